Source: an optimization exercise on an open RTL-to-GDS flow (aim: small area). Production flows keep margins and buffers that such runs may drop. Where RTL was checked, it was by simulation tests only, not by an equivalence proof against the original. The runs stand in the order in which they began. Some may have run side by side, so a run need not build on the results above it, and the first need not be the original design. Some runs may be left out. An edit can pass the tests and still lose a function that they never use. The RTL of runs 9 and 10 was laid out without a check of its function. No driver is modelled on the clock port, so clocking that relies on it looks cheaper here than on a real chip. Power and IR drop assume default switching activity.

===== flow/design.v =====
module wordle(switch_input, clk, enter, SS1, SS2, SS3, SS4, LED1, LED2, LED3, LED4, LED5, LED6, LED7, LED8, LED9, LED0, reset, rst);
	input [9:0] switch_input;  
	input clk, enter, reset; 
	input rst;  
	output reg[6:0] SS1, SS2, SS3, SS4;  
	output reg LED1, LED2, LED3, LED4;  
	output reg LED7, LED8, LED9, LED0;  
	output reg LED5, LED6;  
	reg[6:0] SW1, SW2, SW3, SW4;  
	reg[6:0] sevenSegment;  
	reg[9:0] UG1, UG2, UG3, UG4;  
	reg[31:0] flash_counter;  
	reg slow_clk;  
	reg [5:0] clk_counter;  
	reg enter_old, B, reset_old, led_state, led_state_next;  
	reg [1:0] S;  
	reg [4:0] state, next_state; 
	reg[3:0] count, next_count;
	parameter s0= 4'b0000, s1= 4'b0001, s2= 4'b0010, s3= 4'b0011,  
				 s4= 4'b0100, s5= 4'b0101, s6= 4'b0110, s7= 4'b0111,
				 s8= 4'b1000, s9= 4'b1001; 
	parameter c0= 3'b000, c1= 3'b001, c2= 3'b010, c3= 3'b011, c4= 3'b100, c5= 3'b101, c6= 3'b111;
	always @(posedge clk) begin
	  if (rst) begin
		UG1 <= 10'b0000000000; UG2 <= 10'b0000000000; UG3 <= 10'b0000000000; UG4 <= 10'b0000000000;
		B <= 0; S <= 0;
		state <= s0; next_state <= s0;
		count <= c0; next_count <= c0;
		SW1 <= 7'b1111111; SW2 <= 7'b1111111; SW3 <= 7'b1111111; SW4 <= 7'b1111111;
		flash_counter <= 0; slow_clk <= 0; clk_counter <= 0;
		enter_old <= 0; reset_old <= 0;
	  end else begin
		if (flash_counter == 7500000) begin  
			 flash_counter <= 0;
			 slow_clk <= ~slow_clk;  
		end else begin
			 flash_counter <= flash_counter + 1;  
		end
		if ((enter==0) && (enter_old==1)) begin
			B <= 1;  
		end
		if ((reset==0) && (reset_old==1)) begin
			UG1 <= 10'b0000000000; UG2 <= 10'b0000000000; UG3 <= 10'b0000000000; UG4 <= 10'b0000000000;
			next_state <= s0; 
			next_count <= c0;
			B <= 0;
			S <= 0;
		end
		if (state == s0) begin  
			if (clk_counter == 5'b10011) begin 
				clk_counter <= 5'b00000;  
			end else begin
				clk_counter <= clk_counter + 1;  
			end
		end
		if (B == 1) begin  
			B <= 0;  
			case (state)
				s0: begin  
					case(switch_input)  
						10'b1000000000 : S <= 1;  
						10'b0100000000 : S <= 2;  
						10'b0010000000 : S <= 3;  
					endcase
					if ( S == 1 ) begin
						next_state <= s1;  
						case (clk_counter)  
							5'b00000: begin  
									SW1<=7'b0110001;  
									SW2<=7'b0001000;  
									SW3<=7'b0000100;  
									SW4<=7'b0110000;  
								end
							5'b00001: begin  
									SW1<=7'b1100000;  
									SW2<=7'b0110000;  
									SW3<=7'b0001000;  
									SW4<=7'b1000010;  
								end
							5'b00010: begin  
									SW1<=7'b0110000;  
									SW2<=7'b1000010;  
									SW3<=7'b0000100;  
									SW4<=7'b0110000;  
								end
							5'b00011: begin  
									SW1<=7'b0111000;  
									SW2<=7'b0001000;  
									SW3<=7'b0110001;  
									SW4<=7'b0110000;  
								end
							5'b00100: begin  
									SW1<=7'b1000010;  
									SW2<=7'b0110000;  
									SW3<=7'b0001000;  
									SW4<=7'b1000010;  
								end
							5'b00101: begin  
									SW1<=7'b0111000;  
									SW2<=7'b0110000;  
									SW3<=7'b0110000;  
									SW4<=7'b1000010;  
								end
							5'b00110: begin  
									SW1<=7'b0001000;  
									SW2<=7'b0110001;  
									SW3<=7'b0110000;  
									SW4<=7'b1000010;  
								end
							5'b00111: begin  
									SW1<=7'b1000010;  
									SW2<=7'b0110000;  
									SW3<=7'b0001000;  
									SW4<=7'b0111000;  
								end
							5'b01000: begin  
									SW1<=7'b0001000;  
									SW2<=7'b0000100;  
									SW3<=7'b0110000;  
									SW4<=7'b1000010;  
								end
							5'b01001: begin  
									SW1<=7'b0111000;  
									SW2<=7'b0001000;  
									SW3<=7'b1000010;  
									SW4<=7'b0110000;  
								end
							5'b01010: begin  
									SW1<=7'b1000010;  
									SW2<=7'b0110000;  
									SW3<=7'b0110000;  
									SW4<=7'b1000010;  
								end
							5'b01011: begin  
									SW1<=7'b0110001;  
									SW2<=7'b0001000;  
									SW3<=7'b0000100;  
									SW4<=7'b0110000;  
								end
							5'b01100: begin  
									SW1<=7'b1100000;  
									SW2<=7'b0110000;  
									SW3<=7'b0001000;  
									SW4<=7'b1000010;  
								end
							5'b01101: begin  
									SW1<=7'b0110000;  
									SW2<=7'b1000010;  
									SW3<=7'b0000100;  
									SW4<=7'b0110000;  
								end
							5'b01110: begin  
									SW1<=7'b0111000;  
									SW2<=7'b0001000;  
									SW3<=7'b0110001;  
									SW4<=7'b0110000;  
								end
							5'b01111: begin  
									SW1<=7'b1000010;  
									SW2<=7'b0110000;  
									SW3<=7'b0001000;  
									SW4<=7'b1000010;  
								end
							5'b10000: begin  
									SW1<=7'b0111000;  
									SW2<=7'b0110000;  
									SW3<=7'b0110000;  
									SW4<=7'b1000010;  
								end
							5'b10001: begin  
									SW1<=7'b0001000;  
									SW2<=7'b0110001;  
									SW3<=7'b0110000;  
									SW4<=7'b1000010;  
								end
							5'b10010: begin  
									SW1<=7'b1000010;  
									SW2<=7'b0110000;  
									SW3<=7'b0001000;  
									SW4<=7'b0111000;  
								end
							5'b10011: begin  
									SW1<=7'b0111000;  
									SW2<=7'b0001000;  
									SW3<=7'b1000010;  
									SW4<=7'b0110000;  
								end
							endcase
					end else if ( S ==2 ) begin
						next_state <= s1;  
						case (clk_counter)  
							5'b00000: begin  
								SW1<=7'b0110001;  
								SW2<=7'b0001000;  
								SW3<=7'b1101010;  
								SW4<=7'b0110000;  
								end
							5'b00001: begin  
								SW1<=7'b1110001;  
								SW2<=7'b0001000;  
								SW3<=7'b1101010;  
								SW4<=7'b1000010;  
								end
							5'b00010: begin  
								SW1<=7'b1100000;  
								SW2<=7'b0110000;  
								SW3<=7'b0001000;  
								SW4<=7'b1101010;  
								end
							5'b00011: begin  
								SW1<=7'b1101010;  
								SW2<=7'b0001000;  
								SW3<=7'b1011010;  
								SW4<=7'b0110000;  
								end
							5'b00100: begin  
								SW1<=7'b1011010;  
								SW2<=7'b0001000;  
								SW3<=7'b1000010;  
								SW4<=7'b0110000;  
								end
							5'b00101: begin  
								SW1<=7'b1011010;  
								SW2<=7'b0001000;  
								SW3<=7'b1001111;  
								SW4<=7'b1000010;  
								end
							5'b00110: begin  
								SW1<=7'b1110001;  
								SW2<=7'b0001000;  
								SW3<=7'b1101010;  
								SW4<=7'b0110000;  
								end
							5'b00111: begin  
								SW1<=7'b1101000;  
								SW2<=7'b0001000;  
								SW3<=7'b1101010;  
								SW4<=7'b1000010;  
								end
							5'b01000: begin  
								SW1<=7'b1011010;  
								SW2<=7'b0001000;  
								SW3<=7'b1001111;  
								SW4<=7'b1101010;  
								end
							5'b01001: begin  
								SW1<=7'b1100000;  
								SW2<=7'b0001000;  
								SW3<=7'b1101010;  
								SW4<=7'b1000010;  
								end
							5'b01010: begin  
								SW1<=7'b0110001;  
								SW2<=7'b1110001;  
								SW3<=7'b0001000;  
								SW4<=7'b1101010;  
								end
							5'b01011: begin  
								SW1<=7'b1011010;  
								SW2<=7'b0001000;  
								SW3<=7'b1001111;  
								SW4<=7'b1110001;  
								end
							5'b01100: begin  
								SW1<=7'b1011010;  
								SW2<=7'b0110000;  
								SW3<=7'b1101010;  
								SW4<=7'b1000010;  
								end
							5'b01101: begin  
								SW1<=7'b0111000;  
								SW2<=7'b1001111;  
								SW3<=7'b1110001;  
								SW4<=7'b1011010;  
								end
							5'b01110: begin  
								SW1<=7'b1000010;  
								SW2<=7'b1001111;  
								SW3<=7'b0001000;  
								SW4<=7'b1110001;  
								end
							5'b01111: begin  
								SW1<=7'b1101010;  
								SW2<=7'b0110000;  
								SW3<=7'b0110000;  
								SW4<=7'b1000010;  
								end
							5'b10000: begin  
								SW1<=7'b1101010;  
								SW2<=7'b0001000;  
								SW3<=7'b1001111;  
								SW4<=7'b1110001;  
								end
							5'b10001: begin  
								SW1<=7'b1110001;  
								SW2<=7'b1001111;  
								SW3<=7'b1011010;  
								SW4<=7'b0001000;  
								end
							5'b10010: begin  
								SW1<=7'b1110001;  
								SW2<=7'b0001000;  
								SW3<=7'b1011010;  
								SW4<=7'b1100000;  
								end
							5'b10011: begin  
								SW1<=7'b0000100;  
								SW2<=7'b1110001;  
								SW3<=7'b0001000;  
								SW4<=7'b1011010;  
								end
							endcase
					end else if ( S==3 ) begin
						next_state <= s1;  
						case (clk_counter)  
							5'b00000: begin  
								SW1<=7'b0110001;  
								SW2<=7'b0000001;  
								SW3<=7'b1000010;  
								SW4<=7'b0110000;  
								end
							5'b00001: begin  
								SW1<=7'b1110001;  
								SW2<=7'b0000001;  
								SW3<=7'b1101011;  
								SW4<=7'b0110000;  
								end
							5'b00010: begin  
								SW1<=7'b0111000;  
								SW2<=7'b1110001;  
								SW3<=7'b1001111;  
								SW4<=7'b0011000;  
								end
							5'b00011: begin  
								SW1<=7'b0111000;  
								SW2<=7'b1110001;  
								SW3<=7'b0000001;  
								SW4<=7'b0011000;  
								end
							5'b00100: begin  
								SW1<=7'b0111000;  
								SW2<=7'b0011000;  
								SW3<=7'b0000100;  
								SW4<=7'b0001000;  
								end
							5'b00101: begin  
								SW1<=7'b1100000;  
								SW2<=7'b1110001;  
								SW3<=7'b1000001;  
								SW4<=7'b0110000;  
								end
							5'b00110: begin  
								SW1<=7'b0100100;  
								SW2<=7'b1001110;  
								SW3<=7'b0001000;  
								SW4<=7'b1111010;  
								end
							5'b00111: begin  
								SW1<=7'b0111000;  
								SW2<=7'b1001111;  
								SW3<=7'b1111010;  
								SW4<=7'b0110000;  
								end
							5'b01000: begin  
								SW1<=7'b0000100;  
								SW2<=7'b0000001;  
								SW3<=7'b1110001;  
								SW4<=7'b1000010;  
								end
							5'b01001: begin  
								SW1<=7'b1001001;  
								SW2<=7'b1001111;  
								SW3<=7'b1101010;  
								SW4<=7'b1000010;  
								end
							5'b01010: begin  
								SW1<=7'b0011000;  
								SW2<=7'b0001000;  
								SW3<=7'b1111010;  
								SW4<=7'b1111000;  
								end
							5'b01011: begin  
								SW1<=7'b1011010;  
								SW2<=7'b0000001;  
								SW3<=7'b0000001;  
								SW4<=7'b1101010;  
								end
							5'b01100: begin  
								SW1<=7'b1001001;  
								SW2<=7'b0001000;  
								SW3<=7'b1101011;  
								SW4<=7'b0110000;  
								end
							5'b01101: begin  
								SW1<=7'b1100000;  
								SW2<=7'b0000001;  
								SW3<=7'b0000001;  
								SW4<=7'b1111000;  
								end
							5'b01110: begin  
								SW1<=7'b1001110;  
								SW2<=7'b1111010;  
								SW3<=7'b0110000;  
								SW4<=7'b0110000;  
								end
							5'b01111: begin  
								SW1<=7'b0110001;  
								SW2<=7'b0001000;  
								SW3<=7'b1110001;  
								SW4<=7'b1011010;  
								end
							5'b10000: begin  
								SW1<=7'b1111010;  
								SW2<=7'b0001000;  
								SW3<=7'b1001111;  
								SW4<=7'b1101010;  
								end
							5'b10001: begin  
								SW1<=7'b1100000;  
								SW2<=7'b1111010;  
								SW3<=7'b1001111;  
								SW4<=7'b1011010;  
								end
							5'b10010: begin  
								SW1<=7'b0000100;  
								SW2<=7'b1110001;  
								SW3<=7'b0000001;  
								SW4<=7'b1001001;  
								end
							5'b10011: begin  
								SW1<=7'b1100000;  
								SW2<=7'b1001111;  
								SW3<=7'b1001110;  
								SW4<=7'b0100100;  
								end
							endcase
					end  
				end  
				s1: begin 
						UG1 <= sevenSegment;
						next_state <= s2;
					end  
				s2: begin 
						UG2 <= sevenSegment;
						next_state <= s3;
					end  
				s3: begin
						UG3 <= sevenSegment;
						next_state <= s4;
					end  
				s4: begin 
						UG4 <= sevenSegment;
						next_state <= s5;
					end  
				s5: begin 
						if ((count == c0) || (count == c1) || (count == c2) || (count == c3) || (count == c4))begin  
							if ((UG1==SW1)&&(UG2==SW2)&&(UG3==SW3)&&(UG4==SW4)) begin  
								next_state <= s7;  
							end 
							else begin
								next_state <= s6;  
							end
						end else if (count == c5)begin  
							next_state <= s8;  
						end
						case (count)
							c0: next_count <= c1;
							c1: next_count <= c2;
							c2: next_count <= c3;
							c3: next_count <= c4;
							c4: next_count <= c5;
							c5: next_count <= c0;
							default: next_count <= c0;
						endcase
					end  
				s6: next_state <= s1;
				s7: next_state <= s0;
				s8: next_state <= s9;
				s9: next_state <= s0; 
			endcase  
		end  
		state <= next_state;
		count <= next_count;
		enter_old <= enter;
		reset_old <= reset;
	  end  
	end  
	always @*  
		begin
			case(switch_input)  
			10'b1000000000 : sevenSegment = 7'b0001000;  
			10'b0100000000 : sevenSegment = 7'b1100000;  
			10'b0010000000 : sevenSegment = 7'b0110001;  
			10'b0001000000 : sevenSegment = 7'b1000010;  
			10'b0000100000 : sevenSegment = 7'b0110000;  
			10'b0000010000 : sevenSegment = 7'b0111000;  
			10'b0000001000 : sevenSegment = 7'b0000100;  
			10'b1000000001 : sevenSegment = 7'b1101000;  
			10'b0100000001 : sevenSegment = 7'b1001111;  
			10'b0010000001 : sevenSegment = 7'b1000111;  
			10'b0001000001 : sevenSegment = 7'b1111000;  
			10'b0000100001 : sevenSegment = 7'b1110001;  
			10'b0000010001 : sevenSegment = 7'b1011010;  
			10'b0000001001 : sevenSegment = 7'b1101010;  
			10'b1000000010 : sevenSegment = 7'b0000001;  
			10'b0100000010 : sevenSegment = 7'b0011000;  
			10'b0010000010 : sevenSegment = 7'b0001100;  
			10'b0001000010 : sevenSegment = 7'b1111010;  
			10'b0000100010 : sevenSegment = 7'b0100100;  
			10'b0000010010 : sevenSegment = 7'b1001110;  
			10'b0000001010 : sevenSegment = 7'b1000001;  
			10'b1000000100 : sevenSegment = 7'b1101011;  
			10'b0100000100 : sevenSegment = 7'b1001001;  
			10'b0010000100 : sevenSegment = 7'b1001000;  
			10'b0001000100 : sevenSegment = 7'b1000100;  
			10'b0000100100 : sevenSegment = 7'b0010010;  
			default : sevenSegment = 7'b0000000;  
		endcase	
	end  
	always @(posedge clk) begin
	  if (rst) begin
		SS1 <= 7'b1111111; SS2 <= 7'b1111111; SS3 <= 7'b1111111; SS4 <= 7'b1111111;
		LED1 <= 0; LED2 <= 0; LED3 <= 0; LED4 <= 0;
		LED5 <= 0; LED6 <= 0;
		LED7 <= 0; LED8 <= 0; LED9 <= 0; LED0 <= 0;
	  end else begin
		case (state)
        s0: begin
				LED5 <= 0; LED6 <= 0;
				case(switch_input)
					10'b1000000000 : begin  
						SS1 <= 7'b0110000;  
						SS2 <= 7'b0001000;  
						SS3 <= 7'b0100100;  
						SS4 <= 7'b1000100;  
						end
					10'b0100000000 : begin  
						SS1 <= 7'b1011010;  
						SS2 <= 7'b0110000;  
						SS3 <= 7'b1000010;  
						SS4 <= 7'b1111111;
						end
					10'b0010000000 : begin  
						SS1 <= 7'b1101000;  
						SS2 <= 7'b0001000;  
						SS3 <= 7'b1111010;  
						SS4 <= 7'b1000010;  
						end
					default: begin
						SS1 <= 7'b0100100;  
						SS2 <= 7'b0110000;  
						SS3 <= 7'b1110001;  
						SS4 <= 7'b0110000;  
						end
					endcase
				end  
        s1: begin 
				SS1 <= sevenSegment;  
				SS2 <= 7'b1111111;  
				SS3 <= 7'b1111111;  
				SS4 <= 7'b1111111;  
				end
		  s2: begin
				SS1 <= UG1;  
				SS2 <= sevenSegment;  
				SS3 <= 7'b1111111;  
				SS4 <= 7'b1111111;  
				end
        s3: begin
				SS1 <= UG1;  
				SS2 <= UG2;  
				SS3 <= sevenSegment;  
				SS4 <= 7'b1111111;  
				end
        s4: begin
				SS1 <= UG1;  
				SS2 <= UG2;  
				SS3 <= UG3;  
				SS4 <= sevenSegment;  
				end
		  s5: begin
				SS1 <= UG1;
				SS2 <= UG2;
				SS3 <= UG3; 
				SS4 <= UG4;
				end 
		  s6: begin
				SS1 <= 7'b1111111;  
            SS2 <= 7'b1111111; 
            SS3 <= 7'b1111111;
            SS4 <= 7'b1111111;
				if (UG1 == SW1) begin 
					LED1 <= 1;
				end else begin
					LED1 <= 0;
					end				
				if (UG2 == SW2) begin 
					LED2 <= 1;  
				end else begin
					LED2 <= 0;
					end
				if (UG3 == SW3) begin 
					LED3 <= 1;  
				end else begin
					LED3 <= 0;
					end
				if (UG4 == SW4) begin 
					LED4 <= 1;  
				end else begin
					LED4 <= 0;
					end
				case (count)
						c0: begin  
								LED7 <= 0;
								LED8 <= 0;
								LED9 <= 0; 
								LED0 <= 0; 
							end
						c1: begin  
								LED7 <= 0;
								LED8 <= 0;
								LED9 <= 0; 
								LED0 <= 1; 
							end
						c2: begin  
								LED7 <= 0;
								LED8 <= 0;
								LED9 <= 1; 
								LED0 <= 1;  
							end
						c3: begin  
								LED7 <= 0;
								LED8 <= 1;
								LED9 <= 1; 
								LED0 <= 1; 
							end
						c4: begin  
								LED7 <= 1;
								LED8 <= 1;
								LED9 <= 1; 
								LED0 <= 1; 
							end
						c5: begin  
								LED7 <= 1;
								LED8 <= 1;
								LED9 <= 1; 
								LED0 <= 1; 
							end
					endcase  
				end  
		  s7: begin
            SS1 <= 7'b1001001;  
            SS2 <= 7'b1001111;  
            SS3 <= 7'b1101010;  
            SS4 <= 7'b0100100;  
            LED1 <= slow_clk;
            LED2 <= slow_clk; 
				LED3 <= slow_clk;
            LED4 <= slow_clk;
				LED5 <= slow_clk;
            LED6 <= slow_clk;
				LED7 <= slow_clk;
            LED8 <= slow_clk;
				LED9 <= slow_clk;
            LED0 <= slow_clk;
				end
        s8: begin
            SS1 <= 7'b1110001;  
            SS2 <= 7'b0000001;  
            SS3 <= 7'b0100100;  
            SS4 <= 7'b0110000;  
				LED7 <= 0;
            LED8 <= 0; 
				LED9 <= 0;
            LED0 <= 0; 
				end
       s9: begin
            SS1 <= SW1;
            SS2 <= SW2;
            SS3 <= SW3;
            SS4 <= SW4;
				end
		endcase
	  end  
	end  
endmodule	

===== flow/run.sh =====
#!/bin/bash
# synth_recipe.tcl (not shown) runs the flow's synth.tcl, then flattens the netlist and writes it again
# the make line also repeats each setting of config.mk as NAME=value (left out here)
make -C /OpenROAD-flow-scripts/flow DESIGN_CONFIG=/design/flow/config.mk WORK_HOME=/design/flow/orfs CLKGATE_MAP_FILE= SYNTH_SCRIPT=/design/flow/synth_recipe.tcl finish

===== flow/config.mk =====
export PLATFORM = sky130hd
export DESIGN_NAME = wordle
export DESIGN_NICKNAME = wordle
export VERILOG_FILES = /design/flow/design.v
export SDC_FILE = /design/flow/constraint.sdc
export NUM_CORES = 4
export LEC_CHECK = 0
export ABC_AREA = 1
export CAP_MARGIN = 20
export CORE_MARGIN = 2
export CORE_UTILIZATION = 40
export PLACE_DENSITY = 0.6
export SLEW_MARGIN = 20

===== flow/constraint.sdc =====
create_clock -name core_clock -period 10.0 [get_ports {clk}]
set_input_delay 2.0000 -clock core_clock [delete_from_list [all_inputs] [get_ports {clk}]]
set_output_delay 2.0000 -clock core_clock [all_outputs]
set_load 0.01 [all_outputs]

==> results of run 1 <==
==> worst paths after layout <==
check,cells after the start,start,slack (ps),endpoint
max,11,switch_input[3],6090,SS4[1]
min,2,next_state[2],420,state[2]
max reg2reg,10,S[1],6820,next_state[0]
min reg2reg,2,next_state[2],420,state[2]
==> where the power goes <==
group / leakage (nW) / internal [mW] / switching (mW) / total [mW]
clock network: 0.273 / 0.331 / 0.316 / 0.647
logic: 3.57 / 0.0639 / 0.132 / 0.196
registers: 1.36 / 0.675 / 0.00810 / 0.683
total: 5.20 / 1.07 / 0.456 / 1.53
==> logic make-up after synthesis <==
logic type,Yosys count,synth area share
adders and majority gates,11,0.0134
buffers and inverters,253,0.0974
and+or+nand+nor,1009,0.432
xor gates and xnor gates,31,0.0264
DFF,167,0.325
AOI/OAI and AO/OA,192,0.106
==> per-layer routing <==
metal / vias to the layer above / wire [um] / GRT usage
li1: 5488 / - / -
met4: 0 / 1510 / 0.111
met3: 95 / 2220 / 0.0447
met1: 5039 / 15500 / 0.348
met2: 404 / 16000 / 0.429
met5: - / 0 / 0
==> worst min-delay path: stages, from the launching register on <==
cell	delay [ps]
dfxtp_1	300
inv_1	40
nor2_1	40
==> Yosys cell counts (2+ instances only) <==
cell type | instances | area (um2)
nand3b_1 | 2 | 15.0
or2_2 | 14 | 87.6
ha_1 | 11 | 138
inv_2 | 9 | 33.8
buf_4 | 4 | 30.0
xnor2_1 | 16 | 140
o211ai_1 | 15 | 113
a22oi_1 | 2 | 15.0
buf_1 | 6 | 22.5
o22ai_1 | 6 | 37.5
buf_6 | 4 | 45.0
nor2_1 | 216 | 811
a31oi_1 | 4 | 25.0
clkinv_1 | 3 | 11.3
nor3_1 | 57 | 285
o31ai_1 | 3 | 22.5
nand2_2 | 8 | 50.1
nor3b_1 | 4 | 30.0
clkbuf_1 | 22 | 82.6
a221oi_1 | 8 | 70.1
nor2_2 | 12 | 75.1
nand4_2 | 2 | 25.0
nand3_2 | 5 | 50.1
nand4_1 | 36 | 225
a211oi_1 | 5 | 37.5
o2111ai_1 | 2 | 17.5
nor2_4 | 5 | 56.3
o21ai_0 | 76 | 380
nand3_1 | 185 | 926
o21ai_1 | 2 | 10.0
xor2_1 | 15 | 131
nor4_1 | 12 | 75.1
nand2_1 | 445 | 1670
inv_1 | 199 | 747
a21oi_1 | 65 | 325
buf_2 | 6 | 30.0
dfxtp_1 | 167 | 3340
==> flip-flops by register name, summed over array words and instances, names as in the netlist, 10 cells and up <==
name / flops
UG1: 10
flash_counter: 32
UG3: 10
UG4: 10
UG2: 10
==> layout make-up <==
type,count,area [um2]
clock buffers,18,429
clock inverters,14,134
fillers,2718,13600
inverters,211,792
multi-input cells,1243,5950
flip-flops and latches,167,3340
well taps,330,413
repair buffers,56,548
==> out/qor.txt, run 1 <==
Crit path required time = 10320 ps
Placed Instance Area = 11000 um2
GRT Resource Usage Total = 0.265
Pre-CTS setup slack = 5370 ps
VDD IR-drop max = 80.5 uV
Antenna violations before repair = 0
Gr ovfl total = 0
H-tree depth = 4
Fmax = 0.256 GHz
Clock latency at the later pin of the worst-skew pair = 440 ps
Max-cap violations = 0
Sequential share of the synthesized area = 0.325
Routed WL = 35300 um
Final Util = 0.460
PwrDens = 131 nW/um2
RSZ-0062 raised after global routing = false
Drt pass-1 iters = 6
Vias in the first global route = 10300
Port-buffer cells = 51
Area grow syn2layout = 12.8%
Worst setup margin = 6090 ps
Largest stage delay, worst path = 530 ps
Starting Density = 0.407
Drt via density = 5.41
Post-DRT Antenna Nets = 0
Core area = 25300 um2
Fin. Hold Viols = 0
Critical path capture point type = register
Layout Cell Area excl Fill = 11600 um2
Slew headroom = 0.505
Total CTS buffers = 17
Largest delay share family, worst path = simple AND/OR/NAND/NOR gates
Final nets = 1721
Ratio of final minimum period to clock period = 0.391
CP Max Fanout = 6
Maximum root-to-sink buffer count = 2
Max Slew Vio Count = 0
Post-layout min period = 3910 ps
Cells resized by post-CTS repair = 0
Most common cell after layout, fill and taps aside = nand2_1
CP arrival = 4230 ps
Number of remaining DRC errors = 0
Worst Clk Skew = 13.2 ps
Syn_area_per_cell = 6.19 um2
Most frequent cells in the layout = nand2_1, nor2_1, inv_1
Die area = 27000 um2
Worst min-delay path category = reg -> reg
N_diodes = 0
Crit path launch type = input pin
Clock Sinks = 167
GP Congestion = 1.03
Design Power = 1.53 mW
Layout Cells excl Fill = 2039
Number of flops mapped to enable cells by yosys = 0
Post-Synthesis Cells = 1663
Share of layout cells above drive strength 1 = 0.0562
Critical path type = in -> reg
Netlist Area Pre-Place = 10300 um2
Cell total after placement = 2007
Least-Margin Pin Slew = 739 ps
Largest net degree at the start of global routing = 57
Die X = 164 um
Leakage = 5.20 nW
Vias = 11000
Post-Syn Nets = 1688
#FFs+latches synth = 167
Ys async rst share = 0
Hold buffer count at cts = 0
Postcts setup bufs = 0
Post-DR wirelength/cell = 17.3 um
First-pass GRT wire length = 55700 um
Top-Level Pins = 52
Final setup violation count = 0
Starting DRC count in detailed routing = 1143
Site Rows = 58
Root buf cell = clkbuf_16
Hold_ws = 421 ps
Clk slew on worst S/H paths = 80 ps
Post-synth top flop = dfxtp_1
CTS tree = yes
Yosys cell types = 47
CP max-delay cell = clkdlybuf4s50_1
Setup TNS = 0 ps
Yosys warnings = 1
Most frequent cell on the critical path = nand2_1
Die H = 164 um
CP bufs+invs = 3
CP Cell Sequence = clkdlybuf4s50_1, inv_1, nand2_1, inv_1, nand2_1, nor2_1, nand2_1, nand2_1, a21oi_1, a21boi_0, nand4_1
Status = timing/DRC/antenna clean
HPWL reported at the end of detailed placement = 27400 um
==> run 2, diff against run 1 <==
==> flow/design.v (replaced) <==
module wordle(switch_input, clk, enter, SS1, SS2, SS3, SS4, LED1, LED2, LED3, LED4, LED5, LED6, LED7, LED8, LED9, LED0, reset, rst);
	input [9:0] switch_input;
	input clk, enter, reset;
	input rst;  
	output reg [6:0] SS1, SS2, SS3, SS4;
	output reg LED1, LED2, LED3, LED4;
	output reg LED7, LED8, LED9, LED0;
	output LED5, LED6;
	localparam S0 = 4'd0, S1 = 4'd1, S2 = 4'd2, S3 = 4'd3, S4 = 4'd4,
	           S5 = 4'd5, S6 = 4'd6, S7 = 4'd7, S8 = 4'd8, S9 = 4'd9;
	reg [3:0] state, next_state;
	reg [2:0] count, next_count;
	reg [6:0] UG1, UG2, UG3, UG4;    
	reg [1:0] S;                     
	reg [1:0] wm;                    
	reg [4:0] cc;                    
	reg [22:0] fc;                   
	reg slow_clk;
	reg enter_old, reset_old, B;
	reg led56;
	assign LED5 = led56;
	assign LED6 = led56;
	reg [6:0] seg;
	always @* begin
		case (switch_input)
		10'b1000000000 : seg = 7'b0001000;  
		10'b0100000000 : seg = 7'b1100000;  
		10'b0010000000 : seg = 7'b0110001;  
		10'b0001000000 : seg = 7'b1000010;  
		10'b0000100000 : seg = 7'b0110000;  
		10'b0000010000 : seg = 7'b0111000;  
		10'b0000001000 : seg = 7'b0000100;  
		10'b1000000001 : seg = 7'b1101000;  
		10'b0100000001 : seg = 7'b1001111;  
		10'b0010000001 : seg = 7'b1000111;  
		10'b0001000001 : seg = 7'b1111000;  
		10'b0000100001 : seg = 7'b1110001;  
		10'b0000010001 : seg = 7'b1011010;  
		10'b0000001001 : seg = 7'b1101010;  
		10'b1000000010 : seg = 7'b0000001;  
		10'b0100000010 : seg = 7'b0011000;  
		10'b0010000010 : seg = 7'b0001100;  
		10'b0001000010 : seg = 7'b1111010;  
		10'b0000100010 : seg = 7'b0100100;  
		10'b0000010010 : seg = 7'b1001110;  
		10'b0000001010 : seg = 7'b1000001;  
		10'b1000000100 : seg = 7'b1101011;  
		10'b0100000100 : seg = 7'b1001001;  
		10'b0010000100 : seg = 7'b1001000;  
		10'b0001000100 : seg = 7'b1000100;  
		10'b0000100100 : seg = 7'b0010010;  
		default        : seg = 7'b0000000;
		endcase
	end
	reg [27:0] w;
	always @* begin
		case ({wm, cc})
      7'd32: w = 28'b1000010011000000010000111000;
      7'd33: w = 28'b0111000000100010000100110000;
      7'd34: w = 28'b0110001000100000001000110000;
      7'd35: w = 28'b1100000011000000010001000010;
      7'd36: w = 28'b0110000100001000001000110000;
      7'd37: w = 28'b0111000000100001100010110000;
      7'd38: w = 28'b1000010011000000010001000010;
      7'd39: w = 28'b0111000011000001100001000010;
      7'd40: w = 28'b0001000011000101100001000010;
      7'd41: w = 28'b1000010011000000010000111000;
      7'd42: w = 28'b0001000000010001100001000010;
      7'd43: w = 28'b0111000000100010000100110000;
      7'd44: w = 28'b1000010011000001100001000010;
      7'd45: w = 28'b0110001000100000001000110000;
      7'd46: w = 28'b1100000011000000010001000010;
      7'd47: w = 28'b0110000100001000001000110000;
      7'd48: w = 28'b0111000000100001100010110000;
      7'd49: w = 28'b1000010011000000010001000010;
      7'd50: w = 28'b0111000011000001100001000010;
      7'd51: w = 28'b0001000011000101100001000010;
      7'd64: w = 28'b1110001000100010110101100000;
      7'd65: w = 28'b0000100111000100010001011010;
      7'd66: w = 28'b0110001000100011010100110000;
      7'd67: w = 28'b1110001000100011010101000010;
      7'd68: w = 28'b1100000011000000010001101010;
      7'd69: w = 28'b1101010000100010110100110000;
      7'd70: w = 28'b1011010000100010000100110000;
      7'd71: w = 28'b1011010000100010011111000010;
      7'd72: w = 28'b1110001000100011010100110000;
      7'd73: w = 28'b1101000000100011010101000010;
      7'd74: w = 28'b1011010000100010011111101010;
      7'd75: w = 28'b1100000000100011010101000010;
      7'd76: w = 28'b0110001111000100010001101010;
      7'd77: w = 28'b1011010000100010011111110001;
      7'd78: w = 28'b1011010011000011010101000010;
      7'd79: w = 28'b0111000100111111100011011010;
      7'd80: w = 28'b1000010100111100010001110001;
      7'd81: w = 28'b1101010011000001100001000010;
      7'd82: w = 28'b1101010000100010011111110001;
      7'd83: w = 28'b1110001100111110110100001000;
      7'd96: w = 28'b0000100111000100000011001001;
      7'd97: w = 28'b1100000100111110011100100100;
      7'd98: w = 28'b0110001000000110000100110000;
      7'd99: w = 28'b1110001000000111010110110000;
      7'd100: w = 28'b0111000111000110011110011000;
      7'd101: w = 28'b0111000111000100000010011000;
      7'd102: w = 28'b0111000001100000001000001000;
      7'd103: w = 28'b1100000111000110000010110000;
      7'd104: w = 28'b0100100100111000010001111010;
      7'd105: w = 28'b0111000100111111110100110000;
      7'd106: w = 28'b0000100000000111100011000010;
      7'd107: w = 28'b1001001100111111010101000010;
      7'd108: w = 28'b0011000000100011110101111000;
      7'd109: w = 28'b1011010000000100000011101010;
      7'd110: w = 28'b1001001000100011010110110000;
      7'd111: w = 28'b1100000000000100000011111000;
      7'd112: w = 28'b1001110111101001100000110000;
      7'd113: w = 28'b0110001000100011100011011010;
      7'd114: w = 28'b1111010000100010011111101010;
      7'd115: w = 28'b1100000111101010011111011010;
		default: w = 28'b0;
		endcase
	end
	wire [6:0] SW1 = w[27:21], SW2 = w[20:14], SW3 = w[13:7], SW4 = w[6:0];
	wire m1 = (UG1 == SW1), m2 = (UG2 == SW2), m3 = (UG3 == SW3), m4 = (UG4 == SW4);
	reg [4:0] cc_next;
	always @* begin
		case (cc)
      5'd0: cc_next = 5'd1;
      5'd1: cc_next = 5'd2;
      5'd2: cc_next = 5'd3;
      5'd3: cc_next = 5'd4;
      5'd4: cc_next = 5'd5;
      5'd5: cc_next = 5'd6;
      5'd6: cc_next = 5'd7;
      5'd7: cc_next = 5'd8;
      5'd8: cc_next = 5'd9;
      5'd9: cc_next = 5'd10;
      5'd10: cc_next = 5'd11;
      5'd11: cc_next = 5'd12;
      5'd12: cc_next = 5'd13;
      5'd13: cc_next = 5'd14;
      5'd14: cc_next = 5'd15;
      5'd15: cc_next = 5'd16;
      5'd16: cc_next = 5'd17;
      5'd17: cc_next = 5'd18;
      5'd18: cc_next = 5'd19;
      5'd19: cc_next = 5'd0;
		default: cc_next = 5'd0;
		endcase
	end
	wire tc = (fc == 23'h4aeebd);
	wire ep = ~enter & enter_old;
	wire rp = ~reset & reset_old;
	reg [3:0] ns;
	reg [2:0] nc;
	always @* begin
		ns = rp ? S0 : next_state;
		nc = rp ? 3'd0 : next_count;
		if (B) begin
			case (state)
			S0: if (S != 2'd0) ns = S1;
			S1: ns = S2;
			S2: ns = S3;
			S3: ns = S4;
			S4: ns = S5;
			S5: begin
				ns = (count == 3'd5) ? S8 : ((m1 & m2 & m3 & m4) ? S7 : S6);
				nc = (count == 3'd5) ? 3'd0 : count + 3'd1;
			end
			S6: ns = S1;
			S7: ns = S0;
			S8: ns = S9;
			S9: ns = S0;
			default: ;
			endcase
		end
	end
	always @(posedge clk) begin
		if (rst) begin
			state <= S0; next_state <= S0;
			count <= 3'd0; next_count <= 3'd0;
			UG1 <= 7'd0; UG2 <= 7'd0; UG3 <= 7'd0; UG4 <= 7'd0;
			S <= 2'd0; wm <= 2'd0; cc <= 5'd0;
			fc <= 23'd0; slow_clk <= 1'b0;
			enter_old <= 1'b0; reset_old <= 1'b0; B <= 1'b0;
		end else begin
			if (tc) begin
				fc <= 23'd0;
				slow_clk <= ~slow_clk;
			end else
				fc <= {fc[21:0], ~(fc[22] ^ fc[17])};
			enter_old <= enter;
			reset_old <= reset;
			B <= ep & ~rp & ~B;
			if (state == S0) cc <= cc_next;
			if (rp) begin
				UG1 <= 7'd0; UG2 <= 7'd0; UG3 <= 7'd0; UG4 <= 7'd0;
				S <= 2'd0;
			end
			if (B) begin
				case (state)
				S0: begin
					case (switch_input)
					10'b1000000000: S <= 2'd1;
					10'b0100000000: S <= 2'd2;
					10'b0010000000: S <= 2'd3;
					default: ;
					endcase
					if (S != 2'd0) wm <= S;
				end
				S1: UG1 <= seg;
				S2: UG2 <= seg;
				S3: UG3 <= seg;
				S4: UG4 <= seg;
				default: ;
				endcase
			end
			next_state <= ns;
			state <= next_state;
			next_count <= nc;
			count <= next_count;
		end
	end
	always @(posedge clk) begin
		if (rst) begin
			SS1 <= 7'b1111111; SS2 <= 7'b1111111; SS3 <= 7'b1111111; SS4 <= 7'b1111111;
			LED1 <= 0; LED2 <= 0; LED3 <= 0; LED4 <= 0;
			led56 <= 0;
			LED7 <= 0; LED8 <= 0; LED9 <= 0; LED0 <= 0;
		end else begin
			case (state)
			S0: begin
				led56 <= 0;
				case (switch_input)
				10'b1000000000: begin SS1 <= 7'b0110000; SS2 <= 7'b0001000; SS3 <= 7'b0100100; SS4 <= 7'b1000100; end
				10'b0100000000: begin SS1 <= 7'b1011010; SS2 <= 7'b0110000; SS3 <= 7'b1000010; SS4 <= 7'b1111111; end
				10'b0010000000: begin SS1 <= 7'b1101000; SS2 <= 7'b0001000; SS3 <= 7'b1111010; SS4 <= 7'b1000010; end
				default:        begin SS1 <= 7'b0100100; SS2 <= 7'b0110000; SS3 <= 7'b1110001; SS4 <= 7'b0110000; end
				endcase
			end
			S1: begin SS1 <= seg; SS2 <= 7'b1111111; SS3 <= 7'b1111111; SS4 <= 7'b1111111; end
			S2: begin SS1 <= UG1; SS2 <= seg; SS3 <= 7'b1111111; SS4 <= 7'b1111111; end
			S3: begin SS1 <= UG1; SS2 <= UG2; SS3 <= seg; SS4 <= 7'b1111111; end
			S4: begin SS1 <= UG1; SS2 <= UG2; SS3 <= UG3; SS4 <= seg; end
			S5: begin SS1 <= UG1; SS2 <= UG2; SS3 <= UG3; SS4 <= UG4; end
			S6: begin
				SS1 <= 7'b1111111; SS2 <= 7'b1111111; SS3 <= 7'b1111111; SS4 <= 7'b1111111;
				LED1 <= m1; LED2 <= m2; LED3 <= m3; LED4 <= m4;
				LED0 <= (count != 3'd0);
				LED9 <= (count >= 3'd2);
				LED8 <= (count >= 3'd3);
				LED7 <= (count >= 3'd4);
			end
			S7: begin
				SS1 <= 7'b1001001; SS2 <= 7'b1001111; SS3 <= 7'b1101010; SS4 <= 7'b0100100;
				LED1 <= slow_clk; LED2 <= slow_clk; LED3 <= slow_clk; LED4 <= slow_clk;
				led56 <= slow_clk;
				LED7 <= slow_clk; LED8 <= slow_clk; LED9 <= slow_clk; LED0 <= slow_clk;
			end
			S8: begin
				SS1 <= 7'b1110001; SS2 <= 7'b0000001; SS3 <= 7'b0100100; SS4 <= 7'b0110000;
				LED7 <= 0; LED8 <= 0; LED9 <= 0; LED0 <= 0;
			end
			S9: begin SS1 <= SW1; SS2 <= SW2; SS3 <= SW3; SS4 <= SW4; end
			default: ;
			endcase
		end
	end
endmodule
==> out/qor.txt, run 2 <==
Status = timing/DRC/antenna clean
Post-DR wirelength/cell = 18.8 um
Design Power = 1.29 mW
Total CTS buffers = 17
Final setup violation count = 0
Placed Instance Area = 8690 um2
Die H = 146 um
Layout Cells excl Fill = 1672
Max reg flops = 23
Clock latency at the later pin of the worst-skew pair = 430 ps
Area leader, netlist = dfxtp_1
Post-layout min period = 4200 ps
Site Rows = 51
Least-Margin Pin Slew = 1040 ps
Yosys cell types = 45
Commonest cells post-synth = nand2_1, nor2_1, inv_1, nand3_1, dfxtp_1
Met2 usage = 0.443
VDD IR-drop max = 124 uV
N_diodes = 0
Most frequent cell on the critical path = nor2_1
Critical path capture point type = register
Fin. Hold Viols = 0
Maximum root-to-sink buffer count = 2
CP Max Fanout = 8
Starting DRC count in detailed routing = 1065
Hold buffer count at cts = 0
Worst Clk Skew = 9.92 ps
CP Cell Sequence = clkdlybuf4s50_1, nor2_1, nand2_1, inv_1, nand3_1, o21ai_0, nor2_1, nand2_1, nor2_1, nor2_1, a211oi_1, o21bai_1
Starting Density = 0.410
CP max-delay cell = nor2_1
Vias in the first global route = 8556
Crit path required time = 10310 ps
Die X = 146 um
H-tree depth = 4
Die area = 21200 um2
Post-Syn Nets = 1391
Most common cell after layout, fill and taps aside = nand2_1
Cell total after placement = 1640
Gr ovfl total = 0
Final nets = 1423
Area grow syn2layout = 15.9%
Syn_area_per_cell = 5.89 um2
Largest stage delay, worst path = 750 ps
Critical path type = in -> reg
Most frequent cells in the layout = nand2_1, nor2_1, inv_1
Largest delay share family, worst path = simple AND/OR/NAND/NOR gates
GP Congestion = 1.01
Slew headroom = 0.304
Setup TNS = 0 ps
Share of layout cells above drive strength 1 = 0.0625
Clock Sinks = 115
Drt via density = 5.59
Sequential share of the synthesized area = 0.287
Leakage = 4.35 nW
Layout Cell Area excl Fill = 9300 um2
Most common cell in the netlist = nand2_1
HPWL reported at the end of detailed placement = 23000 um
Ratio of final minimum period to clock period = 0.420
Clk slew on worst S/H paths = 60 ps
GR Util met1 = 0.385
Post-DRT Antenna Nets = 0
CP arrival = 4500 ps
Yosys warnings = 1
Max Slew Vio Count = 0
Root buf cell = clkbuf_16
CP bufs+invs = 2
Postcts setup bufs = 0
Drt pass-1 iters = 7
Post-Synthesis Cells = 1362
RSZ-0062 raised after global routing = false
Port-buffer cells = 51
CTS tree = yes
Worst min-delay path category = reg -> reg
Number of flops mapped to enable cells by yosys = 0
Post-synth top flop = dfxtp_1
#FFs+latches synth = 115
Hold_ws = 425 ps
Global routing's busiest layer = met2
Top-area cell type share of the netlist area = 0.287
Ys async rst share = 0
Routed WL = 31500 um
Synth area leaders = dfxtp_1, nand2_1, nand3_1
PwrDens = 139 nW/um2
Crit path launch type = input pin
Netlist Area Pre-Place = 8030 um2
First-pass GRT wire length = 48100 um
Number of remaining DRC errors = 0
Met3 GRT Util = 0.0843
Cells resized by post-CTS repair = 0
Vias = 9345
Largest net degree at the start of global routing = 51
Fillers = 2135
Top-Level Pins = 52
GRT Resource Usage Total = 0.290
Core area = 19600 um2
Max-cap violations = 0
Top reg by flops = fc
Antenna violations before repair = 0
Fmax = 0.238 GHz
run 2: cell count changes in the layout (fill, tap and decap cells not counted), moves of 11 or more:
cell / previous run / this run
a21oi_1: 65 / 83
dfxtp_1: 167 / 115
inv_1: 198 / 151
nand2_1: 444 / 399
nand3_1: 185 / 140
nand4_1: 36 / 16
nor2_1: 215 / 169
nor3_1: 57 / 17
o21ai_1: 2 / 15
or2_2: 14 / 3
xnor2_1: 16 / 0
xor2_1: 15 / 4
run 2: stage by stage:
step,utilization,worst slack [ps]
floorplan,-,6640
global placement,0.444,5510
detailed placement,0.444,5480
CTS,0.475,5900
global route,0.475,5590
finish,0.475,5800
run 2: cell families (layout without fill, tap and decap cells):
group	count (synthesis)	after routing	synth area share
AO/OA/AOI/OAI	228	228	0.163
XOR/XNOR	4	4	0.00437
adder cells (fa/ha/maj)	15	15	0.0234
buffers and inverters	217	262	0.110
flip-flops	115	115	0.287
AND/OR/NAND/NOR	783	783	0.412
run 2: per-layer routing:
layer | share of wire | up-vias
li1 | - | 4505
met1 | 0.42 | 4208
met2 | 0.44 | 545
met3 | 0.11 | 87
met4 | 0.039 | 0
met5 | 0 | -
run 2: tightest hold or removal path, cell delays in order (launching register included):
cell	delay, ps
dfxtp_1	290
inv_1	60
nor2_1	40
run 2: path summary, 6_finish.rpt:
path / endpoint / startpoint / cells past startpoint / slack (ps)
hold / removal: state[1] / next_state[1] / 2 / 420
setup / recovery: SS2[3] / switch_input[0] / 12 / 5800
setup reg to reg: next_state[0] / cc[1] / 15 / 6420
hold reg to reg: state[1] / next_state[1] / 2 / 420
run 2: area by class of cell:
type | instances | area (um2) | share of cell area
repair buffers | 61 | 581 | 0.0624
well taps | 265 | 332 | 0.0357
clock inverters | 15 | 183 | 0.0196
multi-input cells | 1030 | 4840 | 0.521
inverters | 169 | 637 | 0.0685
flip-flops and latches | 115 | 2300 | 0.248
clock buffers | 17 | 425 | 0.0457
run 2: where the power goes:
part / leakage (nW) / switching, mW / total, mW / internal (mW)
Sequential: 0.936 / 0.00657 / 0.474 / 0.467
Clock: 0.298 / 0.257 / 0.636 / 0.379
Combinational: 3.11 / 0.125 / 0.179 / 0.0540
==> run 3, diff against run 2 <==
==> flow/flow/run.sh (new file) <==
#!/bin/bash
# Layout flow: the standard flow (standard.sh) with three changes that only
# affect how the layout is made:
#  - synthesis maps the logic with an area-driven ABC script (area.abc) instead of
#    ORFS's delay-biased abc_area.script; everything else in synthesis is the standard flow's own
#    script (synth_recipe.tcl), so the registers and their names are unchanged;
#  - port buffers use sky130_fd_sc_hd__buf_1;
#  - CTS does not insert dummy loads.
# Each tool's output goes to its own log under orfs/logs (ORFS), plus flow.log here.
set -euo pipefail
W=$PWD
cp flow/area.abc $W/area.abc
{
  printf 'proc abc {args} {\n'
  printf '  set i [lsearch -exact $args -script]\n'
  printf '  if {$i >= 0} { lset args [expr {$i + 1}] %s }\n' "$W/area.abc"
  printf '  yosys abc {*}$args\n'
  printf '}\n'
  cat synth_recipe.tcl
} > $W/area_synth.tcl
CTS="-sink_clustering_enable -repair_clock_nets -dont_use_dummy_load"
if [[ -f flow/cts_args ]]; then CTS=$(cat flow/cts_args); fi
sed -e "s#SYNTH_SCRIPT=[^ ]*#SYNTH_SCRIPT=$W/area_synth.tcl#" \
    -e "s#\"\${@:-finish}\"#BUFFER_PORTS_ARGS='-buffer_cell sky130_fd_sc_hd__buf_1' CTS_ARGS='$CTS' \"\${@:-finish}\"#" \
    standard.sh > $W/area_standard.sh
bash $W/area_standard.sh > $W/flow.log 2>&1
==> flow/flow/area.abc (new file) <==
strash; &get -n; &deepsyn -T 60; &dch -f; &nf -R 1000; &put; topo
==> flow/standard.sh (new file) <==
#!/bin/bash
# synth_recipe.tcl (not shown) runs the flow's synth.tcl, then flattens the netlist and writes it again
# the make line also repeats each setting of config.mk as NAME=value (left out here)
make -C /OpenROAD-flow-scripts/flow DESIGN_CONFIG=/design/flow/config.mk WORK_HOME=/design/flow/orfs CLKGATE_MAP_FILE= SYNTH_SCRIPT=/design/flow/synth_recipe.tcl "${@:-finish}"
removed: flow/run.sh
==> out/qor.txt, run 3 <==
Status = timing/DRC/antenna clean
Post-synth top flop = dfxtp_1
GP Congestion = 1.03
Largest family of logic cells by synthesized area = simple AND/OR/NAND/NOR gates
Final nets = 971
Slew headroom = 0.327
Post-Syn Nets = 887
Compound-cell area share of the yosys netlist = 0.285
Post-layout min period = 4520 ps
Die area = 17400 um2
Area share of and/or/nand/nor cells after synthesis = 0.292
Port-buffer cells = 51
Max-cap violations = 0
Root buf cell = clkbuf_16
Final Util = 0.472
Critical path capture point type = register
Postcts setup bufs = 0
Largest net degree at the start of global routing = 46
Most frequent cells in the layout = nand2_1, dfxtp_1, nor2_1
Adder-cell share of the synthesized area = 0.0288
Fmax = 0.221 GHz
Critical path type = reg -> reg
Drt pass-1 iters = 9
PwrDens = 138 nW/um2
Cells resized by post-CTS repair = 0
Total CTS buffers = 17
Gr ovfl total = 0
Top reg by flops = fc
#FFs+latches synth = 115
Drt via density = 6.51
Commonest cells post-synth = nand2_1, dfxtp_1, nor2_1, o21ai_0, a21oi_1
Max Slew Vio Count = 0
Worst min-delay path category = reg -> reg
Setup TNS = 0 ps
CP arrival = 4840 ps
CP Max Fanout = 26
Share of layout cells above drive strength 1 = 0.0351
Sequential share of the synthesized area = 0.353
Post-DR wirelength/cell = 23.0 um
Worst Clk Skew = 25.4 ps
Site Rows = 46
Multiplexer share of the synthesized area = 0
Clk slew on worst S/H paths = 50 ps
Maximum root-to-sink buffer count = 2
Number of flops mapped to enable cells by yosys = 0
Netlist Area Pre-Place = 6530 um2
Hold buffer count at cts = 0
H-tree depth = 4
Synth area leaders = dfxtp_1, nand2_1, nor2_1
RSZ-0062 raised after global routing = false
Ratio of final minimum period to clock period = 0.452
Crit path required time = 10320 ps
Most common cell in the netlist = nand2_1
Post-synthesis xor/xnor area fraction = 0.0336
Number of remaining DRC errors = 0
Post-Synthesis Cells = 858
Area grow syn2layout = 15.3%
CTS tree = yes
Area leader, netlist = dfxtp_1
Fin. Hold Viols = 0
Starting DRC count in detailed routing = 1130
Most common cell after layout, fill and taps aside = nand2_1
Yosys warnings = 1
First-pass GRT wire length = 41200 um
Starting Density = 0.409
Top-Level Pins = 52
Ys async rst share = 0
Vias = 7530
Top-area cell type share of the netlist area = 0.353
GRT Resource Usage Total = 0.304
Max reg flops = 23
Die X = 132 um
Least-Margin Pin Slew = 1010 ps
Syn_area_per_cell = 7.61 um2
Core area = 15900 um2
Final setup violation count = 0
HPWL reported at the end of detailed placement = 19500 um
VDD IR-drop max = 106 uV
Antenna violations before repair = 1
Die H = 132 um
Crit path launch type = register
Routed WL = 26600 um
Yosys cell types = 56
Post-DRT Antenna Nets = 0
Clock Sinks = 115
Vias in the first global route = 7137
Leakage = 2.70 nW
Clock latency at the later pin of the worst-skew pair = 410 ps
run 3: critical path: stages (launching register included):
cell       delay, ps
dfxtp_1          310
buf_4            230
nor2_1           790
nand2_1          340
a221oi_1         380
a21oi_1          140
a41oi_1          440
xor2_1           150
a21oi_1          140
o2111ai_1        110
nor4_1           600
nand4_1          210
or3_1            350
a221oi_1         250
run 3: area by class of cell:
| cell class | count | area (um2) |
|---|---|---|
| clock buffers | 17 | 425 |
| well taps | 216 | 270 |
| repair buffers | 66 | 305 |
| fillers | 1645 | 8420 |
| diodes | 1 | 2.50 |
| inverters | 13 | 48.8 |
| multi-input cells | 729 | 4170 |
| flip-flops and latches | 115 | 2300 |
run 3: metal layers:
metal	GRT usage	wire length (um)	vias to the layer above
met2	0.427	10600	576
met5	0	0	-
li1	-	-	3385
met1	0.418	11200	3460
met4	0.145	1320	0
met3	0.0996	3480	109
run 3: cell families (layout without fill, tap and decap cells):
logic type	Yosys count	after routing
adders and majority gates	15	15
and+or+nand+nor	411	411
AOI/OAI and AO/OA	278	278
buffers and inverters	14	96
other	0	1
DFF	115	115
xor gates and xnor gates	25	25
run 3: worst paths after layout:
check / to / from / depth (start not counted) / slack (ps)
worst max register to register: next_state[0] / cc[3] / 13 / 5480
worst min register to register: next_count[0] / next_count[0] / 2 / 440
worst min-delay path: next_count[0] / next_count[0] / 2 / 440
worst max-delay path: next_state[0] / cc[3] / 13 / 5480
run 3: where the power goes:
group | switching, mW | total (mW) | internal, mW
Sequential | 0.00398 | 0.470 | 0.466
Clock | 0.181 | 0.473 | 0.292
Combinational | 0.0682 | 0.0943 | 0.0261
run 3: stage by stage:
stage	area [um2]	std cells	hold WS, ps	power, mW	worst slack (ps)
after floorplan	6530	858	417	0.531	5820
after global placement	7090	1139	427	0.571	5310
after detailed placement	7090	1139	438	0.567	5290
after CTS	7520	1156	444	1.04	5710
after global routing	7520	1156	461	1.07	5260
final	7520	1157	445	1.04	5480
==> run 4, diff against run 3 <==
--- a/flow/flow/run.sh
+++ b/flow/flow/run.sh
@@ -6,5 +6,6 @@
 #    script (synth_recipe.tcl), so the registers and their names are unchanged;
 #  - port buffers use sky130_fd_sc_hd__buf_1;
-#  - CTS does not insert dummy loads.
+#  - CTS uses smaller clock buffers and inserts no dummy loads;
+#  - no adder extraction before ABC.
 # Each tool's output goes to its own log under orfs/logs (ORFS), plus flow.log here.
 set -euo pipefail
@@ -17,7 +18,9 @@
   printf '  yosys abc {*}$args\n'
   printf '}\n'
+  # no half/full-adder extraction: abc maps that logic better than fixed adder cells
+  printf 'proc extract_fa {args} {}\n'
   cat synth_recipe.tcl
 } > $W/area_synth.tcl
-CTS="-sink_clustering_enable -repair_clock_nets -dont_use_dummy_load"
+CTS="-sink_clustering_enable -repair_clock_nets -dont_use_dummy_load -root_buf sky130_fd_sc_hd__clkbuf_4 -buf_list sky130_fd_sc_hd__clkbuf_8"
 if [[ -f flow/cts_args ]]; then CTS=$(cat flow/cts_args); fi
 sed -e "s#SYNTH_SCRIPT=[^ ]*#SYNTH_SCRIPT=$W/area_synth.tcl#" \
==> out/qor.txt, run 4 <==
GRT Resource Usage Total = 0.290
Yosys cell types = 53
Vias = 6954
Leakage = 2.44 nW
Final Util = 0.458
Share of layout cells above drive strength 1 = 0.0330
Pre-CTS setup slack = 4730 ps
Least-Margin Pin Slew = 1110 ps
Worst setup margin = 4540 ps
Post-Syn Nets = 842
CP Cell Sequence = clkinv_1, nor2_1, a21oi_1, a32o_1, a21oi_1, o21ai_0, nand2b_1, o21a_1, o31ai_1, a221oi_1, o311ai_0, nand3_1, o2111ai_1, xor2_1, nor4_1, nand4_1, a221oi_1
Most common cell in the netlist = nand2_1
Antenna violations before repair = 1
Die H = 128 um
Starting DRC count in detailed routing = 857
Netlist Area Pre-Place = 6190 um2
Starting Density = 0.409
Fmax = 0.183 GHz
Hold buffer count at cts = 0
Vias in the first global route = 6495
Number of flops mapped to enable cells by yosys = 0
Syn_area_per_cell = 7.48 um2
Register area = 2300 um2
Critical path type = reg -> reg
#FFs+latches synth = 115
Post-layout min period = 5460 ps
Final setup violation count = 0
Synth area leaders = dfxtp_1, nand2_1, nor2_1
Crit path required time = 10470 ps
Net Switching = 0.236 mW
Post-DR wirelength/cell = 21.3 um
CP max-delay cell = dfxtp_1
Critical path capture point type = register
Postcts setup bufs = 0
Most common cell after layout, fill and taps aside = nand2_1
H-tree depth = 4
Design Power = 0.872 mW
Drt via density = 6.34
Logic pwr share = 0.110
VDD IR-drop max = 71.5 uV
Status = timing/DRC/antenna clean
Fillers = 1553
CP arrival = 5920 ps
Clock latency at the later pin of the worst-skew pair = 590 ps
Post-DRT Antenna Nets = 0
Die area = 16500 um2
Clock Sinks = 115
CP Max Fanout = 23
Hold_ws = 438 ps
Sequential share of the synthesized area = 0.372
Post-synth top flop = dfxtp_1
First-pass GRT wire length = 36700 um
Setup TNS = 0 ps
PwrDens = 126 nW/um2
RSZ-0062 raised after global routing = false
Ratio of final minimum period to clock period = 0.546
Register-to-register setup slack = 4540 ps
Max-cap violations = 0
Fin. Hold Viols = 0
Sequential Power Share = 0.544
Cells resized by post-CTS repair = 0
Total CTS buffers = 17
Most frequent cells in the layout = nand2_1, nor2_1, dfxtp_1
Crit path launch type = register
Switching Share = 0.271
Largest net degree at the start of global routing = 37
CTS tree = yes
Max Slew Vio Count = 0
Drt pass-1 iters = 8
Slew headroom = 0.252
Number of remaining DRC errors = 0
Core area = 15100 um2
Maximum root-to-sink buffer count = 2
Max reg flops = 23
Root buf cell = clkbuf_4
GP Congestion = 1.05
Footprint of the multi-input gates = 3820 um2
Largest stage delay, worst path = 830 ps
Port-buffer cells = 51
Yosys warnings = 1
HPWL reported at the end of detailed placement = 17200 um
Internal = 0.635 mW
Top-area cell type share of the netlist area = 0.372
Worst min-delay path category = reg -> reg
Final nets = 924
Site Rows = 45
Gr ovfl total = 0
Top reg by flops = fc
Area leader, netlist = dfxtp_1
Routed WL = 23300 um
Post-Synthesis Cells = 828
Commonest cells post-synth = nand2_1, nor2_1, dfxtp_1, o21ai_0, a21oi_1
Die X = 128 um
Worst Clk Skew = 26.2 ps
Area grow syn2layout = 12.1%
Ys async rst share = 0
Top-Level Pins = 52
Clock Power Share = 0.347
Clk slew on worst S/H paths = 60 ps
-- run 4: cell count changes in the layout (fill, tap and decap cells not counted), sizes merged, moves of 5 or more --
| cell | change |
|---|---|
| a211oi | +5 |
| ha | -15 |
| nand2 | -16 |
| nor2 | +11 |
| nor4 | -5 |
| o211ai | -5 |
| xor2 | -5 |
-- run 4: power groups by stage --
stage / registers (mW) / clock network [mW] / logic, mW
final: 0.474 / 0.302 / 0.0956
after global routing: 0.475 / 0.328 / 0.103
after CTS: 0.473 / 0.307 / 0.0919
after detailed placement: 0.483 / 0 / 0.0915
after global placement: 0.484 / 0 / 0.0959
after floorplan: 0.484 / 0 / 0.0526
-- run 4: path summary, 6_finish.rpt --
| kind | to | cells past startpoint | from |
|---|---|---|---|
| worst max-delay path | next_state[0] | 17 | cc[0] |
| worst min-delay path | LED3 | 2 | LED3 |
| worst max register to register | next_state[0] | 17 | cc[0] |
| worst min register to register | LED3 | 2 | LED3 |
-- run 4: per-layer routing --
metal  part of all wire  track usage  vias up
li1                   -            -     3228
met1               0.43        0.403     3183
met2               0.42        0.416      451
met3               0.11       0.0827       92
met4              0.042        0.131        0
met5                  0            0        -
-- run 4: area by class of cell --
| type | instances | area share |
|---|---|---|
| Inverter | 15 | 0.00812 |
| Tap cell | 188 | 0.0339 |
| Clock buffer | 17 | 0.0328 |
| Multi-Input combinational cell | 697 | 0.551 |
| Sequential cell | 115 | 0.332 |
| Antenna cell | 1 | 0.000361 |
| Timing Repair Buffer | 64 | 0.0417 |
-- run 4: worst max-delay path, delay by kind of cell (launching register included) --
family                 cells  cell delay, ps
buffers and inverters      1             460
flip-flops                 1             830
XOR/XNOR                   1             210
AO/OA/AOI/OAI             10            2460
AND/OR/NAND/NOR            5            1390
-- run 4: kinds of logic (layout without fill, tap and decap cells) --
logic type | after synthesis | in the layout | share of synthesized area
buffers and inverters | 16 | 96 | 0.0103
AND/OR/NAND/NOR | 417 | 417 | 0.315
other | 0 | 1 | 0
multiplexers | 1 | 1 | 0.00182
AO/OA/AOI/OAI | 259 | 259 | 0.272
XOR/XNOR | 20 | 20 | 0.0283
flip-flops | 115 | 115 | 0.372
-- run 4: through the flow --
stage	cells	area [um2]
2_1_floorplan	828	6190
3_3_place_gp	1079	6710
3_5_place_dp	1079	6710
4_1_cts	1096	6930
5_1_grt	1097	6940
6_report	1097	6940
==> run 5, diff against run 4 <==
--- a/flow/design.v
+++ b/flow/design.v
@@ -10,5 +10,6 @@
 	           S5 = 4'd5, S6 = 4'd6, S7 = 4'd7, S8 = 4'd8, S9 = 4'd9;
 	reg [3:0] state, next_state;
-	reg [2:0] count, next_count;
+	reg [2:0] count;                 
+	reg rpd;                         
 	reg [6:0] UG1, UG2, UG3, UG4;    
 	reg [1:0] S;                     
@@ -154,5 +155,5 @@
 	always @* begin
 		ns = rp ? S0 : next_state;
-		nc = rp ? 3'd0 : next_count;
+		nc = rpd ? 3'd0 : count;
 		if (B) begin
 			case (state)
@@ -177,5 +178,5 @@
 		if (rst) begin
 			state <= S0; next_state <= S0;
-			count <= 3'd0; next_count <= 3'd0;
+			count <= 3'd0; rpd <= 1'b0;
 			UG1 <= 7'd0; UG2 <= 7'd0; UG3 <= 7'd0; UG4 <= 7'd0;
 			S <= 2'd0; wm <= 2'd0; cc <= 5'd0;
@@ -216,6 +217,6 @@
 			next_state <= ns;
 			state <= next_state;
-			next_count <= nc;
-			count <= next_count;
+			count <= nc;
+			rpd <= rp & ~(B & (state == S5));
 		end
 	end
--- a/flow/flow/run.sh
+++ b/flow/flow/run.sh
@@ -1,4 +1,4 @@
 #!/bin/bash
-# Layout flow: the standard flow (standard.sh) with three changes that only
+# Layout flow: the standard flow (standard.sh) with a few changes that only
 # affect how the layout is made:
 #  - synthesis maps the logic with an area-driven ABC script (area.abc) instead of
@@ -7,6 +7,5 @@
 #  - port buffers use sky130_fd_sc_hd__buf_1;
 #  - CTS uses smaller clock buffers and inserts no dummy loads;
-#  - no adder extraction before ABC.
-# Each tool's output goes to its own log under orfs/logs (ORFS), plus flow.log here.
+#  - no adder extraction before ABC;
 set -euo pipefail
 W=$PWD
@@ -25,5 +24,5 @@
 if [[ -f flow/cts_args ]]; then CTS=$(cat flow/cts_args); fi
 sed -e "s#SYNTH_SCRIPT=[^ ]*#SYNTH_SCRIPT=$W/area_synth.tcl#" \
-    -e "s#\"\${@:-finish}\"#BUFFER_PORTS_ARGS='-buffer_cell sky130_fd_sc_hd__buf_1' CTS_ARGS='$CTS' \"\${@:-finish}\"#" \
+    -e "s#\"\${@:-finish}\"#BUFFER_PORTS_ARGS='-buffer_cell sky130_fd_sc_hd__buf_1' CTS_ARGS='$CTS' POST_CTS_TCL=$W/flow/post_cts.tcl \"\${@:-finish}\"#" \
     standard.sh > $W/area_standard.sh
 bash $W/area_standard.sh > $W/flow.log 2>&1
==> flow/flow/area.abc (replaced) <==
strash; &get -n; &deepsyn -T 180; &dch -f; &nf -R 1000; &put; topo
==> flow/flow/post_cts.tcl (new file) <==
set clk_slew_limit 0.100
proc max_ff_clk_slew {} {
  set ms 0
  foreach p [get_pins -hierarchical */CLK] {
    set v [get_property $p slew_max]
    if {$v > $ms} { set ms $v }
  }
  return $ms
}
set sizes {sky130_fd_sc_hd__clkbuf_1 sky130_fd_sc_hd__clkbuf_2 sky130_fd_sc_hd__clkbuf_4 sky130_fd_sc_hd__clkbuf_8 sky130_fd_sc_hd__clkbuf_16}
estimate_parasitics -placement
puts "post_cts: max flip-flop clock slew before: [max_ff_clk_slew]"
foreach inst [get_cells clkbuf_*] {
  set orig [get_property $inst ref_name]
  set oi [lsearch -exact $sizes $orig]
  if {$oi < 0} { continue }
  for {set i 0} {$i < $oi} {incr i} {
    replace_cell $inst [lindex $sizes $i]
    estimate_parasitics -placement
    if {[max_ff_clk_slew] <= $clk_slew_limit} { break }
    replace_cell $inst $orig
    estimate_parasitics -placement
  }
  puts "post_cts: [get_full_name $inst] $orig -> [get_property $inst ref_name]"
}
puts "post_cts: max flip-flop clock slew after: [max_ff_clk_slew]"
detailed_placement
check_placement -verbose
estimate_parasitics -placement
--- a/flow/config.mk
+++ b/flow/config.mk
@@ -10,4 +10,5 @@
 export CORE_MARGIN = 2
 export CORE_UTILIZATION = 40
+export GPL_TIMING_DRIVEN = 0
 export PLACE_DENSITY = 0.6
 export SLEW_MARGIN = 20
==> out/qor.txt, run 5 <==
Slew headroom = 0.250
Core area = 15000 um2
CP bufs+invs = 0
CP arrival = 7320 ps
Port-buffer cells = 51
Post-layout min period = 6690 ps
Vias = 6677
Critical path type = reg -> reg
Most frequent cells in the layout = nand2_1, dfxtp_1, nor2_1
Max reg flops = 23
Drt via density = 6.24
PwrDens = 115 nW/um2
Top-area cell type share of the netlist area = 0.370
Number of flops mapped to enable cells by yosys = 0
HPWL reported at the end of detailed placement = 15600 um
Worst min-delay path category = reg -> reg
Netlist Area Pre-Place = 6110 um2
Logic pwr share = 0.081
RSZ-0062 raised after global routing = false
Starting Density = 0.406
Most common cell after layout, fill and taps aside = nand2_1
Yosys cell types = 55
Starting DRC count in detailed routing = 1068
Drt pass-1 iters = 6
Vias in the first global route = 6141
Antenna violations before repair = 1
Area leader, netlist = dfxtp_1
Global routing's busiest layer = met2
Switching Share = 0.269
Critical path capture point type = register
GP Congestion = 0.996
HP Start = next_state[0]
Post-DRT Antenna Nets = 0
Crit path launch type = register
CTS tree = yes
Area grow syn2layout = 10.1%
Most common cell in the netlist = nand2_1
Post-DR wirelength/cell = 20.3 um
Clock latency at the later pin of the worst-skew pair = 740 ps
Site Rows = 45
Die area = 16300 um2
Clock Power Share = 0.319
Largest delay share family, worst path = compound AO/OA/AOI/OAI gates
Met2 usage = 0.416
Worst Clk Skew = 58.1 ps
Sequential share of the synthesized area = 0.370
Top reg by flops = fc
Placed Instance Area = 6570 um2
Die X = 128 um
Max-cap violations = 0
Syn_area_per_cell = 7.53 um2
Die H = 128 um
Status = timing/DRC/antenna clean
Gr ovfl total = 0
#FFs+latches synth = 113
Leakage = 2.36 nW
CP max-delay cell = dfxtp_1
Commonest cells post-synth = nand2_1, dfxtp_1, nor2_1, o21ai_0, a21oi_1
RR Endpoint = next_state[0]
Internal = 0.568 mW
Yosys warnings = 1
Ratio of final minimum period to clock period = 0.669
Crit path required time = 10630 ps
Met3 GRT Util = 0.0482
Max Slew Vio Count = 0
CP Max Fanout = 31
Largest net degree at the start of global routing = 40
CP Cell Sequence = or2_0, nand2_1, and2_0, a21oi_1, a22o_1, and3_1, o21ai_0, a2111oi_0, a21oi_1, a211oi_1, a32o_1, nor2_1, nor2_1, xor2_1, and4b_1, nand4b_1, o21ai_0
First-pass GRT wire length = 33900 um
GRT Resource Usage Total = 0.268
Clock Sinks = 113
Routed WL = 21700 um
R2R cell count = 17
Least-Margin Pin Slew = 1120 ps
Top-Level Pins = 52
Final nets = 897
Post-Synthesis Cells = 811
Post-synth top flop = dfxtp_1
Synth area leaders = dfxtp_1, nand2_1, nor2_1
GR Util met1 = 0.366
Final setup violation count = 0
VDD IR-drop max = 55.3 uV
Clk slew on worst S/H paths = 90 ps
Fin. Hold Viols = 0
WHS Path Cells = 1
Ys async rst share = 0
Sequential Power Share = 0.600
R2R Path Start = cc[2]
Number of remaining DRC errors = 0
Net Switching = 0.209 mW
Setup TNS = 0 ps
Fmax = 0.149 GHz
Layout Cell Area excl Fill = 6730 um2
Share of layout cells above drive strength 1 = 0.0250
Worst Hold End = state[0]
Register-to-register setup slack = 3310 ps
Post-Syn Nets = 825
Largest stage delay, worst path = 1000 ps
==> run 5: changes by cell type after synthesis, moves of 5 or more <==
cell | before | now
and2_0 | 22 | 30
nand2b_1 | 19 | 24
clkinv_1 | 15 | 3
a22o_1 | 18 | 12
nor2_1 | 118 | 103
nand4_1 | 11 | 4
o21ai_0 | 70 | 77
a21oi_1 | 63 | 68
and3_1 | 3 | 8
==> run 5: area by class of cell <==
type	count	area (um2)
buffer	1	7.51
clock buffer	17	151
inverter	3	11.3
tap	188	235
multi-input combinational	694	3830
fill	1551	8310
sequential	113	2260
antenna	1	2.50
timing repair buffer	53	220
==> run 5: metrics by stage <==
| stage | power, mW | instances | utilization | setup slack (ps) | hold WS (ps) |
|---|---|---|---|---|---|
| floorplan | 0.511 | 811 | - | 5640 | 417 |
| global placement | 0.537 | 1050 | 0.435 | 3460 | 429 |
| detailed placement | 0.537 | 1052 | 0.437 | 3660 | 437 |
| global route | 0.807 | 1070 | 0.447 | 3050 | 457 |
| finish | 0.777 | 1070 | 0.447 | 3310 | 444 |
==> run 5: worst max-delay path by stage <==
stage | startpoint | slack [ps] | endpoint | cells after the start
after global routing | cc[2] | 3050 | next_state[0] | 17
after floorplan | cc[2] | 5640 | next_state[0] | 17
final | cc[2] | 3310 | next_state[0] | 17
after global placement | cc[2] | 3460 | next_state[0] | 17
after detailed placement | cc[2] | 3660 | next_state[0] | 17
==> run 5: cell families (layout without fill, tap and decap cells) <==
kind of cell | count (synthesis) | count (layout) | synth area share
flops | 113 | 113 | 0.370
mux | 1 | 1 | 0.00164
buf+inv | 4 | 74 | 0.00307
other cells | 0 | 1 | 0
simple gates | 414 | 414 | 0.327
compound gates | 259 | 259 | 0.270
xor+xnor | 20 | 20 | 0.0287
==> run 5: power by group through the flow <==
| stage | combinational (mW) | clock, mW | sequential (mW) |
|---|---|---|---|
| 3_5_place_dp | 0.0607 | 0 | 0.476 |
| 6_report | 0.0625 | 0.248 | 0.466 |
| 5_1_grt | 0.0680 | 0.272 | 0.467 |
| 3_3_place_gp | 0.0608 | 0 | 0.477 |
| 2_1_floorplan | 0.0358 | 0 | 0.475 |
==> run 5: worst register-to-register path, delay by kind of cell (launching register included) <==
kind / cells / cell delay [ps]
AND/OR/NAND/NOR: 8 / 2190
flip-flops: 1 / 1000
XOR/XNOR: 1 / 160
AO/OA/AOI/OAI: 8 / 3240
==> run 5: metal layers <==
metal	wire (um)	vias up
met1	9540	3088
met2	9560	382
met4	757	0
met3	1870	58
met5	0	-
li1	-	3149
==> run 6, diff against run 5 <==
--- a/flow/design.v
+++ b/flow/design.v
@@ -56,96 +56,71 @@
 	reg [27:0] w;
 	always @* begin
-		case ({wm, cc})
-      7'd32: w = 28'b1000010011000000010000111000;
-      7'd33: w = 28'b0111000000100010000100110000;
-      7'd34: w = 28'b0110001000100000001000110000;
-      7'd35: w = 28'b1100000011000000010001000010;
-      7'd36: w = 28'b0110000100001000001000110000;
-      7'd37: w = 28'b0111000000100001100010110000;
-      7'd38: w = 28'b1000010011000000010001000010;
-      7'd39: w = 28'b0111000011000001100001000010;
-      7'd40: w = 28'b0001000011000101100001000010;
-      7'd41: w = 28'b1000010011000000010000111000;
-      7'd42: w = 28'b0001000000010001100001000010;
-      7'd43: w = 28'b0111000000100010000100110000;
-      7'd44: w = 28'b1000010011000001100001000010;
-      7'd45: w = 28'b0110001000100000001000110000;
-      7'd46: w = 28'b1100000011000000010001000010;
-      7'd47: w = 28'b0110000100001000001000110000;
-      7'd48: w = 28'b0111000000100001100010110000;
-      7'd49: w = 28'b1000010011000000010001000010;
-      7'd50: w = 28'b0111000011000001100001000010;
-      7'd51: w = 28'b0001000011000101100001000010;
-      7'd64: w = 28'b1110001000100010110101100000;
-      7'd65: w = 28'b0000100111000100010001011010;
-      7'd66: w = 28'b0110001000100011010100110000;
-      7'd67: w = 28'b1110001000100011010101000010;
-      7'd68: w = 28'b1100000011000000010001101010;
-      7'd69: w = 28'b1101010000100010110100110000;
-      7'd70: w = 28'b1011010000100010000100110000;
-      7'd71: w = 28'b1011010000100010011111000010;
-      7'd72: w = 28'b1110001000100011010100110000;
-      7'd73: w = 28'b1101000000100011010101000010;
-      7'd74: w = 28'b1011010000100010011111101010;
-      7'd75: w = 28'b1100000000100011010101000010;
-      7'd76: w = 28'b0110001111000100010001101010;
-      7'd77: w = 28'b1011010000100010011111110001;
-      7'd78: w = 28'b1011010011000011010101000010;
-      7'd79: w = 28'b0111000100111111100011011010;
-      7'd80: w = 28'b1000010100111100010001110001;
-      7'd81: w = 28'b1101010011000001100001000010;
-      7'd82: w = 28'b1101010000100010011111110001;
-      7'd83: w = 28'b1110001100111110110100001000;
-      7'd96: w = 28'b0000100111000100000011001001;
-      7'd97: w = 28'b1100000100111110011100100100;
-      7'd98: w = 28'b0110001000000110000100110000;
-      7'd99: w = 28'b1110001000000111010110110000;
-      7'd100: w = 28'b0111000111000110011110011000;
-      7'd101: w = 28'b0111000111000100000010011000;
-      7'd102: w = 28'b0111000001100000001000001000;
-      7'd103: w = 28'b1100000111000110000010110000;
-      7'd104: w = 28'b0100100100111000010001111010;
-      7'd105: w = 28'b0111000100111111110100110000;
-      7'd106: w = 28'b0000100000000111100011000010;
-      7'd107: w = 28'b1001001100111111010101000010;
-      7'd108: w = 28'b0011000000100011110101111000;
-      7'd109: w = 28'b1011010000000100000011101010;
-      7'd110: w = 28'b1001001000100011010110110000;
-      7'd111: w = 28'b1100000000000100000011111000;
-      7'd112: w = 28'b1001110111101001100000110000;
-      7'd113: w = 28'b0110001000100011100011011010;
-      7'd114: w = 28'b1111010000100010011111101010;
-      7'd115: w = 28'b1100000111101010011111011010;
-		default: w = 28'b0;
+		w = 28'b0;
+		casez ({wm, cc})
+		7'b0?00000: w = 28'b1000010011000000010000111000;
+		7'b0?00001: w = 28'b0111000000100010000100110000;
+		7'b0?00010: w = 28'b0110001000100000001000110000;
+		7'b0?00011: w = 28'b1100000011000000010001000010;
+		7'b0?00100: w = 28'b0110000100001000001000110000;
+		7'b0?00101: w = 28'b0111000000100001100010110000;
+		7'b0?00110: w = 28'b1000010011000000010001000010;
+		7'b0?00111: w = 28'b0111000011000001100001000010;
+		7'b0?01000: w = 28'b0001000011000101100001000010;
+		7'b0?01001: w = 28'b1000010011000000010000111000;
+		7'b0?01010: w = 28'b0001000000010001100001000010;
+		7'b0?01011: w = 28'b0111000000100010000100110000;
+		7'b0?01100: w = 28'b1000010011000001100001000010;
+		7'b0?01101: w = 28'b0110001000100000001000110000;
+		7'b0?01110: w = 28'b1100000011000000010001000010;
+		7'b0?01111: w = 28'b0110000100001000001000110000;
+		7'b0?1??00: w = 28'b0111000000100001100010110000;
+		7'b0?1??01: w = 28'b1000010011000000010001000010;
+		7'b0?1??10: w = 28'b0111000011000001100001000010;
+		7'b0?1??11: w = 28'b0001000011000101100001000010;
+		7'b1000000: w = 28'b1110001000100010110101100000;
+		7'b1000001: w = 28'b0000100111000100010001011010;
+		7'b1000010: w = 28'b0110001000100011010100110000;
+		7'b1000011: w = 28'b1110001000100011010101000010;
+		7'b1000100: w = 28'b1100000011000000010001101010;
+		7'b1000101: w = 28'b1101010000100010110100110000;
+		7'b1000110: w = 28'b1011010000100010000100110000;
+		7'b1000111: w = 28'b1011010000100010011111000010;
+		7'b1001000: w = 28'b1110001000100011010100110000;
+		7'b1001001: w = 28'b1101000000100011010101000010;
+		7'b1001010: w = 28'b1011010000100010011111101010;
+		7'b1001011: w = 28'b1100000000100011010101000010;
+		7'b1001100: w = 28'b0110001111000100010001101010;
+		7'b1001101: w = 28'b1011010000100010011111110001;
+		7'b1001110: w = 28'b1011010011000011010101000010;
+		7'b1001111: w = 28'b0111000100111111100011011010;
+		7'b101??00: w = 28'b1000010100111100010001110001;
+		7'b101??01: w = 28'b1101010011000001100001000010;
+		7'b101??10: w = 28'b1101010000100010011111110001;
+		7'b101??11: w = 28'b1110001100111110110100001000;
+		7'b1100000: w = 28'b0000100111000100000011001001;
+		7'b1100001: w = 28'b1100000100111110011100100100;
+		7'b1100010: w = 28'b0110001000000110000100110000;
+		7'b1100011: w = 28'b1110001000000111010110110000;
+		7'b1100100: w = 28'b0111000111000110011110011000;
+		7'b1100101: w = 28'b0111000111000100000010011000;
+		7'b1100110: w = 28'b0111000001100000001000001000;
+		7'b1100111: w = 28'b1100000111000110000010110000;
+		7'b1101000: w = 28'b0100100100111000010001111010;
+		7'b1101001: w = 28'b0111000100111111110100110000;
+		7'b1101010: w = 28'b0000100000000111100011000010;
+		7'b1101011: w = 28'b1001001100111111010101000010;
+		7'b1101100: w = 28'b0011000000100011110101111000;
+		7'b1101101: w = 28'b1011010000000100000011101010;
+		7'b1101110: w = 28'b1001001000100011010110110000;
+		7'b1101111: w = 28'b1100000000000100000011111000;
+		7'b111??00: w = 28'b1001110111101001100000110000;
+		7'b111??01: w = 28'b0110001000100011100011011010;
+		7'b111??10: w = 28'b1111010000100010011111101010;
+		7'b111??11: w = 28'b1100000111101010011111011010;
 		endcase
 	end
 	wire [6:0] SW1 = w[27:21], SW2 = w[20:14], SW3 = w[13:7], SW4 = w[6:0];
 	wire m1 = (UG1 == SW1), m2 = (UG2 == SW2), m3 = (UG3 == SW3), m4 = (UG4 == SW4);
-	reg [4:0] cc_next;
-	always @* begin
-		case (cc)
-      5'd0: cc_next = 5'd1;
-      5'd1: cc_next = 5'd2;
-      5'd2: cc_next = 5'd3;
-      5'd3: cc_next = 5'd4;
-      5'd4: cc_next = 5'd5;
-      5'd5: cc_next = 5'd6;
-      5'd6: cc_next = 5'd7;
-      5'd7: cc_next = 5'd8;
-      5'd8: cc_next = 5'd9;
-      5'd9: cc_next = 5'd10;
-      5'd10: cc_next = 5'd11;
-      5'd11: cc_next = 5'd12;
-      5'd12: cc_next = 5'd13;
-      5'd13: cc_next = 5'd14;
-      5'd14: cc_next = 5'd15;
-      5'd15: cc_next = 5'd16;
-      5'd16: cc_next = 5'd17;
-      5'd17: cc_next = 5'd18;
-      5'd18: cc_next = 5'd19;
-      5'd19: cc_next = 5'd0;
-		default: cc_next = 5'd0;
-		endcase
-	end
+	wire [4:0] cc_next = (cc[4] & cc[1] & cc[0]) ? 5'd0 : cc + 5'd1;
 	wire tc = (fc == 23'h4aeebd);
 	wire ep = ~enter & enter_old;
@@ -157,5 +132,5 @@
 		nc = rpd ? 3'd0 : count;
 		if (B) begin
-			case (state)
+			casez (state)
 			S0: if (S != 2'd0) ns = S1;
 			S1: ns = S2;
@@ -164,12 +139,11 @@
 			S4: ns = S5;
 			S5: begin
-				ns = (count == 3'd5) ? S8 : ((m1 & m2 & m3 & m4) ? S7 : S6);
-				nc = (count == 3'd5) ? 3'd0 : count + 3'd1;
+				ns = (count[2] & count[0]) ? S8 : ((m1 & m2 & m3 & m4) ? S7 : S6);
+				nc = (count[2] & count[0]) ? 3'd0 : count + 3'd1;
 			end
 			S6: ns = S1;
 			S7: ns = S0;
-			S8: ns = S9;
-			S9: ns = S0;
-			default: ;
+			4'b1??0: ns = S9;
+			4'b1??1: ns = S0;
 			endcase
 		end
@@ -228,5 +202,5 @@
 			LED7 <= 0; LED8 <= 0; LED9 <= 0; LED0 <= 0;
 		end else begin
-			case (state)
+			casez (state)
 			S0: begin
 				led56 <= 0;
@@ -257,10 +231,9 @@
 				LED7 <= slow_clk; LED8 <= slow_clk; LED9 <= slow_clk; LED0 <= slow_clk;
 			end
-			S8: begin
+			4'b1??0: begin
 				SS1 <= 7'b1110001; SS2 <= 7'b0000001; SS3 <= 7'b0100100; SS4 <= 7'b0110000;
 				LED7 <= 0; LED8 <= 0; LED9 <= 0; LED0 <= 0;
 			end
-			S9: begin SS1 <= SW1; SS2 <= SW2; SS3 <= SW3; SS4 <= SW4; end
-			default: ;
+			4'b1??1: begin SS1 <= SW1; SS2 <= SW2; SS3 <= SW3; SS4 <= SW4; end
 			endcase
 		end
--- a/flow/flow/post_cts.tcl
+++ b/flow/flow/post_cts.tcl
@@ -1,3 +1,3 @@
-set clk_slew_limit 0.100
+set clk_slew_limit 0.105
 proc max_ff_clk_slew {} {
   set ms 0
==> out/qor.txt, run 6 <==
Die area = 15500 um2
Vias in the first global route = 5953
Status = timing/DRC/antenna clean
CP Max Fanout = 30
#FFs+latches synth = 113
Site Rows = 43
VDD IR-drop max = 89.0 uV
Levels on crit path = 29
PwrDens = 130 nW/um2
Largest delay share family, worst path = compound AO/OA/AOI/OAI gates
Slew headroom = 0.161
Sequential share of the synthesized area = 0.390
GRT Resource Usage Total = 0.270
Setup crit end = next_state[0]
Number of flops mapped to enable cells by yosys = 0
Starting DRC count in detailed routing = 887
Drt pass-1 iters = 6
Post-DRT Antenna Nets = 0
Final nets = 829
Max-cap violations = 0
Setup TNS = 0 ps
Gr ovfl total = 0
Critical path capture point type = register
First-pass GRT wire length = 32900 um
Die X = 124 um
Area grow syn2layout = 10.5%
R2R Path Start = cc[0]
Post-DR wirelength/cell = 21.2 um
Vias = 6340
RR Endpoint = next_state[0]
Fillers = 1449
Largest net degree at the start of global routing = 40
CP Launch Point = cc[0]
Critical path type = reg -> reg
Top reg by flops = fc
Switching Share = 0.296
RSZ-0062 raised after global routing = false
Yosys warnings = 1
Worst Clk Skew = 65.7 ps
Post-Synthesis Cells = 744
Fin. Hold Viols = 0
Max Slew Vio Count = 0
HPWL reported at the end of detailed placement = 15500 um
Cell total after placement = 976
Yosys cell types = 54
Syn_area_per_cell = 7.79 um2
Ratio of final minimum period to clock period = 0.748
Most frequent cells in the layout = dfxtp_1, nor2_1, nand2_1
Worst setup margin = 2520 ps
CP max-delay cell = dfxtp_1
Sequential Power Share = 0.565
Logic pwr share = 0.146
Commonest cells post-synth = dfxtp_1, nand2_1, nor2_1, o21ai_0, a21oi_1
Antenna violations before repair = 1
Area leader, netlist = dfxtp_1
Max reg flops = 23
CP bufs+invs = 0
Most common cell in the netlist = dfxtp_1
Share of layout cells above drive strength 1 = 0.0320
Core area = 14000 um2
Netlist Area Pre-Place = 5790 um2
Crit path required time = 10650 ps
Routed WL = 21000 um
GP Congestion = 1.00
Register-to-register setup slack = 2520 ps
Leakage = 2.26 nW
Die H = 124 um
Clock Sinks = 113
Worst min-delay path category = reg -> reg
Port-buffer cells = 51
Most common cell after layout, fill and taps aside = dfxtp_1
Clk slew on worst S/H paths = 90 ps
Fmax = 0.134 GHz
Post-Syn Nets = 758
CTS tree = yes
Internal = 0.584 mW
Layout Cells excl Fill = 994
Post-layout min period = 7480 ps
Synth area leaders = dfxtp_1, nand2_1, nor2_1
Number of remaining DRC errors = 0
Final setup violation count = 0
Clock Power Share = 0.289
Largest stage delay, worst path = 1020 ps
CP arrival = 8120 ps
Crit path launch type = register
Starting Density = 0.414
Clock latency at the later pin of the worst-skew pair = 710 ps
Pre-CTS setup slack = 2710 ps
Post-synth top flop = dfxtp_1
Design Power = 0.829 mW
Top-Level Pins = 52
Net Switching = 0.245 mW
Top-area cell type share of the netlist area = 0.390
R2R cell count = 29
Drt via density = 6.38
Least-Margin Pin Slew = 1250 ps
Ys async rst share = 0
==> run 6: cell types whose count changed after synthesis, moves of 5 or more <==
| cell | change |
|---|---|
| nand2_1 | -20 |
| o21ai_0 | -20 |
| a21oi_1 | -16 |
| nor3_1 | -11 |
| a31oi_1 | -9 |
| nand2b_1 | -8 |
| a22o_1 | +7 |
| nand4_1 | +6 |
| a32o_1 | -5 |
| clkinv_1 | +5 |
| o22a_1 | -5 |
| or3_1 | +5 |
==> run 6: kinds of logic (layout without fill, tap and decap cells) <==
group,count (synthesis),count (layout),synth area share
buffers and inverters,9,78,0.00648
XOR/XNOR,19,19,0.0287
other,0,1,0
flip-flops,113,113,0.390
AO/OA/AOI/OAI,219,219,0.250
multiplexers,2,2,0.00367
AND/OR/NAND/NOR,382,382,0.321
==> run 6: final cells by class <==
| cell class | count | area [um2] | share of cell area |
|---|---|---|---|
| multi-input cells | 622 | 3530 | 0.551 |
| inverters | 8 | 30.0 | 0.00469 |
| diodes | 1 | 2.50 | 0.000391 |
| clock buffers | 17 | 145 | 0.0227 |
| flip-flops and latches | 113 | 2260 | 0.354 |
| plain buffers | 1 | 7.51 | 0.00117 |
| well taps | 180 | 225 | 0.0352 |
| repair buffers | 52 | 200 | 0.0313 |
==> run 6: power by group through the flow <==
stage	Clock [mW]	Sequential, mW	Combinational (mW)
floorplan	0	0.478	0.0712
global placement	0	0.479	0.118
detailed placement	0	0.479	0.117
global route	0.266	0.470	0.130
finish	0.239	0.469	0.121
==> run 6: worst min-delay path by stage <==
stage	end	start	slack, ps	cells past startpoint
2_1_floorplan	next_state[2]	next_state[2]	420	1
3_3_place_gp	next_state[2]	next_state[2]	430	1
5_1_grt	fc[1]	fc[0]	470	1
3_5_place_dp	next_state[2]	next_state[2]	430	1
6_report	B	enter_old	450	1
==> run 6: metal layers <==
metal / global-route usage / vias up / wire (um)
met2: 0.397 / 414 / 9040
met5: 0 / - / 0
met3: 0.0735 / 70 / 2170
li1: - / 2893 / -
met1: 0.364 / 2963 / 8980
met4: 0.137 / 0 / 853
==> run 6: per-stage QoR <==
stage,hold slack [ps],instance area (um2),util
3_5_place_dp,432,6240,0.446
3_3_place_gp,427,6210,0.444
2_1_floorplan,418,5790,-
6_report,447,6400,0.458
5_1_grt,466,6400,0.458
==> run 7, diff against run 6 <==
--- a/flow/design.v
+++ b/flow/design.v
@@ -58,24 +58,24 @@
 		w = 28'b0;
 		casez ({wm, cc})
-		7'b0?00000: w = 28'b1000010011000000010000111000;
-		7'b0?00001: w = 28'b0111000000100010000100110000;
-		7'b0?00010: w = 28'b0110001000100000001000110000;
-		7'b0?00011: w = 28'b1100000011000000010001000010;
-		7'b0?00100: w = 28'b0110000100001000001000110000;
-		7'b0?00101: w = 28'b0111000000100001100010110000;
-		7'b0?00110: w = 28'b1000010011000000010001000010;
-		7'b0?00111: w = 28'b0111000011000001100001000010;
-		7'b0?01000: w = 28'b0001000011000101100001000010;
-		7'b0?01001: w = 28'b1000010011000000010000111000;
-		7'b0?01010: w = 28'b0001000000010001100001000010;
-		7'b0?01011: w = 28'b0111000000100010000100110000;
-		7'b0?01100: w = 28'b1000010011000001100001000010;
-		7'b0?01101: w = 28'b0110001000100000001000110000;
-		7'b0?01110: w = 28'b1100000011000000010001000010;
-		7'b0?01111: w = 28'b0110000100001000001000110000;
-		7'b0?1??00: w = 28'b0111000000100001100010110000;
-		7'b0?1??01: w = 28'b1000010011000000010001000010;
-		7'b0?1??10: w = 28'b0111000011000001100001000010;
-		7'b0?1??11: w = 28'b0001000011000101100001000010;
+		7'b0100000: w = 28'b1000010011000000010000111000;
+		7'b0100001: w = 28'b0111000000100010000100110000;
+		7'b0100010: w = 28'b0110001000100000001000110000;
+		7'b0100011: w = 28'b1100000011000000010001000010;
+		7'b0100100: w = 28'b0110000100001000001000110000;
+		7'b0100101: w = 28'b0111000000100001100010110000;
+		7'b0100110: w = 28'b1000010011000000010001000010;
+		7'b0100111: w = 28'b0111000011000001100001000010;
+		7'b0101000: w = 28'b0001000011000101100001000010;
+		7'b0101001: w = 28'b1000010011000000010000111000;
+		7'b0101010: w = 28'b0001000000010001100001000010;
+		7'b0101011: w = 28'b0111000000100010000100110000;
+		7'b0101100: w = 28'b1000010011000001100001000010;
+		7'b0101101: w = 28'b0110001000100000001000110000;
+		7'b0101110: w = 28'b1100000011000000010001000010;
+		7'b0101111: w = 28'b0110000100001000001000110000;
+		7'b011??00: w = 28'b0111000000100001100010110000;
+		7'b011??01: w = 28'b1000010011000000010001000010;
+		7'b011??10: w = 28'b0111000011000001100001000010;
+		7'b011??11: w = 28'b0001000011000101100001000010;
 		7'b1000000: w = 28'b1110001000100010110101100000;
 		7'b1000001: w = 28'b0000100111000100010001011010;
@@ -98,24 +98,24 @@
 		7'b101??10: w = 28'b1101010000100010011111110001;
 		7'b101??11: w = 28'b1110001100111110110100001000;
-		7'b1100000: w = 28'b0000100111000100000011001001;
-		7'b1100001: w = 28'b1100000100111110011100100100;
-		7'b1100010: w = 28'b0110001000000110000100110000;
-		7'b1100011: w = 28'b1110001000000111010110110000;
-		7'b1100100: w = 28'b0111000111000110011110011000;
-		7'b1100101: w = 28'b0111000111000100000010011000;
-		7'b1100110: w = 28'b0111000001100000001000001000;
-		7'b1100111: w = 28'b1100000111000110000010110000;
-		7'b1101000: w = 28'b0100100100111000010001111010;
-		7'b1101001: w = 28'b0111000100111111110100110000;
-		7'b1101010: w = 28'b0000100000000111100011000010;
-		7'b1101011: w = 28'b1001001100111111010101000010;
-		7'b1101100: w = 28'b0011000000100011110101111000;
-		7'b1101101: w = 28'b1011010000000100000011101010;
-		7'b1101110: w = 28'b1001001000100011010110110000;
-		7'b1101111: w = 28'b1100000000000100000011111000;
-		7'b111??00: w = 28'b1001110111101001100000110000;
-		7'b111??01: w = 28'b0110001000100011100011011010;
-		7'b111??10: w = 28'b1111010000100010011111101010;
-		7'b111??11: w = 28'b1100000111101010011111011010;
+		7'b?100000: w = 28'b0000100111000100000011001001;
+		7'b?100001: w = 28'b1100000100111110011100100100;
+		7'b?100010: w = 28'b0110001000000110000100110000;
+		7'b?100011: w = 28'b1110001000000111010110110000;
+		7'b?100100: w = 28'b0111000111000110011110011000;
+		7'b?100101: w = 28'b0111000111000100000010011000;
+		7'b?100110: w = 28'b0111000001100000001000001000;
+		7'b?100111: w = 28'b1100000111000110000010110000;
+		7'b?101000: w = 28'b0100100100111000010001111010;
+		7'b?101001: w = 28'b0111000100111111110100110000;
+		7'b?101010: w = 28'b0000100000000111100011000010;
+		7'b?101011: w = 28'b1001001100111111010101000010;
+		7'b?101100: w = 28'b0011000000100011110101111000;
+		7'b?101101: w = 28'b1011010000000100000011101010;
+		7'b?101110: w = 28'b1001001000100011010110110000;
+		7'b?101111: w = 28'b1100000000000100000011111000;
+		7'b?11??00: w = 28'b1001110111101001100000110000;
+		7'b?11??01: w = 28'b0110001000100011100011011010;
+		7'b?11??10: w = 28'b1111010000100010011111101010;
+		7'b?11??11: w = 28'b1100000111101010011111011010;
 		endcase
 	end
==> flow/flow/area.abc (replaced) <==
strash; &get -n; &deepsyn -T 90; &put; strash; &get -n; &deepsyn -T 90 -S 3; &dch -f; &nf -R 1000; &put; topo
==> out/qor.txt, run 7 <==
CP Max Fanout = 28
Max reg flops = 23
Clock Sinks = 113
Area grow syn2layout = 10.6%
Number of remaining DRC errors = 0
Site Rows = 43
Post-synth top flop = dfxtp_1
Crit path required time = 10640 ps
Starting Density = 0.412
Crit path launch type = register
Die X = 124 um
Max-cap violations = 0
Post-Syn Nets = 746
Die H = 124 um
Clk slew on worst S/H paths = 100 ps
Syn_area_per_cell = 7.84 um2
Final nets = 820
Final Util = 0.456
Setup TNS = 0 ps
VDD IR-drop max = 101 uV
RSZ-0062 raised after global routing = false
Post-Synthesis Cells = 732
Final setup violation count = 0
Cell total after placement = 966
Register area = 2260 um2
Gr ovfl total = 0
Synth area leaders = dfxtp_1, nand2_1, nor2_1
Post-DR wirelength/cell = 21.4 um
Leakage = 2.35 nW
Internal = 0.556 mW
Sequential share of the synthesized area = 0.394
Layout Cells excl Fill = 985
Placed Instance Area = 6200 um2
Ys async rst share = 0
Critical path type = reg -> reg
Commonest cells post-synth = dfxtp_1, nand2_1, nor2_1, o21ai_0, a21oi_1
Slew headroom = 0.246
Clock latency at the later pin of the worst-skew pair = 720 ps
Die area = 15300 um2
Logic pwr share = 0.079
Ratio of final minimum period to clock period = 0.816
Post-layout min period = 8160 ps
Largest stage delay, worst path = 980 ps
Number of flops mapped to enable cells by yosys = 0
Sequential Power Share = 0.613
CP bufs+invs = 1
Yosys warnings = 1
CP max-delay cell = dfxtp_1
Max Slew Vio Count = 0
#FFs+latches synth = 113
Fmax = 0.123 GHz
Post-DRT Antenna Nets = 0
Drt pass-1 iters = 5
Footprint of the multi-input gates = 3450 um2
Most frequent cells in the layout = dfxtp_1, nand2_1, nor2_1
Largest net degree at the start of global routing = 43
Fin. Hold Viols = 0
Most common cell after layout, fill and taps aside = dfxtp_1
GP Congestion = 1.01
Clock Power Share = 0.308
Most common cell in the netlist = dfxtp_1
HPWL reported at the end of detailed placement = 15500 um
Routed WL = 21000 um
Top-area cell type share of the netlist area = 0.394
Drt via density = 6.23
CP arrival = 8800 ps
GRT Resource Usage Total = 0.287
Top-Level Pins = 52
Least-Margin Pin Slew = 1130 ps
CTS tree = yes
Antenna violations before repair = 2
Area leader, netlist = dfxtp_1
Largest delay share family, worst path = simple AND/OR/NAND/NOR gates
Port-buffer cells = 51
Critical path capture point type = register
Yosys cell types = 52
Top reg by flops = fc
Worst min-delay path category = reg -> reg
PwrDens = 119 nW/um2
Fillers = 1473
Status = timing/DRC/antenna clean
Starting DRC count in detailed routing = 745
Core area = 13900 um2
Vias in the first global route = 5783
Vias = 6133
First-pass GRT wire length = 32900 um
Switching Share = 0.267
Layout Cell Area excl Fill = 6350 um2
Net Switching = 0.202 mW
Netlist Area Pre-Place = 5740 um2
Worst Clk Skew = 54.2 ps
Share of layout cells above drive strength 1 = 0.0311
-- run 7: cell types whose count changed after synthesis, moves of 5 or more --
cell,previous run,this run
a22oi_1,6,1
nand3_1,29,38
xnor2_1,7,21
or3_1,9,3
nor2_1,100,90
nand3b_1,7,2
a21o_1,3,9
nor3_1,24,32
and3_1,11,0
-- run 7: power groups by stage --
| stage | combinational, mW | clock, mW | sequential (mW) |
|---|---|---|---|
| 5_1_grt | 0.0657 | 0.256 | 0.466 |
| 2_1_floorplan | 0.0317 | 0 | 0.474 |
| 3_3_place_gp | 0.0569 | 0 | 0.475 |
| 6_report | 0.0599 | 0.234 | 0.465 |
| 3_5_place_dp | 0.0581 | 0 | 0.475 |
-- run 7: logic make-up after synthesis --
family | after synthesis | synth area share
buf+inv | 11 | 0.00785
compound gates | 215 | 0.247
xor+xnor | 30 | 0.0458
simple gates | 363 | 0.305
flops | 113 | 0.394
-- run 7: through the flow --
stage          worst slack [ps]  hold WS [ps]  power (mW)
3_5_place_dp               2150           446       0.533
5_1_grt                    1330           460       0.788
3_3_place_gp               1120           436       0.532
2_1_floorplan              3830           422       0.506
6_report                   1840           434       0.758
-- run 7: final cells by class --
| cell class | count | area share |
|---|---|---|
| Timing Repair Buffer | 55 | 0.0367 |
| Antenna cell | 1 | 0.000394 |
| Sequential cell | 113 | 0.356 |
| Multi-Input combinational cell | 608 | 0.543 |
| Inverter | 10 | 0.00591 |
| Tap cell | 180 | 0.0355 |
| Buffer | 1 | 0.00118 |
| Clock buffer | 17 | 0.0215 |
-- run 7: final timing paths --
| check | end | cells after the start | slack, ps | startpoint |
|---|---|---|---|---|
| worst max-delay path | next_state[0] | 25 | 1840 | cc[1] |
| worst min-delay path | fc[7] | 1 | 430 | fc[6] |
| worst max register to register | next_state[0] | 25 | 1840 | cc[1] |
| worst min register to register | fc[7] | 1 | 430 | fc[6] |
-- run 7: worst register-to-register path, cell delays in order, from the launching register on --
cell and delay [ps]:
dfxtp_1 980, or2_0 590, a32oi_1 230, nand3_1 160, nor3_1 60, a21oi_1 210, nor2_1 150, nor4_1 550
a31o_1 330, o21ai_0 210, a21oi_1 360, and2_0 460, o21ai_0 210, nand2_1 120, o32ai_1 130, clkinv_1 120
nor3_1 70, a31oi_1 390, nand2_1 190, nor2_1 560, nor3_1 140, nor4_1 780, xnor2_1 140, nor4_1 540
a31oi_1 170, o21ai_0 220
-- run 7: layer usage --
metal	share of wire	routed length (um)	track usage
met5	0	0	0
met4	0.034	710	0.120
met3	0.076	1590	0.0508
met2	0.45	9560	0.450
met1	0.44	9180	0.388
==> run 8, diff against run 7 <==
--- a/flow/design.v
+++ b/flow/design.v
@@ -12,5 +12,7 @@
 	reg [2:0] count;                 
 	reg rpd;                         
-	reg [6:0] UG1, UG2, UG3, UG4;    
+	reg [6:0] P;                     
+	reg Bd, Bdd;                     
+	reg m1, m2, m3, m4;              
 	reg [1:0] S;                     
 	reg [1:0] wm;                    
@@ -121,5 +123,6 @@
 	end
 	wire [6:0] SW1 = w[27:21], SW2 = w[20:14], SW3 = w[13:7], SW4 = w[6:0];
-	wire m1 = (UG1 == SW1), m2 = (UG2 == SW2), m3 = (UG3 == SW3), m4 = (UG4 == SW4);
+	wire [6:0] SWsel = state[2] ? SW4 : (state[1] ? (state[0] ? SW3 : SW2) : SW1);
+	wire mnew = (seg == SWsel);
 	wire [4:0] cc_next = (cc[4] & cc[1] & cc[0]) ? 5'd0 : cc + 5'd1;
 	wire tc = (fc == 23'h4aeebd);
@@ -130,5 +133,5 @@
 	always @* begin
 		ns = rp ? S0 : next_state;
-		nc = rpd ? 3'd0 : count;
+		nc = (rpd & ~(Bd & (state == S5))) ? 3'd0 : count;
 		if (B) begin
 			casez (state)
@@ -153,5 +156,6 @@
 			state <= S0; next_state <= S0;
 			count <= 3'd0; rpd <= 1'b0;
-			UG1 <= 7'd0; UG2 <= 7'd0; UG3 <= 7'd0; UG4 <= 7'd0;
+			P <= 7'd0; Bd <= 1'b0; Bdd <= 1'b0;
+			m1 <= 1'b0; m2 <= 1'b0; m3 <= 1'b0; m4 <= 1'b0;
 			S <= 2'd0; wm <= 2'd0; cc <= 5'd0;
 			fc <= 23'd0; slow_clk <= 1'b0;
@@ -168,5 +172,5 @@
 			if (state == S0) cc <= cc_next;
 			if (rp) begin
-				UG1 <= 7'd0; UG2 <= 7'd0; UG3 <= 7'd0; UG4 <= 7'd0;
+				m1 <= 1'b0; m2 <= 1'b0; m3 <= 1'b0; m4 <= 1'b0;
 				S <= 2'd0;
 			end
@@ -182,8 +186,8 @@
 					if (S != 2'd0) wm <= S;
 				end
-				S1: UG1 <= seg;
-				S2: UG2 <= seg;
-				S3: UG3 <= seg;
-				S4: UG4 <= seg;
+				S1: begin P <= seg; m1 <= mnew; end
+				S2: begin P <= seg; m2 <= mnew; end
+				S3: begin P <= seg; m3 <= mnew; end
+				S4: begin P <= seg; m4 <= mnew; end
 				default: ;
 				endcase
@@ -192,7 +196,37 @@
 			state <= next_state;
 			count <= nc;
-			rpd <= rp & ~(B & (state == S5));
+			rpd <= rp;
+			Bd <= B;
+			Bdd <= Bd;
 		end
 	end
+	wire st0 = (state == S0), st1 = (state == S1), st2 = (state == S2), st3 = (state == S3),
+	     st4 = (state == S4), st5 = (state == S5), st6 = (state == S6), st7 = (state == S7),
+	     st8 = state[3] & ~state[0], st9 = state[3] & state[0];
+	wire md_e = (switch_input == 10'b1000000000);
+	wire md_m = (switch_input == 10'b0100000000);
+	wire md_h = (switch_input == 10'b0010000000);
+	wire md_s = ~(md_e | md_m | md_h);
+	wire p2 = ~rpd & Bdd & st2, p3 = ~rpd & Bdd & st3, p4 = ~rpd & Bdd & st4, p5 = ~rpd & Bdd & st5;
+	wire h1 = ~rpd & ~p2 & (st2 | st3 | st4 | st5);
+	wire h2 = ~rpd & ~p3 & (st3 | st4 | st5);
+	wire h3 = ~rpd & ~p4 & (st4 | st5);
+	wire h4 = ~rpd & ~p5 & st5;
+	wire [6:0] SS1n = ({7{st1}} & seg) | ({7{p2}} & P) | ({7{h1}} & SS1) | ({7{st9}} & SW1)
+	                | ({7{st0 & md_e}} & 7'b0110000) | ({7{st0 & md_m}} & 7'b1011010)
+	                | ({7{st0 & md_h}} & 7'b1101000) | ({7{st0 & md_s}} & 7'b0100100)
+	                | ({7{st6}} & 7'b1111111) | ({7{st7}} & 7'b1001001) | ({7{st8}} & 7'b1110001);
+	wire [6:0] SS2n = ({7{st2}} & seg) | ({7{p3}} & P) | ({7{h2}} & SS2) | ({7{st9}} & SW2)
+	                | ({7{st0 & md_e}} & 7'b0001000) | ({7{st0 & md_m}} & 7'b0110000)
+	                | ({7{st0 & md_h}} & 7'b0001000) | ({7{st0 & md_s}} & 7'b0110000)
+	                | ({7{st1 | st6}} & 7'b1111111) | ({7{st7}} & 7'b1001111) | ({7{st8}} & 7'b0000001);
+	wire [6:0] SS3n = ({7{st3}} & seg) | ({7{p4}} & P) | ({7{h3}} & SS3) | ({7{st9}} & SW3)
+	                | ({7{st0 & md_e}} & 7'b0100100) | ({7{st0 & md_m}} & 7'b1000010)
+	                | ({7{st0 & md_h}} & 7'b1111010) | ({7{st0 & md_s}} & 7'b1110001)
+	                | ({7{st1 | st2 | st6}} & 7'b1111111) | ({7{st7}} & 7'b1101010) | ({7{st8}} & 7'b0100100);
+	wire [6:0] SS4n = ({7{st4}} & seg) | ({7{p5}} & P) | ({7{h4}} & SS4) | ({7{st9}} & SW4)
+	                | ({7{st0 & md_e}} & 7'b1000100) | ({7{st0 & md_m}} & 7'b1111111)
+	                | ({7{st0 & md_h}} & 7'b1000010) | ({7{st0 & md_s}} & 7'b0110000)
+	                | ({7{st1 | st2 | st3 | st6}} & 7'b1111111) | ({7{st7}} & 7'b0100100) | ({7{st8}} & 7'b0110000);
 	always @(posedge clk) begin
 		if (rst) begin
@@ -202,21 +236,7 @@
 			LED7 <= 0; LED8 <= 0; LED9 <= 0; LED0 <= 0;
 		end else begin
-			casez (state)
-			S0: begin
-				led56 <= 0;
-				case (switch_input)
-				10'b1000000000: begin SS1 <= 7'b0110000; SS2 <= 7'b0001000; SS3 <= 7'b0100100; SS4 <= 7'b1000100; end
-				10'b0100000000: begin SS1 <= 7'b1011010; SS2 <= 7'b0110000; SS3 <= 7'b1000010; SS4 <= 7'b1111111; end
-				10'b0010000000: begin SS1 <= 7'b1101000; SS2 <= 7'b0001000; SS3 <= 7'b1111010; SS4 <= 7'b1000010; end
-				default:        begin SS1 <= 7'b0100100; SS2 <= 7'b0110000; SS3 <= 7'b1110001; SS4 <= 7'b0110000; end
-				endcase
-			end
-			S1: begin SS1 <= seg; SS2 <= 7'b1111111; SS3 <= 7'b1111111; SS4 <= 7'b1111111; end
-			S2: begin SS1 <= UG1; SS2 <= seg; SS3 <= 7'b1111111; SS4 <= 7'b1111111; end
-			S3: begin SS1 <= UG1; SS2 <= UG2; SS3 <= seg; SS4 <= 7'b1111111; end
-			S4: begin SS1 <= UG1; SS2 <= UG2; SS3 <= UG3; SS4 <= seg; end
-			S5: begin SS1 <= UG1; SS2 <= UG2; SS3 <= UG3; SS4 <= UG4; end
-			S6: begin
-				SS1 <= 7'b1111111; SS2 <= 7'b1111111; SS3 <= 7'b1111111; SS4 <= 7'b1111111;
+			SS1 <= SS1n; SS2 <= SS2n; SS3 <= SS3n; SS4 <= SS4n;
+			if (st0) led56 <= 0;
+			if (st6) begin
 				LED1 <= m1; LED2 <= m2; LED3 <= m3; LED4 <= m4;
 				LED0 <= (count != 3'd0);
@@ -225,16 +245,12 @@
 				LED7 <= (count >= 3'd4);
 			end
-			S7: begin
-				SS1 <= 7'b1001001; SS2 <= 7'b1001111; SS3 <= 7'b1101010; SS4 <= 7'b0100100;
+			if (st7) begin
 				LED1 <= slow_clk; LED2 <= slow_clk; LED3 <= slow_clk; LED4 <= slow_clk;
 				led56 <= slow_clk;
 				LED7 <= slow_clk; LED8 <= slow_clk; LED9 <= slow_clk; LED0 <= slow_clk;
 			end
-			4'b1??0: begin
-				SS1 <= 7'b1110001; SS2 <= 7'b0000001; SS3 <= 7'b0100100; SS4 <= 7'b0110000;
+			if (st8) begin
 				LED7 <= 0; LED8 <= 0; LED9 <= 0; LED0 <= 0;
 			end
-			4'b1??1: begin SS1 <= SW1; SS2 <= SW2; SS3 <= SW3; SS4 <= SW4; end
-			endcase
 		end
 	end
--- a/flow/flow/run.sh
+++ b/flow/flow/run.sh
@@ -2,6 +2,6 @@
 # Layout flow: the standard flow (standard.sh) with a few changes that only
 # affect how the layout is made:
-#  - synthesis maps the logic with an area-driven ABC script (area.abc) instead of
-#    ORFS's delay-biased abc_area.script; everything else in synthesis is the standard flow's own
+#  - synthesis maps the logic with area-driven ABC scripts (area.abc, best of several
+#    seeds) instead of ORFS's delay-biased abc_area.script; everything else in synthesis is the standard flow's own
 #    script (synth_recipe.tcl), so the registers and their names are unchanged;
 #  - port buffers use sky130_fd_sc_hd__buf_1;
@@ -10,11 +10,17 @@
 set -euo pipefail
 W=$PWD
-cp flow/area.abc $W/area.abc
+# area.abc holds one ABC script per line; each line becomes a script file, abc runs
+# with each and the smallest mapping is kept (abc_best.tcl)
+scripts=""
+n=0
+while IFS= read -r line; do
+  [[ -z "$line" ]] && continue
+  n=$((n + 1))
+  printf '%s\n' "$line" > $W/area_$n.abc
+  scripts="$scripts $W/area_$n.abc"
+done < flow/area.abc
 {
-  printf 'proc abc {args} {\n'
-  printf '  set i [lsearch -exact $args -script]\n'
-  printf '  if {$i >= 0} { lset args [expr {$i + 1}] %s }\n' "$W/area.abc"
-  printf '  yosys abc {*}$args\n'
-  printf '}\n'
+  printf 'set ::abc_best_scripts {%s}\n' "$scripts"
+  cat flow/abc_best.tcl
   # no half/full-adder extraction: abc maps that logic better than fixed adder cells
   printf 'proc extract_fa {args} {}\n'
==> flow/flow/abc_best.tcl (new file) <==
# Replaces the abc step of the standard flow's synthesis script: abc runs once per script in
# $::abc_best_scripts (area-driven, differing only in deepsyn's random seed), starting
# each time from the same netlist, and the mapping with the smallest cell area is kept.
# Only the combinational logic between the registers is mapped here; the registers and
# their names are those of the standard flow's own synthesis.
proc my_cell_area {} {
  set txt [tee -q -s result.string stat -liberty [lindex $::env(LIB_FILES) 0]]
  if {[regexp {Chip area for module [^:]*:\s*([0-9.eE+]+)} $txt -> a]} { return $a }
  return 1e30
}
proc abc {args} {
  set i [lsearch -exact $args -script]
  if {$i < 0} { return [yosys abc {*}$args] }
  yosys design -save my_pre_abc
  set best 1e30
  set n 0
  foreach script $::abc_best_scripts {
    if {$n > 0} { yosys design -load my_pre_abc }
    lset args [expr {$i + 1}] $script
    yosys abc {*}$args
    set a [my_cell_area]
    puts "abc_best: $script -> area $a"
    if {$a < $best} { set best $a; yosys design -save my_best_abc }
    incr n
  }
  yosys design -load my_best_abc
  puts "abc_best: kept area $best"
}
==> flow/flow/area.abc (replaced) <==
strash; &get -n; &deepsyn -T 45 -S 1; &put; strash; &get -n; &deepsyn -T 45 -S 51; &dch -f; &nf -R 1000; &put; topo
strash; &get -n; &deepsyn -T 45 -S 2; &put; strash; &get -n; &deepsyn -T 45 -S 52; &dch -f; &nf -R 1000; &put; topo
strash; &get -n; &deepsyn -T 45 -S 3; &put; strash; &get -n; &deepsyn -T 45 -S 53; &dch -f; &nf -R 1000; &put; topo
==> flow/flow/post_cts.tcl (replaced) <==
set clk_slew_limit 0.100
proc max_ff_clk_slew {} {
  set ms 0
  foreach p [get_pins -hierarchical */CLK] {
    set v [get_property $p slew_max]
    if {$v > $ms} { set ms $v }
  }
  return $ms
}
set sizes {sky130_fd_sc_hd__clkbuf_1 sky130_fd_sc_hd__clkbuf_2 sky130_fd_sc_hd__clkbuf_4 sky130_fd_sc_hd__clkbuf_8 sky130_fd_sc_hd__clkbuf_16}
estimate_parasitics -placement
puts "post_cts: max flip-flop clock slew from CTS: [max_ff_clk_slew]"
# start from the largest size, then shrink one buffer at a time
set orig_size [dict create]
foreach inst [get_cells clkbuf_*] {
  dict set orig_size [get_full_name $inst] [get_property $inst ref_name]
  if {[lsearch -exact $sizes [get_property $inst ref_name]] >= 0} {
    replace_cell $inst [lindex $sizes end]
  }
}
estimate_parasitics -placement
puts "post_cts: max flip-flop clock slew at the largest size: [max_ff_clk_slew]"
# shrink in rounds, one size step per buffer per round, leaf buffers before the root
# buffer (the one the clock port drives), until no buffer can shrink
set bufs {}
set roots {}
foreach inst [get_cells clkbuf_*] {
  if {[lsearch -exact $sizes [get_property $inst ref_name]] < 0} { continue }
  set drv [get_nets -of_objects [get_pins -of_objects $inst -filter "direction == input"]]
  if {[get_full_name $drv] eq "clk"} { lappend roots $inst } else { lappend bufs $inst }
}
set bufs [concat $bufs $roots]
set changed 1
while {$changed} {
  set changed 0
  foreach inst $bufs {
    set cur [get_property $inst ref_name]
    set ci [lsearch -exact $sizes $cur]
    if {$ci <= 0} { continue }
    replace_cell $inst [lindex $sizes [expr {$ci - 1}]]
    estimate_parasitics -placement
    if {[max_ff_clk_slew] <= $clk_slew_limit} {
      set changed 1
    } else {
      replace_cell $inst $cur
      estimate_parasitics -placement
    }
  }
}
foreach inst $bufs {
  puts "post_cts: [get_full_name $inst] [dict get $orig_size [get_full_name $inst]] -> [get_property $inst ref_name]"
}
puts "post_cts: max flip-flop clock slew after: [max_ff_clk_slew]"
detailed_placement
check_placement -verbose
estimate_parasitics -placement
==> out/qor.txt, run 8 <==
WHS Path Cells = 1
Max-cap violations = 0
Commonest cells post-synth = dfxtp_1, nand2_1, nor2_1, o21ai_0, a21oi_1
#FFs+latches synth = 98
Post-Synthesis Cells = 694
Share of layout cells above drive strength 1 = 0.0238
Worst Hold End = B
Clock Sinks = 98
Yosys cell types = 52
First-pass GRT wire length = 32700 um
CP Max Fanout = 25
Setup TNS = 0 ps
VDD IR-drop max = 124 uV
Status = timing/DRC/antenna clean
Antenna violations before repair = 0
Fmax = 0.124 GHz
Drt via density = 6.60
Port-buffer cells = 51
Top-Level Pins = 52
Worst Clk Skew = 24.1 ps
Placed Instance Area = 5730 um2
CP bufs+invs = 1
Synth area leaders = dfxtp_1, nand2_1, nor2_1
R2R cell count = 26
Area leader, netlist = dfxtp_1
GP Congestion = 1.02
Leakage = 1.96 nW
Most frequent cells in the layout = dfxtp_1, nand2_1, nor2_1
Post-DR wirelength/cell = 22.7 um
CTS tree = yes
RR Endpoint = m4
Die X = 119 um
Ys async rst share = 0
Design Power = 0.664 mW
Post-DRT Antenna Nets = 0
Gr ovfl total = 0
Sequential share of the synthesized area = 0.371
Post-layout min period = 8060 ps
Ratio of final minimum period to clock period = 0.806
Critical path capture point type = register
Post-synth top flop = dfxtp_1
Layout Cells excl Fill = 928
Top-area cell type share of the netlist area = 0.371
Largest delay share family, worst path = compound AO/OA/AOI/OAI gates
Cell total after placement = 919
Crit path required time = 10400 ps
Largest net degree at the start of global routing = 33
CP arrival = 8460 ps
Drt pass-1 iters = 6
R2R Path Start = cc[4]
Most frequent cell on the critical path = o21ai_0
Hold_ws = 449 ps
Clk slew on worst S/H paths = 100 ps
GRT Resource Usage Total = 0.297
HPWL reported at the end of detailed placement = 15700 um
Starting DRC count in detailed routing = 737
HP Start = enter_old
Area grow syn2layout = 10.6%
Clock latency at the later pin of the worst-skew pair = 480 ps
Final setup violation count = 0
Site Rows = 41
PwrDens = 114 nW/um2
Final Util = 0.458
Number of remaining DRC errors = 0
Top reg by flops = fc
CP max-delay cell = dfxtp_1
N_diodes = 0
Pre-CTS setup slack = 2380 ps
Final nets = 772
Max Slew Vio Count = 0
Die H = 119 um
Post-Syn Nets = 708
Die area = 14100 um2
Crit path launch type = register
Slew headroom = 0.283
RSZ-0062 raised after global routing = false
Worst setup margin = 1940 ps
Layout Cell Area excl Fill = 5840 um2
Register-to-register setup slack = 1940 ps
Starting Density = 0.414
Most common cell after layout, fill and taps aside = dfxtp_1
Levels on crit path = 26
Max reg flops = 23
Most common cell in the netlist = dfxtp_1
Number of flops mapped to enable cells by yosys = 0
Vias = 6123
Worst min-delay path category = reg -> reg
Vias in the first global route = 5749
Syn_area_per_cell = 7.61 um2
Least-Margin Pin Slew = 1060 ps
Core area = 12800 um2
Netlist Area Pre-Place = 5280 um2
Fillers = 1378
Largest stage delay, worst path = 1010 ps
Routed WL = 21100 um
Critical path type = reg -> reg
Yosys warnings = 1
Fin. Hold Viols = 0
-- run 8: changes by cell type after synthesis, moves of 5 or more --
cell	delta
a22o_1	-19
nand3_1	-11
nor3_1	-8
xnor2_1	-14
xor2_1	-6
nand3b_1	+5
a21oi_1	-7
a221oi_1	+9
dfxtp_1	-15
a22oi_1	+6
o21a_1	+6
-- run 8: cell type report --
type | count | area (um2) | share of cell area
Sequential cell | 98 | 1960 | 0.336
Buffer | 1 | 7.51 | 0.00128
Tap cell | 172 | 215 | 0.0368
Inverter | 10 | 37.5 | 0.00642
Timing Repair Buffer | 53 | 205 | 0.0351
Clock buffer | 9 | 111 | 0.0191
Multi-Input combinational cell | 585 | 3310 | 0.566
-- run 8: worst max-delay path by stage --
stage	from	to
floorplan	switch_input[5]	m1
finish	cc[4]	m4
global placement	switch_input[7]	m1
global route	cc[4]	m3
detailed placement	cc[4]	m2
-- run 8: worst register-to-register path, stage by stage (launching register included) --
cell	delay, ps
dfxtp_1	1010
nor2b_1	410
or3_1	480
nand2_1	100
o21ai_0	100
a21oi_1	210
a21oi_1	90
a211o_1	380
o21ai_0	150
a21oi_1	140
o21ai_0	450
o211ai_1	250
or2_0	410
a211oi_1	360
a211oi_1	130
a31oi_1	520
a21oi_1	130
nor3_1	620
a211o_1	220
o21ai_0	170
nor2_1	210
a311oi_1	90
xor2_1	190
o21ai_0	110
nor4b_1	580
clkinv_1	270
o21ai_0	210
-- run 8: report_power, final --
group / switching, mW / total [mW] / leakage [nW] / internal [mW]
logic: 0.0424 / 0.0607 / 1.10 / 0.0183
registers: 0.00912 / 0.406 / 0.799 / 0.397
clock network: 0.126 / 0.198 / 0.0595 / 0.0713
-- run 8: routing by layer --
layer  part of all wire  track usage
met5                  0            0
met4              0.029        0.125
met3               0.10       0.0771
met2               0.44        0.432
met1               0.43        0.412
-- run 8: cells by family after synthesis --
family | count (synthesis) | share of synthesized area
simple gates | 341 | 0.307
compound gates | 234 | 0.296
flops | 98 | 0.371
buf+inv | 11 | 0.00853
xor+xnor | 10 | 0.0166
==> run 9, diff against run 8 <==
--- a/flow/design.v
+++ b/flow/design.v
@@ -56,70 +56,77 @@
 		endcase
 	end
-	reg [27:0] w;
+	reg [27:0] t1, t2, t3;
 	always @* begin
-		w = 28'b0;
-		casez ({wm, cc})
-		7'b0100000: w = 28'b1000010011000000010000111000;
-		7'b0100001: w = 28'b0111000000100010000100110000;
-		7'b0100010: w = 28'b0110001000100000001000110000;
-		7'b0100011: w = 28'b1100000011000000010001000010;
-		7'b0100100: w = 28'b0110000100001000001000110000;
-		7'b0100101: w = 28'b0111000000100001100010110000;
-		7'b0100110: w = 28'b1000010011000000010001000010;
-		7'b0100111: w = 28'b0111000011000001100001000010;
-		7'b0101000: w = 28'b0001000011000101100001000010;
-		7'b0101001: w = 28'b1000010011000000010000111000;
-		7'b0101010: w = 28'b0001000000010001100001000010;
-		7'b0101011: w = 28'b0111000000100010000100110000;
-		7'b0101100: w = 28'b1000010011000001100001000010;
-		7'b0101101: w = 28'b0110001000100000001000110000;
-		7'b0101110: w = 28'b1100000011000000010001000010;
-		7'b0101111: w = 28'b0110000100001000001000110000;
-		7'b011??00: w = 28'b0111000000100001100010110000;
-		7'b011??01: w = 28'b1000010011000000010001000010;
-		7'b011??10: w = 28'b0111000011000001100001000010;
-		7'b011??11: w = 28'b0001000011000101100001000010;
-		7'b1000000: w = 28'b1110001000100010110101100000;
-		7'b1000001: w = 28'b0000100111000100010001011010;
-		7'b1000010: w = 28'b0110001000100011010100110000;
-		7'b1000011: w = 28'b1110001000100011010101000010;
-		7'b1000100: w = 28'b1100000011000000010001101010;
-		7'b1000101: w = 28'b1101010000100010110100110000;
-		7'b1000110: w = 28'b1011010000100010000100110000;
-		7'b1000111: w = 28'b1011010000100010011111000010;
-		7'b1001000: w = 28'b1110001000100011010100110000;
-		7'b1001001: w = 28'b1101000000100011010101000010;
-		7'b1001010: w = 28'b1011010000100010011111101010;
-		7'b1001011: w = 28'b1100000000100011010101000010;
-		7'b1001100: w = 28'b0110001111000100010001101010;
-		7'b1001101: w = 28'b1011010000100010011111110001;
-		7'b1001110: w = 28'b1011010011000011010101000010;
-		7'b1001111: w = 28'b0111000100111111100011011010;
-		7'b101??00: w = 28'b1000010100111100010001110001;
-		7'b101??01: w = 28'b1101010011000001100001000010;
-		7'b101??10: w = 28'b1101010000100010011111110001;
-		7'b101??11: w = 28'b1110001100111110110100001000;
-		7'b?100000: w = 28'b0000100111000100000011001001;
-		7'b?100001: w = 28'b1100000100111110011100100100;
-		7'b?100010: w = 28'b0110001000000110000100110000;
-		7'b?100011: w = 28'b1110001000000111010110110000;
-		7'b?100100: w = 28'b0111000111000110011110011000;
-		7'b?100101: w = 28'b0111000111000100000010011000;
-		7'b?100110: w = 28'b0111000001100000001000001000;
-		7'b?100111: w = 28'b1100000111000110000010110000;
-		7'b?101000: w = 28'b0100100100111000010001111010;
-		7'b?101001: w = 28'b0111000100111111110100110000;
-		7'b?101010: w = 28'b0000100000000111100011000010;
-		7'b?101011: w = 28'b1001001100111111010101000010;
-		7'b?101100: w = 28'b0011000000100011110101111000;
-		7'b?101101: w = 28'b1011010000000100000011101010;
-		7'b?101110: w = 28'b1001001000100011010110110000;
-		7'b?101111: w = 28'b1100000000000100000011111000;
-		7'b?11??00: w = 28'b1001110111101001100000110000;
-		7'b?11??01: w = 28'b0110001000100011100011011010;
-		7'b?11??10: w = 28'b1111010000100010011111101010;
-		7'b?11??11: w = 28'b1100000111101010011111011010;
-		endcase
-	end
+		t1 = 28'b0;
+		casez (cc)
+		5'b00000: t1 = 28'b1000010011000000010000111000;
+		5'b00001: t1 = 28'b0111000000100010000100110000;
+		5'b00010: t1 = 28'b0110001000100000001000110000;
+		5'b00011: t1 = 28'b1100000011000000010001000010;
+		5'b00100: t1 = 28'b0110000100001000001000110000;
+		5'b00101: t1 = 28'b0111000000100001100010110000;
+		5'b00110: t1 = 28'b1000010011000000010001000010;
+		5'b00111: t1 = 28'b0111000011000001100001000010;
+		5'b01000: t1 = 28'b0001000011000101100001000010;
+		5'b01001: t1 = 28'b1000010011000000010000111000;
+		5'b01010: t1 = 28'b0001000000010001100001000010;
+		5'b01011: t1 = 28'b0111000000100010000100110000;
+		5'b01100: t1 = 28'b1000010011000001100001000010;
+		5'b01101: t1 = 28'b0110001000100000001000110000;
+		5'b01110: t1 = 28'b1100000011000000010001000010;
+		5'b01111: t1 = 28'b0110000100001000001000110000;
+		5'b1??00: t1 = 28'b0111000000100001100010110000;
+		5'b1??01: t1 = 28'b1000010011000000010001000010;
+		5'b1??10: t1 = 28'b0111000011000001100001000010;
+		5'b1??11: t1 = 28'b0001000011000101100001000010;
+		endcase
+		t2 = 28'b0;
+		casez (cc)
+		5'b00000: t2 = 28'b1110001000100010110101100000;
+		5'b00001: t2 = 28'b0000100111000100010001011010;
+		5'b00010: t2 = 28'b0110001000100011010100110000;
+		5'b00011: t2 = 28'b1110001000100011010101000010;
+		5'b00100: t2 = 28'b1100000011000000010001101010;
+		5'b00101: t2 = 28'b1101010000100010110100110000;
+		5'b00110: t2 = 28'b1011010000100010000100110000;
+		5'b00111: t2 = 28'b1011010000100010011111000010;
+		5'b01000: t2 = 28'b1110001000100011010100110000;
+		5'b01001: t2 = 28'b1101000000100011010101000010;
+		5'b01010: t2 = 28'b1011010000100010011111101010;
+		5'b01011: t2 = 28'b1100000000100011010101000010;
+		5'b01100: t2 = 28'b0110001111000100010001101010;
+		5'b01101: t2 = 28'b1011010000100010011111110001;
+		5'b01110: t2 = 28'b1011010011000011010101000010;
+		5'b01111: t2 = 28'b0111000100111111100011011010;
+		5'b1??00: t2 = 28'b1000010100111100010001110001;
+		5'b1??01: t2 = 28'b1101010011000001100001000010;
+		5'b1??10: t2 = 28'b1101010000100010011111110001;
+		5'b1??11: t2 = 28'b1110001100111110110100001000;
+		endcase
+		t3 = 28'b0;
+		casez (cc)
+		5'b00000: t3 = 28'b0000100111000100000011001001;
+		5'b00001: t3 = 28'b1100000100111110011100100100;
+		5'b00010: t3 = 28'b0110001000000110000100110000;
+		5'b00011: t3 = 28'b1110001000000111010110110000;
+		5'b00100: t3 = 28'b0111000111000110011110011000;
+		5'b00101: t3 = 28'b0111000111000100000010011000;
+		5'b00110: t3 = 28'b0111000001100000001000001000;
+		5'b00111: t3 = 28'b1100000111000110000010110000;
+		5'b01000: t3 = 28'b0100100100111000010001111010;
+		5'b01001: t3 = 28'b0111000100111111110100110000;
+		5'b01010: t3 = 28'b0000100000000111100011000010;
+		5'b01011: t3 = 28'b1001001100111111010101000010;
+		5'b01100: t3 = 28'b0011000000100011110101111000;
+		5'b01101: t3 = 28'b1011010000000100000011101010;
+		5'b01110: t3 = 28'b1001001000100011010110110000;
+		5'b01111: t3 = 28'b1100000000000100000011111000;
+		5'b1??00: t3 = 28'b1001110111101001100000110000;
+		5'b1??01: t3 = 28'b0110001000100011100011011010;
+		5'b1??10: t3 = 28'b1111010000100010011111101010;
+		5'b1??11: t3 = 28'b1100000111101010011111011010;
+		endcase
+	end
+	wire [27:0] w = wm[1] ? (wm[0] ? t3 : t2) : t1;
 	wire [6:0] SW1 = w[27:21], SW2 = w[20:14], SW3 = w[13:7], SW4 = w[6:0];
 	wire [6:0] SWsel = state[2] ? SW4 : (state[1] ? (state[0] ? SW3 : SW2) : SW1);
==> out/qor.txt, run 9 <==
Status = timing/DRC/antenna clean
Most common cell in the netlist = nand2_1
Ratio of final minimum period to clock period = 0.554
PwrDens = 120 nW/um2
Post-DRT Antenna Nets = 0
Max Slew Vio Count = 0
Antenna violations before repair = 0
Fin. Hold Viols = 0
Fmax = 0.180 GHz
Gr ovfl total = 0
Yosys warnings = 1
Max-cap violations = 0
Die X = 120 um
Critical path type = reg -> reg
Die area = 14400 um2
CTS tree = yes
Clock Sinks = 98
Final setup violation count = 0
Commonest cells post-synth = nand2_1, nor2_1, dfxtp_1, o21ai_0, a21oi_1
Critical path capture point type = register
N_diodes = 0
Sequential share of the synthesized area = 0.364
Crit path required time = 10500 ps
Port-buffer cells = 51
GRT Resource Usage Total = 0.301
WHS Path Cells = 2
Clock latency at the later pin of the worst-skew pair = 620 ps
Vias = 6327
Worst setup margin = 4460 ps
R2R cell count = 17
Core area = 13200 um2
Share of layout cells above drive strength 1 = 0.0238
Area leader, netlist = dfxtp_1
Top reg by flops = fc
Slew headroom = 0.241
Worst Hold End = state[2]
Post-Synthesis Cells = 737
Worst Clk Skew = 29.5 ps
Post-layout min period = 5540 ps
Cell total after placement = 965
Placed Instance Area = 5840 um2
Layout Cells excl Fill = 974
Most common cell after layout, fill and taps aside = nand2_1
Crit path launch type = register
HP Start = next_state[2]
Design Power = 0.715 mW
Post-synth top flop = dfxtp_1
Area grow syn2layout = 10.6%
Hold_ws = 427 ps
Netlist Area Pre-Place = 5400 um2
Syn_area_per_cell = 7.32 um2
Top-Level Pins = 52
VDD IR-drop max = 94.4 uV
Starting DRC count in detailed routing = 958
GP Congestion = 0.968
RR Endpoint = m1
Site Rows = 42
Number of remaining DRC errors = 0
Final Util = 0.453
First-pass GRT wire length = 33000 um
CP arrival = 6050 ps
Synth area leaders = dfxtp_1, nand2_1, nor2_1
Max reg flops = 23
Drt via density = 6.50
Die H = 120 um
Most frequent cells in the layout = nand2_1, nor2_1, dfxtp_1
Least-Margin Pin Slew = 1130 ps
Vias in the first global route = 5883
Number of flops mapped to enable cells by yosys = 0
Fillers = 1378
Yosys cell types = 47
Ys async rst share = 0
Routed WL = 21500 um
RSZ-0062 raised after global routing = false
Clk slew on worst S/H paths = 90 ps
HPWL reported at the end of detailed placement = 16300 um
Leakage = 2.04 nW
Worst min-delay path category = reg -> reg
Starting Density = 0.409
Top-area cell type share of the netlist area = 0.364
CP Launch Point = cc[4]
#FFs+latches synth = 98
Layout Cell Area excl Fill = 5970 um2
Largest net degree at the start of global routing = 36
Setup TNS = 0 ps
Drt pass-1 iters = 6
Final nets = 814
Pre-CTS setup slack = 4720 ps
Post-DR wirelength/cell = 22.1 um
CP Max Fanout = 22
Register-to-register setup slack = 4460 ps
Post-Syn Nets = 751
R2R Path Start = cc[4]
run 9: cell families after synthesis:
logic type / count (synthesis) / share of synthesized area
AO/OA/AOI/OAI: 223 / 0.267
buffers and inverters: 9 / 0.00696
AND/OR/NAND/NOR: 395 / 0.343
XOR/XNOR: 12 / 0.0195
flip-flops: 98 / 0.364
run 9: final cells by class:
type,instances,area (um2),area share
multi-input combinational,630,3430,0.575
sequential,98,1960,0.329
tap,176,220,0.0369
timing repair buffer,52,198,0.0331
clock buffer,9,120,0.0201
inverter,8,30.0,0.00503
buffer,1,7.51,0.00126
run 9: power breakdown:
group / switching, mW / leakage (nW) / internal, mW
registers: 0.00813 / 0.799 / 0.397
clock network: 0.125 / 0.0642 / 0.0771
logic: 0.0765 / 1.18 / 0.0319
total: 0.210 / 2.04 / 0.506
run 9: worst max-delay path by stage:
stage	to	slack [ps]	depth (start not counted)
2_1_floorplan	m4	5850	12
3_3_place_gp	m1	4170	13
3_5_place_dp	m1	4720	17
5_1_grt	m2	3980	17
6_report	m1	4460	17
run 9: worst max-delay path, cell delays in order (launching register included):
cell      delay, ps
dfxtp_1         830
nor2b_1         250
and2_0          350
o211ai_1        510
nand2b_1        130
or4_1           560
nor2_1          310
or3_1           200
nor2_1           90
a22oi_1         290
or2_0           190
a31oi_1          50
nor4_1          320
a21oi_1         100
xor2_1          190
nor4_1          660
nand2_1         180
o21ai_0         220
run 9: routing by layer:
layer / part of all wire / track usage / wire length [um] / up-vias
met1: 0.42 / 0.425 / 9110 / 2946
met2: 0.43 / 0.436 / 9290 / 444
li1: - / - / - / 2866
met3: 0.11 / 0.0718 / 2400 / 71
met5: 0 / 0 / 0 / -
met4: 0.033 / 0.124 / 710 / 0
==> run 10, diff against run 9 <==
--- a/flow/config.mk
+++ b/flow/config.mk
@@ -9,6 +9,6 @@
 export CAP_MARGIN = 20
 export CORE_MARGIN = 2
-export CORE_UTILIZATION = 40
+export CORE_UTILIZATION = 60
 export GPL_TIMING_DRIVEN = 0
-export PLACE_DENSITY = 0.6
+export PLACE_DENSITY = 0.75
 export SLEW_MARGIN = 20
==> out/qor.txt, run 10 <==
Status = timing/DRC/antenna clean
CP arrival = 5800 ps
Post-Syn Nets = 751
Die H = 98.8 um
N_diodes = 0
Area leader, netlist = dfxtp_1
Worst min-delay path category = reg -> reg
Clk slew on worst S/H paths = 90 ps
Slew headroom = 0.204
RR Endpoint = m4
Met2 WL post-DR = 8680 um
PwrDens = 121 nW/um2
CP Cell Sequence = nor2b_1, and2_0, o211ai_1, nand2b_1, or4_1, nor2_1, or3_1, nor2_1, a22oi_1, or2_0, a31oi_1, nor4_1, a21oi_1, xor2_1, nor4_1, nand2_1, o21ai_0
WL met3 = 2410 um
Post-DR wirelength/cell = 21.4 um
Synth area leaders = dfxtp_1, nand2_1, nor2_1
GP Congestion = 1.11
Die X = 98.8 um
Wl on met1 = 7250 um
R2R Path Start = cc[4]
Number of flops mapped to enable cells by yosys = 0
RSZ-0062 raised after global routing = false
HPWL reported at the end of detailed placement = 14600 um
Final setup violation count = 0
CP Max Fanout = 22
#FFs+latches synth = 98
Clock Sinks = 98
Largest net degree at the start of global routing = 36
Ys async rst share = 0
Ratio of final minimum period to clock period = 0.533
Starting Density = 0.619
Least-Margin Pin Slew = 1190 ps
WHS Path Cells = 2
Setup TNS = 0 ps
Gr ovfl total = 0
Core area = 8720 um2
Most common cell in the netlist = nand2_1
Max Slew Vio Count = 0
Largest stage delay, worst path = 830 ps
R2R cell count = 17
Uppermost layer routed = met4
Drt pass-1 iters = 6
Sequential share of the synthesized area = 0.364
Top-Level Pins = 52
Leakage = 2.04 nW
Die area = 9770 um2
Worst Clk Skew = 37.5 ps
VDD IR-drop max = 119 uV
HP Start = next_state[2]
Most frequent cells in the layout = nand2_1, nor2_1, dfxtp_1
Clock Power Share = 0.276
Critical path capture point type = register
Critical path type = reg -> reg
GRT Resource Usage Total = 0.393
Post-layout min period = 5330 ps
Net Switching = 0.206 mW
Top reg by flops = fc
Crit path launch type = register
Internal = 0.502 mW
Final Util = 0.673
Share of layout cells above drive strength 1 = 0.0201
Starting DRC count in detailed routing = 892
Final nets = 813
Vias = 6401
Yosys warnings = 1
Routed WL = 19400 um
Fin. Hold Viols = 0
Post-synth top flop = dfxtp_1
Port-buffer cells = 51
Post-Synthesis Cells = 737
Drt via density = 7.07
Fmax = 0.188 GHz
Max reg flops = 23
Crit path required time = 10470 ps
Number of remaining DRC errors = 0
Site Rows = 34
First-pass GRT wire length = 30700 um
Commonest cells post-synth = nand2_1, nor2_1, dfxtp_1, o21ai_0, a21oi_1
Sequential Power Share = 0.572
Yosys cell types = 47
CTS tree = yes
Antenna violations before repair = 0
CP max-delay cell = dfxtp_1
Worst Hold End = state[2]
Top-area cell type share of the netlist area = 0.364
Netlist Area Pre-Place = 5400 um2
Syn_area_per_cell = 7.32 um2
Clock latency at the later pin of the worst-skew pair = 550 ps
Switching Share = 0.291
Register-to-register setup slack = 4670 ps
Most common cell after layout, fill and taps aside = nand2_1
Max-cap violations = 0
Vias in the first global route = 5753
Post-DRT Antenna Nets = 0
Hold_ws = 410 ps
Area grow syn2layout = 8.74%
Logic pwr share = 0.152
## run 10: cell counts after synthesis
Identical to the previous run, type by type.
## run 10: area by class of cell
cell class / count / area (um2)
plain buffers: 1 / 7.51
well taps: 108 / 135
flip-flops and latches: 98 / 1960
inverters: 8 / 30.0
fillers: 786 / 2850
repair buffers: 51 / 193
clock buffers: 9 / 114
multi-input cells: 630 / 3430
## run 10: worst max-delay path: cells and delay by family, from the launching register on
family,cells,cell delay [ps]
and+or+nand+nor,11,3170
xor gates and xnor gates,1,170
AOI/OAI and AO/OA,5,1100
DFF,1,830
## run 10: power by group through the flow
stage                     sequential (mW)  combinational [mW]  clock (mW)
after floorplan                     0.413              0.0644           0
after global placement              0.413               0.101           0
after detailed placement            0.413               0.101           0
after global routing                0.405               0.116       0.207
final                               0.404               0.108       0.195
## run 10: kinds of logic after synthesis
logic type,Yosys count,share of synthesized area
AO/OA/AOI/OAI,223,0.267
flip-flops,98,0.364
buffers and inverters,9,0.00696
XOR/XNOR,12,0.0195
AND/OR/NAND/NOR,395,0.343
## run 10: per-layer routing
metal  track usage  vias to the layer above
li1              -                     2857
met5             0                        -
met2         0.618                      558
met3        0.0738                      114
met1         0.521                     2872
met4         0.190                        0
## run 10: worst max-delay path by stage
stage | from | endpoint
3_3_place_gp | switch_input[6] | m4
6_report | cc[4] | m4
3_5_place_dp | switch_input[6] | m4
2_1_floorplan | switch_input[4] | m4
5_1_grt | cc[4] | m4
## run 10: per-stage QoR
stage	total power, mW	instances	area (um2)	setup slack, ps
detailed placement	0.514	896	5750	4850
floorplan	0.477	737	5400	5850
finish	0.707	905	5870	4670
global route	0.728	905	5870	4370
global placement	0.513	896	5720	4580
==> run 11, diff against run 10 <==
--- a/flow/design.v
+++ b/flow/design.v
@@ -56,77 +56,70 @@
 		endcase
 	end
-	reg [27:0] t1, t2, t3;
+	reg [27:0] w;
 	always @* begin
-		t1 = 28'b0;
-		casez (cc)
-		5'b00000: t1 = 28'b1000010011000000010000111000;
-		5'b00001: t1 = 28'b0111000000100010000100110000;
-		5'b00010: t1 = 28'b0110001000100000001000110000;
-		5'b00011: t1 = 28'b1100000011000000010001000010;
-		5'b00100: t1 = 28'b0110000100001000001000110000;
-		5'b00101: t1 = 28'b0111000000100001100010110000;
-		5'b00110: t1 = 28'b1000010011000000010001000010;
-		5'b00111: t1 = 28'b0111000011000001100001000010;
-		5'b01000: t1 = 28'b0001000011000101100001000010;
-		5'b01001: t1 = 28'b1000010011000000010000111000;
-		5'b01010: t1 = 28'b0001000000010001100001000010;
-		5'b01011: t1 = 28'b0111000000100010000100110000;
-		5'b01100: t1 = 28'b1000010011000001100001000010;
-		5'b01101: t1 = 28'b0110001000100000001000110000;
-		5'b01110: t1 = 28'b1100000011000000010001000010;
-		5'b01111: t1 = 28'b0110000100001000001000110000;
-		5'b1??00: t1 = 28'b0111000000100001100010110000;
-		5'b1??01: t1 = 28'b1000010011000000010001000010;
-		5'b1??10: t1 = 28'b0111000011000001100001000010;
-		5'b1??11: t1 = 28'b0001000011000101100001000010;
+		w = 28'b0;
+		casez ({wm, cc})
+		7'b0100000: w = 28'b1000010011000000010000111000;
+		7'b0100001: w = 28'b0111000000100010000100110000;
+		7'b0100010: w = 28'b0110001000100000001000110000;
+		7'b0100011: w = 28'b1100000011000000010001000010;
+		7'b0100100: w = 28'b0110000100001000001000110000;
+		7'b0100101: w = 28'b0111000000100001100010110000;
+		7'b0100110: w = 28'b1000010011000000010001000010;
+		7'b0100111: w = 28'b0111000011000001100001000010;
+		7'b0101000: w = 28'b0001000011000101100001000010;
+		7'b0101001: w = 28'b1000010011000000010000111000;
+		7'b0101010: w = 28'b0001000000010001100001000010;
+		7'b0101011: w = 28'b0111000000100010000100110000;
+		7'b0101100: w = 28'b1000010011000001100001000010;
+		7'b0101101: w = 28'b0110001000100000001000110000;
+		7'b0101110: w = 28'b1100000011000000010001000010;
+		7'b0101111: w = 28'b0110000100001000001000110000;
+		7'b011??00: w = 28'b0111000000100001100010110000;
+		7'b011??01: w = 28'b1000010011000000010001000010;
+		7'b011??10: w = 28'b0111000011000001100001000010;
+		7'b011??11: w = 28'b0001000011000101100001000010;
+		7'b1000000: w = 28'b1110001000100010110101100000;
+		7'b1000001: w = 28'b0000100111000100010001011010;
+		7'b1000010: w = 28'b0110001000100011010100110000;
+		7'b1000011: w = 28'b1110001000100011010101000010;
+		7'b1000100: w = 28'b1100000011000000010001101010;
+		7'b1000101: w = 28'b1101010000100010110100110000;
+		7'b1000110: w = 28'b1011010000100010000100110000;
+		7'b1000111: w = 28'b1011010000100010011111000010;
+		7'b1001000: w = 28'b1110001000100011010100110000;
+		7'b1001001: w = 28'b1101000000100011010101000010;
+		7'b1001010: w = 28'b1011010000100010011111101010;
+		7'b1001011: w = 28'b1100000000100011010101000010;
+		7'b1001100: w = 28'b0110001111000100010001101010;
+		7'b1001101: w = 28'b1011010000100010011111110001;
+		7'b1001110: w = 28'b1011010011000011010101000010;
+		7'b1001111: w = 28'b0111000100111111100011011010;
+		7'b101??00: w = 28'b1000010100111100010001110001;
+		7'b101??01: w = 28'b1101010011000001100001000010;
+		7'b101??10: w = 28'b1101010000100010011111110001;
+		7'b101??11: w = 28'b1110001100111110110100001000;
+		7'b?100000: w = 28'b0000100111000100000011001001;
+		7'b?100001: w = 28'b1100000100111110011100100100;
+		7'b?100010: w = 28'b0110001000000110000100110000;
+		7'b?100011: w = 28'b1110001000000111010110110000;
+		7'b?100100: w = 28'b0111000111000110011110011000;
+		7'b?100101: w = 28'b0111000111000100000010011000;
+		7'b?100110: w = 28'b0111000001100000001000001000;
+		7'b?100111: w = 28'b1100000111000110000010110000;
+		7'b?101000: w = 28'b0100100100111000010001111010;
+		7'b?101001: w = 28'b0111000100111111110100110000;
+		7'b?101010: w = 28'b0000100000000111100011000010;
+		7'b?101011: w = 28'b1001001100111111010101000010;
+		7'b?101100: w = 28'b0011000000100011110101111000;
+		7'b?101101: w = 28'b1011010000000100000011101010;
+		7'b?101110: w = 28'b1001001000100011010110110000;
+		7'b?101111: w = 28'b1100000000000100000011111000;
+		7'b?11??00: w = 28'b1001110111101001100000110000;
+		7'b?11??01: w = 28'b0110001000100011100011011010;
+		7'b?11??10: w = 28'b1111010000100010011111101010;
+		7'b?11??11: w = 28'b1100000111101010011111011010;
 		endcase
-		t2 = 28'b0;
-		casez (cc)
-		5'b00000: t2 = 28'b1110001000100010110101100000;
-		5'b00001: t2 = 28'b0000100111000100010001011010;
-		5'b00010: t2 = 28'b0110001000100011010100110000;
-		5'b00011: t2 = 28'b1110001000100011010101000010;
-		5'b00100: t2 = 28'b1100000011000000010001101010;
-		5'b00101: t2 = 28'b1101010000100010110100110000;
-		5'b00110: t2 = 28'b1011010000100010000100110000;
-		5'b00111: t2 = 28'b1011010000100010011111000010;
-		5'b01000: t2 = 28'b1110001000100011010100110000;
-		5'b01001: t2 = 28'b1101000000100011010101000010;
-		5'b01010: t2 = 28'b1011010000100010011111101010;
-		5'b01011: t2 = 28'b1100000000100011010101000010;
-		5'b01100: t2 = 28'b0110001111000100010001101010;
-		5'b01101: t2 = 28'b1011010000100010011111110001;
-		5'b01110: t2 = 28'b1011010011000011010101000010;
-		5'b01111: t2 = 28'b0111000100111111100011011010;
-		5'b1??00: t2 = 28'b1000010100111100010001110001;
-		5'b1??01: t2 = 28'b1101010011000001100001000010;
-		5'b1??10: t2 = 28'b1101010000100010011111110001;
-		5'b1??11: t2 = 28'b1110001100111110110100001000;
-		endcase
-		t3 = 28'b0;
-		casez (cc)
-		5'b00000: t3 = 28'b0000100111000100000011001001;
-		5'b00001: t3 = 28'b1100000100111110011100100100;
-		5'b00010: t3 = 28'b0110001000000110000100110000;
-		5'b00011: t3 = 28'b1110001000000111010110110000;
-		5'b00100: t3 = 28'b0111000111000110011110011000;
-		5'b00101: t3 = 28'b0111000111000100000010011000;
-		5'b00110: t3 = 28'b0111000001100000001000001000;
-		5'b00111: t3 = 28'b1100000111000110000010110000;
-		5'b01000: t3 = 28'b0100100100111000010001111010;
-		5'b01001: t3 = 28'b0111000100111111110100110000;
-		5'b01010: t3 = 28'b0000100000000111100011000010;
-		5'b01011: t3 = 28'b1001001100111111010101000010;
-		5'b01100: t3 = 28'b0011000000100011110101111000;
-		5'b01101: t3 = 28'b1011010000000100000011101010;
-		5'b01110: t3 = 28'b1001001000100011010110110000;
-		5'b01111: t3 = 28'b1100000000000100000011111000;
-		5'b1??00: t3 = 28'b1001110111101001100000110000;
-		5'b1??01: t3 = 28'b0110001000100011100011011010;
-		5'b1??10: t3 = 28'b1111010000100010011111101010;
-		5'b1??11: t3 = 28'b1100000111101010011111011010;
-		endcase
-	end
-	wire [27:0] w = wm[1] ? (wm[0] ? t3 : t2) : t1;
+	end
 	wire [6:0] SW1 = w[27:21], SW2 = w[20:14], SW3 = w[13:7], SW4 = w[6:0];
 	wire [6:0] SWsel = state[2] ? SW4 : (state[1] ? (state[0] ? SW3 : SW2) : SW1);
@@ -162,8 +155,6 @@
 		if (rst) begin
 			state <= S0; next_state <= S0;
-			count <= 3'd0; rpd <= 1'b0;
-			P <= 7'd0; Bd <= 1'b0; Bdd <= 1'b0;
-			m1 <= 1'b0; m2 <= 1'b0; m3 <= 1'b0; m4 <= 1'b0;
-			S <= 2'd0; wm <= 2'd0; cc <= 5'd0;
+			count <= 3'd0;
+			S <= 2'd0; cc <= 5'd0;
 			fc <= 23'd0; slow_clk <= 1'b0;
 			enter_old <= 1'b0; reset_old <= 1'b0; B <= 1'b0;
@@ -178,32 +169,33 @@
 			B <= ep & ~rp & ~B;
 			if (state == S0) cc <= cc_next;
-			if (rp) begin
-				m1 <= 1'b0; m2 <= 1'b0; m3 <= 1'b0; m4 <= 1'b0;
-				S <= 2'd0;
-			end
-			if (B) begin
-				case (state)
-				S0: begin
-					case (switch_input)
-					10'b1000000000: S <= 2'd1;
-					10'b0100000000: S <= 2'd2;
-					10'b0010000000: S <= 2'd3;
-					default: ;
-					endcase
-					if (S != 2'd0) wm <= S;
-				end
-				S1: begin P <= seg; m1 <= mnew; end
-				S2: begin P <= seg; m2 <= mnew; end
-				S3: begin P <= seg; m3 <= mnew; end
-				S4: begin P <= seg; m4 <= mnew; end
+			if (rp) S <= 2'd0;
+			if (B & (state == S0))
+				case (switch_input)
+				10'b1000000000: S <= 2'd1;
+				10'b0100000000: S <= 2'd2;
+				10'b0010000000: S <= 2'd3;
 				default: ;
 				endcase
-			end
 			next_state <= ns;
 			state <= next_state;
 			count <= nc;
-			rpd <= rp;
-			Bd <= B;
-			Bdd <= Bd;
+		end
+	end
+	always @(posedge clk) begin
+		rpd <= rp;
+		Bd <= B;
+		Bdd <= Bd;
+		if (rp) begin
+			m1 <= 1'b0; m2 <= 1'b0; m3 <= 1'b0; m4 <= 1'b0;
+		end
+		if (B) begin
+			case (state)
+			S0: if (S != 2'd0) wm <= S;
+			S1: begin P <= seg; m1 <= mnew; end
+			S2: begin P <= seg; m2 <= mnew; end
+			S3: begin P <= seg; m3 <= mnew; end
+			S4: begin P <= seg; m4 <= mnew; end
+			default: ;
+			endcase
 		end
 	end
--- a/flow/flow/area.abc
+++ b/flow/flow/area.abc
@@ -2,2 +2,4 @@
 strash; &get -n; &deepsyn -T 45 -S 2; &put; strash; &get -n; &deepsyn -T 45 -S 52; &dch -f; &nf -R 1000; &put; topo
 strash; &get -n; &deepsyn -T 45 -S 3; &put; strash; &get -n; &deepsyn -T 45 -S 53; &dch -f; &nf -R 1000; &put; topo
+strash; &get -n; &deepsyn -T 45 -S 4; &put; strash; &get -n; &deepsyn -T 45 -S 54; &dch -f; &nf -R 1000; &put; topo
+strash; &get -n; &deepsyn -T 45 -S 5; &put; strash; &get -n; &deepsyn -T 45 -S 55; &dch -f; &nf -R 1000; &put; topo
==> out/qor.txt, run 11 <==
Layout Cell Area excl Fill = 5810 um2
Post-Syn Nets = 711
Most frequent cells in the layout = nand2_1, dfxtp_1, nor2_1
Fin. Hold Viols = 0
Least-Margin Pin Slew = 1120 ps
Number of remaining DRC errors = 0
Post-synthesis xor/xnor area fraction = 0.00984
Syn_area_per_cell = 7.66 um2
Commonest cells post-synth = nand2_1, dfxtp_1, nor2_1, a21oi_1
Post-Synthesis Cells = 697
Clk slew on worst S/H paths = 100 ps
Antenna violations before repair = 0
Final setup violation count = 0
Core area = 8680 um2
#FFs+latches synth = 98
Largest delay share family, worst path = simple AND/OR/NAND/NOR gates
Switching Share = 0.278
PwrDens = 120 nW/um2
Slew headroom = 0.246
Fillers = 731
Max-cap violations = 0
Starting Density = 0.615
Placed Instance Area = 5690 um2
Compound-cell area share of the yosys netlist = 0.239
Die H = 98.3 um
Max Slew Vio Count = 0
Global routing's busiest layer = met2
Vias = 6272
Die X = 98.3 um
Area grow syn2layout = 8.88%
Drt via density = 7.24
Netlist Area Pre-Place = 5340 um2
Met2 usage = 0.588
Most common cell after layout, fill and taps aside = nand2_1
Critical path type = reg -> reg
Area share of and/or/nand/nor cells after synthesis = 0.359
CP bufs+invs = 1
Sequential share of the synthesized area = 0.384
Post-DR wirelength/cell = 22.4 um
Clock Sinks = 98
Leakage = 2.00 nW
Largest net degree at the start of global routing = 32
Pre-CTS setup slack = 3930 ps
Post-DRT Antenna Nets = 0
Crit path required time = 10390 ps
Top reg by flops = fc
Top-Level Pins = 52
Final nets = 774
VDD IR-drop max = 87.5 uV
Max reg flops = 23
Footprint of the multi-input gates = 3270 um2
First-pass GRT wire length = 30600 um
GRT Resource Usage Total = 0.397
Yosys cell types = 49
CP Max Fanout = 24
Port-buffer cells = 51
CP max-delay cell = nor2_1
Largest stage delay, worst path = 850 ps
Logic pwr share = 0.129
Site Rows = 34
Synth area leaders = dfxtp_1, nand2_1, nor2_1
Adder-cell share of the synthesized area = 0
Multiplexer share of the synthesized area = 0
Crit path launch type = register
Fmax = 0.152 GHz
Number of flops mapped to enable cells by yosys = 9
GR Util met1 = 0.542
Most common cell in the netlist = nand2_1
Net Switching = 0.195 mW
Post-synth top flop = dfxtp_1
Vias in the first global route = 5740
GP Congestion = 1.05
Top-area cell type share of the netlist area = 0.334
Status = timing/DRC/antenna clean
Drt pass-1 iters = 9
Worst Clk Skew = 23.0 ps
Largest family of logic cells by synthesized area = simple AND/OR/NAND/NOR gates
RSZ-0062 raised after global routing = false
Met3 GRT Util = 0.0852
CP Cell Sequence = nor2_1, nand2_1, a2111oi_0, nor2_1, nand2_1, nor2_1, nor3_1, nand2_1, a21oi_1, or3_1, a31o_1, o2111ai_1, clkinv_1, nand3_1, nand4_1, o21a_1, o211ai_1, a221oi_1, xor2_1, nand3_1, nor2_1, a32o_1
Clock latency at the later pin of the worst-skew pair = 450 ps
Share of layout cells above drive strength 1 = 0.0198
CP arrival = 6950 ps
Hold_ws = 342 ps
Register area = 2050 um2
Routed WL = 19400 um
Gr ovfl total = 0
HPWL reported at the end of detailed placement = 14300 um
Ratio of final minimum period to clock period = 0.656
Yosys warnings = 1
Sequential Power Share = 0.588
Most frequent cell on the critical path = nor2_1
Critical path capture point type = register
N_diodes = 0
Clock Power Share = 0.283
Post-layout min period = 6560 ps
Worst setup margin = 3440 ps
Worst min-delay path category = reg -> reg
CTS tree = yes
Internal = 0.506 mW
Ys async rst share = 0
Starting DRC count in detailed routing = 989
Die area = 9670 um2
Area leader, netlist = dfxtp_1
Setup TNS = 0 ps
## run 11: changes by cell type after synthesis, moves of 9 or more
cell	before	now
o21ai_0	63	43
nand2_1	122	106
nor3_1	23	43
nor2_1	105	81
edfxtp_1	0	9
dfxtp_1	98	89
## run 11: worst reg2reg max path: stages, from the launching register on
cell and delay, ps:
dfxtp_1 610, nor2_1 850, nand2_1 220, a2111oi_0 740, nor2_1 240, nand2_1 230, nor2_1 80, nor3_1 250
nand2_1 130, a21oi_1 420, or3_1 180, a31o_1 220, o2111ai_1 130, clkinv_1 130, nand3_1 120, nand4_1 310
o21a_1 180, o211ai_1 190, a221oi_1 380, xor2_1 220, nand3_1 100, nor2_1 380, a32o_1 210
## run 11: final timing paths
| path | from | endpoint | slack (ps) | cells after the start |
|---|---|---|---|---|
| max | cc[4] | m2 | 3440 | 22 |
| min | Bd | Bdd | 340 | 0 |
| max reg2reg | cc[4] | m2 | 3440 | 22 |
| min reg2reg | Bd | Bdd | 340 | 0 |
## run 11: cell families (layout without fill, tap and decap cells)
logic type,after synthesis,in the layout
AO/OA/AOI/OAI,190,190
XOR/XNOR,6,6
buffers and inverters,10,71
flip-flops,98,98
AND/OR/NAND/NOR,393,393
## run 11: cell type report
cell class / instances / area share
sequential: 98 / 0.353
timing repair buffer: 52 / 0.0342
buffer: 1 / 0.00129
multi-input combinational: 589 / 0.563
tap: 108 / 0.0232
inverter: 9 / 0.00581
clock buffer: 9 / 0.0200
## run 11: stage by stage
step | power (mW) | cells | util
2_1_floorplan | 0.472 | 697 | -
3_3_place_gp | 0.505 | 856 | 0.653
3_5_place_dp | 0.506 | 857 | 0.655
5_1_grt | 0.718 | 866 | 0.670
6_report | 0.701 | 866 | 0.670
## run 11: power groups by stage
stage / sequential, mW / clock (mW) / combinational [mW]
2_1_floorplan: 0.419 / 0 / 0.0525
3_3_place_gp: 0.420 / 0 / 0.0848
3_5_place_dp: 0.420 / 0 / 0.0851
5_1_grt: 0.413 / 0.210 / 0.0956
6_report: 0.412 / 0.199 / 0.0901
## run 11: routing by layer
| layer | vias to the layer above | share of wire |
|---|---|---|
| met1 | 2852 | 0.37 |
| met4 | 0 | 0.064 |
| met3 | 132 | 0.14 |
| met2 | 546 | 0.43 |
| li1 | 2742 | - |
| met5 | - | 0 |
==> run 12, diff against run 11 <==
--- a/flow/config.mk
+++ b/flow/config.mk
@@ -9,6 +9,6 @@
 export CAP_MARGIN = 20
 export CORE_MARGIN = 2
-export CORE_UTILIZATION = 60
+export CORE_UTILIZATION = 70
 export GPL_TIMING_DRIVEN = 0
-export PLACE_DENSITY = 0.75
+export PLACE_DENSITY = 0.85
 export SLEW_MARGIN = 20
==> out/qor.txt, run 12 <==
PwrDens = 128 nW/um2
Switching Share = 0.294
Status = timing/DRC/antenna clean
Layout Cell Area excl Fill = 5780 um2
Leakage = 2.06 nW
Setup TNS = 0 ps
Crit path required time = 10300 ps
Critical path capture point type = register
GRT Resource Usage Total = 0.430
Commonest cells post-synth = nand2_1, dfxtp_1, nor2_1, o21ai_0, a21oi_1
R2R Path Start = cc[0]
Vias in the first global route = 5539
Clock Sinks = 98
Final nets = 770
Core area = 7330 um2
Site Rows = 31
Most common cell after layout, fill and taps aside = nand2_1
CP Max Fanout = 14
Number of flops mapped to enable cells by yosys = 9
Net Switching = 0.217 mW
Post-layout min period = 7110 ps
Worst min-delay path category = reg -> reg
N_diodes = 0
CP arrival = 7420 ps
Fmax = 0.141 GHz
CTS tree = yes
Area leader, netlist = dfxtp_1
First-pass GRT wire length = 28500 um
Die X = 91.3 um
Cell total after placement = 844
Max Slew Vio Count = 0
Slew headroom = 0.195
Drt via density = 7.57
Netlist Area Pre-Place = 5330 um2
Logic pwr share = 0.162
Ratio of final minimum period to clock period = 0.711
HPWL reported at the end of detailed placement = 13000 um
Synth area leaders = dfxtp_1, nand2_1, nor2_1
Register-to-register setup slack = 3220 ps
HP Start = Bd
Critical path type = in -> reg
Most frequent cells in the layout = nand2_1, dfxtp_1, nor2_1
Clock latency at the later pin of the worst-skew pair = 380 ps
Starting Density = 0.727
RR Endpoint = m2
Layout Cells excl Fill = 853
Placed Instance Area = 5650 um2
Vias = 6461
Port-buffer cells = 51
Top-area cell type share of the netlist area = 0.334
Fin. Hold Viols = 0
Least-Margin Pin Slew = 1200 ps
Yosys warnings = 1
Footprint of the multi-input gates = 3240 um2
Sequential Power Share = 0.560
Ys async rst share = 0
Area grow syn2layout = 8.45%
Worst Clk Skew = 23.4 ps
Sequential share of the synthesized area = 0.385
Routed WL = 17900 um
#FFs+latches synth = 98
GP Congestion = 1.23
Most common cell in the netlist = nand2_1
Die H = 91.3 um
Top reg by flops = fc
Post-Synthesis Cells = 694
Post-DR wirelength/cell = 21.0 um
Register area = 2050 um2
Clk slew on worst S/H paths = 70 ps
Syn_area_per_cell = 7.68 um2
RSZ-0062 raised after global routing = false
Clock Power Share = 0.277
Max-cap violations = 0
Final setup violation count = 0
Yosys cell types = 55
WHS Path Cells = 0
Antenna violations before repair = 0
CP Launch Point = switch_input[0]
Post-Syn Nets = 708
R2R cell count = 21
Gr ovfl total = 0
Starting DRC count in detailed routing = 1451
VDD IR-drop max = 94.7 uV
Fillers = 534
Number of remaining DRC errors = 0
Worst Hold End = Bdd
Post-DRT Antenna Nets = 0
Post-synth top flop = dfxtp_1
Crit path launch type = input pin
Internal = 0.521 mW
Largest net degree at the start of global routing = 26
Design Power = 0.739 mW
Share of layout cells above drive strength 1 = 0.0159
Die area = 8330 um2
Top-Level Pins = 52
Drt pass-1 iters = 12
Max reg flops = 23
[run 12: cell type report]
class	count	area share
Inverter	12	0.00779
Clock buffer	9	0.0212
Sequential cell	98	0.355
Timing Repair Buffer	51	0.0331
Multi-Input combinational cell	583	0.560
Tap cell	99	0.0214
Buffer	1	0.00130
[run 12: power by group through the flow]
stage	registers, mW	clock network (mW)	logic [mW]
6_report	0.414	0.205	0.120
5_1_grt	0.415	0.216	0.126
3_5_place_dp	0.422	0	0.110
3_3_place_gp	0.422	0	0.108
2_1_floorplan	0.421	0	0.0724
[run 12: logic make-up (layout without fill, tap and decap cells)]
kind of cell	Yosys count	in the layout	synth area share
multiplexers	1	1	0.00211
AND/OR/NAND/NOR	367	367	0.329
XOR/XNOR	10	10	0.0164
AO/OA/AOI/OAI	205	205	0.258
buffers and inverters	13	73	0.00986
flip-flops	98	98	0.385
[run 12: metrics by stage]
stage | hold WS, ps | utilization | setup WS, ps
2_1_floorplan | 326 | - | 4670
3_3_place_gp | 334 | 0.770 | 3040
3_5_place_dp | 335 | 0.771 | 2870
5_1_grt | 363 | 0.788 | 2700
6_report | 350 | 0.788 | 2890
[run 12: routing by layer]
layer / vias to the layer above / wire [um] / GRT usage
met5: - / 0 / 0
met4: 0 / 1540 / 0.259
met3: 216 / 2760 / 0.106
met2: 690 / 7110 / 0.606
met1: 2828 / 6490 / 0.592
li1: 2727 / - / -
[run 12: worst max-delay path, cell delays in order]
cell and delay, ps:
buf_1 450, nor2_1 180, nand2_1 160, nor2_1 70, nand2_1 80, o21ai_0 80
a211oi_1 690, a21oi_1 150, o22ai_1 260, a21oi_1 130, nor4_1 590, a41oi_1 260
and4_1 290, o21ai_0 910, o211ai_1 240, nor4_1 650, a32o_1 230
[run 12: how the worst max path moves through the flow]
stage / end / slack (ps) / cells after the start
3_3_place_gp: m2 / 3040 / 17
6_report: m2 / 2890 / 17
5_1_grt: m2 / 2700 / 17
2_1_floorplan: m2 / 4670 / 15
3_5_place_dp: m2 / 2870 / 17
==> run 13, diff against run 12 <==
--- a/flow/design.v
+++ b/flow/design.v
@@ -156,5 +156,6 @@
 			state <= S0; next_state <= S0;
 			count <= 3'd0;
-			S <= 2'd0; cc <= 5'd0;
+			P <= 7'd0;
+			S <= 2'd0; wm <= 2'd0; cc <= 5'd0;
 			fc <= 23'd0; slow_clk <= 1'b0;
 			enter_old <= 1'b0; reset_old <= 1'b0; B <= 1'b0;
@@ -170,5 +171,5 @@
 			if (state == S0) cc <= cc_next;
 			if (rp) S <= 2'd0;
-			if (B & (state == S0))
+			if (B & (state == S0)) begin
 				case (switch_input)
 				10'b1000000000: S <= 2'd1;
@@ -177,4 +178,7 @@
 				default: ;
 				endcase
+				if (S != 2'd0) wm <= S;
+			end
+			if (B & ((state == S1) | (state == S2) | (state == S3) | (state == S4))) P <= seg;
 			next_state <= ns;
 			state <= next_state;
@@ -191,9 +195,8 @@
 		if (B) begin
 			case (state)
-			S0: if (S != 2'd0) wm <= S;
-			S1: begin P <= seg; m1 <= mnew; end
-			S2: begin P <= seg; m2 <= mnew; end
-			S3: begin P <= seg; m3 <= mnew; end
-			S4: begin P <= seg; m4 <= mnew; end
+			S1: m1 <= mnew;
+			S2: m2 <= mnew;
+			S3: m3 <= mnew;
+			S4: m4 <= mnew;
 			default: ;
 			endcase
--- a/flow/config.mk
+++ b/flow/config.mk
@@ -9,6 +9,6 @@
 export CAP_MARGIN = 20
 export CORE_MARGIN = 2
-export CORE_UTILIZATION = 70
+export CORE_UTILIZATION = 60
 export GPL_TIMING_DRIVEN = 0
-export PLACE_DENSITY = 0.85
+export PLACE_DENSITY = 0.75
 export SLEW_MARGIN = 20
==> out/qor.txt, run 13 <==
CTS tree = yes
Critical path capture point type = register
Antenna violations before repair = 0
Top-Level Pins = 52
CP arrival = 6740 ps
Max reg flops = 23
Top reg by flops = fc
Commonest cells post-synth = nand2_1, dfxtp_1, nor2_1, nand3_1, o21ai_0
Post-DRT Antenna Nets = 0
Fmax = 0.156 GHz
Yosys warnings = 1
Worst Clk Skew = 26.2 ps
Share of layout cells above drive strength 1 = 0.0184
Post-Syn Nets = 715
Sequential share of the synthesized area = 0.371
Crit path required time = 10340 ps
Final nets = 777
Max-cap violations = 0
RSZ-0062 raised after global routing = false
HPWL reported at the end of detailed placement = 13900 um
N_diodes = 0
Top-area cell type share of the netlist area = 0.371
Worst min-delay path category = reg -> reg
Starting Density = 0.612
Fillers = 713
Design Power = 0.672 mW
Vias = 6390
Final setup violation count = 0
GRT Resource Usage Total = 0.394
Core area = 8640 um2
Fin. Hold Viols = 0
Area leader, netlist = dfxtp_1
Die X = 97.8 um
CP Max Fanout = 8
Vias in the first global route = 6093
Number of flops mapped to enable cells by yosys = 0
Gr ovfl total = 0
Drt via density = 7.35
Number of remaining DRC errors = 0
Least-Margin Pin Slew = 1160 ps
Most common cell in the netlist = nand2_1
Status = timing/DRC/antenna clean
Worst setup margin = 3600 ps
Post-synth top flop = dfxtp_1
Clock latency at the later pin of the worst-skew pair = 440 ps
Largest net degree at the start of global routing = 29
First-pass GRT wire length = 30700 um
Footprint of the multi-input gates = 3290 um2
Leakage = 2.09 nW
Drt pass-1 iters = 9
Register-to-register setup slack = 3620 ps
PwrDens = 117 nW/um2
Crit path launch type = input pin
Clock Sinks = 98
Post-DR wirelength/cell = 22.0 um
HP Start = Bd
Critical path type = in -> reg
#FFs+latches synth = 98
GP Congestion = 1.17
RR Endpoint = m4
VDD IR-drop max = 122 uV
Most common cell after layout, fill and taps aside = nand2_1
Routed WL = 19100 um
Ratio of final minimum period to clock period = 0.640
R2R cell count = 20
Setup TNS = 0 ps
Ys async rst share = 0
Register area = 1960 um2
R2R Path Start = cc[4]
Post-Synthesis Cells = 701
Site Rows = 34
Syn_area_per_cell = 7.54 um2
Post-layout min period = 6400 ps
Port-buffer cells = 51
Cell total after placement = 860
Placed Instance Area = 5620 um2
Die area = 9570 um2
WHS Path Cells = 0
Yosys cell types = 53
Pre-CTS setup slack = 3470 ps
Layout Cells excl Fill = 869
Area grow syn2layout = 8.86%
Die H = 97.8 um
Starting DRC count in detailed routing = 1319
Max Slew Vio Count = 0
Synth area leaders = dfxtp_1, nand2_1, nor2_1
Layout Cell Area excl Fill = 5750 um2
Worst Hold End = Bdd
Most frequent cells in the layout = nand2_1, dfxtp_1, nor2_1
Clk slew on worst S/H paths = 80 ps
Slew headroom = 0.218
Netlist Area Pre-Place = 5280 um2
-- run 13: worst max-delay path by stage --
stage	from	to	slack [ps]	depth (start not counted)
final	switch_input[5]	m4	3600	19
after detailed placement	switch_input[5]	m4	3470	19
after global placement	switch_input[5]	m2	3650	19
after floorplan	switch_input[7]	m3	4800	16
after global routing	cc[4]	m3	3390	20
-- run 13: cell families after synthesis --
kind of cell | count (synthesis) | synth area share
AND/OR/NAND/NOR | 385 | 0.346
AO/OA/AOI/OAI | 193 | 0.251
flip-flops | 98 | 0.371
buffers and inverters | 12 | 0.00924
XOR/XNOR | 11 | 0.0182
multiplexers | 1 | 0.00213
adder cells (fa/ha/maj) | 1 | 0.00189
-- run 13: routing by layer --
| layer | share of wire | GRT usage |
|---|---|---|
| met4 | 0.064 | 0.220 |
| met2 | 0.42 | 0.596 |
| met5 | 0 | 0 |
| met3 | 0.15 | 0.109 |
| met1 | 0.36 | 0.508 |
-- run 13: area by class of cell --
type / instances / area share
tap: 108 / 0.0235
multi-input combinational: 591 / 0.572
sequential: 98 / 0.341
clock buffer: 9 / 0.0213
inverter: 11 / 0.00718
buffer: 1 / 0.00131
timing repair buffer: 51 / 0.0335
-- run 13: through the flow --
step	util	hold WS, ps
2_1_floorplan	-	326
3_3_place_gp	0.650	330
3_5_place_dp	0.651	347
5_1_grt	0.666	373
6_report	0.666	359
-- run 13: where the power goes --
group          leakage, nW  switching, mW  total, mW  internal (mW)
combinational         1.22         0.0433     0.0611         0.0177
sequential           0.799         0.0116      0.408          0.397
clock               0.0647          0.122      0.203         0.0802
-- run 13: worst max-delay path, cell delays in order --
cell and delay (ps):
buf_1 150, or3_1 420, nor3_1 290, nand2_1 180, nor2_1 160, nand3_1 130
o41a_1 160, o21ai_0 130, a2111o_1 340, or3_1 180, nor2_1 70, a221oi_1 380
nand4_1 390, xnor2_1 250, a2111oi_0 290, o311ai_0 270, nor4_1 460, clkinv_1 250
o21ai_0 250
==> run 14, diff against run 13 <==
--- a/flow/design.v
+++ b/flow/design.v
@@ -155,6 +155,7 @@
 		if (rst) begin
 			state <= S0; next_state <= S0;
-			count <= 3'd0;
-			P <= 7'd0;
+			count <= 3'd0; rpd <= 1'b0;
+			P <= 7'd0; Bd <= 1'b0; Bdd <= 1'b0;
+			m1 <= 1'b0; m2 <= 1'b0; m3 <= 1'b0; m4 <= 1'b0;
 			S <= 2'd0; wm <= 2'd0; cc <= 5'd0;
 			fc <= 23'd0; slow_clk <= 1'b0;
@@ -170,35 +171,32 @@
 			B <= ep & ~rp & ~B;
 			if (state == S0) cc <= cc_next;
-			if (rp) S <= 2'd0;
-			if (B & (state == S0)) begin
-				case (switch_input)
-				10'b1000000000: S <= 2'd1;
-				10'b0100000000: S <= 2'd2;
-				10'b0010000000: S <= 2'd3;
+			if (rp) begin
+				m1 <= 1'b0; m2 <= 1'b0; m3 <= 1'b0; m4 <= 1'b0;
+				S <= 2'd0;
+			end
+			if (B) begin
+				case (state)
+				S0: begin
+					case (switch_input)
+					10'b1000000000: S <= 2'd1;
+					10'b0100000000: S <= 2'd2;
+					10'b0010000000: S <= 2'd3;
+					default: ;
+					endcase
+					if (S != 2'd0) wm <= S;
+				end
+				S1: begin P <= seg; m1 <= mnew; end
+				S2: begin P <= seg; m2 <= mnew; end
+				S3: begin P <= seg; m3 <= mnew; end
+				S4: begin P <= seg; m4 <= mnew; end
 				default: ;
 				endcase
-				if (S != 2'd0) wm <= S;
-			end
-			if (B & ((state == S1) | (state == S2) | (state == S3) | (state == S4))) P <= seg;
+			end
 			next_state <= ns;
 			state <= next_state;
 			count <= nc;
-		end
-	end
-	always @(posedge clk) begin
-		rpd <= rp;
-		Bd <= B;
-		Bdd <= Bd;
-		if (rp) begin
-			m1 <= 1'b0; m2 <= 1'b0; m3 <= 1'b0; m4 <= 1'b0;
-		end
-		if (B) begin
-			case (state)
-			S1: m1 <= mnew;
-			S2: m2 <= mnew;
-			S3: m3 <= mnew;
-			S4: m4 <= mnew;
-			default: ;
-			endcase
+			rpd <= rp;
+			Bd <= B;
+			Bdd <= Bd;
 		end
 	end
==> out/qor.txt, run 14 <==
Post-layout min period = 5390 ps
Ratio of final minimum period to clock period = 0.539
Post-DR wirelength/cell = 22.4 um
Top-Level Pins = 52
Area grow syn2layout = 8.69%
Post-Synthesis Cells = 701
CP bufs+invs = 1
Netlist Area Pre-Place = 5320 um2
GRT Resource Usage Total = 0.398
Setup TNS = 0 ps
Share of layout cells above drive strength 1 = 0.0171
Routed WL = 19500 um
Footprint of the multi-input gates = 3310 um2
Starting DRC count in detailed routing = 1317
Placed Instance Area = 5650 um2
Most frequent cells in the layout = nand2_1, dfxtp_1, nor2_1
Post-Syn Nets = 715
Max-cap violations = 0
Levels on crit path = 12
Crit path required time = 10510 ps
CP Max Fanout = 7
Top-area cell type share of the netlist area = 0.369
Status = timing/DRC/antenna clean
Drt via density = 7.36
Max Slew Vio Count = 0
Area leader, netlist = dfxtp_1
Final setup violation count = 0
#FFs+latches synth = 98
RSZ-0062 raised after global routing = false
Starting Density = 0.615
VDD IR-drop max = 110 uV
PwrDens = 117 nW/um2
Clk slew on worst S/H paths = 100 ps
CP Launch Point = switch_input[5]
Setup crit end = m1
Synth area leaders = dfxtp_1, nand2_1, nor2_1
CP arrival = 5900 ps
Drt pass-1 iters = 10
Port-buffer cells = 51
Sequential share of the synthesized area = 0.369
RR Endpoint = m1
Max reg flops = 23
Critical path type = in -> reg
Worst Clk Skew = 24.5 ps
Fmax = 0.185 GHz
R2R Path Start = wm[0]
HPWL reported at the end of detailed placement = 14100 um
Most common cell after layout, fill and taps aside = nand2_1
Worst min-delay path category = reg -> reg
CTS tree = yes
Yosys cell types = 54
Die area = 9630 um2
Commonest cells post-synth = nand2_1, dfxtp_1, nor2_1, o21ai_0, a21oi_1
Register-to-register setup slack = 4800 ps
Gr ovfl total = 0
Largest net degree at the start of global routing = 28
CP Cell Sequence = buf_1, nor4_1, nand2_1, nor2_1, a21oi_1, a21oi_1, o22ai_1, a31oi_1, nor4_1, or4_1, nor4_1, mux2_1
GP Congestion = 1.14
Least-Margin Pin Slew = 1080 ps
Vias = 6399
Final Util = 0.669
Fillers = 736
First-pass GRT wire length = 30700 um
Largest delay share family, worst path = simple AND/OR/NAND/NOR gates
Clock latency at the later pin of the worst-skew pair = 560 ps
Top reg by flops = fc
Most frequent cell on the critical path = nor4_1
Die X = 98.1 um
Number of remaining DRC errors = 0
CP max-delay cell = nor4_1
Register area = 1960 um2
Number of flops mapped to enable cells by yosys = 0
Core area = 8640 um2
Crit path launch type = input pin
Clock Sinks = 98
Leakage = 1.93 nW
Layout Cell Area excl Fill = 5780 um2
Antenna violations before repair = 0
N_diodes = 0
Critical path capture point type = register
Slew headroom = 0.280
Post-synth top flop = dfxtp_1
Site Rows = 34
Ys async rst share = 0
Die H = 98.1 um
Fin. Hold Viols = 0
Most common cell in the netlist = nand2_1
Final nets = 777
Yosys warnings = 1
Design Power = 0.679 mW
Hold_ws = 454 ps
R2R cell count = 12
Vias in the first global route = 5785
Syn_area_per_cell = 7.58 um2
Post-DRT Antenna Nets = 0
Largest stage delay, worst path = 860 ps
[run 14: cell count changes after synthesis, sizes merged, moves of 5 or more]
| cell | change |
|---|---|
| a21oi | +7 |
| a221o | -5 |
| and2 | +7 |
| nand2 | -19 |
| nand2b | +9 |
| nand3 | -23 |
| nand4 | -6 |
| o211ai | +7 |
| o21ai | +22 |
| o221ai | +6 |
| o32ai | +5 |
| xor2 | -5 |
[run 14: per-layer routing]
layer	wire length (um)	vias up	global-route usage	share of wire
li1	-	2775	-	-
met1	7360	2827	0.551	0.38
met2	7930	645	0.572	0.41
met3	3010	152	0.112	0.15
met4	1170	0	0.194	0.060
met5	0	-	0	0
[run 14: cell type report]
cell class,count,area share
multi-input cells,589,0.573
flip-flops and latches,98,0.340
repair buffers,51,0.0334
well taps,108,0.0234
clock buffers,9,0.0208
inverters,13,0.00845
plain buffers,1,0.00130
[run 14: cells by family after synthesis]
| family | share of synthesized area |
|---|---|
| multiplexers | 0.00212 |
| AND/OR/NAND/NOR | 0.315 |
| buffers and inverters | 0.0106 |
| AO/OA/AOI/OAI | 0.297 |
| XOR/XNOR | 0.00659 |
| flip-flops | 0.369 |
[run 14: worst min path at each step]
stage / endpoint / cells after the start / from / slack [ps]
floorplan: slow_clk / 1 / slow_clk / 420
global placement: B / 1 / enter_old / 430
detailed placement: B / 1 / enter_old / 440
global route: B / 1 / enter_old / 470
finish: B / 1 / enter_old / 450
[run 14: worst reg2reg max path: stages, from the launching register on]
cell	delay (ps)
dfxtp_1	820
nor2b_1	470
o21ai_0	210
nor4_1	870
nand2b_1	270
nor2_1	110
a31oi_1	410
nor2_1	80
a211oi_1	280
o21ai_0	110
or4_1	410
nor4_1	860
mux2_1	250
[run 14: report_power, final]
| group | leakage (nW) | switching (mW) | internal (mW) |
|---|---|---|---|
| sequential | 0.799 | 0.00965 | 0.397 |
| combinational | 1.07 | 0.0472 | 0.0193 |
| clock | 0.0642 | 0.128 | 0.0773 |
| total | 1.93 | 0.185 | 0.493 |
[run 14: stage by stage]
stage | setup slack (ps) | cells
6_report | 4610 | 869
3_3_place_gp | 4410 | 860
5_1_grt | 4460 | 869
3_5_place_dp | 4230 | 860
2_1_floorplan | 5430 | 701

-- static timing again, ports no longer ideal --
Ports are ideal in the flow. The routed layouts listed here were re-timed in OpenROAD. Step 1: set_driving_cell puts a clkbuf_16 on clk and a buf_2 on each other input, an assumption about the parent block. Step 2 moves the port delays by t, midway between the first and last clock arrival at a register: inputs arrive t later, outputs are due t later. That takes back most of the time a late clock gives input paths. Three values: ideal ports, drivers, drivers and shift; two values: the first two.
run	t, ns	setup WS [ns]	clock arrival spread, ns	worst data-port slew with drivers (ns)
run 1	0.476	6.091 / 6.098 / 5.622	0.016 / 0.016	0.04
run 2	0.462	5.803 / 5.819 / 5.357	0.010 / 0.010	0.03
run 3	0.448	5.480 / 5.480 / 5.145	0.029 / 0.028	0.03
run 4	0.611	4.545 / 4.545 / 4.545	0.030 / 0.030	0.03
run 5	0.750	3.309 / 3.309 / 3.309	0.058 / 0.058	0.04
run 6	0.717	2.524 / 2.524 / 2.524	0.068 / 0.068	0.04
run 7	0.732	1.841 / 1.841 / 1.841	0.062 / 0.061	0.03
run 8	0.505	1.941 / 1.941 / 1.941	0.024 / 0.024	0.05
run 9	0.640	4.457 / 4.457 / 4.457	0.035 / 0.034	0.03
run 10	0.564	4.674 / 4.674 / 4.665	0.037 / 0.038	0.04
run 11	0.470	3.442 / 3.442 / 3.442	0.023 / 0.023	0.03
run 12	0.401	2.886 / 2.894 / 2.493	0.024 / 0.024	0.03
run 13	0.458	3.602 / 3.614 / 3.156	0.027 / 0.028	0.03
run 14	0.579	4.606 / 4.616 / 4.037	0.025 / 0.025	0.03
After both steps every run listed still meets setup and hold. The setup slack of run 14, which loses most, moves by +0.010 ns with the drivers and by -0.569 ns with both steps.
